Context: an optimization exercise on an open-source flow, tuned for small area. The choices shown serve that exercise and are no tape-out recipe.
Function was checked by simulation only, so behaviour that the tests miss may differ from the original.
Order is by start time. A run may have started before the one above it ended, and the first run may already hold edits.
Some runs may be left out. An edit can pass the tests and still lose a function that they never use.
Power and IR drop assume default switching activity.

### flow/run.sh
#!/bin/bash
# synth_recipe.tcl (not shown) runs the flow's synth.tcl, then flattens the netlist and writes it again
# the make line also repeats each setting of config.mk as NAME=value (left out here)
make -C /OpenROAD-flow-scripts/flow DESIGN_CONFIG=/design/flow/config.mk WORK_HOME=/design/flow/orfs CLKGATE_MAP_FILE= SYNTH_SCRIPT=/design/flow/synth_recipe.tcl finish
### flow/config.mk
export PLATFORM = sky130hd
export DESIGN_NAME = top
export DESIGN_NICKNAME = top
export VERILOG_FILES = /design/flow/design.v
export SDC_FILE = /design/flow/constraint.sdc
export NUM_CORES = 4
export LEC_CHECK = 0
export CAP_MARGIN = 20
export CORE_MARGIN = 2
export CORE_UTILIZATION = 40
export SLEW_MARGIN = 20
### flow/constraint.sdc
create_clock -name core_clock -period 16.0 [get_ports {clk}]
set_input_delay 3.2000 -clock core_clock [delete_from_list [all_inputs] [get_ports {clk}]]
set_output_delay 3.2000 -clock core_clock [all_outputs]
set_load 0.01 [all_outputs]
### flow/design.v
`timescale 1ns / 1ps
module uart_rx(clk, rst, rx, p1, p2, p3, d_n, s_h, s_l, led1, led2, led3);
input clk;				 
input rst;				 
input rx;				 
output [7:0]p1;			 
output [7:0]p2;			 
output [7:0]p3;			 
output [3:0]d_n;		 
output [7:0]s_h;		 
output [7:0]s_l;		 
localparam UART_CLK = 18432000;
localparam BAUD_RATE = 9600;
localparam NUM = 8;
localparam STOP = 1;
reg [10:0]cnt;			 
reg [11:0]cnt_stop;		 
reg rx_idle;				 
reg rx_done;				 
reg [3:0]rx_cnt;			 
reg [15:0]data;
reg [3:0]data_cnt;		 
reg [3:0]data_num;		 
reg [7:0]para;
reg [7:0]para1;			 
reg [7:0]para2;			 
reg [7:0]para3;			 
reg [7:0]n_para1, n_para2, n_para3;
reg [3:0]n_num;
reg [7:0]segment_h;		 
reg [7:0]segment_l;		 
output led1, led2, led3;
reg t1, t2, t3;
assign led1 = t1;		 
assign led2 = t2;		 
assign led3 = t3;		 
always @(posedge clk or posedge rst) begin
	if(rst) begin
		segment_h = 0;
		segment_l = 0;
		cnt = 0;
		cnt_stop = 0;
		rx_idle = 1;
		rx_done = 0;
		rx_cnt = 0;
		data = 0;
		data_cnt = 0;
		data_num <= 1;
		para = 0;
		para1 <= 0;
		para2 <= 0;
		para3 <= 0;
		t1 = 0;
		t2 = 0;
		t3 = 0;
	end
	else begin
		n_para1 = para1;
		n_para2 = para2;
		n_para3 = para3;
		n_num = data_num;
		if(rx_idle && !rx) begin
			cnt = cnt + 1;
			if(cnt == UART_CLK / (2 * BAUD_RATE)) begin	 
				cnt = 0;
				rx_idle = 0;
				data = 0;
				end
		end
		if(!rx_idle && rx_cnt < NUM) begin
			cnt = cnt + 1;
			if(cnt == UART_CLK / BAUD_RATE) begin
				cnt = 0;
				data[data_cnt + rx_cnt] = rx;
				rx_cnt = rx_cnt + 1;
			end
		end
		else if(!rx_idle && rx_cnt == NUM) begin
			cnt_stop = cnt_stop + 1;
			if(cnt_stop == UART_CLK * (STOP + 1) / BAUD_RATE) begin
				cnt_stop = 0;
				rx_cnt = 0;
				if(!rx) begin	 
					data_cnt = data_cnt + 8;
				end
				else begin
					rx_idle = 1;
					rx_done = 1;
					data_cnt = 0;
				end
			end
		end
		if(rx_done) begin
			rx_done = 0;
			case(data & 8'hff)						 
				8'h30: begin						 
					segment_h = 8'b00111111;
					para = 0;
				end
				8'h31: begin						 
					segment_h = 8'b00000110;
					para = 1;
				end
				8'h32: begin						 
					segment_h = 8'b01011011;
					para = 2;
				end
				8'h33: begin						 
					segment_h = 8'b01001111;
					para = 3;
				end
				8'h34: begin						 
					segment_h = 8'b01100110;
					para = 4;
				end
				8'h35: begin						 
					segment_h = 8'b01101101;
					para = 5;
				end
				8'h36: begin						 
					segment_h = 8'b01111101;
					para = 6;
				end
				8'h37: begin						 
					segment_h = 8'b00000111;
					para = 7;
				end
				8'h38: begin						 
					segment_h = 8'b01111111;
					para = 8;
				end
				8'h39: begin						 
					segment_h = 8'b01101111;
					para = 9;
				end
				8'h00: segment_h = 8'b00000000;		 
				default: segment_h = 8'b01111001;	 
			endcase
			case((data >> 8) & 8'hff)				 
				8'h30: begin
					segment_l = 8'b00111111;
					para = para * 10;
				end
				8'h31: begin
					segment_l = 8'b00000110;
					para = para * 10 + 1;
				end
				8'h32: begin
					segment_l = 8'b01011011;
					para = para * 10 + 2;
				end
				8'h33: begin
					segment_l = 8'b01001111;
					para = para * 10 + 3;
				end
				8'h34: begin
					segment_l = 8'b01100110;
					para = para * 10 + 4;
				end
				8'h35: begin
					segment_l = 8'b01101101;
					para = para * 10 + 5;
				end
				8'h36: begin
					segment_l = 8'b01111101;
					para = para * 10 + 6;
				end
				8'h37: begin
					segment_l = 8'b00000111;
					para = para * 10 + 7;
				end
				8'h38: begin
					segment_l = 8'b01111111;
					para = para * 10 + 8;
				end
				8'h39: begin
					segment_l = 8'b01101111;
					para = para * 10 + 9;
				end
				8'h00: segment_l = 8'b00000000;
				default: segment_l = 8'b01111001;
			endcase
			case(n_num)
				1: n_para1 = para;
				2: n_para2 = para << 1;
				3: n_para3 = para << 1;
				default: n_num = 4;
			endcase
			n_num = n_num + 1;
		end
		t1 = (n_para1 == 3) ? 1 : 0;
		t2 = (n_para2 == 12) ? 1 : 0;
		t3 = (n_para3 == 20) ? 1 : 0;
		para1 <= n_para1;
		para2 <= n_para2;
		para3 <= n_para3;
		data_num <= n_num;
	end
end
assign p1 = para1;
assign p2 = para2;
assign p3 = para3;
assign d_n = data_num;
assign s_h = segment_h;
assign s_l = segment_l;
endmodule
`timescale 1ns / 1ps
module line(clk, rst, para1, para2, para3, data_num, pul1, pul2, dir1, dir2, stop);
input clk;
input rst;
input [7:0]para1;
input [7:0]para2;
input [7:0]para3;
input [3:0]data_num;
output pul1, pul2;
output dir1, dir2;
output stop;
localparam RATIO = 62;
localparam SCALE = 20;
reg [31:0]cnt_x, cnt_y;
reg [15:0]num_x, num_y;
reg line_stop;
reg px, py;
wire dx, dy;		 
assign dx = 1'b0;
assign dy = 1'b0;
always @(posedge clk or posedge rst) begin
	if(rst) begin
		cnt_x = 0;
		px = 1;
		num_x = 0;
		line_stop <= 0;
	end
	else if(!line_stop && para1 == 1 && data_num == 5) begin
		cnt_x = cnt_x + 1;
		if(cnt_x == SCALE * para3) begin
			cnt_x = 0;
			px = ~px;
			num_x = (px == 0) ? (num_x + 1) : num_x;
			if(num_x == para2 * RATIO)
				line_stop <= 1;	 
		end
	end
end
always @(posedge clk or posedge rst) begin
	if(rst) begin
		cnt_y = 0;
		py = 1;
		num_y = 0;
	end
	else if(!line_stop && para1 == 1 && data_num == 5) begin
		cnt_y = cnt_y + 1;
		if(cnt_y == SCALE * para2) begin
			cnt_y = 0;
			py = ~py;
			num_y = (py == 0) ? (num_y + 1) : num_y;
		end
	end
end
assign pul1 = px;
assign pul2 = py;
assign dir1 = dx;
assign dir2 = dy;
assign stop = line_stop;
endmodule
`timescale 1ns / 1ps
module rectangle(clk, rst, para1, para2, para3, data_num, pul1, pul2, dir1, dir2, stop);
input clk;
input rst;
input [7:0]para1;
input [7:0]para2;
input [7:0]para3;
input [3:0]data_num;
output pul1, pul2;
output dir1, dir2;
output stop;
localparam DIVISION = 40;
localparam RATIO = 62;
reg [5:0]cnt;				 
reg clk1;
reg tick;			 
reg [3:0]num;
reg [15:0]num_x;
reg [15:0]num_y;
reg px, py;
reg dx, dy;
reg rec_flag;		 
reg rec_stop;
always @(posedge clk or posedge rst) begin
	if(rst) begin
		cnt = 0;
		clk1 = 0;
		tick <= 0;
	end
	else begin
		tick <= 0;
		cnt = cnt + 1;
		if(cnt == DIVISION)
			cnt = 0;
		else if(cnt == (DIVISION >> 2)) begin
			clk1 = ~clk1;
			tick <= clk1;	 
		end
	end
end
always @(posedge clk or posedge rst) begin
	if(rst) begin
		num = 0;
		num_x = 0;
		num_y = 0;
		px = 1;
		py = 1;
		dx = 0;
		dy = 0;
		rec_flag = 0;
		rec_stop = 0;
	end
	else if(tick && !rec_stop && para1 == 2 && data_num == 5) begin
		if(!rec_flag) begin
			px = ~px;
			num_x = (px == 0) ? (num_x + 1) : num_x;
			if(num_x == para2 * RATIO) begin
				num_x = 0;
				rec_flag = 1;
				dx = ~dx;
			end
		end
		else begin
			py = ~py;
			num_y = (py == 0) ? (num_y + 1) : num_y;
			if(num_y == para3 * RATIO) begin
				num_y = 0;
				rec_flag = 0;
				dy = ~dy;
				num = num + 1;
				rec_stop = (num == 2) ? 1 : 0;
			end
		end
	end
end
assign pul1 = px;
assign pul2 = py;
assign dir1 = dx;
assign dir2 = dy;
assign stop = rec_stop;
endmodule
`timescale 1ns / 1ps
module circle(clk, rst, data_num, para1, para2, pul1, pul2, dir1, dir2, stop);
input clk;
input rst;
input [7:0]para1;
input [7:0]para2;
input [3:0]data_num;
output pul1, pul2;
output dir1, dir2;
output stop;
localparam DIVISION = 30;
localparam RATIO = 62;
reg [5:0]cnt;				 
reg clk1;
reg tick;			 
reg signed[15:0]site_x, site_y;		 
reg px, py;
reg dx, dy;
reg cir_start, cir_stop;
always @(posedge clk or posedge rst) begin
	if(rst) begin
		cnt = 0;
		clk1 = 0;
		tick <= 0;
	end
	else begin
		tick <= 0;
		cnt = cnt + 1;
		if(cnt == DIVISION)
			cnt = 0;
		else if(cnt == (DIVISION >> 2)) begin
			clk1 = ~clk1;
			tick <= clk1;	 
		end
	end
end
always @(posedge clk or posedge rst) begin
	if(rst) begin
		site_x = 0;
		site_y = 0;
		px = 1;
		py = 1;
		dx = 0;
		dy = 0;
		cir_start = 0;
		cir_stop = 0;
	end
	else if(tick && para1 == 3 && data_num == 5) begin
		if(!cir_start && para2) begin
			site_x = para2 * RATIO;	 
			cir_start = 1;
		end
		if(site_x >= 0 && site_y >= 0 && !cir_stop) begin
			dx = 0;
			dy = 1;
			if((site_x*site_x + site_y*site_y) >= para2*para2*RATIO**2) begin
				px = ~px;
				site_x = (px == 0) ? (site_x - 1) : site_x;
			end
			else begin
				py = ~py;
				site_y = (py == 0) ? (site_y + 1) : site_y;
			end
		end
		else if(site_x < 0 && site_y >= 0) begin
			dx = 0;
			dy = 0;
			if((site_x*site_x + site_y*site_y) >= para2*para2*RATIO**2) begin
				py = ~py;
				site_y = (py == 0) ? (site_y - 1) : site_y;
			end
			else begin
				px = ~px;
				site_x = (px == 0) ? (site_x - 1) : site_x;
			end
		end
		else if(site_x < 0 && site_y < 0) begin
			dx = 1;
			dy = 0;
			if((site_x*site_x + site_y*site_y) >= para2*para2*RATIO**2) begin
				px = ~px;
				site_x = (px == 0) ? (site_x + 1) : site_x;
			end
			else begin
				py = ~py;
				site_y = (py == 0) ? (site_y - 1) : site_y;
			end
		end
		else if(site_x >= 0 && site_y < 0) begin
			dx = 1;
			dy = 1;
			if((site_x*site_x + site_y*site_y) >= para2*para2*RATIO**2) begin
				py = ~py;
				site_y = (py == 0) ? (site_y + 1) : site_y;
                if(site_y == 0)
                    cir_stop = 1;
			end
			else begin
				px = ~px;
				site_x = (px == 0) ? (site_x + 1) : site_x;
			end
		end
	end
end
assign pul1 = px;
assign pul2 = py;
assign dir1 = dx;
assign dir2 = dy;
assign stop = cir_stop;
endmodule
`timescale 1ns / 1ps
module top(
	input clk, 
	input rst, 
	output stop, 
	input rx, 
	output [7:0]segment_h, 
	output [7:0]segment_l, 
	output pul1, 
	output pul2, 
	output dir1, 
	output dir2, 
	output led1, 
	output led2, 
	output led3
);
wire [7:0]para1;		 
wire [7:0]para2;		 
wire [7:0]para3;		 
wire [3:0]data_num;		 
wire lin_p1, lin_p2, rec_p1, rec_p2, cir_p1, cir_p2;
wire lin_d1, lin_d2, rec_d1, rec_d2, cir_d1, cir_d2;
wire lin_stop, rec_stop, cir_stop;
uart_rx uart_rx(
	clk, 
	rst, 
	rx, 
	para1, 
	para2, 
	para3, 
	data_num, 
	segment_h, 
	segment_l, 
	led1, 
	led2, 
	led3
);
line line(
	clk, 
	rst, 
	para1, 
	para2, 
	para3, 
	data_num, 
	lin_p1, 
	lin_p2, 
	lin_d1, 
	lin_d2, 
	lin_stop
);
rectangle rectangle(
	clk, 
	rst, 
	para1, 
	para2, 
	para3, 
	data_num, 
	rec_p1, 
	rec_p2, 
	rec_d1, 
	rec_d2, 
	rec_stop
);
circle circle(
	clk, 
	rst, 
	data_num, 
	para1, 
	para2, 
	cir_p1, 
	cir_p2, 
	cir_d1, 
	cir_d2, 
	cir_stop
);
assign stop = (rec_stop || lin_stop || cir_stop) ? 1 : 0;
assign pul1 = (para1 == 1) ? lin_p1 : ((para1 == 2) ? rec_p1 : cir_p1);
assign pul2 = (para1 == 1) ? lin_p2 : ((para1 == 2) ? rec_p2 : cir_p2);
assign dir1 = (para1 == 1) ? lin_d1 : ((para1 == 2) ? rec_d1 : cir_d1);
assign dir2 = (para1 == 1) ? lin_d2 : ((para1 == 2) ? rec_d2 : cir_d2);
endmodule
==> out/qor.yml, run 1 <==
outcome:
  status: "timing/DRC/antenna clean"
finish:
  drive_above_1_share_pct: 4.31
  area.growth.synth_to_final_pct: 6.65
  final_nets: 5440
  final_core_util_pct: 43.0
global_route:
  antenna_found_initial: 3
  grt_pass1_wl_um: 174000
  grt_max_degree: 151
  grt_pass1_vias: 31800
  grt_usage_pct: 20.9
  overflow: 0
route:
  drt_iter0_drc: 2435
  antenna_left: 0
  dr.pass1.iters: 7
  route.vias.total: 31400
  viasPerCell: 5.38
  drc: 0
  wl_um: 106000
  detail_route.wl_per_cell_um: 18.1
cts:
  cts_tree: "built"
  cts_setup_buffers: 0
  cts_hold_buf: 0
  clkSinkCount: 277
  cts_made_buffers: 31
  clock_latency_ns: 0.61
  ctsRootBufferMaster: "clkbuf_16"
  clk_pin_slew_ns: 0.07
  cts_resized: 0
  htreeDepth: 1
  clockBufferDepth: 3
timing:
  fmax_mhz: 67.1
  hold_viol: 0
  tightest_slew_ns: 1.30
  setup_viol: 0
  fin_worst_skew_ns: 0.0212
  rsz0062_at_grt: "false"
  max-slew-margin-rel_pct: 12.4
  min_period_ns: 14.91
  finalMaxSlewViolations: 0
  fin_tns_setup_ns: 0
  period_share_pct: 93.2
logic_synthesis:
  async_flop_share_pct: 100
  synth.most_common_cell: "inv_1"
  ys_ff_latch: 277
  synth_area_leaders: "fa_1 (24%), dfrtp_1 (17%), ha_1 (14%), inv_1 (7.0%), xnor2_1 (5.9%)"
  yosysTopAreaCell: "fa_1"
  yosys_warnings: 4
  ys_types: 104
  synthCells: 4592
  synthTopCellsByCount: "inv_1 (750), fa_1 (480), ha_1 (437)"
  synth_area_um2: 40400
  synth_area_per_cell_um2: 8.80
  ys_seq_area_share_pct: 17.2
  synth_edf_count: 0
  synth-main-ff-cell: "dfrtp_1"
  synth_top_area_share_pct: 23.8
placed_design:
  io_buffers: 24
  hpwl_um: 83700
  gp_congestion: 0.937
critical_path:
  start_kind: "flip-flop"
  cp_common_cell: "fa_1"
  critPathLaunch: "uart_rx.para2[1]"
  worstSetupEndpointType: "flip-flop"
  critPathSlowestCell: "o21ai_0"
  worstSetupPathType: "reg -> reg"
  reg2reg_to: "circle.site_x[14]"
  crit_required_ns: 16.50
  rr_worst_depth: 48
  arrival_ns: 15.41
  critPathMaxStageDelay_ns: 1.01
  rrSetupSlack_ns: 1.09
  r2r_start: "uart_rx.para2[1]"
  worstPathMaxFanout: 14
  crit_end: "circle.site_x[14]"
die:
  die-height_um: 322
  initial_core_util_pct: 40.4
  ios: 27
  rows: 116
  die_x_um: 322
  core_area_um2: 100000
  die_area_um2: 104000
power:
  p_per_area_nw_per_um2: 37.7
  p_leak_nw: 21.2
  ir_drop_uv: 76.5
hold_path:
  min_path_type: "reg -> reg"
job:
  maxCapViolations: 0
-- logic make-up (layout without fill, tap and decap cells) --
| group | after synthesis | in the layout | synth area share (%) |
|---|---|---|---|
| adder cells (fa/ha/maj) | 918 | 918 | 37.3 |
| multiplexers | 49 | 49 | 1.34 |
| AO/OA/AOI/OAI | 720 | 720 | 11.5 |
| other | 2 | 7 | 0.0186 |
| buffers and inverters | 944 | 895 | 8.85 |
| XOR/XNOR | 361 | 361 | 7.82 |
| AND/OR/NAND/NOR | 1321 | 1321 | 16.0 |
| flip-flops | 277 | 277 | 17.2 |
-- final cells by class --
type / instances / area [um2]
antenna: 3 / 7.51
clock inverter: 20 / 238
timing repair buffer: 72 / 613
multi-input combinational: 3373 / 30000
clock buffer: 38 / 842
fill: 9924 / 57000
tap: 1298 / 1620
sequential: 277 / 6940
inverter: 765 / 2880
-- sequential cells by signal (all words and copies together) (netlist names), 11 cells and up --
signal	count
circle.site_x	16
circle.site_y	16
line.cnt_x	32
line.cnt_y	32
line.num_x	16
rectangle.num_x	16
rectangle.num_y	16
uart_rx.cnt	11
uart_rx.cnt_stop	12
uart_rx.data	16
-- how the worst min path moves through the flow --
stage | startpoint | end | slack, ns | cells after the start
finish | rectangle.clk1 | rectangle.tick | 0.44 | 1
global route | rectangle.clk1 | rectangle.tick | 0.47 | 1
CTS | rectangle.clk1 | rectangle.tick | 0.45 | 1
detailed placement | rectangle.clk1 | rectangle.tick | 0.43 | 1
global placement | rectangle.clk1 | rectangle.tick | 0.43 | 1
floorplan | rectangle.clk1 | rectangle.tick | 0.42 | 1
-- report_power, final --
part | internal [mW] | total [mW] | switching (mW)
combinational | 0.0443 | 0.147 | 0.103
clock | 0.442 | 0.779 | 0.337
sequential | 0.700 | 0.700 | 0
total | 1.19 | 1.63 | 0.440
-- stage by stage --
stage               cells  hold slack, ns  instance area, um2  power (mW)  setup WS, ns
floorplan            4594           0.424               40400       0.811          2.39
global placement     5785           0.434               42000       0.854          1.23
detailed placement   5785           0.435               42000       0.855         0.961
CTS                  5843           0.446               43100        1.64         0.920
global route         5843           0.471               43100        1.69        0.0183
finish               5846           0.442               43100        1.63          1.09
-- layout by cell type, fill, tap and decap left out, drive strengths merged, types with 28 or more instances in the layout --
cell type  synthesis  layout
a21o              57      57
a21oi            170     170
a31oi             43      43
and2              60      60
and3              96      96
buf               27      48
clkbuf           152      38
dfrtp            269     269
fa               480     480
ha               437     437
inv              755     757
nand2            407     407
nand2b            45      45
nand3            150     150
nand4             58      58
nor2             281     281
nor3              71      71
nor4              28      28
o21ai            199     199
o31ai             51      51
xnor2            271     271
xor2              90      90
-- critical path, delay by kind of cell (launching register included) --
family | cells | cell delay (ns)
multiplexers | 1 | 0.35
AND/OR/NAND/NOR | 10 | 2.30
flip-flops | 1 | 0.67
buffers and inverters | 7 | 0.61
XOR/XNOR | 1 | 0.28
AO/OA/AOI/OAI | 16 | 4.22
adder cells (fa/ha/maj) | 13 | 6.34
-- routing by layer --
metal  vias to the layer above  track usage (%)  wire length [um]
li1                      14900                -                 -
met5                         -                0                 7
met4                         2             5.20              2620
met1                     15500             30.2             49300
met2                       828             33.1             47500
met3                       153             2.80              6510
==> inputs of run 2 (changes only) <==
==> flow/design.v (replaced) <==
module uart_rx(
	input clk,
	input rst,
	input rx,
	output reg [1:0] sel,		 
	output reg [6:0] q2,		 
	output reg [6:0] q3,		 
	output run,					 
	output go,					 
	output [7:0] s_h,
	output [7:0] s_l,
	output led1,
	output led2,
	output led3
);
reg [10:0] cnt;
reg idle;
reg [3:0] rx_cnt;		 
reg dc;					 
reg [15:0] data;
reg [2:0] dn;			 
reg [7:0] para;
reg [6:0] seg_h, seg_l;
wire [10:0] cnt_inc = cnt + 11'd1;
wire bit_end = (cnt_inc == 11'd1920);
wire start = idle && !rx && (cnt_inc == 11'd960);
wire done = !idle && rx_cnt[3] && rx_cnt[0] && bit_end && rx;
wire [7:0] bh = data[7:0];
wire [7:0] bl = data[15:8];
wire h_dig = (bh[7:4] == 4'h3) && (bh[3:0] <= 4'd9);
wire l_dig = (bl[7:4] == 4'h3) && (bl[3:0] <= 4'd9);
function [6:0] pat;
	input [3:0] d;
	case (d)
		4'd0: pat = 7'b0111111;
		4'd1: pat = 7'b0000110;
		4'd2: pat = 7'b1011011;
		4'd3: pat = 7'b1001111;
		4'd4: pat = 7'b1100110;
		4'd5: pat = 7'b1101101;
		4'd6: pat = 7'b1111101;
		4'd7: pat = 7'b0000111;
		4'd8: pat = 7'b1111111;
		default: pat = 7'b1101111;
	endcase
endfunction
wire [6:0] n_seg_h = h_dig ? pat(bh[3:0]) : ((bh == 8'h00) ? 7'b0000000 : 7'b1111001);
wire [6:0] n_seg_l = l_dig ? pat(bl[3:0]) : ((bl == 8'h00) ? 7'b0000000 : 7'b1111001);
wire [7:0] para_a = h_dig ? {4'd0, bh[3:0]} : para;
wire [7:0] para_b = l_dig ? (para_a * 8'd10 + {4'd0, bl[3:0]}) : para_a;
assign go = done && (dn == 3'd3);
assign run = (dn == 3'd4);
always @(posedge clk or posedge rst) begin
	if (rst) begin
		cnt <= 0;
		idle <= 1'b1;
		rx_cnt <= 0;
		dc <= 1'b0;
		data <= 0;
		dn <= 0;
		para <= 0;
		sel <= 0;
		q2 <= 0;
		q3 <= 0;
		seg_h <= 0;
		seg_l <= 0;
	end else begin
		if (idle) begin
			if (!rx) begin
				if (start) begin
					cnt <= 11'd1;
					idle <= 1'b0;
					data <= 0;
				end else
					cnt <= cnt_inc;
			end
		end else begin
			cnt <= bit_end ? 11'd0 : cnt_inc;
			if (bit_end) begin
				if (!rx_cnt[3]) begin
					data[{dc, rx_cnt[2:0]}] <= rx;
					rx_cnt <= rx_cnt + 4'd1;
				end else if (!rx_cnt[0]) begin
					rx_cnt <= 4'd9;
				end else begin
					rx_cnt <= 0;
					if (!rx)
						dc <= ~dc;
					else begin
						idle <= 1'b1;
						dc <= 1'b0;
					end
				end
			end
		end
		if (done) begin
			seg_h <= n_seg_h;
			seg_l <= n_seg_l;
			para <= para_b;
			case (dn)
				3'd0: sel <= (para_b == 8'd1) ? 2'd1 : (para_b == 8'd2) ? 2'd2 :
				             (para_b == 8'd3) ? 2'd3 : 2'd0;
				3'd1: q2 <= para_b[6:0];
				3'd2: q3 <= para_b[6:0];
				default: ;
			endcase
			if (dn != 3'd4)
				dn <= dn + 3'd1;
		end
	end
end
assign s_h = {1'b0, seg_h};
assign s_l = {1'b0, seg_l};
assign led1 = (sel == 2'd3);
assign led2 = (q2 == 7'd6);
assign led3 = (q3 == 7'd10);
endmodule
module motion(
	input clk,
	input rst,
	input [1:0] sel,
	input [6:0] q2,
	input [6:0] q3,
	input run,
	input go,
	output pul1,
	output pul2,
	output dir1,
	output dir2,
	output stop
);
reg [7:0] t;
reg px, py, dx, dy, stp;
reg [15:0] A;
reg [15:0] B;
reg [15:0] D;
reg [28:0] V;
reg rf;
reg [1:0] rn;
wire m_line = run && (sel == 2'd1) && !stp;
wire m_rect = run && (sel == 2'd2) && !stp;
wire m_circ = run && (sel == 2'd3);
wire tick_r = (t == 8'd10) || (t == 8'd90) || (t == 8'd170);
wire tick_c = (t == 8'd7) || (t == 8'd67) || (t == 8'd127) || (t == 8'd187);
wire ev = (t == 8'd39);
wire load_q3 = m_rect && tick_r && !rf;
wire [6:0] qs = load_q3 ? q3 : q2;
wire [15:0] T = {qs, 7'd0} - {7'd0, qs, 2'd0};
wire [6:0] kx = B[6:0];
wire [6:0] ky = B[13:7];
wire hit_x = (q3 != 0) && (kx == q3 - 7'd1);
wire hit_y = (q2 != 0) && (ky == q2 - 7'd1);
wire rt = rf ? py : px;			 
wire lp = m_line ? px : rt;
wire [15:0] A_dec = A - {15'd0, lp};	 
wire A_zero = (A_dec == 16'd0);
wire x_neg = A[15];
wire y_neg = B[15];
wire q1 = !x_neg && !y_neg && !stp;
wire q2_ = x_neg && !y_neg;
wire q3_ = x_neg && y_neg;
wire q4 = !x_neg && y_neg;
wire ge = q1 ? !D[15] : q2_ ? V[28] : 1'b1;
wire [15:0] x_dn = A - 16'd1;
wire [15:0] x_up = A + 16'd1;
wire [15:0] y_up = B + 16'd1;
wire [15:0] y_dn = B - 16'd1;
wire [16:0] y2p1 = {B, 1'b1};				 
wire [16:0] mx = ~{x_dn, 1'b1} + 17'd1;		 
wire x_pos = !x_neg && (A != 16'd0);
always @(posedge clk or posedge rst) begin
	if (rst) begin
		t <= 0;
		px <= 1'b1;
		py <= 1'b1;
		dx <= 1'b0;
		dy <= 1'b0;
		stp <= 1'b0;
		A <= 0;
		B <= 0;
		D <= 0;
		V <= 0;
		rf <= 1'b0;
		rn <= 0;
	end else begin
		if (go && sel == 2'd1)
			t <= 0;
		else if (run && sel == 2'd1)
			t <= ev ? 8'd0 : t + 8'd1;
		else
			t <= (t == 8'd239) ? 8'd0 : t + 8'd1;
		if (go)
			A <= T;
		if (m_line && ev) begin
			if (hit_x) begin
				B[6:0] <= 0;
				px <= ~px;
				A <= A_dec;
				if (A_zero)
					stp <= 1'b1;
			end else
				B[6:0] <= kx + 7'd1;
			if (hit_y) begin
				B[13:7] <= 0;
				py <= ~py;
			end else
				B[13:7] <= ky + 7'd1;
		end
		if (m_rect && tick_r) begin
			if (!rf) begin
				px <= ~px;
				if (A_zero) begin
					A <= T;
					rf <= 1'b1;
					dx <= ~dx;
				end else
					A <= A_dec;
			end else begin
				py <= ~py;
				if (A_zero) begin
					A <= T;
					rf <= 1'b0;
					dy <= ~dy;
					rn <= rn + 2'd1;
					if (rn == 2'd1)
						stp <= 1'b1;
				end else
					A <= A_dec;
			end
		end
		if (m_circ && tick_c) begin
			if (q1) begin
				dx <= 1'b0;
				dy <= 1'b1;
				if (ge) begin
					px <= ~px;
					if (px) begin
						A <= x_dn;
						if (x_pos)
							D <= D + mx[15:0];
						else
							V <= V + {{12{mx[16]}}, mx} - 29'h20000;
					end
				end else begin
					py <= ~py;
					if (py) begin
						B <= y_up;
						D <= D + y2p1[15:0];
						V <= V + {12'd0, y2p1};
					end
				end
			end else if (q2_) begin
				dx <= 1'b0;
				dy <= 1'b0;
				if (ge) begin
					py <= ~py;
					if (py)
						B <= y_dn;
				end else begin
					px <= ~px;
					if (px) begin
						A <= x_dn;
						V <= V + {{12{mx[16]}}, mx} - 29'h20000;
					end
				end
			end else if (q3_) begin
				dx <= 1'b1;
				dy <= 1'b0;
				px <= ~px;
				if (px)
					A <= x_up;
			end else if (q4) begin
				dx <= 1'b1;
				dy <= 1'b1;
				py <= ~py;
				if (py) begin
					B <= y_up;
					stp <= 1'b1;
				end
			end
		end
	end
end
assign pul1 = px;
assign pul2 = py;
assign dir1 = dx;
assign dir2 = dy;
assign stop = stp;
endmodule
module top(
	input clk,
	input rst,
	output stop,
	input rx,
	output [7:0]segment_h,
	output [7:0]segment_l,
	output pul1,
	output pul2,
	output dir1,
	output dir2,
	output led1,
	output led2,
	output led3
);
wire [1:0] sel;
wire [6:0] q2, q3;
wire run, go;
uart_rx uart_rx(
	.clk(clk), .rst(rst), .rx(rx),
	.sel(sel), .q2(q2), .q3(q3), .run(run), .go(go),
	.s_h(segment_h), .s_l(segment_l),
	.led1(led1), .led2(led2), .led3(led3)
);
motion motion(
	.clk(clk), .rst(rst),
	.sel(sel), .q2(q2), .q3(q3), .run(run), .go(go),
	.pul1(pul1), .pul2(pul2), .dir1(dir1), .dir2(dir2), .stop(stop)
);
endmodule
==> run 2 against run 1 <==
Against the previous run: still clean; clock skew shrank 0.0054 ns; sequential share of layout area rose by 8.8 points; core utilization is 0.56 points higher; critical endpoint is now motion.D[15]; largest cell class unchanged.
==> out/qor.yml, run 2 <==
job:
  maxCapViolations: 0  # unchanged
logic_synthesis:
  synth_edf_count: 0  # unchanged
  synth_compound_area_share_pct: 23.4  # +12 points
  synthMuxAreaShare_pct: 1.90  # +0.56 points
  synth_fa_ha_area_share_pct: 11.9  # -25 points
  synth_top_family_by_area: "compound AO/OA/AOI/OAI gates"
  yosys_warnings: 2  # -2
  synth_xor_area_share_pct: 9.09  # +1.3 points
  yosysTopAreaCell: "dfrtp_1"
  async_flop_share_pct: 100  # unchanged
  synth_area_leaders: "dfrtp_1 (26%), ha_1 (11%), nand2_1 (6.1%), xnor2_1 (5.9%), o21ai_0 (5.8%)"
  yosys.area_share.simple_pct: 21.8  # +5.8 points
  synthCells: 1992  # -57%
  synthTopCellsByCount: "nand2_1 (253), o21ai_0 (179), dfrtp_1 (164)"
  synth_area_per_cell_um2: 7.79  # -11%
  synth_area_um2: 15500  # -62%
  ys_seq_area_share_pct: 27.0  # +9.8 points
  ys_ff_latch: 167  # -40%
  synth.most_common_cell: "nand2_1"
  ys_types: 92  # -12%
  synth_top_area_share_pct: 26.4  # +2.7 points
  synth-main-ff-cell: "dfrtp_1"
timing:
  finalMaxSlewViolations: 0  # unchanged
  fin_worst_skew_ns: 0.0158  # -0.00537 ns
  tightest_slew_ns: 0.995  # -0.305 ns
  setup_viol: 0  # unchanged
  fmax_mhz: 179  # +170%
  hold_viol: 0  # unchanged
  min_period_ns: 5.58  # -9.33 ns
  fin_tns_setup_ns: 0  # unchanged
  rsz0062_at_grt: "false"
  period_share_pct: 34.9  # -58 points
  max-slew-margin-rel_pct: 33.2  # +21 points
route:
  route.vias.total: 14600  # -54%
  wl_um: 46800  # -56%
  detail_route.wl_per_cell_um: 18.9  # +4.1%
  viasPerCell: 5.89  # +9.4%
  antenna_left: 0  # unchanged
  drt_iter0_drc: 1406  # -42%
  drc: 0  # unchanged
  dr.pass1.iters: 7  # unchanged
finish:
  final_nets: 2100  # -61%
  largest_register_ffs: 29
  final_cell_mix: "nand2_1 (253), o21ai_0 (179), dfrtp_1 (164), nor2_1 (149), a21oi_1 (148)"
  fill_cells: 3879  # -61%
  layout_commonest_cell: "nand2_1"
  area.growth.synth_to_final_pct: 8.09
  diodes: 0  # -3
  multiInputGateArea_um2: 10600  # -65%
  regMostFlops: "motion.V"
  final-seq-area_um2: 4180  # -40%
  drive_above_1_share_pct: 4.73  # +0.42 points
global_route:
  grt_max_degree: 93  # -38%
  grt_pass1_vias: 14000  # -56%
  grt-busiest-layer: "met2"
  grt_use_met3_pct: 3.23  # +0.43 points
  grt_use_met1_pct: 31.7  # +1.5 points
  gr-usage-met2_pct: 38.0  # +4.9 points
  grt_usage_pct: 23.3  # +2.4 points
  antenna_found_initial: 1  # -2
  overflow: 0  # unchanged
  grt_pass1_wl_um: 76300  # -56%
die:
  rows: 72  # -38%
  die-height_um: 201  # -38%
  die_x_um: 201  # -38%
  die_area_um2: 40400  # -61%
  core_area_um2: 38500  # -62%
  initial_core_util_pct: 40.3  # about the same
  ios: 27  # unchanged
critical_path:
  path_cells: "inv_1, ha_1, nand2b_1, nand2_1, o21ai_1, o21ai_0, ha_1, a21o_1, a21oi_1, o21bai_1, a41oi_1, a21oi_1, a2111oi_0, nor3b_1, nor4_1, a221oi_1, xnor2_1"
  critPathSlowestCell: "o21ai_1"
  arrival_ns: 5.93  # -9.48 ns
  critPathMaxStageDelay_ns: 0.84  # -0.17 ns
  cp_top_family: "compound AO/OA/AOI/OAI gates"
  crit_required_ns: 16.34  # -0.16 ns
  start_kind: "flip-flop"
  cp_num_buf_inv: 1  # -6
  worstSetupEndpointType: "flip-flop"
  worstSetupPathType: "reg -> reg"
  worstPathMaxFanout: 16  # +2
outcome:
  status: "timing/DRC/antenna clean"
placed_design:
  gp_congestion: 0.974  # +3.9%
  hpwl_um: 34700  # -59%
  io_buffers: 24  # unchanged
cts:
  clkSinkCount: 167  # -40%
  clk_pin_slew_ns: 0.08  # about the same
  ctsRootBufferMaster: "clkbuf_16"
  clock_latency_ns: 0.46  # -0.15 ns
  cts_hold_buf: 0  # unchanged
  cts_resized: 0  # unchanged
  htreeDepth: 4  # +3
  cts_tree: "built"
  cts_made_buffers: 17  # -45%
  cts_setup_buffers: 0  # unchanged
  clockBufferDepth: 2  # -1
hold_path:
  min_path_type: "reg -> reg"
## run 2: cell type report
type	instances	share of cell area [%]
inverters	99	2.25
clock buffers	18	2.56
flip-flops and latches	167	24.9
multi-input cells	1626	63.2
clock inverters	14	0.962
well taps	518	3.86
repair buffers	41	2.22
## run 2: through the flow
step / util [%] / worst slack [ns] / hold slack [ns] / std cells / area [um2]
after detailed placement: 42.0 / 10.26 / 0.468 / 2451 / 16200
after CTS: 43.6 / 10.47 / 0.486 / 2483 / 16800
after global placement: 42.0 / 10.30 / 0.460 / 2451 / 16200
after floorplan: - / 8.29 / 0.439 / 1993 / 15500
final: 43.6 / 10.42 / 0.481 / 2483 / 16800
after global routing: 43.6 / 9.96 / 0.509 / 2483 / 16800
## run 2: cell families (layout without fill, tap and decap cells)
group	after synthesis	count (layout)
simple gates	703	703
compound gates	587	587
buf+inv	200	172
flops	167	167
xor+xnor	161	161
fa+ha+maj	145	145
mux	28	28
other cells	1	2
## run 2: worst min-delay path, stage by stage (launching register included)
cell,delay [ns]
dfrtp_1,0.34
nand2_1,0.04
o21ai_0,0.06
## run 2: worst paths after layout
check / from / cells after the start / slack (ns) / to
min in group asynchronous: rst / 2 / 3.30 / uart_rx.q2[6]
hold reg to reg: uart_rx.para[2] / 2 / 0.48 / uart_rx.para[2]
setup / recovery: motion.A[15] / 17 / 10.42 / motion.D[15]
max in group asynchronous: rst / 3 / 11.40 / motion.A[15]
setup reg to reg: motion.A[15] / 17 / 10.42 / motion.D[15]
hold / removal: uart_rx.para[2] / 2 / 0.48 / uart_rx.para[2]
## run 2: metal layers
metal	up-vias	share of wire [%]	wire length, um
met5	-	0	0
met3	85	5.8	2720
met4	0	3.0	1420
met1	6954	46	21400
li1	7061	-	-
met2	514	46	21300
Power of run 2 is not shown: the default activity estimate is doubtful for this run.
==> inputs of run 3 (changes only) <==
--- a/flow/design.v
+++ b/flow/design.v
@@ -137,37 +137,49 @@
 reg [28:0] V;
 reg rf;
 reg [1:0] rn;
-wire m_line = run && (sel == 2'd1) && !stp;
-wire m_rect = run && (sel == 2'd2) && !stp;
-wire m_circ = run && (sel == 2'd3);
+wire s_line = (sel == 2'd1);
 wire tick_r = (t == 8'd10) || (t == 8'd90) || (t == 8'd170);
 wire tick_c = (t == 8'd7) || (t == 8'd67) || (t == 8'd127) || (t == 8'd187);
 wire ev = (t == 8'd39);
-wire load_q3 = m_rect && tick_r && !rf;
-wire [6:0] qs = load_q3 ? q3 : q2;
-wire [15:0] T = {qs, 7'd0} - {7'd0, qs, 2'd0};
+wire act_l = run && s_line && !stp && ev;
+wire act_r = run && (sel == 2'd2) && !stp && tick_r;
+wire act_c = run && (sel == 2'd3) && tick_c;
 wire [6:0] kx = B[6:0];
 wire [6:0] ky = B[13:7];
 wire hit_x = (q3 != 0) && (kx == q3 - 7'd1);
 wire hit_y = (q2 != 0) && (ky == q2 - 7'd1);
-wire rt = rf ? py : px;			 
-wire lp = m_line ? px : rt;
-wire [15:0] A_dec = A - {15'd0, lp};	 
-wire A_zero = (A_dec == 16'd0);
 wire x_neg = A[15];
 wire y_neg = B[15];
-wire q1 = !x_neg && !y_neg && !stp;
-wire q2_ = x_neg && !y_neg;
-wire q3_ = x_neg && y_neg;
-wire q4 = !x_neg && y_neg;
-wire ge = q1 ? !D[15] : q2_ ? V[28] : 1'b1;
-wire [15:0] x_dn = A - 16'd1;
-wire [15:0] x_up = A + 16'd1;
-wire [15:0] y_up = B + 16'd1;
-wire [15:0] y_dn = B - 16'd1;
-wire [16:0] y2p1 = {B, 1'b1};				 
-wire [16:0] mx = ~{x_dn, 1'b1} + 17'd1;		 
+wire c1 = !x_neg && !y_neg && !stp;
+wire c2 = x_neg && !y_neg;
+wire c3 = x_neg && y_neg;
+wire c4 = !x_neg && y_neg;
+wire cq = c1 || c2 || c3 || c4;
+wire ge = c1 ? !D[15] : c2 ? V[28] : 1'b1;
+wire c_tx = (c1 && ge) || (c2 && !ge) || c3;	 
+wire c_ty = cq && !c_tx;						 
+wire tog_x = (act_l && hit_x) || (act_r && !rf) || (act_c && c_tx);
+wire tog_y = (act_l && hit_y) || (act_r && rf) || (act_c && c_ty);
+wire a_up = c3;
+wire [15:0] A_sum = A + (a_up ? 16'd1 : 16'hffff);
+wire lp = rf ? py : px;							 
+wire cnt_dec = act_l ? px : lp;					 
+wire A_hit = (A[15:1] == 15'd0) && (A[0] == cnt_dec);	 
+wire load_q3 = act_r && !rf;
+wire [6:0] qs = load_q3 ? q3 : q2;
+wire [15:0] T = {qs, 7'd0} - {7'd0, qs, 2'd0};
+wire inc_x = act_l && !hit_x && (q3 != 0);
+wire inc_y = act_l && !hit_y && (q2 != 0);
+wire [15:0] B_add = act_c ? (c2 ? 16'hffff : 16'd1) : {8'd0, inc_y, 6'd0, inc_x};
+wire [15:0] B_sum = B + B_add;
 wire x_pos = !x_neg && (A != 16'd0);
+wire step_x = act_c && c_tx && px;
+wire step_y = act_c && c_ty && py;
+wire d_x = step_x && c1 && x_pos;
+wire d_y = step_y && c1;
+wire v_x = step_x && !c3 && !x_pos;
+wire [15:0] D_sum = D + (d_x ? {~A_sum[14:0], 1'b1} : {B[14:0], 1'b1});
+wire [28:0] V_sum = V + (v_x ? {12'hfff, 4'd0, ~A_sum[11:0], 1'b1} : {13'd0, B[14:0], 1'b1});
 always @(posedge clk or posedge rst) begin
 	if (rst) begin
 		t <= 0;
@@ -183,101 +195,45 @@
 		rf <= 1'b0;
 		rn <= 0;
 	end else begin
-		if (go && sel == 2'd1)
+		if (go && s_line)
 			t <= 0;
-		else if (run && sel == 2'd1)
+		else if (run && s_line)
 			t <= ev ? 8'd0 : t + 8'd1;
 		else
 			t <= (t == 8'd239) ? 8'd0 : t + 8'd1;
-		if (go)
+		if (tog_x)
+			px <= ~px;
+		if (tog_y)
+			py <= ~py;
+		if (go || (act_r && A_hit))
 			A <= T;
-		if (m_line && ev) begin
-			if (hit_x) begin
-				B[6:0] <= 0;
-				px <= ~px;
-				A <= A_dec;
-				if (A_zero)
-					stp <= 1'b1;
-			end else
-				B[6:0] <= kx + 7'd1;
-			if (hit_y) begin
-				B[13:7] <= 0;
-				py <= ~py;
-			end else
-				B[13:7] <= ky + 7'd1;
-		end
-		if (m_rect && tick_r) begin
-			if (!rf) begin
-				px <= ~px;
-				if (A_zero) begin
-					A <= T;
-					rf <= 1'b1;
-					dx <= ~dx;
-				end else
-					A <= A_dec;
-			end else begin
-				py <= ~py;
-				if (A_zero) begin
-					A <= T;
-					rf <= 1'b0;
-					dy <= ~dy;
-					rn <= rn + 2'd1;
-					if (rn == 2'd1)
-						stp <= 1'b1;
-				end else
-					A <= A_dec;
-			end
-		end
-		if (m_circ && tick_c) begin
-			if (q1) begin
-				dx <= 1'b0;
-				dy <= 1'b1;
-				if (ge) begin
-					px <= ~px;
-					if (px) begin
-						A <= x_dn;
-						if (x_pos)
-							D <= D + mx[15:0];
-						else
-							V <= V + {{12{mx[16]}}, mx} - 29'h20000;
-					end
-				end else begin
-					py <= ~py;
-					if (py) begin
-						B <= y_up;
-						D <= D + y2p1[15:0];
-						V <= V + {12'd0, y2p1};
-					end
-				end
-			end else if (q2_) begin
-				dx <= 1'b0;
-				dy <= 1'b0;
-				if (ge) begin
-					py <= ~py;
-					if (py)
-						B <= y_dn;
-				end else begin
-					px <= ~px;
-					if (px) begin
-						A <= x_dn;
-						V <= V + {{12{mx[16]}}, mx} - 29'h20000;
-					end
-				end
-			end else if (q3_) begin
-				dx <= 1'b1;
-				dy <= 1'b0;
-				px <= ~px;
-				if (px)
-					A <= x_up;
-			end else if (q4) begin
-				dx <= 1'b1;
-				dy <= 1'b1;
-				py <= ~py;
-				if (py) begin
-					B <= y_up;
-					stp <= 1'b1;
-				end
-			end
+		else if ((act_l && hit_x && px) || (act_r && cnt_dec) || step_x)
+			A <= A_sum;
+		if (act_l) begin
+			B[6:0] <= hit_x ? 7'd0 : B_sum[6:0];
+			B[13:7] <= hit_y ? 7'd0 : B_sum[13:7];
+		end else if (step_y)
+			B <= B_sum;
+		if (d_x || d_y)
+			D <= D_sum;
+		if (v_x || d_y)
+			V <= V_sum;
+		if ((act_l && hit_x && A_hit) || (act_r && rf && A_hit && rn == 2'd1) || (step_y && c4))
+			stp <= 1'b1;
+		if (act_r && A_hit) begin
+			rf <= ~rf;
+			if (rf)
+				rn <= rn + 2'd1;
+		end
+		if (act_r && A_hit) begin
+			if (rf)
+				dy <= ~dy;
+			else
+				dx <= ~dx;
+		end
+		if (act_c && cq) begin
+			dx <= y_neg;
+			dy <= !x_neg;
 		end
 	end
 end
==> run 3 against run 2 <==
Against the previous run: still clean; non-clock buffer count fell by 7; core utilization is 0.80 points higher; via count down 27%; sequential cell count did not move; count of clock-buffer cells in the layout did not move; register-to-register slack better by 0.05 ns; synthesized cell count is 24% lower; critical endpoint is now motion.V[18]; largest cell class unchanged.
==> out/qor.yml, run 3 <==
outcome:
  status: "timing/DRC/antenna clean"
global_route:
  overflow: 0  # unchanged
  grt_pass1_vias: 10400  # -25%
  grt_usage_pct: 19.3  # -4.0 points
  grt_max_degree: 100  # +7.5%
  grt_pass1_wl_um: 53300  # -30%
  antenna_found_initial: 0  # -1
finish:
  fin_area_um2: 14100  # -16%
  regMostFlops: "motion.V"
  final-seq-area_um2: 4180  # unchanged
  layout_commonest_cell: "nand2_1"
  final_cell_mix: "nand2_1 (213), dfrtp_1 (164), o21ai_0 (148), ha_1 (113), nor2_1 (104)"
  area.growth.synth_to_final_pct: 8.53
  largest_register_ffs: 29  # unchanged
  drive_above_1_share_pct: 6.13  # +1.4 points
  diodes: 0  # unchanged
  final_nets: 1626  # -23%
  fill_cells: 3128  # -19%
  final_cells: 1919  # -23%
  multiInputGateArea_um2: 8270  # -22%
logic_synthesis:
  synth_xor_area_share_pct: 7.83  # -1.3 points
  synth_compound_area_share_pct: 20.1  # -3.3 points
  ys_ff_latch: 167  # unchanged
  synthCells: 1516  # -24%
  synth_area_per_cell_um2: 8.56  # +9.9%
  synth.most_common_cell: "nand2_1"
  yosys.area_share.simple_pct: 19.2  # -2.5 points
  synthMuxAreaShare_pct: 4.66  # +2.8 points
  yosysTopAreaCell: "dfrtp_1"
  synth_top_area_share_pct: 31.6  # +5.2 points
  yosys_warnings: 2  # unchanged
  synth_area_um2: 13000  # -16%
  synth-main-ff-cell: "dfrtp_1"
  ys_types: 89  # -3.3%
  synthTopCellsByCount: "nand2_1 (213), dfrtp_1 (164), o21ai_0 (148)"
  synth_top_family_by_area: "compound AO/OA/AOI/OAI gates"
  synth_fa_ha_area_share_pct: 11.8  # -0.11 points
  synth_edf_count: 0  # unchanged
  async_flop_share_pct: 100  # unchanged
  ys_seq_area_share_pct: 32.2  # +5.3 points
  synth_area_leaders: "dfrtp_1 (32%), ha_1 (11%), nand2_1 (6.2%), o21ai_0 (5.7%), xnor2_1 (4.5%)"
die:
  rows: 65  # -9.7%
  ios: 27  # unchanged
  die_area_um2: 33900  # -16%
  core_area_um2: 31700  # -18%
  die_x_um: 184  # -8.4%
  die-height_um: 184  # -8.4%
  initial_core_util_pct: 40.9  # +0.58 points
cts:
  cts_resized: 0  # unchanged
  ctsRootBufferMaster: "clkbuf_16"
  clkSinkCount: 167  # unchanged
  htreeDepth: 4  # unchanged
  clock_latency_ns: 0.45  # about the same
  cts_hold_buf: 0  # unchanged
  cts_tree: "built"
  clk_pin_slew_ns: 0.07  # about the same
  cts_setup_buffers: 0  # unchanged
  clockBufferDepth: 2  # unchanged
  cts_made_buffers: 17  # unchanged
route:
  detail_route.wl_per_cell_um: 16.4  # -13%
  wl_um: 31400  # -33%
  viasPerCell: 5.53  # -6.0%
  route.vias.total: 10600  # -27%
  antenna_left: 0  # unchanged
  drt_iter0_drc: 555  # -61%
  drc: 0  # unchanged
  dr.pass1.iters: 5  # -2
placed_design:
  place_area_um2: 13500  # -17%
  dp_cells: 1887  # -23%
  gp_congestion: 0.865  # -11%
  io_buffers: 24  # unchanged
  hpwl_um: 23000  # -34%
critical_path:
  crit_required_ns: 16.32  # -0.02 ns
  worstPathMaxFanout: 16  # unchanged
  arrival_ns: 5.85  # -0.08 ns
  start_kind: "flip-flop"
  worstSetupEndpointType: "flip-flop"
  worstSetupPathType: "reg -> reg"
timing:
  fin_worst_skew_ns: 0.0128  # -0.00299 ns
  min_period_ns: 5.53  # -0.0514 ns
  hold_viol: 0  # unchanged
  rsz0062_at_grt: "false"
  fmax_mhz: 181  # +0.93%
  period_share_pct: 34.6  # -0.32 points
  fin_tns_setup_ns: 0  # unchanged
  tightest_slew_ns: 0.956  # -0.0392 ns
  finalMaxSlewViolations: 0  # unchanged
  max-slew-margin-rel_pct: 36.3  # +3.1 points
  setup_viol: 0  # unchanged
hold_path:
  min_path_type: "reg -> reg"
job:
  maxCapViolations: 0  # unchanged
## run 3: changes by cell type in the layout (fill, tap and decap cells not counted), sizes merged, moves of 23 or more
cell,before,now
a21oi,148,89
nor2,149,106
nand2,254,213
xnor2,104,67
inv,104,71
o21ai,183,154
o22ai,31,2
ha,140,113
nor3,56,31
nand3,58,35
## run 3: path summary, 6_finish.rpt
| path | startpoint | endpoint | slack [ns] | depth (start not counted) |
|---|---|---|---|---|
| hold reg to reg | uart_rx.para[5] | uart_rx.para[5] | 0.46 | 2 |
| min in group asynchronous | rst | uart_rx.para[7] | 3.31 | 2 |
| setup / recovery | motion.A[15] | motion.V[18] | 10.47 | 19 |
| setup reg to reg | motion.A[15] | motion.V[18] | 10.47 | 19 |
| max in group asynchronous | rst | motion.V[6] | 11.19 | 3 |
| hold / removal | uart_rx.para[5] | uart_rx.para[5] | 0.46 | 2 |
## run 3: stage by stage
step	util (%)	hold WS, ns	setup slack [ns]
after floorplan	-	0.431	8.29
after global placement	42.6	0.442	10.31
final	44.4	0.462	10.47
after global routing	44.4	0.502	9.94
after CTS	44.4	0.466	10.52
after detailed placement	42.6	0.450	10.17
## run 3: cell families after synthesis
logic type / count (synthesis)
buf+inv: 126
fa+ha+maj: 119
flops: 167
compound gates: 411
simple gates: 519
xor+xnor: 116
other cells: 1
mux: 57
## run 3: routing by layer
metal / global-route usage, % / share of wire [%] / vias to the layer above
met5: 0 / 0 / -
met4: 3.68 / 0.67 / 0
met3: 3.02 / 2.6 / 18
met2: 33.9 / 49 / 147
met1: 25.3 / 47 / 5089
li1: - / - / 5362
## run 3: layout make-up
class                           instances  area share, %
Clock buffer                           18           3.12
Clock inverter                         14           1.03
Inverter                               60           1.63
Multi-Input combinational cell       1224           58.7
Sequential cell                       167           29.7
Tap cell                              402           3.57
Timing Repair Buffer                   34           2.24
## run 3: worst max-delay path: stages (launching register included)
cell and delay [ns]:
dfrtp_1 0.62, nand2_1 0.51, fa_1 0.60, a211oi_1 0.44
o21ai_0 0.16, o211ai_1 0.21, nor2b_1 0.08, nor2_1 0.12
xnor2_1 0.19, o21ai_0 0.16, ha_1 0.35, nand2_1 0.08
nor4_1 0.37, o21ai_0 0.23, a21oi_1 0.45, o21ai_0 0.19
a21oi_1 0.21, o211ai_1 0.15, mux2i_1 0.17, o311ai_1 0.11
Power of run 3 is not shown: the default activity estimate is doubtful for this run.
==> inputs of run 4 (changes only) <==
--- a/flow/design.v
+++ b/flow/design.v
@@ -13,64 +13,72 @@
 	output led2,
 	output led3
 );
+localparam [3:0] C_BLANK = 4'd10;
+localparam [3:0] C_ERR = 4'd11;
 reg [10:0] cnt;
 reg idle;
 reg [3:0] rx_cnt;		 
 reg dc;					 
-reg [15:0] data;
+reg [3:0] ch, cl;		 
 reg [2:0] dn;			 
 reg [7:0] para;
-reg [6:0] seg_h, seg_l;
+reg [3:0] seg_h, seg_l;	 
 wire [10:0] cnt_inc = cnt + 11'd1;
 wire bit_end = (cnt_inc == 11'd1920);
 wire start = idle && !rx && (cnt_inc == 11'd960);
 wire done = !idle && rx_cnt[3] && rx_cnt[0] && bit_end && rx;
-wire [7:0] bh = data[7:0];
-wire [7:0] bl = data[15:8];
-wire h_dig = (bh[7:4] == 4'h3) && (bh[3:0] <= 4'd9);
-wire l_dig = (bl[7:4] == 4'h3) && (bl[3:0] <= 4'd9);
-function [6:0] pat;
-	input [3:0] d;
-	case (d)
-		4'd0: pat = 7'b0111111;
-		4'd1: pat = 7'b0000110;
-		4'd2: pat = 7'b1011011;
-		4'd3: pat = 7'b1001111;
-		4'd4: pat = 7'b1100110;
-		4'd5: pat = 7'b1101101;
-		4'd6: pat = 7'b1111101;
-		4'd7: pat = 7'b0000111;
-		4'd8: pat = 7'b1111111;
-		default: pat = 7'b1101111;
+wire sample = !idle && !rx_cnt[3] && bit_end;
+function [3:0] cls_next;
+	input [3:0] c;
+	input [2:0] i;
+	input b;
+	case (i)
+		3'd0: cls_next = {3'b000, b};
+		3'd1: cls_next = {2'b00, b, c[0]};
+		3'd2: cls_next = {1'b0, b, c[1:0]};
+		3'd3: cls_next = !b ? c : (c[2:1] == 2'b00) ? {3'b100, c[0]} : C_ERR;
+		3'd4: cls_next = (c == C_ERR) ? C_ERR : b ? c : (c == 4'd0) ? C_BLANK : C_ERR;
+		3'd5: cls_next = (c == C_ERR) ? C_ERR : (b == (c != C_BLANK)) ? c : C_ERR;
+		default: cls_next = b ? C_ERR : c;
 	endcase
 endfunction
-wire [6:0] n_seg_h = h_dig ? pat(bh[3:0]) : ((bh == 8'h00) ? 7'b0000000 : 7'b1111001);
-wire [6:0] n_seg_l = l_dig ? pat(bl[3:0]) : ((bl == 8'h00) ? 7'b0000000 : 7'b1111001);
-wire [7:0] para_a = h_dig ? {4'd0, bh[3:0]} : para;
-wire [7:0] para_b = l_dig ? (para_a * 8'd10 + {4'd0, bl[3:0]}) : para_a;
+wire [3:0] c_new = cls_next(dc ? cl : ch, rx_cnt[2:0], rx);
+wire h_dig = (ch <= 4'd9);
+wire l_dig = (cl <= 4'd9);
+wire [7:0] para_a = h_dig ? {4'd0, ch} : para;
+wire [7:0] para_b = l_dig ? (para_a * 8'd10 + {4'd0, cl}) : para_a;
 assign go = done && (dn == 3'd3);
 assign run = (dn == 3'd4);
+always @(posedge clk) begin
+	if (start) begin
+		ch <= C_BLANK;
+		cl <= C_BLANK;
+	end else if (sample) begin
+		if (dc)
+			cl <= c_new;
+		else
+			ch <= c_new;
+	end
+end
 always @(posedge clk or posedge rst) begin
 	if (rst) begin
 		cnt <= 0;
 		idle <= 1'b1;
 		rx_cnt <= 0;
 		dc <= 1'b0;
-		data <= 0;
 		dn <= 0;
 		para <= 0;
 		sel <= 0;
 		q2 <= 0;
 		q3 <= 0;
-		seg_h <= 0;
-		seg_l <= 0;
+		seg_h <= C_BLANK;
+		seg_l <= C_BLANK;
 	end else begin
 		if (idle) begin
 			if (!rx) begin
 				if (start) begin
 					cnt <= 11'd1;
 					idle <= 1'b0;
-					data <= 0;
 				end else
 					cnt <= cnt_inc;
 			end
@@ -78,7 +86,6 @@
 			cnt <= bit_end ? 11'd0 : cnt_inc;
 			if (bit_end) begin
 				if (!rx_cnt[3]) begin
-					data[{dc, rx_cnt[2:0]}] <= rx;
 					rx_cnt <= rx_cnt + 4'd1;
 				end else if (!rx_cnt[0]) begin
 					rx_cnt <= 4'd9;
@@ -94,8 +101,8 @@
 			end
 		end
 		if (done) begin
-			seg_h <= n_seg_h;
-			seg_l <= n_seg_l;
+			seg_h <= ch;
+			seg_l <= cl;
 			para <= para_b;
 			case (dn)
 				3'd0: sel <= (para_b == 8'd1) ? 2'd1 : (para_b == 8'd2) ? 2'd2 :
@@ -109,8 +116,25 @@
 		end
 	end
 end
-assign s_h = {1'b0, seg_h};
-assign s_l = {1'b0, seg_l};
+function [6:0] pat;
+	input [3:0] c;
+	case (c)
+		4'd0: pat = 7'b0111111;
+		4'd1: pat = 7'b0000110;
+		4'd2: pat = 7'b1011011;
+		4'd3: pat = 7'b1001111;
+		4'd4: pat = 7'b1100110;
+		4'd5: pat = 7'b1101101;
+		4'd6: pat = 7'b1111101;
+		4'd7: pat = 7'b0000111;
+		4'd8: pat = 7'b1111111;
+		4'd9: pat = 7'b1101111;
+		4'd10: pat = 7'b0000000;
+		default: pat = 7'b1111001;
+	endcase
+endfunction
+assign s_h = {1'b0, pat(seg_h)};
+assign s_l = {1'b0, pat(seg_l)};
 assign led1 = (sel == 2'd3);
 assign led2 = (q2 == 7'd6);
 assign led3 = (q3 == 7'd10);
@@ -134,7 +158,6 @@
 reg [15:0] A;
 reg [15:0] B;
 reg [15:0] D;
-reg [28:0] V;
 reg rf;
 reg [1:0] rn;
 wire s_line = (sel == 2'd1);
@@ -148,6 +171,140 @@
 wire [6:0] ky = B[13:7];
 wire hit_x = (q3 != 0) && (kx == q3 - 7'd1);
 wire hit_y = (q2 != 0) && (ky == q2 - 7'd1);
+reg [10:0] astar_m1;		 
+always @* begin
+	case (q2)
+		7'd0: astar_m1 = 11'd0;
+		7'd1: astar_m1 = 11'd0;
+		7'd2: astar_m1 = 11'd0;
+		7'd3: astar_m1 = 11'd1;
+		7'd4: astar_m1 = 11'd1;
+		7'd5: astar_m1 = 11'd2;
+		7'd6: astar_m1 = 11'd4;
+		7'd7: astar_m1 = 11'd5;
+		7'd8: astar_m1 = 11'd7;
+		7'd9: astar_m1 = 11'd9;
+		7'd10: astar_m1 = 11'd11;
+		7'd11: astar_m1 = 11'd14;
+		7'd12: astar_m1 = 11'd16;
+		7'd13: astar_m1 = 11'd19;
+		7'd14: astar_m1 = 11'd22;
+		7'd15: astar_m1 = 11'd26;
+		7'd16: astar_m1 = 11'd30;
+		7'd17: astar_m1 = 11'd33;
+		7'd18: astar_m1 = 11'd38;
+		7'd19: astar_m1 = 11'd42;
+		7'd20: astar_m1 = 11'd46;
+		7'd21: astar_m1 = 11'd51;
+		7'd22: astar_m1 = 11'd56;
+		7'd23: astar_m1 = 11'd62;
+		7'd24: astar_m1 = 11'd67;
+		7'd25: astar_m1 = 11'd73;
+		7'd26: astar_m1 = 11'd79;
+		7'd27: astar_m1 = 11'd85;
+		7'd28: astar_m1 = 11'd92;
+		7'd29: astar_m1 = 11'd98;
+		7'd30: astar_m1 = 11'd105;
+		7'd31: astar_m1 = 11'd112;
+		7'd32: astar_m1 = 11'd120;
+		7'd33: astar_m1 = 11'd127;
+		7'd34: astar_m1 = 11'd135;
+		7'd35: astar_m1 = 11'd143;
+		7'd36: astar_m1 = 11'd152;
+		7'd37: astar_m1 = 11'd160;
+		7'd38: astar_m1 = 11'd169;
+		7'd39: astar_m1 = 11'd178;
+		7'd40: astar_m1 = 11'd187;
+		7'd41: astar_m1 = 11'd197;
+		7'd42: astar_m1 = 11'd207;
+		7'd43: astar_m1 = 11'd217;
+		7'd44: astar_m1 = 11'd227;
+		7'd45: astar_m1 = 11'd237;
+		7'd46: astar_m1 = 11'd248;
+		7'd47: astar_m1 = 11'd259;
+		7'd48: astar_m1 = 11'd270;
+		7'd49: astar_m1 = 11'd282;
+		7'd50: astar_m1 = 11'd293;
+		7'd51: astar_m1 = 11'd305;
+		7'd52: astar_m1 = 11'd317;
+		7'd53: astar_m1 = 11'd330;
+		7'd54: astar_m1 = 11'd342;
+		7'd55: astar_m1 = 11'd355;
+		7'd56: astar_m1 = 11'd368;
+		7'd57: astar_m1 = 11'd382;
+		7'd58: astar_m1 = 11'd395;
+		7'd59: astar_m1 = 11'd409;
+		7'd60: astar_m1 = 11'd423;
+		7'd61: astar_m1 = 11'd437;
+		7'd62: astar_m1 = 11'd452;
+		7'd63: astar_m1 = 11'd467;
+		7'd64: astar_m1 = 11'd482;
+		7'd65: astar_m1 = 11'd497;
+		7'd66: astar_m1 = 11'd513;
+		7'd67: astar_m1 = 11'd528;
+		7'd68: astar_m1 = 11'd544;
+		7'd69: astar_m1 = 11'd560;
+		7'd70: astar_m1 = 11'd577;
+		7'd71: astar_m1 = 11'd594;
+		7'd72: astar_m1 = 11'd610;
+		7'd73: astar_m1 = 11'd628;
+		7'd74: astar_m1 = 11'd645;
+		7'd75: astar_m1 = 11'd663;
+		7'd76: astar_m1 = 11'd681;
+		7'd77: astar_m1 = 11'd699;
+		7'd78: astar_m1 = 11'd717;
+		7'd79: astar_m1 = 11'd736;
+		7'd80: astar_m1 = 11'd755;
+		7'd81: astar_m1 = 11'd774;
+		7'd82: astar_m1 = 11'd793;
+		7'd83: astar_m1 = 11'd813;
+		7'd84: astar_m1 = 11'd833;
+		7'd85: astar_m1 = 11'd853;
+		7'd86: astar_m1 = 11'd873;
+		7'd87: astar_m1 = 11'd894;
+		7'd88: astar_m1 = 11'd914;
+		7'd89: astar_m1 = 11'd935;
+		7'd90: astar_m1 = 11'd957;
+		7'd91: astar_m1 = 11'd978;
+		7'd92: astar_m1 = 11'd1000;
+		7'd93: astar_m1 = 11'd1022;
+		7'd94: astar_m1 = 11'd1044;
+		7'd95: astar_m1 = 11'd1067;
+		7'd96: astar_m1 = 11'd1090;
+		7'd97: astar_m1 = 11'd1113;
+		7'd98: astar_m1 = 11'd1136;
+		7'd99: astar_m1 = 11'd1160;
+		7'd100: astar_m1 = 11'd1183;
+		7'd101: astar_m1 = 11'd1207;
+		7'd102: astar_m1 = 11'd1232;
+		7'd103: astar_m1 = 11'd1256;
+		7'd104: astar_m1 = 11'd1281;
+		7'd105: astar_m1 = 11'd1306;
+		7'd106: astar_m1 = 11'd1331;
+		7'd107: astar_m1 = 11'd1357;
+		7'd108: astar_m1 = 11'd1382;
+		7'd109: astar_m1 = 11'd1408;
+		7'd110: astar_m1 = 11'd1435;
+		7'd111: astar_m1 = 11'd1461;
+		7'd112: astar_m1 = 11'd1488;
+		7'd113: astar_m1 = 11'd1515;
+		7'd114: astar_m1 = 11'd1542;
+		7'd115: astar_m1 = 11'd1570;
+		7'd116: astar_m1 = 11'd1598;
+		7'd117: astar_m1 = 11'd1626;
+		7'd118: astar_m1 = 11'd1654;
+		7'd119: astar_m1 = 11'd1682;
+		7'd120: astar_m1 = 11'd1711;
+		7'd121: astar_m1 = 11'd1740;
+		7'd122: astar_m1 = 11'd1769;
+		7'd123: astar_m1 = 11'd1799;
+		7'd124: astar_m1 = 11'd1829;
+		7'd125: astar_m1 = 11'd1859;
+		7'd126: astar_m1 = 11'd1889;
+		7'd127: astar_m1 = 11'd1920;
+		default: astar_m1 = 11'd0;
+	endcase
+end
 wire x_neg = A[15];
 wire y_neg = B[15];
 wire c1 = !x_neg && !y_neg && !stp;
@@ -155,7 +312,7 @@
 wire c3 = x_neg && y_neg;
 wire c4 = !x_neg && y_neg;
 wire cq = c1 || c2 || c3 || c4;
-wire ge = c1 ? !D[15] : c2 ? V[28] : 1'b1;
+wire ge = c1 ? !D[15] : c2 ? (~A[10:0] == astar_m1) : 1'b1;
 wire c_tx = (c1 && ge) || (c2 && !ge) || c3;	 
 wire c_ty = cq && !c_tx;						 
 wire tog_x = (act_l && hit_x) || (act_r && !rf) || (act_c && c_tx);
@@ -177,9 +334,13 @@
 wire step_y = act_c && c_ty && py;
 wire d_x = step_x && c1 && x_pos;
 wire d_y = step_y && c1;
-wire v_x = step_x && !c3 && !x_pos;
 wire [15:0] D_sum = D + (d_x ? {~A_sum[14:0], 1'b1} : {B[14:0], 1'b1});
-wire [28:0] V_sum = V + (v_x ? {12'hfff, 4'd0, ~A_sum[11:0], 1'b1} : {13'd0, B[14:0], 1'b1});
+always @(posedge clk) begin
+	if (go || (act_r && A_hit))
+		A <= T;
+	else if ((act_l && hit_x && px) || (act_r && cnt_dec) || step_x)
+		A <= A_sum;
+end
 always @(posedge clk or posedge rst) begin
 	if (rst) begin
 		t <= 0;
@@ -188,10 +349,8 @@
 		dx <= 1'b0;
 		dy <= 1'b0;
 		stp <= 1'b0;
-		A <= 0;
 		B <= 0;
 		D <= 0;
-		V <= 0;
 		rf <= 1'b0;
 		rn <= 0;
 	end else begin
@@ -205,10 +364,6 @@
 			px <= ~px;
 		if (tog_y)
 			py <= ~py;
-		if (go || (act_r && A_hit))
-			A <= T;
-		else if ((act_l && hit_x && px) || (act_r && cnt_dec) || step_x)
-			A <= A_sum;
 		if (act_l) begin
 			B[6:0] <= hit_x ? 7'd0 : B_sum[6:0];
 			B[13:7] <= hit_y ? 7'd0 : B_sum[13:7];
@@ -216,8 +371,6 @@
 			B <= B_sum;
 		if (d_x || d_y)
 			D <= D_sum;
-		if (v_x || d_y)
-			V <= V_sum;
 		if ((act_l && hit_x && A_hit) || (act_r && rf && A_hit && rn == 2'd1) || (step_y && c4))
 			stp <= 1'b1;
 		if (act_r && A_hit) begin
==> run 4 against run 3 <==
Against the previous run: final cell count decreased by 5.3%; count of clock-buffer cells in the layout is 2 higher; global-route usage increased by 0.90 points; core utilization is 0.45 points lower; first-iteration DRC count up 77%; clock skew is 0.0020 ns higher; register-to-register slack worse by 0.06 ns; design area fell by 8.2%; sequential cell count fell by 43; die area fell by 8.4%; hold slack better by 0.021 ns; critical path type is now reg -> out; critical endpoint is now led2.
==> out/qor.yml, run 4 <==
outcome:
  status: "timing/DRC/antenna clean"
logic_synthesis:
  synth_top_area_share_pct: 19.6  # -12 points
  ys_ff_latch: 124  # -26%
  async_flop_share_pct: 80.6  # -19 points
  synth_area_per_cell_um2: 8.28  # -3.3%
  synth_edf_count: 16  # +16
  yosysTopAreaCell: "dfrtp_1"
  ys_types: 97  # +9.0%
  synthTopCellsByCount: "nand2_1 (134), nor2_1 (127), o21ai_0 (104)"
  yosys_warnings: 2  # unchanged
  synth.most_common_cell: "nand2_1"
  synth_area_leaders: "dfrtp_1 (20%), ha_1 (11%), xnor2_1 (4.5%), o21ai_0 (4.4%), nand2_1 (4.2%)"
  synth_area_um2: 11900  # -8.6%
  ys_seq_area_share_pct: 26.6  # -5.7 points
  synth-main-ff-cell: "dfrtp_1"
  synthCells: 1433  # -5.5%
timing:
  finalMaxSlewViolations: 0  # unchanged
  hold_viol: 0  # unchanged
  fin_worst_skew_ns: 0.0148  # +0.00199 ns
  max-slew-margin-rel_pct: 34.3  # -2.0 points
  setup_viol: 0  # unchanged
  rsz0062_at_grt: "false"
  min_period_ns: 5.89  # +0.356 ns
  fmax_mhz: 170  # -6.0%
  fin_tns_setup_ns: 0  # unchanged
  period_share_pct: 36.8  # +2.2 points
  tightest_slew_ns: 0.974  # +0.0178 ns
global_route:
  overflow: 0  # unchanged
  antenna_found_initial: 0  # unchanged
  grt_max_degree: 74  # -26%
  grt_pass1_vias: 9772  # -6.4%
  grt_usage_pct: 20.2  # +0.90 points
  grt_pass1_wl_um: 51000  # -4.3%
die:
  die_x_um: 176  # -4.3%
  die-height_um: 176  # -4.3%
  rows: 63  # -3.1%
  die_area_um2: 31000  # -8.4%
  core_area_um2: 29400  # -7.3%
  initial_core_util_pct: 40.3  # -0.58 points
  ios: 27  # unchanged
critical_path:
  path_cells: "inv_1, ha_1, and3_1, clkdlybuf4s50_1"
  critPathMaxStageDelay_ns: 0.81  # +0.19 ns
  worstPathMaxFanout: 20  # +4
  worstSetupEndpointType: "output port"
  cp_top_family: "flip-flops"
  arrival_ns: 2.69  # -3.16 ns
  start_kind: "flip-flop"
  critPathSlowestCell: "dfrtp_1"
  worstSetupPathType: "reg -> out"
  cp_num_buf_inv: 2  # +2
  crit_required_ns: 12.80  # -3.52 ns
cts:
  cts_resized: 0  # unchanged
  ctsRootBufferMaster: "clkbuf_16"
  htreeDepth: 4  # unchanged
  cts_tree: "built"
  clkSinkCount: 124  # -26%
  cts_hold_buf: 0  # unchanged
  cts_made_buffers: 17  # unchanged
  clockBufferDepth: 2  # unchanged
  cts_setup_buffers: 0  # unchanged
  clock_latency_ns: 0.43  # -0.02 ns
  clk_pin_slew_ns: 0.06  # about the same
route:
  dr.pass1.iters: 8  # +3
  viasPerCell: 5.72  # +3.4%
  wl_um: 30800  # -1.8%
  drc: 0  # unchanged
  route.vias.total: 10400  # -2.1%
  drt_iter0_drc: 983  # +77%
  antenna_left: 0  # unchanged
  detail_route.wl_per_cell_um: 17.0  # +3.7%
job:
  maxCapViolations: 0  # unchanged
placed_design:
  io_buffers: 24  # unchanged
  gp_congestion: 0.919  # +6.3%
  hpwl_um: 22500  # -2.2%
finish:
  diodes: 0  # unchanged
  fill_cells: 2910  # -7.0%
  layout_commonest_cell: "nand2_1"
  area.growth.synth_to_final_pct: 8.98
  final_cell_mix: "nand2_1 (134), nor2_1 (127), o21ai_0 (103), ha_1 (101), a21oi_1 (100)"
  drive_above_1_share_pct: 7.57  # +1.4 points
  final_nets: 1523  # -6.3%
hold_path:
  min_path_type: "reg -> reg"
[run 4: cell types whose count changed after synthesis, sizes merged, moves of 8 or more]
cell | previous run | this run
nand3 | 35 | 48
o21ai | 154 | 105
dfxtp | 0 | 8
nor2b | 14 | 31
a22o | 12 | 1
buf | 24 | 39
ha | 113 | 101
mux2i | 30 | 40
edfxtp | 0 | 16
o31ai | 16 | 8
nor2 | 106 | 129
dfrtp | 164 | 93
a21oi | 89 | 101
nand2 | 213 | 134
[run 4: worst reg2reg max path, cell delays in order, from the launching register on]
cell and delay (ns):
dfrtp_2 0.34, buf_4 0.49, inv_1 0.49, ha_1 0.41
a21boi_0 0.56, nand2_1 0.15, xnor2_1 0.17, a21oi_1 0.08
a21oi_1 0.25, nand3_1 0.11, a31o_2 0.26, ha_1 0.34
and2_1 0.16, o21ai_0 0.14, o31ai_1 0.11, o21ai_0 0.24
a21boi_0 0.13, nor2_1 0.16, o21ai_0 0.18, or4_1 0.49
a31oi_1 0.17, a21oi_1 0.05
[run 4: kinds of logic after synthesis]
family,Yosys count,share of synthesized area (%)
mux,66,6.32
compound gates,387,21.5
simple gates,500,21.0
xor+xnor,106,7.83
fa+ha+maj,106,11.5
other cells,1,0.0316
flops,124,26.6
buf+inv,143,5.34
[run 4: final timing paths]
| kind | start | to | slack (ns) | cells past startpoint |
|---|---|---|---|---|
| max in group asynchronous | rst | uart_rx.q2[2] | 11.56 | 3 |
| min | motion.rn[1] | motion.rn[1] | 0.48 | 2 |
| min reg2reg | motion.rn[1] | motion.rn[1] | 0.48 | 2 |
| max reg2reg | uart_rx.q2[2] | motion.B[15] | 10.41 | 21 |
| max | uart_rx.q2[0] | led2 | 10.11 | 4 |
| min in group asynchronous | rst | motion.D[3] | 3.11 | 2 |
[run 4: metal layers]
metal / routed length, um / global-route usage (%)
met5: 0 / 0
met4: 668 / 6.44
met3: 1370 / 2.99
met2: 14100 / 32.0
met1: 14700 / 28.4
[run 4: through the flow]
step                      cells  util (%)  setup WS [ns]  area [um2]  hold WS, ns
after floorplan            1434         -          10.19       11900        0.417
after global placement     1785      41.9           9.88       12300        0.463
after CTS                  1817      43.9          10.12       12900        0.487
after global routing       1817      44.0           9.93       12900        0.499
final                      1817      44.0          10.11       12900        0.482
after detailed placement   1785      41.9           9.80       12300        0.473
[run 4: layout make-up]
class,count,area [um2],area share [%]
Tap cell,390,488,3.78
Multi-Input combinational cell,1167,8090,62.6
Clock inverter,12,120,0.929
Sequential cell,124,3150,24.4
Clock buffer,20,489,3.79
Inverter,68,258,1.99
Timing Repair Buffer,36,330,2.56
Power of run 4 is not shown: the default activity estimate is doubtful for this run.
==> inputs of run 5 (changes only) <==
--- a/flow/config.mk
+++ b/flow/config.mk
@@ -5,7 +5,11 @@
 export SDC_FILE = /design/flow/constraint.sdc
 export NUM_CORES = 4
 export LEC_CHECK = 0
+export ABC_AREA = 1
 export CAP_MARGIN = 20
 export CORE_MARGIN = 2
-export CORE_UTILIZATION = 40
+export CORE_UTILIZATION = 65
+export CTS_BUF_LIST = sky130_fd_sc_hd__clkbuf_4 sky130_fd_sc_hd__clkbuf_8
+export CTS_CLUSTER_DIAMETER = 100
+export CTS_CLUSTER_SIZE = 40
 export SLEW_MARGIN = 20
==> run 5 against run 4 <==
Against the previous run: still clean; final cell count grew 3.7%; die area down 40%; register-to-register slack lost 0.35 ns; design area is 6.8% lower; setup slack lost 0.25 ns; sequential cell count stayed put; fmax decreased by 4.1%; clock skew fell by 0.0017 ns; sequential share of layout area up 1.8 points; wire length decreased by 2.6%.
==> out/qor.yml, run 5 <==
timing:
  min_period_ns: 6.14  # +0.252 ns
  setup_viol: 0  # unchanged
  tightest_slew_ns: 1.11  # +0.137 ns
  period_share_pct: 38.4  # +1.6 points
  fmax_mhz: 163  # -4.1%
  fin_tns_setup_ns: 0  # unchanged
  hold_viol: 0  # unchanged
  max-slew-margin-rel_pct: 26.0  # -8.3 points
  fin_worst_skew_ns: 0.0131  # -0.00171 ns
  rsz0062_at_grt: "false"
  finalMaxSlewViolations: 0  # unchanged
logic_synthesis:
  synth_area_leaders: "dfrtp_1 (21%), nand2_1 (15%), ha_1 (11%), nand3_1 (6.4%), inv_1 (5.5%)"
  synth_area_um2: 11300  # -4.6%
  synthCells: 1640  # +14%
  ys_types: 59  # -39%
  synthTopCellsByCount: "nand2_1 (451), inv_1 (166), nand3_1 (144)"
  yosysTopAreaCell: "dfrtp_1"
  synth_area_per_cell_um2: 6.90  # -17%
  synth_top_area_share_pct: 20.6  # +0.94 points
  synth.most_common_cell: "nand2_1"
  synth-main-ff-cell: "dfrtp_1"
  ys_ff_latch: 124  # unchanged
  yosys_warnings: 2  # unchanged
  ys_seq_area_share_pct: 27.8  # +1.3 points
  synth_edf_count: 16  # unchanged
  async_flop_share_pct: 80.6  # unchanged
critical_path:
  reg2reg_to: "motion.D[13]"
  critPathMaxStageDelay_ns: 1.08  # +0.27 ns
  cp_num_buf_inv: 2  # unchanged
  start_kind: "flip-flop"
  worstPathMaxFanout: 32  # +60%
  arrival_ns: 2.94  # +0.25 ns
  path_cells: "inv_2, nor4_1, clkdlybuf4s50_1"
  rr_worst_depth: 28  # +33%
  rrSetupSlack_ns: 10.06  # -0.35 ns
  worstSetupEndpointType: "output port"
  critPathLaunch: "uart_rx.q2[2]"
  worstSetupPathType: "reg -> out"
  r2r_start: "uart_rx.q2[0]"
  crit_required_ns: 12.80  # about the same
  critPathSlowestCell: "dfrtp_1"
  cp_top_family: "flip-flops"
cts:
  cts_resized: 0  # unchanged
  clkSinkCount: 124  # unchanged
  cts_setup_buffers: 0  # unchanged
  cts_made_buffers: 17  # unchanged
  clk_pin_slew_ns: 0.08  # +0.02 ns
  clockBufferDepth: 2  # unchanged
  cts_tree: "built"
  clock_latency_ns: 0.45  # +0.02 ns
  ctsRootBufferMaster: "clkbuf_8"
  cts_hold_buf: 0  # unchanged
  htreeDepth: 4  # unchanged
hold_path:
  hold_end: "motion.rn[1]"
  min_path_cells: 2  # unchanged
  hold_start: "motion.rn[1]"
  min_path_type: "reg -> reg"
power:
  power_frac_clock_pct: 45.7
  p_comb_share_pct: 3.9
  sw_frac_of_total_pct: 25.6
  power_frac_seq_pct: 50.5
  p_per_area_nw_per_um2: 52.7
  switchingPower_mw: 0.162
  p_leak_nw: 5.88
  p_int_mw: 0.473
  ir_drop_uv: 50.7
route:
  antenna_left: 0  # unchanged
  detail_route.wl_per_cell_um: 15.9  # -6.1%
  dr.pass1.iters: 5  # -3
  route.vias.total: 11100  # +6.9%
  wl_um: 30000  # -2.6%
  drc: 0  # unchanged
  drt_iter0_drc: 1019  # +3.7%
  viasPerCell: 5.90  # +3.1%
global_route:
  grt_usage_pct: 33.5  # +13 points
  grt_pass1_wl_um: 49500  # -3.0%
  antenna_found_initial: 0  # unchanged
  grt_max_degree: 63  # -15%
  grt_pass1_vias: 10200  # +4.7%
  overflow: 0  # unchanged
finish:
  area.growth.synth_to_final_pct: 6.40
  multiInputGateArea_um2: 7250  # -10%
  fill_cells: 1545  # -47%
  final-seq-area_um2: 3150  # about the same
  final_nets: 1755  # +15%
  drive_above_1_share_pct: 5.30  # -2.3 points
  final_core_util_pct: 70.1  # +26 points
  diodes: 0  # unchanged
  layout_commonest_cell: "nand2_1"
  final_cell_mix: "nand2_1 (451), inv_1 (165), nand3_1 (144), o21ai_0 (119), nor2_1 (112)"
placed_design:
  io_buffers: 24  # unchanged
  gp_congestion: 0.992  # +7.9%
  hpwl_um: 22700  # +0.92%
die:
  initial_core_util_pct: 65.9  # +26 points
  ios: 27  # unchanged
  core_area_um2: 17200  # -42%
  die_x_um: 136  # -23%
  die-height_um: 136  # -23%
  die_area_um2: 18500  # -40%
  rows: 48  # -24%
job:
  maxCapViolations: 0  # unchanged
outcome:
  status: "timing/DRC/antenna clean"
## run 5: cell types whose count changed after synthesis, sizes merged, moves of 20 or more
cell    delta
mux2      -20
xnor2     -40
mux2i     -39
o21ai     +54
nor2b     -31
nand3     +97
clkbuf    -23
inv      +114
nand2    +324
nand2b    -29
## run 5: cell families after synthesis
kind of cell    share of synthesized area (%)
simple gates                             30.1
compound gates                           15.0
buf+inv                                  8.22
flops                                    27.8
fa+ha+maj                                12.0
xor+xnor                                 6.58
mux                                     0.188
other cells                            0.0331
## run 5: metrics by stage
stage | setup WS, ns | std cells | area (um2) | hold slack (ns) | power, mW
3_5_place_dp | 9.75 | 1852 | 11600 | 0.478 | 0.352
6_report | 9.86 | 1884 | 12000 | 0.490 | 0.635
5_1_grt | 9.45 | 1884 | 12000 | 0.520 | 0.655
4_1_cts | 9.91 | 1884 | 12000 | 0.492 | 0.638
2_1_floorplan | 10.19 | 1641 | 11300 | 0.426 | 0.342
3_3_place_gp | 9.79 | 1852 | 11600 | 0.469 | 0.351
## run 5: power by group through the flow
| stage | clock, mW | combinational [mW] | sequential (mW) |
|---|---|---|---|
| final | 0.290 | 0.0246 | 0.321 |
| after global routing | 0.306 | 0.0283 | 0.321 |
| after CTS | 0.293 | 0.0250 | 0.321 |
| after detailed placement | 0 | 0.0250 | 0.327 |
| after global placement | 0 | 0.0245 | 0.327 |
| after floorplan | 0 | 0.0152 | 0.327 |
## run 5: how the worst max path moves through the flow
stage	endpoint	cells after the start	slack, ns
3_5_place_dp	motion.A[5]	8	9.75
2_1_floorplan	motion.B[0]	1	10.19
6_report	led2	3	9.86
5_1_grt	motion.D[13]	31	9.45
4_1_cts	led2	3	9.91
3_3_place_gp	motion.A[13]	8	9.79
## run 5: worst min-delay path, delay by kind of cell, from the launching register on
family	cells	cell delay, ns
AO/OA/AOI/OAI	1	0.06
flip-flops	1	0.35
AND/OR/NAND/NOR	1	0.05
## run 5: metal layers
| metal | up-vias | track usage [%] | share of wire, % | wire length, um |
|---|---|---|---|---|
| li1 | 5473 | - | - | - |
| met1 | 5152 | 45.8 | 44 | 13100 |
| met2 | 427 | 54.2 | 46 | 13900 |
| met3 | 61 | 6.38 | 7.7 | 2310 |
| met4 | 0 | 9.78 | 2.2 | 670 |
| met5 | - | 0 | 0 | 0 |
## run 5: area by class of cell
class                           instances  area share (%)
Multi-Input combinational cell       1293            60.2
Clock inverter                         14            1.31
Sequential cell                       124            26.2
Tap cell                              225            2.34
Timing Repair Buffer                   29            2.31
Clock buffer                           18            2.00
Inverter                              181            5.68
==> inputs of run 6 (changes only) <==
--- a/flow/design.v
+++ b/flow/design.v
@@ -4,7 +4,7 @@
 	input rx,
 	output reg [1:0] sel,		 
 	output reg [6:0] q2,		 
-	output reg [6:0] q3,		 
+	output [6:0] q3,			 
 	output run,					 
 	output go,					 
 	output [7:0] s_h,
@@ -70,7 +70,6 @@
 		para <= 0;
 		sel <= 0;
 		q2 <= 0;
-		q3 <= 0;
 		seg_h <= C_BLANK;
 		seg_l <= C_BLANK;
 	end else begin
@@ -103,12 +102,12 @@
 		if (done) begin
 			seg_h <= ch;
 			seg_l <= cl;
-			para <= para_b;
+			if (!dn[2] && dn != 3'd3)
+				para <= para_b;
 			case (dn)
 				3'd0: sel <= (para_b == 8'd1) ? 2'd1 : (para_b == 8'd2) ? 2'd2 :
 				             (para_b == 8'd3) ? 2'd3 : 2'd0;
 				3'd1: q2 <= para_b[6:0];
-				3'd2: q3 <= para_b[6:0];
 				default: ;
 			endcase
 			if (dn != 3'd4)
@@ -137,7 +136,8 @@
 assign s_l = {1'b0, pat(seg_l)};
 assign led1 = (sel == 2'd3);
 assign led2 = (q2 == 7'd6);
-assign led3 = (q3 == 7'd10);
+assign led3 = (dn[2] || dn == 3'd3) && (para[6:0] == 7'd10);
+assign q3 = para[6:0];
 endmodule
 module motion(
 	input clk,
@@ -153,17 +153,19 @@
 	output dir2,
 	output stop
 );
-reg [7:0] t;
+reg [3:0] t16, t15;
 reg px, py, dx, dy, stp;
 reg [15:0] A;
-reg [15:0] B;
+reg [14:0] B;
 reg [15:0] D;
 reg rf;
 reg [1:0] rn;
 wire s_line = (sel == 2'd1);
-wire tick_r = (t == 8'd10) || (t == 8'd90) || (t == 8'd170);
-wire tick_c = (t == 8'd7) || (t == 8'd67) || (t == 8'd127) || (t == 8'd187);
-wire ev = (t == 8'd39);
+wire t5_0 = (t15 == 4'd0) || (t15 == 4'd5) || (t15 == 4'd10);
+wire t5_4 = (t15 == 4'd4) || (t15 == 4'd9) || (t15 == 4'd14);
+wire tick_r = (t16 == 4'd10) && t5_0;
+wire tick_c = (t16[1:0] == 2'd3) && (t15 == 4'd7);
+wire ev = (t16[2:0] == 3'd7) && t5_4;
 wire act_l = run && s_line && !stp && ev;
 wire act_r = run && (sel == 2'd2) && !stp && tick_r;
 wire act_c = run && (sel == 2'd3) && tick_c;
@@ -274,39 +276,11 @@
 		7'd97: astar_m1 = 11'd1113;
 		7'd98: astar_m1 = 11'd1136;
 		7'd99: astar_m1 = 11'd1160;
-		7'd100: astar_m1 = 11'd1183;
-		7'd101: astar_m1 = 11'd1207;
-		7'd102: astar_m1 = 11'd1232;
-		7'd103: astar_m1 = 11'd1256;
-		7'd104: astar_m1 = 11'd1281;
-		7'd105: astar_m1 = 11'd1306;
-		7'd106: astar_m1 = 11'd1331;
-		7'd107: astar_m1 = 11'd1357;
-		7'd108: astar_m1 = 11'd1382;
-		7'd109: astar_m1 = 11'd1408;
-		7'd110: astar_m1 = 11'd1435;
-		7'd111: astar_m1 = 11'd1461;
-		7'd112: astar_m1 = 11'd1488;
-		7'd113: astar_m1 = 11'd1515;
-		7'd114: astar_m1 = 11'd1542;
-		7'd115: astar_m1 = 11'd1570;
-		7'd116: astar_m1 = 11'd1598;
-		7'd117: astar_m1 = 11'd1626;
-		7'd118: astar_m1 = 11'd1654;
-		7'd119: astar_m1 = 11'd1682;
-		7'd120: astar_m1 = 11'd1711;
-		7'd121: astar_m1 = 11'd1740;
-		7'd122: astar_m1 = 11'd1769;
-		7'd123: astar_m1 = 11'd1799;
-		7'd124: astar_m1 = 11'd1829;
-		7'd125: astar_m1 = 11'd1859;
-		7'd126: astar_m1 = 11'd1889;
-		7'd127: astar_m1 = 11'd1920;
-		default: astar_m1 = 11'd0;
+		default: astar_m1 = 11'd0;	 
 	endcase
 end
 wire x_neg = A[15];
-wire y_neg = B[15];
+wire y_neg = B[14];
 wire c1 = !x_neg && !y_neg && !stp;
 wire c2 = x_neg && !y_neg;
 wire c3 = x_neg && y_neg;
@@ -327,8 +301,8 @@
 wire [15:0] T = {qs, 7'd0} - {7'd0, qs, 2'd0};
 wire inc_x = act_l && !hit_x && (q3 != 0);
 wire inc_y = act_l && !hit_y && (q2 != 0);
-wire [15:0] B_add = act_c ? (c2 ? 16'hffff : 16'd1) : {8'd0, inc_y, 6'd0, inc_x};
-wire [15:0] B_sum = B + B_add;
+wire [14:0] B_add = act_c ? (c2 ? 15'h7fff : 15'd1) : {7'd0, inc_y, 6'd0, inc_x};
+wire [14:0] B_sum = B + B_add;
 wire x_pos = !x_neg && (A != 16'd0);
 wire step_x = act_c && c_tx && px;
 wire step_y = act_c && c_ty && py;
@@ -343,7 +317,8 @@
 end
 always @(posedge clk or posedge rst) begin
 	if (rst) begin
-		t <= 0;
+		t16 <= 0;
+		t15 <= 0;
 		px <= 1'b1;
 		py <= 1'b1;
 		dx <= 1'b0;
@@ -354,12 +329,13 @@
 		rf <= 1'b0;
 		rn <= 0;
 	end else begin
-		if (go && s_line)
-			t <= 0;
-		else if (run && s_line)
-			t <= ev ? 8'd0 : t + 8'd1;
-		else
-			t <= (t == 8'd239) ? 8'd0 : t + 8'd1;
+		if (go && s_line) begin
+			t16 <= 0;
+			t15 <= 0;
+		end else begin
+			t16 <= t16 + 4'd1;
+			t15 <= (t15 == 4'd14) ? 4'd0 : t15 + 4'd1;
+		end
 		if (tog_x)
 			px <= ~px;
 		if (tog_y)
==> run 6 against run 5 <==
Against the previous run: clock power fell by 8.3%; clock skew rose by 0.0072 ns; sequential cell count fell by 8.
==> out/qor.yml, run 6 <==
timing:
  hold_viol: 0  # unchanged
  fin_worst_skew_ns: 0.0203  # +0.00721 ns
  period_share_pct: 36.7  # -1.7 points
  finalMaxSlewViolations: 0  # unchanged
  min_period_ns: 5.87  # -0.270 ns
  finalWorstSetupSlack_ns: 10.13  # +0.270 ns
  rsz0062_at_grt: "false"
  max-slew-margin-rel_pct: 39.6  # +14 points
  setup_viol: 0  # unchanged
  fin_tns_setup_ns: 0  # unchanged
  hold_slack_ns: 0.487  # -0.00369 ns
  tightest_slew_ns: 0.897  # -0.214 ns
  fmax_mhz: 170  # +4.6%
finish:
  final_cell_mix: "nand2_1 (400), inv_1 (192), nor2_1 (138), o21ai_0 (129), nand3_1 (123)"
  drive_above_1_share_pct: 4.32  # -0.98 points
  final_cells: 1812  # -3.8%
  layout_commonest_cell: "nand2_1"
  final-seq-area_um2: 2950  # -6.4%
  fin_area_um2: 11400  # -5.0%
  final_core_util_pct: 71.5  # +1.4 points
  multiInputGateArea_um2: 6820  # -5.9%
  diodes: 0  # unchanged
  final_nets: 1692  # -3.6%
  fill_cells: 1470  # -4.9%
  area.growth.synth_to_final_pct: 6.97
die:
  die-height_um: 132  # -2.7%
  die_area_um2: 17500  # -5.3%
  core_area_um2: 16000  # -6.8%
  die_x_um: 132  # -2.7%
  rows: 46  # -4.2%
  initial_core_util_pct: 66.9  # +0.97 points
  ios: 27  # unchanged
critical_path:
  rrSetupSlack_ns: 10.13  # +0.07 ns
  critPathSlowestCell: "nor2_1"
  start_kind: "flip-flop"
  rr_worst_depth: 29  # +3.6%
  worstSetupEndpointType: "flip-flop"
  critPathMaxStageDelay_ns: 0.77  # -0.31 ns
  worstPathMaxFanout: 19  # -41%
  worstSetupPathType: "reg -> reg"
  r2r_start: "uart_rx.q2[4]"
  cp_common_cell: "nand2_1"
  reg2reg_to: "motion.D[13]"
  arrival_ns: 6.18  # +3.24 ns
  crit_required_ns: 16.30  # +3.50 ns
logic_synthesis:
  synth.most_common_cell: "nand2_1"
  ys_ff_latch: 116  # -6.5%
  yosysTopAreaCell: "dfrtp_1"
  synth_top_area_share_pct: 19.9  # -0.68 points
  synth_area_leaders: "dfrtp_1 (20%), nand2_1 (14%), ha_1 (12%), inv_1 (6.8%), o21ai_0 (6.0%)"
  synthCells: 1571  # -4.2%
  synth-main-ff-cell: "dfrtp_1"
  synth_area_per_cell_um2: 6.81  # -1.3%
  ys_types: 54  # -8.5%
  synth_area_um2: 10700  # -5.5%
  ys_seq_area_share_pct: 27.6  # -0.26 points
  yosys_warnings: 2  # unchanged
  synthTopCellsByCount: "nand2_1 (400), inv_1 (193), nor2_1 (139)"
  synth_edf_count: 16  # unchanged
  async_flop_share_pct: 79.3  # -1.3 points
job:
  maxCapViolations: 0  # unchanged
placed_design:
  hpwl_um: 21800  # -3.9%
  io_buffers: 24  # unchanged
  gp_congestion: 1.02  # +2.5%
  place_area_um2: 11100  # -5.0%
  dp_cells: 1780  # -3.9%
  dpl_worst_slack_ns: 10.27  # +0.523 ns
cts:
  clk_pin_slew_ns: 0.07  # about the same
  cts_hold_buf: 0  # unchanged
  clockBufferDepth: 2  # unchanged
  cts_made_buffers: 17  # unchanged
  cts_resized: 0  # unchanged
  clkSinkCount: 116  # -6.5%
  cts_setup_buffers: 0  # unchanged
  cts_tree: "built"
  clock_latency_ns: 0.46  # about the same
  htreeDepth: 4  # unchanged
  ctsRootBufferMaster: "clkbuf_8"
hold_path:
  min_path_cells: 1  # -1
  hold_start: "motion.rn[0]"
  hold_end: "motion.rn[0]"
  min_path_type: "reg -> reg"
route:
  wl_um: 28200  # -6.0%
  drt_iter0_drc: 1020  # +0.098%
  dr.pass1.iters: 6  # +1
  drc: 0  # unchanged
  detail_route.wl_per_cell_um: 15.6  # -2.3%
  route.vias.total: 10500  # -5.4%
  antenna_left: 0  # unchanged
  viasPerCell: 5.80  # -1.6%
power:
  power_mw: 0.621  # -2.2%
  p_leak_nw: 5.73  # -2.5%
  p_per_area_nw_per_um2: 54.3  # +2.9%
  ir_drop_uv: 90.2  # +78%
global_route:
  overflow: 0  # unchanged
  grt_pass1_wl_um: 47100  # -4.9%
  grt_usage_pct: 32.8  # -0.68 points
  grt_pass1_vias: 10000  # -2.0%
  grt_max_degree: 71  # +13%
  antenna_found_initial: 0  # unchanged
outcome:
  status: "timing/DRC/antenna clean"
-- run 6: how the worst max path moves through the flow --
stage	from	end	cells after the start
after floorplan	rst	motion.B[0]	1
after global placement	rx	motion.A[3]	5
after detailed placement	rx	motion.A[3]	5
after CTS	uart_rx.q2[0]	motion.D[13]	35
after global routing	uart_rx.q2[0]	motion.D[13]	35
final	uart_rx.q2[4]	motion.D[13]	29
-- run 6: per-layer routing --
metal / vias to the layer above / GRT usage [%] / routed length (um)
li1: 5228 / - / -
met1: 4830 / 42.6 / 12300
met2: 387 / 54.4 / 13200
met3: 67 / 7.42 / 2060
met4: 0 / 10.7 / 643
met5: - / 0 / 0
-- run 6: final cells by class --
cell class                 instances  share of cell area, %
clock inverter                    13                   1.09
multi-input combinational       1219                   59.6
inverter                         202                   6.65
clock buffer                      19                   2.23
timing repair buffer              27                   2.30
tap                              216                   2.36
sequential                       116                   25.8
-- run 6: cells by family after synthesis --
logic type      share of synthesized area, %
xor+xnor                                6.30
other cells                           0.0350
fa+ha+maj                               12.7
flops                                   27.6
mux                                    0.479
simple gates                            29.1
compound gates                          15.0
buf+inv                                 8.73
-- run 6: worst max-delay path: cells and delay by family, from the launching register on --
family                     cells  cell delay [ns]
xor gates and xnor gates       1             0.13
DFF                            1             0.61
buffers and inverters          3             0.33
AOI/OAI and AO/OA              7             1.35
and+or+nand+nor               17             2.96
adders and majority gates      1             0.35
-- run 6: where the power goes --
part | leakage (nW) | internal, mW | switching (mW)
sequential | 1.49 | 0.306 | 0.00768
combinational | 4.06 | 0.0138 | 0.0274
clock | 0.179 | 0.130 | 0.136
total | 5.73 | 0.450 | 0.171
==> inputs of run 7 (changes only) <==
==> flow/flow/run.sh (new file) <==
#!/bin/bash
# Standard layout with a smaller clock tree (no dummy loads, one buffer type)
# and the smallest buffer on the ports. Each tool's log is under orfs/logs;
# the whole make output goes to standard.log.
set -euo pipefail
export CTS_ARGS="-sink_clustering_enable -repair_clock_nets -sink_clustering_size 40 -sink_clustering_max_diameter 150 -buf_list sky130_fd_sc_hd__clkbuf_8 -root_buf sky130_fd_sc_hd__clkbuf_8 -dont_use_dummy_load"
export BUFFER_PORTS_ARGS="-buffer_cell sky130_fd_sc_hd__buf_1"
bash standard.sh > standard.log 2>&1
==> flow/standard.sh (new file) <==
#!/bin/bash
# synth_recipe.tcl (not shown) runs the flow's synth.tcl, then flattens the netlist and writes it again
# the make line also repeats each setting of config.mk as NAME=value (left out here)
make -C /OpenROAD-flow-scripts/flow DESIGN_CONFIG=/design/flow/config.mk WORK_HOME=/design/flow/orfs CLKGATE_MAP_FILE= SYNTH_SCRIPT=/design/flow/synth_recipe.tcl "${@:-finish}"
removed: flow/run.sh
==> run 7 against run 6 <==
Against the previous run: still clean on timing, DRC and antenna; die area did not move; wire length up 0.46%; hold slack got worse by 0.0081 ns; synthesized area is the same; via count hardly changed; critical endpoint unchanged.
==> out/qor.yml, run 7 <==
outcome:
  status: "timing/DRC/antenna clean"
route:
  antenna_left: 0  # unchanged
  viasPerCell: 5.85  # +0.83%
  dr.pass1.iters: 6  # unchanged
  route.vias.total: 10500  # -0.0095%
  drt_iter0_drc: 1068  # +4.7%
  wl_um: 28400  # +0.46%
  detail_route.wl_per_cell_um: 15.8  # +1.3%
  drc: 0  # unchanged
cts:
  clock_latency_ns: 0.46  # about the same
  clk_pin_slew_ns: 0.07  # about the same
  ctsRootBufferMaster: "clkbuf_8"
  cts_made_buffers: 17  # unchanged
  clockBufferDepth: 2  # unchanged
  cts_hold_buf: 0  # unchanged
  cts_setup_buffers: 0  # unchanged
  cts_tree: "built"
  clkSinkCount: 116  # unchanged
  cts_resized: 0  # unchanged
  htreeDepth: 4  # unchanged
placed_design:
  place_area_um2: 10900  # -1.4%
  hpwl_um: 21900  # +0.68%
  io_buffers: 24  # unchanged
  dp_cells: 1780  # unchanged
  gp_congestion: 0.998  # -1.8%
logic_synthesis:
  synth_xor_area_share_pct: 6.30  # unchanged
  synth_area_um2: 10700  # unchanged
  synth_top_family_by_area: "simple AND/OR/NAND/NOR gates"
  yosys.area_share.simple_pct: 29.1  # unchanged
  async_flop_share_pct: 79.3  # unchanged
  ys_seq_area_share_pct: 27.6  # unchanged
  ys_ff_latch: 116  # unchanged
  synth_fa_ha_area_share_pct: 12.7  # unchanged
  synthMuxAreaShare_pct: 0.479  # unchanged
  synth_top_area_share_pct: 19.9  # unchanged
  synth.most_common_cell: "nand2_1"
  yosysTopAreaCell: "dfrtp_1"
  synthCells: 1571  # unchanged
  synth_area_leaders: "dfrtp_1 (20%), nand2_1 (14%), ha_1 (12%), inv_1 (6.8%), o21ai_0 (6.0%)"
  yosys_warnings: 2  # unchanged
  synth_compound_area_share_pct: 15.0  # unchanged
  synth_area_per_cell_um2: 6.81  # unchanged
  synthTopCellsByCount: "nand2_1 (400), inv_1 (193), nor2_1 (139)"
  synth-main-ff-cell: "dfrtp_1"
  ys_types: 54  # unchanged
  synth_edf_count: 16  # unchanged
die:
  ios: 27  # unchanged
  die_area_um2: 17500  # unchanged
  initial_core_util_pct: 66.9  # unchanged
  core_area_um2: 16000  # unchanged
  die-height_um: 132  # unchanged
  die_x_um: 132  # unchanged
  rows: 46  # unchanged
global_route:
  grt_pass1_wl_um: 46700  # -0.73%
  grt_max_degree: 74  # +4.2%
  antenna_found_initial: 0  # unchanged
  overflow: 0  # unchanged
  grt_pass1_vias: 9617  # -4.1%
  grt_usage_pct: 32.7  # -0.13 points
timing:
  max-slew-margin-rel_pct: 30.5  # -9.1 points
  hold_viol: 0  # unchanged
  tightest_slew_ns: 1.03  # +0.134 ns
  fmax_mhz: 170  # about the same
  period_share_pct: 36.7  # about the same
  rsz0062_at_grt: "false"
  min_period_ns: 5.87  # +0.00130 ns
  finalMaxSlewViolations: 0  # unchanged
  hold_slack_ns: 0.479  # -0.00807 ns
  setup_viol: 0  # unchanged
  fin_worst_skew_ns: 0.0493  # +0.0290 ns
  fin_tns_setup_ns: 0  # unchanged
critical_path:
  worstPathMaxFanout: 19  # unchanged
  critPathMaxStageDelay_ns: 0.85  # +0.08 ns
  arrival_ns: 6.16  # -0.02 ns
  cp_common_cell: "nand2_1"
  rrSetupSlack_ns: 10.13  # about the same
  critPathLaunch: "uart_rx.q2[4]"
  worstSetupEndpointType: "flip-flop"
  worstSetupPathType: "reg -> reg"
  reg2reg_to: "motion.D[13]"
  critPathSlowestCell: "nor2_1"
  cp_num_buf_inv: 3  # unchanged
  r2r_start: "uart_rx.q2[4]"
  crit_end: "motion.D[13]"
  rr_worst_depth: 28  # -3.4%
  crit_required_ns: 16.29  # about the same
  path_depth: 28  # -3.4%
  start_kind: "flip-flop"
  cp_top_family: "simple AND/OR/NAND/NOR gates"
hold_path:
  min_path_type: "reg -> reg"
finish:
  final_cell_mix: "nand2_1 (400), inv_1 (192), nor2_1 (138), o21ai_0 (129), nand3_1 (123)"
  final_cells: 1797  # -0.83%
  diodes: 0  # unchanged
  drive_above_1_share_pct: 3.42  # -0.91 points
  fill_cells: 1457  # -0.88%
  fin_area_um2: 11100  # -2.6%
  final_nets: 1692  # unchanged
  area.growth.synth_to_final_pct: 4.20
  layout_commonest_cell: "nand2_1"
power:
  ir_drop_uv: 67.9  # -25%
  p_per_area_nw_per_um2: 49.2  # -9.3%
  p_leak_nw: 5.60  # -2.2%
job:
  maxCapViolations: 0  # unchanged
[run 7: cell counts after synthesis]
Identical to the previous run, type by type.
[run 7: power breakdown]
| group | switching, mW | leakage (nW) | internal (mW) |
|---|---|---|---|
| sequential | 0.00747 | 1.49 | 0.307 |
| clock | 0.102 | 0.122 | 0.0929 |
| combinational | 0.0266 | 4.00 | 0.0133 |
[run 7: cell type report]
cell class | count | area, um2 | share of cell area, %
clock buffer | 17 | 234 | 2.10
inverter | 202 | 761 | 6.82
multi-input combinational | 1219 | 6820 | 61.2
sequential | 116 | 2950 | 26.5
tap | 216 | 270 | 2.42
timing repair buffer | 27 | 113 | 1.01
[run 7: worst min-delay path by stage]
| stage | start | end | slack, ns | cells after the start |
|---|---|---|---|---|
| 6_report | uart_rx.para[7] | uart_rx.para[7] | 0.48 | 2 |
| 5_1_grt | motion.rn[0] | motion.rn[0] | 0.51 | 1 |
| 4_1_cts | uart_rx.para[7] | uart_rx.para[7] | 0.48 | 2 |
| 3_5_place_dp | uart_rx.para[7] | uart_rx.para[7] | 0.47 | 2 |
| 3_3_place_gp | uart_rx.para[7] | uart_rx.para[7] | 0.46 | 2 |
| 2_1_floorplan | uart_rx.para[7] | uart_rx.para[7] | 0.44 | 2 |
[run 7: worst reg2reg max path, delay by kind of cell, from the launching register on]
kind	cells	cell delay (ns)
and+or+nand+nor	15	2.82
AOI/OAI and AO/OA	8	1.53
adders and majority gates	1	0.33
xor gates and xnor gates	1	0.11
buffers and inverters	3	0.32
DFF	1	0.60
[run 7: routing by layer]
| metal | vias up | part of all wire, % | global-route usage (%) |
|---|---|---|---|
| met1 | 4821 | 44 | 44.4 |
| met4 | 0 | 2.4 | 9.98 |
| met3 | 58 | 7.5 | 6.07 |
| met5 | - | 0 | 0 |
| met2 | 417 | 46 | 53.2 |
| li1 | 5215 | - | - |
[run 7: kinds of logic (layout without fill, tap and decap cells)]
kind of cell / after synthesis / count (layout)
flip-flops: 116 / 116
multiplexers: 5 / 5
buffers and inverters: 237 / 246
adder cells (fa/ha/maj): 106 / 106
XOR/XNOR: 77 / 77
other: 1 / 2
AND/OR/NAND/NOR: 737 / 737
AO/OA/AOI/OAI: 292 / 292
[run 7: metrics by stage]
step           setup WS (ns)  utilization, %  total power, mW
2_1_floorplan          10.42               -            0.351
3_3_place_gp           10.50            68.2            0.358
3_5_place_dp           10.40            68.2            0.359
4_1_cts                10.38            69.7            0.551
5_1_grt                 9.59            69.7            0.570
6_report               10.13            69.7            0.549
==> inputs of run 8 (changes only) <==
--- a/flow/design.v
+++ b/flow/design.v
@@ -23,9 +23,12 @@
 reg [2:0] dn;			 
 reg [7:0] para;
 reg [3:0] seg_h, seg_l;	 
-wire [10:0] cnt_inc = cnt + 11'd1;
-wire bit_end = (cnt_inc == 11'd1920);
-wire start = idle && !rx && (cnt_inc == 11'd960);
+localparam [10:0] S1 = 11'h001;		 
+localparam [10:0] S959 = 11'h607;		 
+localparam [10:0] S1919 = 11'h37e;		 
+wire [10:0] cnt_inc = {cnt[9:0], ~(cnt[10] ^ cnt[8])};
+wire bit_end = (cnt == S1919);
+wire start = idle && !rx && (cnt == S959);
 wire done = !idle && rx_cnt[3] && rx_cnt[0] && bit_end && rx;
 wire sample = !idle && !rx_cnt[3] && bit_end;
 function [3:0] cls_next;
@@ -76,7 +79,7 @@
 		if (idle) begin
 			if (!rx) begin
 				if (start) begin
-					cnt <= 11'd1;
+					cnt <= S1;
 					idle <= 1'b0;
 				end else
 					cnt <= cnt_inc;
@@ -161,18 +164,18 @@
 reg rf;
 reg [1:0] rn;
 wire s_line = (sel == 2'd1);
-wire t5_0 = (t15 == 4'd0) || (t15 == 4'd5) || (t15 == 4'd10);
-wire t5_4 = (t15 == 4'd4) || (t15 == 4'd9) || (t15 == 4'd14);
+wire t5_0 = (t15 == 4'h0) || (t15 == 4'hd) || (t15 == 4'h2);
+wire t5_4 = (t15 == 4'he) || (t15 == 4'h9) || (t15 == 4'h8);
 wire tick_r = (t16 == 4'd10) && t5_0;
-wire tick_c = (t16[1:0] == 2'd3) && (t15 == 4'd7);
+wire tick_c = (t16[1:0] == 2'd3) && (t15 == 4'h6);
 wire ev = (t16[2:0] == 3'd7) && t5_4;
 wire act_l = run && s_line && !stp && ev;
 wire act_r = run && (sel == 2'd2) && !stp && tick_r;
 wire act_c = run && (sel == 2'd3) && tick_c;
 wire [6:0] kx = B[6:0];
 wire [6:0] ky = B[13:7];
-wire hit_x = (q3 != 0) && (kx == q3 - 7'd1);
-wire hit_y = (q2 != 0) && (ky == q2 - 7'd1);
+wire nz3 = (q3 != 0);
+wire nz2 = (q2 != 0);
 reg [10:0] astar_m1;		 
 always @* begin
 	case (q2)
@@ -299,14 +302,13 @@
 wire load_q3 = act_r && !rf;
 wire [6:0] qs = load_q3 ? q3 : q2;
 wire [15:0] T = {qs, 7'd0} - {7'd0, qs, 2'd0};
-wire inc_x = act_l && !hit_x && (q3 != 0);
-wire inc_y = act_l && !hit_y && (q2 != 0);
-wire [14:0] B_add = act_c ? (c2 ? 15'h7fff : 15'd1) : {7'd0, inc_y, 6'd0, inc_x};
+wire [14:0] B_add = act_c ? (c2 ? 15'h7fff : 15'd1) : {7'd0, nz2, 6'd0, nz3};
 wire [14:0] B_sum = B + B_add;
-wire x_pos = !x_neg && (A != 16'd0);
+wire hit_x = nz3 && (B_sum[6:0] == q3);
+wire hit_y = nz2 && (B_sum[13:7] == q2);
 wire step_x = act_c && c_tx && px;
 wire step_y = act_c && c_ty && py;
-wire d_x = step_x && c1 && x_pos;
+wire d_x = step_x && c1;			 
 wire d_y = step_y && c1;
 wire [15:0] D_sum = D + (d_x ? {~A_sum[14:0], 1'b1} : {B[14:0], 1'b1});
 always @(posedge clk) begin
@@ -334,7 +336,7 @@
 			t15 <= 0;
 		end else begin
 			t16 <= t16 + 4'd1;
-			t15 <= (t15 == 4'd14) ? 4'd0 : t15 + 4'd1;
+			t15 <= {t15[2:0], ~(t15[3] ^ t15[2])};
 		end
 		if (tog_x)
 			px <= ~px;
==> flow/flow/run.sh (replaced) <==
#!/bin/bash
# The standard layout (standard.sh) with these changes:
#  - synthesis maps adders and comparators with Yosys's default ripple
#    structures: no Kogge-Stone carry lookahead (SYNTH_OPERATIONS_ARGS set)
#    and no separate half/full adder cells (ADDER_MAP_FILE empty); the
#    registers are the same as the standard synthesis's
#  - clock tree: one buffer type and no dummy loads
#  - the smallest buffer on the ports
# Each tool's log is under orfs/logs; make's whole output goes to own.log.
set -euo pipefail
export CTS_ARGS="-sink_clustering_enable -repair_clock_nets -buf_list sky130_fd_sc_hd__clkbuf_8 -root_buf sky130_fd_sc_hd__clkbuf_8 -dont_use_dummy_load"
export BUFFER_PORTS_ARGS="-buffer_cell sky130_fd_sc_hd__buf_1"
sed 's|CLKGATE_MAP_FILE= |CLKGATE_MAP_FILE= ADDER_MAP_FILE= SYNTH_OPERATIONS_ARGS=-noshare |' standard.sh > own.sh
grep -q 'ADDER_MAP_FILE= SYNTH_OPERATIONS_ARGS=-noshare' own.sh
bash own.sh > own.log 2>&1
--- a/flow/config.mk
+++ b/flow/config.mk
@@ -9,7 +9,4 @@
 export CAP_MARGIN = 20
 export CORE_MARGIN = 2
 export CORE_UTILIZATION = 65
-export CTS_BUF_LIST = sky130_fd_sc_hd__clkbuf_4 sky130_fd_sc_hd__clkbuf_8
-export CTS_CLUSTER_DIAMETER = 100
-export CTS_CLUSTER_SIZE = 40
 export SLEW_MARGIN = 20
==> run 8 against run 7 <==
Against the previous run: via count shrank 0.99%; sequential share of layout area grew 2.7 points; non-clock buffer count grew 2; clock power is essentially flat; count of clock-buffer cells in the layout unchanged; critical path type is now reg -> out; hold slack got worse by 0.0080 ns.
==> out/qor.yml, run 8 <==
die:
  initial_core_util_pct: 66.7  # -0.16 points
  die-height_um: 126  # -4.5%
  die_x_um: 126  # -4.5%
  rows: 44  # -4.3%
  ios: 27  # unchanged
  core_area_um2: 14600  # -8.8%
  die_area_um2: 16000  # -8.8%
hold_path:
  min_path_type: "reg -> reg"
  hold_start: "motion.rn[0]"
  hold_end: "motion.rn[0]"
  min_path_cells: 1  # -1
logic_synthesis:
  synth_area_per_cell_um2: 6.07  # -11%
  ys_ff_latch: 116  # unchanged
  async_flop_share_pct: 79.3  # unchanged
  ys_seq_area_share_pct: 30.3  # +2.7 points
  synth_edf_count: 16  # unchanged
  synth_area_um2: 9730  # -9.0%
  yosys_warnings: 2  # unchanged
  synth_area_leaders: "dfrtp_1 (22%), nand2_1 (20%), inv_1 (8.1%), nand3_1 (6.8%), nor2_1 (6.1%)"
  yosysTopAreaCell: "dfrtp_1"
  synth.most_common_cell: "nand2_1"
  synth-main-ff-cell: "dfrtp_1"
  synth_top_area_share_pct: 21.9  # +2.0 points
  synthTopCellsByCount: "nand2_1 (531), inv_1 (211), nor2_1 (157)"
  synthCells: 1603  # +2.0%
  ys_types: 57  # +5.6%
route:
  dr.pass1.iters: 6  # unchanged
  viasPerCell: 5.82  # -0.49%
  antenna_left: 0  # unchanged
  route.vias.total: 10400  # -0.99%
  drc: 0  # unchanged
  detail_route.wl_per_cell_um: 15.0  # -4.7%
  drt_iter0_drc: 1367  # +28%
  wl_um: 26900  # -5.2%
power:
  p_leak_nw: 5.18  # -7.5%
  ir_drop_uv: 48.6  # -28%
  p_per_area_nw_per_um2: 52.9  # +7.4%
timing:
  max-slew-margin-rel_pct: 33.0  # +2.5 points
  hold_viol: 0  # unchanged
  fmax_mhz: 186  # +9.4%
  finalMaxSlewViolations: 0  # unchanged
  fin_tns_setup_ns: 0  # unchanged
  period_share_pct: 33.6  # -3.2 points
  setup_viol: 0  # unchanged
  rsz0062_at_grt: "false"
  tightest_slew_ns: 0.996  # -0.0353 ns
  min_period_ns: 5.37  # -0.505 ns
  fin_worst_skew_ns: 0.0289  # -0.0204 ns
critical_path:
  reg2reg_to: "motion.A[8]"
  worstPathMaxFanout: 20  # +1
  start_kind: "flip-flop"
  crit_required_ns: 12.80  # -3.49 ns
  worstSetupPathType: "reg -> out"
  r2r_start: "uart_rx.dn[0]"
  rr_worst_depth: 24  # -14%
  worstSetupEndpointType: "output port"
  rrSetupSlack_ns: 11.03  # +0.90 ns
  arrival_ns: 2.17  # -3.99 ns
cts:
  htreeDepth: 4  # unchanged
  cts_setup_buffers: 0  # unchanged
  cts_made_buffers: 17  # unchanged
  clock_latency_ns: 0.46  # about the same
  cts_hold_buf: 0  # unchanged
  ctsRootBufferMaster: "clkbuf_8"
  clk_pin_slew_ns: 0.07  # about the same
  clockBufferDepth: 2  # unchanged
  clkSinkCount: 116  # unchanged
  cts_tree: "built"
  cts_resized: 0  # unchanged
finish:
  final_cells: 1788  # -0.50%
  diodes: 0  # unchanged
  final_core_util_pct: 69.4  # -0.32 points
  drive_above_1_share_pct: 4.05  # +0.64 points
  area.growth.synth_to_final_pct: 3.97
  multiInputGateArea_um2: 5760  # -16%
  fill_cells: 1387  # -4.8%
  final-seq-area_um2: 2950  # unchanged
  fin_area_um2: 10100  # -9.2%
  layout_commonest_cell: "nand2_1"
  final_cell_mix: "nand2_1 (531), inv_1 (210), nor2_1 (157), nand3_1 (133), o21ai_0 (110)"
  final_nets: 1609  # -4.9%
placed_design:
  hpwl_um: 20500  # -6.7%
  place_area_um2: 9890  # -9.4%
  io_buffers: 24  # unchanged
  gp_congestion: 0.992  # -0.60%
  dp_cells: 1771  # -0.51%
global_route:
  grt_pass1_wl_um: 44200  # -5.5%
  antenna_found_initial: 0  # unchanged
  grt_usage_pct: 33.9  # +1.2 points
  overflow: 0  # unchanged
  grt_pass1_vias: 9088  # -5.5%
  grt_max_degree: 58  # -22%
outcome:
  status: "timing/DRC/antenna clean"
job:
  maxCapViolations: 0  # unchanged
-- run 8: final cells by class --
cell class	instances	share of cell area [%]
multi-input cells	1226	56.9
flip-flops and latches	116	29.2
inverters	216	8.04
clock buffers	17	2.31
well taps	184	2.27
repair buffers	29	1.26
-- run 8: through the flow --
| stage | total power [mW] | hold WS (ns) | worst slack (ns) |
|---|---|---|---|
| after global placement | 0.345 | 0.452 | 10.61 |
| after CTS | 0.539 | 0.478 | 10.66 |
| after floorplan | 0.337 | 0.427 | 10.42 |
| final | 0.535 | 0.471 | 10.63 |
| after detailed placement | 0.345 | 0.464 | 10.54 |
| after global routing | 0.555 | 0.506 | 10.52 |
-- run 8: cells by family (layout without fill, tap and decap cells) --
| family | after synthesis | count (layout) | share of synthesized area (%) |
|---|---|---|---|
| DFF | 116 | 116 | 30.3 |
| buffers and inverters | 262 | 262 | 10.6 |
| and+or+nand+nor | 926 | 926 | 40.4 |
| AOI/OAI and AO/OA | 244 | 244 | 13.8 |
| xor gates and xnor gates | 53 | 53 | 4.77 |
| other | 1 | 2 | 0.0385 |
| muxes | 1 | 1 | 0.103 |
-- run 8: metal layers --
| metal | vias up | part of all wire [%] | track usage [%] |
|---|---|---|---|
| met3 | 74 | 7.9 | 6.54 |
| li1 | 5172 | - | - |
| met4 | 0 | 3.0 | 12.0 |
| met1 | 4710 | 43 | 46.4 |
| met5 | - | 0 | 0 |
| met2 | 451 | 46 | 54.2 |
-- run 8: worst max-delay path: stages, from the launching register on --
cell and delay [ns]:
dfrtp_1 0.64, nor2_1 0.54, inv_1 0.12, nor4_1 0.24
buf_1 0.19
-- run 8: power by group --
group | internal [mW] | switching [mW] | total [mW]
logic | 0.00851 | 0.0206 | 0.0291
clock network | 0.0927 | 0.102 | 0.195
registers | 0.305 | 0.00623 | 0.311
-- run 8: how the worst max path moves through the flow --
stage,end,cells past startpoint,from
final,led2,4,uart_rx.q2[4]
after global routing,led2,4,uart_rx.q2[4]
after CTS,led2,4,uart_rx.q2[4]
after detailed placement,motion.A[6],8,rx
after global placement,motion.A[4],8,rx
after floorplan,motion.B[0],1,rst
==> inputs of run 9 (changes only) <==
==> flow/flow/run.sh (replaced) <==
#!/bin/bash
# The standard layout (standard.sh) with these changes:
#  - synthesis maps adders and comparators with Yosys's default ripple
#    structures: no Kogge-Stone carry lookahead (SYNTH_OPERATIONS_ARGS set)
#    and no separate half/full adder cells (ADDER_MAP_FILE empty)
#  - then the logic between the registers is mapped again with a stronger
#    ABC area script (flow/reopt.ys); the registers, their names and cell
#    types stay those of the standard synthesis
#  - clock tree: one buffer type and no dummy loads
#  - the smallest buffer on the ports
# Logs: synth.log and own.log (make), reopt.log (yosys), orfs/logs (each step).
set -euo pipefail
export CTS_ARGS="-sink_clustering_enable -repair_clock_nets -buf_list sky130_fd_sc_hd__clkbuf_8 -root_buf sky130_fd_sc_hd__clkbuf_8 -dont_use_dummy_load"
export BUFFER_PORTS_ARGS="-buffer_cell sky130_fd_sc_hd__buf_1"
sed 's|CLKGATE_MAP_FILE= |CLKGATE_MAP_FILE= ADDER_MAP_FILE= SYNTH_OPERATIONS_ARGS=-noshare |' standard.sh > own.sh
grep -q 'ADDER_MAP_FILE= SYNTH_OPERATIONS_ARGS=-noshare' own.sh
bash own.sh synth > synth.log 2>&1
R=orfs/results/sky130hd/top/base
YOSYS=${YOSYS_EXE:-$FLOW_HOME/../tools/install/yosys/bin/yosys}
cp "$FLOW_HOME/platforms/sky130hd/lib/sky130_fd_sc_hd__tt_025C_1v80.lib" lib.lib
python3 flow/genfunc.py lib.lib cells_func.v > genfunc.log 2>&1
cp $R/1_2_yosys.v reopt_in.v
"$YOSYS" -s flow/reopt.ys > reopt.log 2>&1
cp reopt_out.v $R/1_2_yosys.v
rm -f $R/1_synth.odb
bash own.sh > own.log 2>&1
rm -f lib.lib
==> flow/flow/genfunc.py (new file) <==
# Writes Verilog modules, with their logic functions, for the combinational
# cells of the sky130hd liberty (used to re-map a mapped netlist's logic).
import re,sys
lib=open(sys.argv[1]).read()
out=[]
cells=[(m.start(), m.group(1)) for m in re.finditer(r'\n\s*cell\s*\(\s*"?(sky130_fd_sc_hd__\w+)"?\s*\)',lib)]
cells.append((len(lib),None))
def conv(f):
    f=f.strip().strip('"')
    f=f.replace('!','~').replace('*','&').replace('+','|')
    # juxtaposition AND: "A B" -> "A & B"
    f=re.sub(r'(\w|\))\s+(?=[\w(~])', r'\1 & ', f)
    return f
for i in range(len(cells)-1):
    s,name=cells[i]; body=lib[s:cells[i+1][0]]
    if re.search(r'\b(ff|latch|statetable)\s*\(',body): continue
    if 'lpflow' in name or 'probe' in name: continue
    pins=re.findall(r'\n\s*pin\s*\(\s*"?(\w+)"?\s*\)\s*\{(.*?)\n\s{8}\}',body,re.S)
    ins=[];outs=[]
    for p,pb in pins:
        d=re.search(r'direction\s*:\s*"?(\w+)',pb)
        if not d: continue
        if d.group(1)=='input': ins.append(p)
        elif d.group(1)=='output':
            fn=re.search(r'function\s*:\s*"([^"]*)"',pb)
            if not fn: break
            outs.append((p,conv(fn.group(1))))
    else:
        if not outs: continue
        ports=ins+[o for o,_ in outs]
        v="module %s(%s);\n"%(name,", ".join(ports))
        for p in ins: v+="  input %s;\n"%p
        for o,f in outs: v+="  output %s;\n  assign %s = %s;\n"%(o,o,f)
        v+="endmodule\n"
        out.append(v)
open(sys.argv[2],'w').write("".join(out))
print(len(out),"cells")
==> flow/flow/reopt.ys (new file) <==
# Re-maps the logic between the registers of the standard synthesis's netlist
# (reopt_in.v) with a stronger ABC area script. The register instances keep
# their names and cell types: only the combinational cells, read as their
# logic functions (cells_func.v, made by genfunc.py from the liberty), are
# flattened and mapped again.
read_liberty -lib lib.lib
read_verilog -overwrite cells_func.v
read_verilog reopt_in.v
hierarchy -check -top top
flatten
techmap
opt -purge
abc -liberty lib.lib -dont_use sky130_fd_sc_hd__lpflow* -dont_use sky130_fd_sc_hd__probe* -dont_use *_16 -dont_use *_12 -dont_use *_8 -dont_use *_6 -dont_use *_4 -dont_use *clkbuf* -dont_use *bufinv* -dont_use *buf_2 -dont_use *dly* -script +strash;dc2;dc2;dch,-f;amap;mfs2;strash;dc2;dc2;dch,-f;amap;mfs2;strash;dc2;dch,-f;amap
opt_clean -purge
write_verilog -noattr reopt_tmp.v
design -reset
read_liberty -lib lib.lib
read_verilog reopt_tmp.v
hierarchy -check -top top
hilomap -singleton -hicell sky130_fd_sc_hd__conb_1 HI -locell sky130_fd_sc_hd__conb_1 LO
insbuf -buf sky130_fd_sc_hd__buf_4 A X
splitnets
opt_clean -purge
check -assert -mapped
tee -o reopt_stat.txt stat -liberty lib.lib
write_verilog -noattr -nohex -nodec reopt_out.v
==> run 9 against run 8 <==
Against the previous run: still clean; via count is 16% lower; count of clock-buffer cells in the layout stayed put; sequential power is 4% higher; hold slack worse by 0.0056 ns; sequential share of layout area is 5.4 points higher; die area is 18% lower; critical endpoint is now motion.D[15].
==> out/qor.yml, run 9 <==
critical_path:
  critPathMaxStageDelay_ns: 0.78  # +0.14 ns
  worstSetupPathType: "reg -> reg"
  cp_common_cell: "o21ai_0"
  arrival_ns: 9.51  # +7.34 ns
  start_kind: "flip-flop"
  worstSetupEndpointType: "flip-flop"
  critPathSlowestCell: "dfrtp_1"
  crit_required_ns: 16.35  # +3.55 ns
  worstPathMaxFanout: 21  # +5.0%
die:
  die-height_um: 115  # -9.3%
  initial_core_util_pct: 66.5  # -0.26 points
  die_x_um: 115  # -9.3%
  ios: 27  # unchanged
  rows: 40  # -9.1%
  core_area_um2: 12000  # -18%
  die_area_um2: 13100  # -18%
logic_synthesis:
  yosys_warnings: 2  # unchanged
  synth_area_per_cell_um2: 7.15  # +18%
  synth_area_um2: 7950  # -18%
  synthCells: 1111  # -31%
finish:
  final-seq-area_um2: 2950  # unchanged
  final_cell_mix: "nor2_1 (209), clkinv_1 (153), o21ai_0 (122), nand2_1 (94), a21oi_1 (91)"
  multiInputGateArea_um2: 4420  # -23%
  layout_commonest_cell: "nor2_1"
  area.growth.synth_to_final_pct: 7.32
  fill_cells: 961  # -31%
  diodes: 0  # unchanged
  final_cells: 1307  # -27%
  final_nets: 1165  # -28%
  drive_above_1_share_pct: 3.02  # -1.0 points
hold_path:
  min_path_type: "reg -> reg"
timing:
  fmax_mhz: 109  # -41%
  fin_worst_skew_ns: 0.0177  # -0.0112 ns
  max-slew-margin-rel_pct: 25.4  # -7.6 points
  fin_tns_setup_ns: 0  # unchanged
  setup_viol: 0  # unchanged
  finalMaxSlewViolations: 0  # unchanged
  hold_slack_ns: 0.465  # -0.00564 ns
  min_period_ns: 9.16  # +3.79 ns
  hold_viol: 0  # unchanged
  period_share_pct: 57.2  # +24 points
  rsz0062_at_grt: "false"
  tightest_slew_ns: 1.12  # +0.123 ns
global_route:
  grt_max_degree: 49  # -16%
  grt_pass1_wl_um: 37100  # -16%
  grt_usage_pct: 35.7  # +1.8 points
  overflow: 0  # unchanged
  grt_pass1_vias: 7712  # -15%
  antenna_found_initial: 0  # unchanged
cts:
  cts_made_buffers: 17  # unchanged
  htreeDepth: 4  # unchanged
  cts_tree: "built"
  clockBufferDepth: 2  # unchanged
  clkSinkCount: 116  # unchanged
  clock_latency_ns: 0.43  # -0.03 ns
  clk_pin_slew_ns: 0.06  # about the same
  cts_hold_buf: 0  # unchanged
  ctsRootBufferMaster: "clkbuf_8"
  cts_setup_buffers: 0  # unchanged
  cts_resized: 0  # unchanged
route:
  wl_um: 23000  # -15%
  viasPerCell: 6.69  # +15%
  drt_iter0_drc: 1108  # -19%
  antenna_left: 0  # unchanged
  detail_route.wl_per_cell_um: 17.6  # +17%
  route.vias.total: 8748  # -16%
  drc: 0  # unchanged
  dr.pass1.iters: 6  # unchanged
power:
  p_int_mw: 0.428  # +5.3%
  p_leak_nw: 2.98  # -43%
  power_frac_clock_pct: 32.5  # -3.9 points
  p_per_area_nw_per_um2: 68.8  # +30%
  p_comb_share_pct: 12.4  # +7.0 points
  ir_drop_uv: 105  # +120%
  power_frac_seq_pct: 55.1  # -3.0 points
  power_mw: 0.587  # +9.6%
  switchingPower_mw: 0.159  # +23%
  sw_frac_of_total_pct: 27.1  # +3.0 points
job:
  maxCapViolations: 0  # unchanged
placed_design:
  hpwl_um: 17100  # -16%
  gp_congestion: 1.01  # +1.5%
  dp_cells: 1290  # -27%
  io_buffers: 24  # unchanged
outcome:
  status: "timing/DRC/antenna clean"
run 9: worst paths after layout:
path / startpoint / endpoint / slack [ns] / cells past startpoint
setup / recovery: uart_rx.q2[3] / motion.D[15] / 6.84 / 43
hold / removal: motion.t16[3] / motion.t16[3] / 0.47 / 1
setup reg to reg: uart_rx.q2[3] / motion.D[15] / 6.84 / 43
hold reg to reg: motion.t16[3] / motion.t16[3] / 0.47 / 1
max in group asynchronous: rst / uart_rx.seg_l[2] / 12.14 / 3
min in group asynchronous: rst / motion.D[4] / 2.81 / 2
run 9: area by class of cell:
type / count / share of cell area, %
multi-input cells: 840 / 51.8
flip-flops and latches: 116 / 34.6
inverters: 154 / 6.81
clock buffers: 17 / 2.74
well taps: 147 / 2.16
repair buffers: 33 / 1.85
run 9: through the flow:
step | area [um2] | setup WS [ns] | util [%]
2_1_floorplan | 7950 | 7.62 | -
3_3_place_gp | 8290 | 7.02 | 69.3
3_5_place_dp | 8290 | 6.72 | 69.3
4_1_cts | 8520 | 6.66 | 71.2
5_1_grt | 8530 | 5.65 | 71.3
6_report | 8530 | 6.84 | 71.3
run 9: critical path, delay by kind of cell (launching register included):
family / cells / cell delay, ns
AOI/OAI and AO/OA: 20 / 3.65
and+or+nand+nor: 18 / 3.08
buffers and inverters: 4 / 1.44
xor gates and xnor gates: 1 / 0.14
DFF: 1 / 0.78
run 9: power by group through the flow:
| stage | clock network, mW | registers, mW | logic (mW) |
|---|---|---|---|
| after floorplan | 0 | 0.325 | 0.0538 |
| after global placement | 0 | 0.327 | 0.0710 |
| after detailed placement | 0 | 0.327 | 0.0703 |
| after CTS | 0.192 | 0.323 | 0.0706 |
| after global routing | 0.202 | 0.325 | 0.0809 |
| final | 0.191 | 0.323 | 0.0726 |
run 9: metal layers:
layer	wire length [um]	up-vias	global-route usage, %
met1	9220	3953	47.7
met3	2380	105	6.93
met2	10500	524	57.5
li1	-	4166	-
met5	0	-	0
met4	903	0	14.5
==> inputs of run 10 (changes only) <==
--- a/flow/flow/run.sh
+++ b/flow/flow/run.sh
@@ -10,7 +10,7 @@
 #  - the smallest buffer on the ports
 # Logs: synth.log and own.log (make), reopt.log (yosys), orfs/logs (each step).
 set -euo pipefail
-export CTS_ARGS="-sink_clustering_enable -repair_clock_nets -buf_list sky130_fd_sc_hd__clkbuf_8 -root_buf sky130_fd_sc_hd__clkbuf_8 -dont_use_dummy_load"
+export CTS_ARGS="-sink_clustering_enable -repair_clock_nets -buf_list sky130_fd_sc_hd__clkbuf_4 -root_buf sky130_fd_sc_hd__clkbuf_8 -dont_use_dummy_load"
 export BUFFER_PORTS_ARGS="-buffer_cell sky130_fd_sc_hd__buf_1"
 sed 's|CLKGATE_MAP_FILE= |CLKGATE_MAP_FILE= ADDER_MAP_FILE= SYNTH_OPERATIONS_ARGS=-noshare |' standard.sh > own.sh
 grep -q 'ADDER_MAP_FILE= SYNTH_OPERATIONS_ARGS=-noshare' own.sh
--- a/flow/config.mk
+++ b/flow/config.mk
@@ -8,5 +8,5 @@
 export ABC_AREA = 1
 export CAP_MARGIN = 20
 export CORE_MARGIN = 2
-export CORE_UTILIZATION = 65
+export CORE_UTILIZATION = 72
 export SLEW_MARGIN = 20
==> run 10 against run 9 <==
Against the previous run: still clean on timing, DRC and antenna; setup slack got worse by 0.33 ns; register-to-register slack got worse by 0.33 ns; final cell count decreased by 0.54%; total power decreased by 7.2%; hold slack improved by 0.030 ns; global-route usage increased by 5.5 points; clock power decreased by 24%; count of clock-buffer cells in the layout unchanged; critical path type unchanged; largest cell class unchanged.
==> out/qor.yml, run 10 <==
route:
  detail_route.wl_per_cell_um: 18.4  # +4.9%
  antenna_left: 0  # unchanged
  dr.pass1.iters: 8  # +2
  drt_iter0_drc: 1463  # +32%
  route.vias.total: 8987  # +2.7%
  wl_um: 24000  # +4.4%
  drc: 0  # unchanged
  viasPerCell: 6.91  # +3.3%
critical_path:
  start_kind: "flip-flop"
  worstPathMaxFanout: 17  # -19%
  critPathSlowestCell: "nor4_4"
  worstSetupPathType: "reg -> reg"
  critPathMaxStageDelay_ns: 0.66  # -0.12 ns
  cp_common_cell: "o21ai_0"
  crit_required_ns: 16.36  # about the same
  arrival_ns: 9.85  # +0.34 ns
  worstSetupEndpointType: "flip-flop"
cts:
  cts_hold_buf: 0  # unchanged
  clkSinkCount: 116  # unchanged
  htreeDepth: 4  # unchanged
  cts_made_buffers: 17  # unchanged
  clockBufferDepth: 2  # unchanged
  cts_tree: "built"
  cts_resized: 0  # unchanged
  clock_latency_ns: 0.42  # about the same
  cts_setup_buffers: 0  # unchanged
  clk_pin_slew_ns: 0.11  # +0.05 ns
  ctsRootBufferMaster: "clkbuf_8"
logic_synthesis:
  synth_area_um2: 7950  # unchanged
  synthCells: 1111  # unchanged
  synth_area_per_cell_um2: 7.15  # unchanged
  yosys_warnings: 2  # unchanged
finish:
  fill_cells: 773  # -20%
  multiInputGateArea_um2: 4420  # unchanged
  drive_above_1_share_pct: 3.02  # unchanged
  layout_commonest_cell: "nor2_1"
  final_nets: 1165  # unchanged
  final_core_util_pct: 78.0  # +6.7 points
  final_cells: 1300  # -0.54%
  final_cell_mix: "nor2_1 (209), clkinv_1 (153), o21ai_0 (122), nand2_1 (94), a21oi_1 (91)"
  diodes: 0  # unchanged
  area.growth.synth_to_final_pct: 5.93
  final-seq-area_um2: 2950  # unchanged
power:
  ir_drop_uv: 91.4  # -13%
  p_leak_nw: 2.93  # -1.5%
  p_per_area_nw_per_um2: 64.6  # -6.0%
global_route:
  grt_usage_pct: 41.2  # +5.5 points
  overflow: 0  # unchanged
  grt_pass1_wl_um: 37700  # +1.5%
  grt_max_degree: 66  # +35%
  grt_pass1_vias: 7825  # +1.5%
  antenna_found_initial: 0  # unchanged
timing:
  fin_tns_setup_ns: 0  # unchanged
  setup_viol: 0  # unchanged
  fin_worst_skew_ns: 0.0289  # +0.0112 ns
  finalMaxSlewViolations: 0  # unchanged
  max-slew-margin-rel_pct: 32.3  # +6.8 points
  period_share_pct: 59.3  # +2.1 points
  fmax_mhz: 105  # -3.5%
  rsz0062_at_grt: "false"
  finalWorstSetupSlack_ns: 6.51  # -0.334 ns
  hold_viol: 0  # unchanged
  tightest_slew_ns: 0.991  # -0.128 ns
  min_period_ns: 9.49  # +0.334 ns
job:
  maxCapViolations: 0  # unchanged
placed_design:
  dp_cells: 1282  # -0.62%
  io_buffers: 24  # unchanged
  dpl_worst_slack_ns: 6.46  # -0.265 ns
  hpwl_um: 17700  # +3.5%
  gp_congestion: 1.10  # +9.5%
outcome:
  status: "timing/DRC/antenna clean"
hold_path:
  min_path_type: "reg -> reg"
die:
  die-height_um: 109  # -4.8%
  initial_core_util_pct: 73.6  # +7.2 points
  die_x_um: 109  # -4.8%
  die_area_um2: 11900  # -9.4%
  core_area_um2: 10800  # -9.8%
  rows: 38  # -5.0%
  ios: 27  # unchanged
## run 10: area by class of cell
class                   count  share of cell area, %
multi-input cells         840                   52.5
flip-flops and latches    116                   35.1
inverters                 154                   6.88
well taps                 140                   2.08
repair buffers             33                   1.87
clock buffers              17                   1.59
## run 10: worst paths after layout
kind | cells after the start | end | slack [ns] | startpoint
max in group asynchronous | 3 | uart_rx.q2[2] | 12.05 | rst
max | 41 | motion.D[15] | 6.51 | uart_rx.q2[1]
max reg2reg | 41 | motion.D[15] | 6.51 | uart_rx.q2[1]
min reg2reg | 1 | motion.t16[0] | 0.50 | motion.t16[0]
min | 1 | motion.t16[0] | 0.50 | motion.t16[0]
min in group asynchronous | 2 | motion.rn[1] | 2.75 | rst
## run 10: metrics by stage
| stage | power, mW | cell area [um2] | hold WS [ns] |
|---|---|---|---|
| floorplan | 0.379 | 7950 | 0.438 |
| global placement | 0.397 | 8270 | 0.461 |
| detailed placement | 0.399 | 8270 | 0.483 |
| CTS | 0.538 | 8400 | 0.496 |
| global route | 0.561 | 8420 | 0.509 |
| finish | 0.544 | 8420 | 0.495 |
## run 10: worst max-delay path: cells and delay by family (launching register included)
family / cells / cell delay (ns)
buffers and inverters: 4 / 1.28
AO/OA/AOI/OAI: 15 / 3.75
XOR/XNOR: 1 / 0.13
AND/OR/NAND/NOR: 21 / 3.69
flip-flops: 1 / 0.58
## run 10: routing by layer
metal | up-vias | part of all wire (%) | track usage [%]
met5 | - | 0 | 0
met4 | 0 | 4.6 | 18.5
met3 | 144 | 11 | 10.2
met2 | 669 | 46 | 66.7
met1 | 4018 | 38 | 52.4
li1 | 4156 | - | -
## run 10: power breakdown
part | internal, mW | leakage [nW] | switching (mW)
Clock | 0.0520 | 0.0808 | 0.0937
Sequential | 0.311 | 1.28 | 0.0120
Combinational | 0.0231 | 1.58 | 0.0528
==> inputs of run 11 (changes only) <==
--- a/flow/config.mk
+++ b/flow/config.mk
@@ -6,7 +6,7 @@
 export NUM_CORES = 4
 export LEC_CHECK = 0
 export ABC_AREA = 1
-export CAP_MARGIN = 20
+export CAP_MARGIN = 0
 export CORE_MARGIN = 2
 export CORE_UTILIZATION = 72
-export SLEW_MARGIN = 20
+export SLEW_MARGIN = 0
==> run 11 against run 10 <==
Against the previous run: total power is 0.12% higher; largest power group unchanged; fmax is 4.9% lower; clock power hardly changed; synthesized area stayed put; non-clock buffer count is 1 lower; hold slack worse by 0.0019 ns; first-iteration DRC count is 14% lower.
==> out/qor.yml, run 11 <==
timing:
  min_period_ns: 9.98  # +0.493 ns
  period_share_pct: 62.4  # +3.1 points
  finalMaxSlewViolations: 0  # unchanged
  tightest_slew_ns: 1.16  # +0.165 ns
  fin_worst_skew_ns: 0.0305  # +0.00162 ns
  max-slew-margin-rel_pct: 22.9  # -9.3 points
  fin_tns_setup_ns: 0  # unchanged
  hold_slack_ns: 0.493  # -0.00192 ns
  hold_viol: 0  # unchanged
  rsz0062_at_grt: "false"
  finalWorstSetupSlack_ns: 6.02  # -0.493 ns
  setup_viol: 0  # unchanged
  fmax_mhz: 100  # -4.9%
cts:
  cts_made_buffers: 17  # unchanged
  clkSinkCount: 116  # unchanged
  cts_setup_buffers: 0  # unchanged
  clk_pin_slew_ns: 0.10  # about the same
  cts_hold_buf: 0  # unchanged
  htreeDepth: 4  # unchanged
  ctsRootBufferMaster: "clkbuf_8"
  clockBufferDepth: 2  # unchanged
  clock_latency_ns: 0.42  # about the same
  cts_resized: 0  # unchanged
  cts_tree: "built"
die:
  core_area_um2: 10800  # unchanged
  die_area_um2: 11900  # unchanged
  initial_core_util_pct: 73.6  # unchanged
  die_x_um: 109  # unchanged
  die-height_um: 109  # unchanged
  ios: 27  # unchanged
  rows: 38  # unchanged
power:
  p_leak_nw: 2.93  # -0.15%
  ir_drop_uv: 91.2  # -0.17%
  p_per_area_nw_per_um2: 64.8  # +0.31%
global_route:
  grt_pass1_vias: 7825  # unchanged
  antenna_found_initial: 0  # unchanged
  overflow: 0  # unchanged
  grt_pass1_wl_um: 37700  # unchanged
  grt_max_degree: 66  # unchanged
  grt_usage_pct: 41.2  # unchanged
logic_synthesis:
  synth_area_per_cell_um2: 7.15  # unchanged
  yosys_warnings: 2  # unchanged
  synthCells: 1111  # unchanged
  synth_area_um2: 7950  # unchanged
critical_path:
  start_kind: "flip-flop"
  crit_required_ns: 16.35  # about the same
  critPathMaxStageDelay_ns: 0.96  # +0.30 ns
  path_depth: 41  # unchanged
  worstPathMaxFanout: 17  # unchanged
  rr_worst_depth: 41  # unchanged
  worstSetupEndpointType: "flip-flop"
  arrival_ns: 10.34  # +0.49 ns
  critPathSlowestCell: "nor4_2"
  cp_top_family: "simple AND/OR/NAND/NOR gates"
  worstSetupPathType: "reg -> reg"
  cp_num_buf_inv: 4  # unchanged
  cp_common_cell: "o21ai_0"
hold_path:
  min_path_type: "reg -> reg"
  min_path_cells: 1  # unchanged
placed_design:
  io_buffers: 24  # unchanged
  gp_congestion: 1.10  # unchanged
  place_area_um2: 8270  # unchanged
  dpl_worst_slack_ns: 6.46  # unchanged
  hpwl_um: 17700  # unchanged
finish:
  final_nets: 1164  # -0.086%
  fill_cells: 777  # +0.52%
  fin_area_um2: 8400  # -0.19%
  layout_commonest_cell: "nor2_1"
  final-seq-area_um2: 2950  # unchanged
  drive_above_1_share_pct: 2.93  # -0.084 points
  final_core_util_pct: 77.9  # -0.15 points
  diodes: 0  # unchanged
  multiInputGateArea_um2: 4410  # -0.20%
  final_cell_mix: "nor2_1 (209), clkinv_1 (153), o21ai_0 (122), nand2_1 (94), a21oi_1 (91)"
  area.growth.synth_to_final_pct: 5.73
route:
  wl_um: 24000  # about the same
  antenna_left: 0  # unchanged
  drt_iter0_drc: 1255  # -14%
  drc: 0  # unchanged
  dr.pass1.iters: 6  # -2
  viasPerCell: 6.92  # about the same
  route.vias.total: 8985  # -0.022%
  detail_route.wl_per_cell_um: 18.4  # about the same
outcome:
  status: "timing/DRC/antenna clean"
job:
  maxCapViolations: 0  # unchanged
[run 11: metal layers]
| layer | GRT usage [%] | up-vias | part of all wire (%) |
|---|---|---|---|
| li1 | - | 4160 | - |
| met4 | 18.5 | 0 | 4.7 |
| met5 | 0 | - | 0 |
| met1 | 52.4 | 4024 | 38 |
| met3 | 10.2 | 149 | 11 |
| met2 | 66.7 | 652 | 46 |
[run 11: area by class of cell]
cell class,count,share of cell area [%]
clock buffers,17,1.59
well taps,140,2.08
inverters,154,6.89
repair buffers,32,1.79
flip-flops and latches,116,35.1
multi-input cells,840,52.5
[run 11: stage by stage]
step           power, mW  std cells
2_1_floorplan      0.379       1112
3_3_place_gp       0.397       1282
3_5_place_dp       0.399       1282
4_1_cts            0.538       1299
5_1_grt            0.561       1299
6_report           0.545       1299
[run 11: power breakdown]
part	switching, mW	total (mW)	internal [mW]	leakage [nW]
clock network	0.0943	0.146	0.0520	0.0808
registers	0.0120	0.323	0.311	1.28
logic	0.0528	0.0760	0.0231	1.57
[run 11: worst paths after layout]
| path | from | endpoint | slack [ns] |
|---|---|---|---|
| min in group asynchronous | rst | motion.D[6] | 2.75 |
| hold reg to reg | motion.t16[0] | motion.t16[0] | 0.49 |
| max in group asynchronous | rst | uart_rx.q2[2] | 12.05 |
| setup reg to reg | uart_rx.q2[1] | motion.D[15] | 6.02 |
| hold / removal | motion.t16[0] | motion.t16[0] | 0.49 |
| setup / recovery | uart_rx.q2[1] | motion.D[15] | 6.02 |
==> inputs of run 12 (changes only) <==
--- a/flow/config.mk
+++ b/flow/config.mk
@@ -6,7 +6,7 @@
 export NUM_CORES = 4
 export LEC_CHECK = 0
 export ABC_AREA = 1
-export CAP_MARGIN = 0
+export CAP_MARGIN = 20
 export CORE_MARGIN = 2
-export CORE_UTILIZATION = 72
-export SLEW_MARGIN = 0
+export CORE_UTILIZATION = 78
+export SLEW_MARGIN = 20
==> run 12 against run 11 <==
Against the previous run: fmax increased by 9.0%; largest cell class unchanged; final cell count decreased by 0.62%; clock skew increased by 0.0011 ns; combinational power decreased by 4.6%; non-clock buffer count decreased by 1; count of clock-buffer cells in the layout unchanged; synthesized area unchanged; wire length decreased by 5.1%; critical endpoint unchanged; first-iteration DRC count increased by 20%; still clean; core utilization increased by 7.7 points; largest power group unchanged; clock power about the same.
==> out/qor.yml, run 12 <==
outcome:
  status: "timing/DRC/antenna clean"
route:
  antenna_left: 0  # unchanged
  dr.pass1.iters: 14  # +8
  viasPerCell: 6.91  # about the same
  drc: 0  # unchanged
  wl_um: 22700  # -5.1%
  route.vias.total: 8923  # -0.69%
  detail_route.wl_per_cell_um: 17.6  # -4.5%
  drt_iter0_drc: 1501  # +20%
timing:
  setup_viol: 0  # unchanged
  hold_viol: 0  # unchanged
  fmax_mhz: 109  # +9.0%
  finalMaxSlewViolations: 0  # unchanged
  min_period_ns: 9.16  # -0.828 ns
  fin_worst_skew_ns: 0.0316  # +0.00109 ns
  rsz0062_at_grt: "false"
  fin_tns_setup_ns: 0  # unchanged
  tightest_slew_ns: 1.20  # +0.0442 ns
  period_share_pct: 57.2  # -5.2 points
  max-slew-margin-rel_pct: 20.0  # -2.9 points
logic_synthesis:
  synth_area_um2: 7950  # unchanged
  synthCells: 1111  # unchanged
  yosys_warnings: 2  # unchanged
  synth_area_per_cell_um2: 7.15  # unchanged
placed_design:
  io_buffers: 24  # unchanged
  gp_congestion: 1.26  # +14%
  hpwl_um: 16700  # -6.0%
global_route:
  grt_max_degree: 93  # +41%
  grt_usage_pct: 43.0  # +1.8 points
  antenna_found_initial: 0  # unchanged
  overflow: 0  # unchanged
  grt_pass1_vias: 8028  # +2.6%
  grt_pass1_wl_um: 38100  # +0.97%
finish:
  drive_above_1_share_pct: 2.85  # -0.084 points
  diodes: 0  # unchanged
  final_nets: 1163  # -0.086%
  area.growth.synth_to_final_pct: 5.70  # about the same
  final-seq-area_um2: 2950  # unchanged
  layout_commonest_cell: "nor2_1"
  multiInputGateArea_um2: 4420  # +0.23%
  final_cell_mix: "nor2_1 (209), clkinv_1 (153), o21ai_0 (122), nand2_1 (94), a21oi_1 (91)"
  fill_cells: 655  # -16%
cts:
  clkSinkCount: 116  # unchanged
  clock_latency_ns: 0.42  # about the same
  cts_tree: "built"
  htreeDepth: 4  # unchanged
  cts_hold_buf: 0  # unchanged
  ctsRootBufferMaster: "clkbuf_8"
  clockBufferDepth: 2  # unchanged
  cts_setup_buffers: 0  # unchanged
  clk_pin_slew_ns: 0.08  # -0.02 ns
  cts_resized: 0  # unchanged
  cts_made_buffers: 17  # unchanged
critical_path:
  cp_common_cell: "o21ai_0"
  worstPathMaxFanout: 21  # +4
  crit_required_ns: 16.32  # -0.03 ns
  critPathSlowestCell: "dfrtp_1"
  worstSetupPathType: "reg -> reg"
  arrival_ns: 9.48  # -0.86 ns
  start_kind: "flip-flop"
  critPathMaxStageDelay_ns: 0.79  # -0.17 ns
  worstSetupEndpointType: "flip-flop"
power:
  power_mw: 0.540  # -0.92%
  p_leak_nw: 2.92  # -0.13%
  ir_drop_uv: 76.2  # -17%
  p_per_area_nw_per_um2: 64.3  # -0.90%
job:
  maxCapViolations: 0  # unchanged
die:
  die_x_um: 105  # -3.8%
  die-height_um: 105  # -3.8%
  rows: 36  # -5.3%
  core_area_um2: 9820  # -9.0%
  ios: 27  # unchanged
  initial_core_util_pct: 81.0  # +7.3 points
  die_area_um2: 11000  # -7.4%
hold_path:
  min_path_type: "reg -> reg"
run 12: power breakdown:
| part | total (mW) | leakage, nW | internal (mW) | switching, mW |
|---|---|---|---|---|
| Combinational | 0.0725 | 1.57 | 0.0232 | 0.0493 |
| Clock | 0.145 | 0.0808 | 0.0519 | 0.0935 |
| Sequential | 0.322 | 1.28 | 0.311 | 0.0112 |
| Total | 0.540 | 2.92 | 0.386 | 0.154 |
run 12: cell type report:
cell class              count  share of cell area, %
repair buffers             31                   1.74
inverters                 154                   6.90
multi-input cells         840                   52.7
clock buffers              17                   1.59
well taps                 133                   1.98
flip-flops and latches    116                   35.1
run 12: final timing paths:
check | end | startpoint | cells past startpoint | slack (ns)
max in group asynchronous | uart_rx.q2[1] | rst | 3 | 12.44
min | motion.t16[3] | motion.t16[3] | 1 | 0.47
min reg2reg | motion.t16[3] | motion.t16[3] | 1 | 0.47
max | motion.D[15] | uart_rx.q2[3] | 43 | 6.84
max reg2reg | motion.D[15] | uart_rx.q2[3] | 43 | 6.84
min in group asynchronous | motion.D[2] | rst | 3 | 3.00
run 12: critical path: cells and delay by family, from the launching register on:
kind                      cells  cell delay [ns]
buffers and inverters         4             1.39
xor gates and xnor gates      1             0.14
DFF                           1             0.79
AOI/OAI and AO/OA            20             3.66
and+or+nand+nor              18             3.09
run 12: stage by stage:
step | worst slack (ns) | hold slack [ns] | area [um2] | utilization, % | instances
after floorplan | 7.62 | 0.438 | 7950 | - | 1112
after global routing | 6.04 | 0.498 | 8400 | 85.6 | 1291
after CTS | 6.78 | 0.471 | 8390 | 85.4 | 1291
after global placement | 7.44 | 0.459 | 8250 | 84.1 | 1274
final | 6.84 | 0.475 | 8400 | 85.6 | 1291
after detailed placement | 6.86 | 0.463 | 8250 | 84.1 | 1274
run 12: routing by layer:
metal,vias to the layer above,wire length [um],global-route usage (%),share of wire (%)
li1,4160,-,-,-
met1,3927,8820,59.1,39
met2,673,9570,63.0,42
met3,163,3130,11.7,14
met4,0,1210,21.7,5.3
met5,-,0,0,0
==> inputs of run 13 (changes only) <==
--- a/flow/config.mk
+++ b/flow/config.mk
@@ -8,5 +8,5 @@
 export ABC_AREA = 1
 export CAP_MARGIN = 20
 export CORE_MARGIN = 2
-export CORE_UTILIZATION = 78
+export CORE_UTILIZATION = 75
 export SLEW_MARGIN = 20
==> run 13 against run 12 <==
Against the previous run: design area increased by 0.13%; count of clock-buffer cells in the layout unchanged; sequential cell count unchanged; sequential power about the same; sequential share of layout area about the same; global-route usage decreased by 1.2 points; synthesized cell count unchanged; critical endpoint unchanged; largest cell class unchanged; highest routed layer unchanged.
==> out/qor.yml, run 13 <==
outcome:
  status: "timing/DRC/antenna clean"
route:
  viasPerCell: 6.84  # -1.0%
  drc: 0  # unchanged
  antenna_left: 0  # unchanged
  route.vias.total: 8858  # -0.73%
  detail_route.wl_per_cell_um: 17.4  # -1.3%
  wl_um: 22500  # -1.0%
  dr.pass1.iters: 10  # -4
  drt_iter0_drc: 1687  # +12%
critical_path:
  critPathSlowestCell: "dfrtp_1"
  arrival_ns: 9.55  # +0.07 ns
  worstSetupEndpointType: "flip-flop"
  critPathMaxStageDelay_ns: 0.79  # about the same
  worstSetupPathType: "reg -> reg"
  start_kind: "flip-flop"
  cp_top_family: "compound AO/OA/AOI/OAI gates"
  path_depth: 43  # unchanged
  crit_required_ns: 16.31  # about the same
  cp_num_buf_inv: 4  # unchanged
  cp_common_cell: "o21ai_0"
  worstPathMaxFanout: 21  # unchanged
  rr_worst_depth: 43  # unchanged
logic_synthesis:
  synth_area_per_cell_um2: 7.15  # unchanged
  synthCells: 1111  # unchanged
  synth_area_um2: 7950  # unchanged
  yosys_warnings: 2  # unchanged
timing:
  hold_viol: 0  # unchanged
  max-slew-margin-rel_pct: 34.3  # +14 points
  finalMaxSlewViolations: 0  # unchanged
  fin_worst_skew_ns: 0.0367  # +0.00511 ns
  rsz0062_at_grt: "false"
  fin_tns_setup_ns: 0  # unchanged
  min_period_ns: 9.24  # +0.0840 ns
  fmax_mhz: 108  # -0.91%
  setup_viol: 0  # unchanged
  tightest_slew_ns: 0.977  # -0.223 ns
  period_share_pct: 57.7  # +0.53 points
  hold_slack_ns: 0.480  # +0.00503 ns
global_route:
  grt_pass1_vias: 7774  # -3.2%
  antenna_found_initial: 0  # unchanged
  grt_pass1_wl_um: 37800  # -0.73%
  grt_usage_pct: 41.8  # -1.2 points
  overflow: 0  # unchanged
  grt_max_degree: 82  # -12%
power:
  p_int_mw: 0.386  # about the same
  power_frac_seq_pct: 59.9  # +0.3 points
  p_comb_share_pct: 13.4  # about the same
  power_frac_clock_pct: 26.7  # -0.2 points
  switchingPower_mw: 0.151  # -1.7%
  ir_drop_uv: 82.9  # +8.8%
  p_leak_nw: 2.93  # +0.14%
  p_per_area_nw_per_um2: 63.9  # -0.60%
  power_mw: 0.537  # -0.47%
  sw_frac_of_total_pct: 28.2  # -0.34 points
die:
  die-height_um: 107  # +1.9%
  initial_core_util_pct: 77.0  # -4.0 points
  rows: 37  # +2.8%
  die_x_um: 107  # +1.9%
  die_area_um2: 11400  # +3.8%
  ios: 27  # unchanged
  core_area_um2: 10300  # +5.1%
cts:
  cts_tree: "built"
  clk_pin_slew_ns: 0.09  # about the same
  cts_resized: 0  # unchanged
  cts_made_buffers: 17  # unchanged
  htreeDepth: 4  # unchanged
  clock_latency_ns: 0.41  # about the same
  clockBufferDepth: 2  # unchanged
  cts_hold_buf: 0  # unchanged
  ctsRootBufferMaster: "clkbuf_8"
  cts_setup_buffers: 0  # unchanged
  clkSinkCount: 116  # unchanged
finish:
  final_nets: 1164  # +0.086%
  drive_above_1_share_pct: 2.93  # +0.084 points
  layout_commonest_cell: "nor2_1"
  final_cell_mix: "nor2_1 (209), clkinv_1 (153), o21ai_0 (122), nand2_1 (94), a21oi_1 (91)"
  area.growth.synth_to_final_pct: 5.84
  diodes: 0  # unchanged
placed_design:
  io_buffers: 24  # unchanged
  gp_congestion: 1.28  # +1.8%
  hpwl_um: 16600  # -0.25%
hold_path:
  min_path_type: "reg -> reg"
  min_path_cells: 1  # unchanged
job:
  maxCapViolations: 0  # unchanged
[run 13: metal layers]
metal	global-route usage (%)	wire, um	up-vias
met4	13.7	894	0
met5	0	0	-
met2	61.8	9550	620
li1	-	-	4154
met1	60.4	9290	3955
met3	10.8	2770	129
[run 13: worst paths after layout]
path | endpoint | start | slack [ns]
max | motion.D[15] | uart_rx.q2[3] | 6.76
max in group asynchronous | uart_rx.q2[3] | rst | 12.31
min | motion.t16[0] | motion.t16[0] | 0.48
min reg2reg | motion.t16[0] | motion.t16[0] | 0.48
max reg2reg | motion.D[15] | uart_rx.q2[3] | 6.76
min in group asynchronous | motion.D[12] | rst | 2.68
[run 13: area by class of cell]
| type | count | area [um2] |
|---|---|---|
| multi-input cells | 840 | 4420 |
| flip-flops and latches | 116 | 2950 |
| fillers | 743 | 1910 |
| inverters | 154 | 579 |
| well taps | 136 | 170 |
| repair buffers | 32 | 154 |
| clock buffers | 17 | 134 |
[run 13: worst register-to-register path: cells and delay by family, from the launching register on]
kind,cells,cell delay [ns]
AOI/OAI and AO/OA,20,3.72
and+or+nand+nor,18,3.11
buffers and inverters,4,1.40
xor gates and xnor gates,1,0.16
DFF,1,0.79
[run 13: power groups by stage]
stage	Sequential, mW	Combinational (mW)	Clock [mW]
after floorplan	0.325	0.0538	0
after global placement	0.327	0.0671	0
after detailed placement	0.328	0.0682	0
after CTS	0.322	0.0689	0.143
after global routing	0.324	0.0821	0.154
final	0.322	0.0719	0.143
[run 13: per-stage QoR]
step           setup slack (ns)  cells  util, %  area [um2]
6_report                   6.76   1295     81.5        8410
5_1_grt                    5.42   1295     81.5        8410
4_1_cts                    6.70   1295     81.4        8400
3_5_place_dp               6.73   1278     80.1        8270
3_3_place_gp               7.39   1278     80.1        8270
2_1_floorplan              7.62   1112        -        7950

## port drivers added, routing unchanged
The results above use ideal ports. As a check the final layouts listed here were re-extracted and re-timed, cells and wires unchanged.
Step 1: set_driving_cell puts a clkbuf_16 on clk and a buf_2 on each other input, an assumption about the parent block.
Step 2 moves the port delays by t, midway between the first and last clock arrival at a register: inputs arrive t later, outputs are due t later. That takes back most of the time a late clock gives input paths.
Three values: ideal ports, drivers, drivers and shift; two values: the first two.
run | t, ns | setup WS [ns] | worst hold slack (ns) | cell pins on the clock port's net
run 1 | 0.665 | 1.086 / 1.086 / 1.086 | 0.442 / 0.442 / 0.442 | 1
run 2 | 0.506 | 10.415 / 10.415 / 10.206 | 0.481 / 0.481 / 0.481 | 1
run 3 | 0.491 | 10.466 / 10.466 / 10.125 | 0.462 / 0.462 / 0.462 | 1
run 4 | 0.467 | 10.110 / 10.063 / 9.818 | 0.482 / 0.482 / 0.482 | 1
run 5 | 0.485 | 9.858 / 9.815 / 9.748 | 0.490 / 0.490 / 0.490 | 1
run 6 | 0.486 | 10.128 / 10.128 / 10.128 | 0.487 / 0.487 / 0.487 | 1
run 7 | 0.477 | 10.127 / 10.127 / 10.127 | 0.479 / 0.479 / 0.479 | 1
run 8 | 0.480 | 10.631 / 10.595 / 10.413 | 0.471 / 0.471 / 0.471 | 1
run 9 | 0.457 | 6.844 / 6.844 / 6.844 | 0.465 / 0.465 / 0.465 | 1
run 10 | 0.448 | 6.510 / 6.510 / 6.510 | 0.495 / 0.495 / 0.495 | 1
run 11 | 0.448 | 6.017 / 6.017 / 6.017 | 0.493 / 0.493 / 0.493 | 1
run 12 | 0.446 | 6.845 / 6.845 / 6.845 | 0.475 / 0.475 / 0.475 | 1
run 13 | 0.431 | 6.761 / 6.761 / 6.761 | 0.480 / 0.480 / 0.480 | 1
After both steps setup and hold are still met in every run listed. The setup slack of run 3, which loses most, moves by 0.000 ns with the drivers and by -0.341 ns with both steps.
